From an optimization exercise on the open Yosys and OpenROAD flow, aimed at small area, a short achievable clock period and few clock cycles; shortcuts taken in it are not production practice.
RTL that was checked went through simulation tests only; none was proved equivalent to the original.
Runs are listed by start time; runs that overlapped did not see each other's results, and the first one shown may already differ from the original design.
The series may have gaps, and a smaller design here may also do less where the tests do not look.
Only the layout flow was run in runs 2 to 7; the RTL was not checked for function there.
No driver is modelled on the clock port, so clocking that relies on it looks cheaper here than on a real chip.
Power and IR drop assume default switching activity.

==> flow/design.v <==
module addr_sel
(
	input clk,
	input [6:0] addr_serial_num,							 
	output reg [9:0] sram_raddr_w0,			 
	output reg [9:0] sram_raddr_w1,			 
	output reg [9:0] sram_raddr_d0,
	output reg [9:0] sram_raddr_d1
);
wire [9:0] sram_raddr_w0_nx;			 
wire [9:0] sram_raddr_w1_nx;			 
wire [9:0] sram_raddr_d0_nx;
wire [9:0] sram_raddr_d1_nx;
always@(posedge clk) begin				 
	sram_raddr_w0 <= sram_raddr_w0_nx;
	sram_raddr_w1 <= sram_raddr_w1_nx;
	sram_raddr_d0 <= sram_raddr_d0_nx;
	sram_raddr_d1 <= sram_raddr_d1_nx;
end
assign sram_raddr_w0_nx = (addr_serial_num<=98)? { {3{1'd0}} , addr_serial_num} : 127;
assign sram_raddr_w1_nx = (addr_serial_num>=4 && addr_serial_num<=102)? { {3{1'd0}} , addr_serial_num-7'd4} : 127;
assign sram_raddr_d0_nx = (addr_serial_num<=98)? { {3{1'd0}} , addr_serial_num} : 127;
assign sram_raddr_d1_nx = (addr_serial_num>=4 && addr_serial_num<=102)? { {3{1'd0}} , addr_serial_num-7'd4} : 127;
endmodule
module quantize#(
	parameter ARRAY_SIZE = 8,
	parameter SRAM_DATA_WIDTH = 32,
	parameter DATA_WIDTH = 8,
	parameter OUTPUT_DATA_WIDTH = 16
)
(
	input signed [ARRAY_SIZE*(DATA_WIDTH+DATA_WIDTH+5)-1:0] ori_data,
	output reg signed [ARRAY_SIZE*OUTPUT_DATA_WIDTH-1:0] quantized_data
);
localparam max_val = 32767,min_val = -32768;
localparam ORI_WIDTH = DATA_WIDTH+DATA_WIDTH+5;
reg signed [ORI_WIDTH-1:0] ori_shifted_data;
integer i;
always@* begin
	for(i=0; i<ARRAY_SIZE; i=i+1) begin	
		ori_shifted_data = ori_data[i*ORI_WIDTH +: ORI_WIDTH];
		if(ori_shifted_data >= max_val) quantized_data[i*OUTPUT_DATA_WIDTH +: OUTPUT_DATA_WIDTH] = max_val;
		else if(ori_shifted_data <= min_val) quantized_data[i*OUTPUT_DATA_WIDTH +: OUTPUT_DATA_WIDTH] = min_val;
		else quantized_data[i*OUTPUT_DATA_WIDTH +: OUTPUT_DATA_WIDTH] = ori_shifted_data[OUTPUT_DATA_WIDTH-1:0];
	end
end
endmodule
module systolic#(
	parameter ARRAY_SIZE = 8,
	parameter SRAM_DATA_WIDTH = 32,
	parameter DATA_WIDTH = 8
)
(
	input clk,
	input srstn,
	input alu_start,												 
	input [8:0] cycle_num,
	input [SRAM_DATA_WIDTH-1:0] sram_rdata_w0,		 
	input [SRAM_DATA_WIDTH-1:0] sram_rdata_w1,
	input [SRAM_DATA_WIDTH-1:0] sram_rdata_d0,		 
	input [SRAM_DATA_WIDTH-1:0] sram_rdata_d1,
	input [5:0] matrix_index,
	output reg signed [(ARRAY_SIZE*(DATA_WIDTH+DATA_WIDTH+5))-1:0] mul_outcome
);
localparam FIRST_OUT = ARRAY_SIZE+1;
localparam PARALLEL_START = ARRAY_SIZE+ARRAY_SIZE+1;
localparam OUTCOME_WIDTH = DATA_WIDTH+DATA_WIDTH+5;
reg signed [OUTCOME_WIDTH-1:0] matrix_mul_2D [0:ARRAY_SIZE-1] [0:ARRAY_SIZE-1]; 		
reg signed [OUTCOME_WIDTH-1:0] matrix_mul_2D_nx [0:ARRAY_SIZE-1] [0:ARRAY_SIZE-1]; 		
reg signed [DATA_WIDTH-1:0] data_queue [0:ARRAY_SIZE-1] [0:ARRAY_SIZE-1];
reg signed [DATA_WIDTH-1:0] weight_queue [0:ARRAY_SIZE-1] [0:ARRAY_SIZE-1];
reg signed [DATA_WIDTH+DATA_WIDTH-1:0] mul_result;
reg [5:0] upper_bound;
reg [5:0] lower_bound;
integer i,j;
always@(posedge clk) begin
	if(~srstn) begin
		for(i=0; i<ARRAY_SIZE; i=i+1) begin
			for(j=0; j<ARRAY_SIZE; j=j+1) begin
				weight_queue[i][j] <= 0;
				data_queue[i][j]   <= 0;
			end
		end
	end
	else begin
		if(alu_start) begin
			for(i=0; i<4; i=i+1) begin
				weight_queue[0][i] <= sram_rdata_w0[31-8*i-:8];
				weight_queue[0][i+4] <= sram_rdata_w1[31-8*i-:8];
			end
			for(i=1; i<ARRAY_SIZE; i=i+1) 
				for(j=0; j<ARRAY_SIZE; j=j+1) 
					weight_queue[i][j] <= weight_queue[i-1][j];
			for(i=0; i<4; i=i+1) begin
				data_queue[i][0] <= sram_rdata_d0[31-8*i-:8];
				data_queue[i+4][0] <= sram_rdata_d1[31-8*i-:8];
			end
			for(i=0; i<ARRAY_SIZE; i=i+1) 
				for(j=1; j<ARRAY_SIZE; j=j+1) 
					data_queue[i][j] <= data_queue[i][j-1];
		end
	end
end
always@(posedge clk) begin
	if(~srstn) begin
		for(i=0; i<ARRAY_SIZE; i=i+1) 
			for(j=0; j<ARRAY_SIZE; j=j+1)  
				matrix_mul_2D[i][j] <= 0;
	end
	else begin
		for(i=0; i<ARRAY_SIZE; i=i+1) 
			for(j=0; j<ARRAY_SIZE; j=j+1) 
				matrix_mul_2D[i][j] <= matrix_mul_2D_nx[i][j];
	end
end
always@(*) begin
	if(alu_start) begin			 
		for(i=0; i<ARRAY_SIZE; i=i+1) begin
			for(j=0; j<ARRAY_SIZE; j=j+1) begin
				if( (cycle_num>=FIRST_OUT && (i+j)==(cycle_num-FIRST_OUT)%16) || (cycle_num >=PARALLEL_START && (i+j)==(cycle_num-PARALLEL_START)%16) ) begin
					mul_result = weight_queue[i][j] * data_queue[i][j];
					matrix_mul_2D_nx[i][j] =  { {5{mul_result[15]}} , mul_result };
				end
				else if( cycle_num>=1 && i+j<=(cycle_num-1) ) begin
					mul_result = weight_queue[i][j] * data_queue[i][j];
					matrix_mul_2D_nx[i][j] = matrix_mul_2D[i][j] + { {5{mul_result[15]}} , mul_result };
				end
				else begin
				 	mul_result = 0;	
					matrix_mul_2D_nx[i][j] = matrix_mul_2D[i][j];
				end
			end
		end
	end
	else begin
		mul_result = 0;
		for(i=0; i<ARRAY_SIZE; i=i+1) 
			for(j=0; j<ARRAY_SIZE; j=j+1) 
				matrix_mul_2D_nx[i][j] = matrix_mul_2D[i][j];
	end		
end
always@(*) begin	
	if(matrix_index < ARRAY_SIZE) begin
		upper_bound = matrix_index;
		lower_bound = matrix_index + ARRAY_SIZE;
	end
	else begin
		upper_bound = matrix_index - ARRAY_SIZE;
		lower_bound = matrix_index;
	end
	for(i=0; i<ARRAY_SIZE*OUTCOME_WIDTH; i=i+1)
		mul_outcome[i] = 0;
	for(i=0; i<ARRAY_SIZE; i=i+1) begin
		for(j=0; j<ARRAY_SIZE-i; j=j+1) begin
			if(i+j == upper_bound)
				mul_outcome[i*OUTCOME_WIDTH+:OUTCOME_WIDTH] = matrix_mul_2D[i][j];
		end
	end
	for(i=1; i<ARRAY_SIZE; i=i+1) begin
		for(j=ARRAY_SIZE-i; j<ARRAY_SIZE; j=j+1) begin
			if(i+j == lower_bound)
				mul_outcome[i*OUTCOME_WIDTH+:OUTCOME_WIDTH] = matrix_mul_2D[i][j];
		end
	end
end
endmodule
module systolic_controll#(
	parameter ARRAY_SIZE = 8
)
(
	input clk,
	input srstn,
	input tpu_start,																 
	output reg sram_write_enable,
	output reg [6:0] addr_serial_num,
	output reg alu_start,																 
	output reg [8:0] cycle_num,													 
	output reg [5:0] matrix_index,													 
	output reg [1:0] data_set,
	output reg tpu_done														 
);
localparam IDLE = 3'd0, LOAD_DATA = 3'd1, WAIT1 = 3'd2, ROLLING = 3'd3;
reg [2:0] state;
reg [2:0] state_nx;
reg [1:0] data_set_nx;
reg tpu_done_nx;
reg [6:0] addr_serial_num_nx;
reg [8:0] cycle_num_nx;
reg [5:0] matrix_index_nx;
always@(posedge clk) begin
	if(~srstn) begin
		state <= IDLE;
		data_set <= 0;
		cycle_num <= 0;
		matrix_index <= 0;
		addr_serial_num <= 0;
		tpu_done <= 0;
	end
	else begin
		state <= state_nx;
		data_set <= data_set_nx;
		cycle_num <= cycle_num_nx;
		matrix_index <= matrix_index_nx;
		addr_serial_num <= addr_serial_num_nx;
		tpu_done <= tpu_done_nx;
	end
end
always@(*) begin
	case(state) 
		IDLE:	 begin
			if(tpu_start)
				state_nx = LOAD_DATA;
			else
				state_nx = IDLE;
			tpu_done_nx = 0;
		end
		LOAD_DATA: begin
			state_nx = WAIT1;
			tpu_done_nx = 0;
		end
		WAIT1: begin
			state_nx = ROLLING;
			tpu_done_nx = 0;
		end
		ROLLING: begin
			if(matrix_index==15 && data_set == 1) begin
				state_nx = IDLE;
				tpu_done_nx = 1;
			end
			else begin
				state_nx = ROLLING;
				tpu_done_nx = 0;
			end
		end
		default: begin
			state_nx = IDLE;
			tpu_done_nx = 0;
		end
	endcase
end
always@(*) begin
	case(state)
		IDLE: begin
			if(tpu_start)
				addr_serial_num_nx = 0;
			else
				addr_serial_num_nx = addr_serial_num;
		end
		LOAD_DATA:
			addr_serial_num_nx = 1;
		WAIT1: 
			addr_serial_num_nx = 2;
		ROLLING: begin
			if(addr_serial_num == 127)
				addr_serial_num_nx = addr_serial_num;
			else
				addr_serial_num_nx = addr_serial_num + 1;
		end
		default:
			addr_serial_num_nx = 0;
	endcase
end
always@(*) begin
	case(state)
		IDLE: begin
			alu_start = 0;
			cycle_num_nx = 0;
			matrix_index_nx = 0;
			data_set_nx = 0;
			sram_write_enable = 0;
		end
		LOAD_DATA: begin
			alu_start = 0;
			cycle_num_nx = 0;
			matrix_index_nx = 0;
			data_set_nx = 0;
			sram_write_enable = 0;
		end
		WAIT1: begin
			alu_start = 0;
			cycle_num_nx = 0;
			matrix_index_nx = 0;
			data_set_nx = 0;
			sram_write_enable = 0;
		end
		ROLLING: begin
			alu_start = 1;
			cycle_num_nx = cycle_num + 1;
			if(cycle_num >= ARRAY_SIZE+1) begin
				if(matrix_index == 15) begin
					matrix_index_nx = 0;
					data_set_nx = data_set + 1;
				end
				else begin
					matrix_index_nx = matrix_index + 1;
					data_set_nx = data_set;
				end
				sram_write_enable = 1;
			end
			else begin
				matrix_index_nx = 0;
				data_set_nx = data_set;
				sram_write_enable = 0;
			end
		end
		default: begin
			alu_start = 0;
			cycle_num_nx = 0;
			matrix_index_nx = 0;
			data_set_nx = 0;
			sram_write_enable = 0;
		end
	endcase
end
endmodule
module write_out#(
	parameter ARRAY_SIZE = 8,
	parameter OUTPUT_DATA_WIDTH = 16
)
(
	input clk,
	input srstn,
	input sram_write_enable,
	input [1:0] data_set,
	input [5:0] matrix_index,
	input signed [ARRAY_SIZE*OUTPUT_DATA_WIDTH-1:0] quantized_data,
	output reg sram_write_enable_a0,
	output reg [ARRAY_SIZE*OUTPUT_DATA_WIDTH-1:0] sram_wdata_a,
 	output reg [5:0] sram_waddr_a,
	output reg sram_write_enable_b0,
	output reg [ARRAY_SIZE*OUTPUT_DATA_WIDTH-1:0] sram_wdata_b,
 	output reg [5:0] sram_waddr_b,
	output reg sram_write_enable_c0,
	output reg [ARRAY_SIZE*OUTPUT_DATA_WIDTH-1:0] sram_wdata_c,
 	output reg [5:0] sram_waddr_c
);
integer i;
localparam MAX_INDEX = ARRAY_SIZE - 1;
reg sram_write_enable_a0_nx;
reg sram_write_enable_b0_nx;
reg sram_write_enable_c0_nx;
reg [ARRAY_SIZE*OUTPUT_DATA_WIDTH-1:0] sram_wdata_a_nx;
reg [ARRAY_SIZE*OUTPUT_DATA_WIDTH-1:0] sram_wdata_b_nx;
reg [ARRAY_SIZE*OUTPUT_DATA_WIDTH-1:0] sram_wdata_c_nx;
reg [5:0] sram_waddr_a_nx;
reg [5:0] sram_waddr_b_nx;
reg [5:0] sram_waddr_c_nx;
always@(posedge clk) begin
	if(~srstn) begin
		sram_write_enable_a0 <= 1;
		sram_write_enable_b0 <= 1;
		sram_write_enable_c0 <= 1;
		sram_wdata_a <= 0;
		sram_wdata_b <= 0;
		sram_wdata_c <= 0;
		sram_waddr_a <= 0;
		sram_waddr_b <= 0;
		sram_waddr_c <= 0;
	end
	else begin
		sram_write_enable_a0 <= sram_write_enable_a0_nx;
		sram_write_enable_b0 <= sram_write_enable_b0_nx;
		sram_write_enable_c0 <= sram_write_enable_c0_nx;
		sram_wdata_a <= sram_wdata_a_nx;
		sram_wdata_b <= sram_wdata_b_nx;
		sram_wdata_c <= sram_wdata_c_nx;
		sram_waddr_a <= sram_waddr_a_nx;
		sram_waddr_b <= sram_waddr_b_nx;
		sram_waddr_c <= sram_waddr_c_nx;
	end
end
always@(*) begin
	if(sram_write_enable) begin
		case(data_set)
			0: begin
				if(matrix_index < ARRAY_SIZE) begin
					sram_write_enable_a0_nx = 0;
					for(i=0; i<ARRAY_SIZE; i=i+1) begin
						if(i<=matrix_index)
							sram_wdata_a_nx[(MAX_INDEX-i)*OUTPUT_DATA_WIDTH +: OUTPUT_DATA_WIDTH] = quantized_data[i*OUTPUT_DATA_WIDTH +: OUTPUT_DATA_WIDTH];
						else
							sram_wdata_a_nx[(MAX_INDEX-i)*OUTPUT_DATA_WIDTH +: OUTPUT_DATA_WIDTH] = 0;
					end
					sram_waddr_a_nx = matrix_index;
				end
				else begin							 
					sram_write_enable_a0_nx = 0;
				 	for(i=0; i<ARRAY_SIZE; i=i+1) begin
						if(i < 15-matrix_index)
							sram_wdata_a_nx[(MAX_INDEX-i)*OUTPUT_DATA_WIDTH +: OUTPUT_DATA_WIDTH] = quantized_data[(i+1+(matrix_index-ARRAY_SIZE))*OUTPUT_DATA_WIDTH +: OUTPUT_DATA_WIDTH];
						else
							sram_wdata_a_nx[(MAX_INDEX-i)*OUTPUT_DATA_WIDTH +: OUTPUT_DATA_WIDTH] = 0;
					end
					sram_waddr_a_nx = matrix_index;
				end
			end
			default: begin
				sram_write_enable_a0_nx = 1;
				for(i=0; i<ARRAY_SIZE*OUTPUT_DATA_WIDTH; i=i+1) 
					sram_wdata_a_nx[i] = 0;
				sram_waddr_a_nx = 0;
			end
		endcase
	end
	else begin
		sram_write_enable_a0_nx = 1;
		for(i=0; i<ARRAY_SIZE*OUTPUT_DATA_WIDTH; i=i+1) 
			sram_wdata_a_nx[i] = 0;
		sram_waddr_a_nx = 0;
	end
end
always@(*) begin
	if(sram_write_enable) begin
		case(data_set)
			0: begin
				if(matrix_index < ARRAY_SIZE) begin			 
					sram_write_enable_b0_nx = 1;
					for(i=0; i<ARRAY_SIZE*OUTPUT_DATA_WIDTH; i=i+1) 
						sram_wdata_b_nx[i] = 0;
					sram_waddr_b_nx = 0;
				end
				else begin														 
					sram_write_enable_b0_nx = 0;
					for(i=0; i<ARRAY_SIZE; i=i+1) begin
						if(i <= matrix_index-ARRAY_SIZE)
							sram_wdata_b_nx[(MAX_INDEX-i)*OUTPUT_DATA_WIDTH +: OUTPUT_DATA_WIDTH] = quantized_data[i*OUTPUT_DATA_WIDTH +: OUTPUT_DATA_WIDTH];
						else
							sram_wdata_b_nx[(MAX_INDEX-i)*OUTPUT_DATA_WIDTH +: OUTPUT_DATA_WIDTH] = 0;
					end	
					sram_waddr_b_nx = matrix_index - ARRAY_SIZE;
				end
			end
			1: begin
				if(matrix_index < ARRAY_SIZE) begin
					sram_write_enable_b0_nx = 0;
					for(i=0; i<ARRAY_SIZE; i=i+1) begin
						if(i < ARRAY_SIZE-matrix_index-1)
							sram_wdata_b_nx[(MAX_INDEX-i)*OUTPUT_DATA_WIDTH +: OUTPUT_DATA_WIDTH] = quantized_data[(i+1+matrix_index)*OUTPUT_DATA_WIDTH +: OUTPUT_DATA_WIDTH];
						else
							sram_wdata_b_nx[(MAX_INDEX-i)*OUTPUT_DATA_WIDTH +: OUTPUT_DATA_WIDTH] = 0;
					end
					sram_waddr_b_nx = matrix_index + ARRAY_SIZE;	
				end
				else begin
					sram_write_enable_b0_nx = 1;
					for(i=0; i<ARRAY_SIZE*OUTPUT_DATA_WIDTH; i=i+1)
						sram_wdata_b_nx[i] = 0;
					sram_waddr_b_nx = 0;
				end
			end
			default: begin
				sram_write_enable_b0_nx = 1;
				for(i=0; i<ARRAY_SIZE*OUTPUT_DATA_WIDTH; i=i+1) 
					sram_wdata_b_nx[i] = 0;
				sram_waddr_b_nx = 0;
			end
		endcase
	end
	else begin
		sram_write_enable_b0_nx = 1;
		for(i=0; i<ARRAY_SIZE*OUTPUT_DATA_WIDTH; i=i+1) 
			sram_wdata_b_nx[i] = 0;
		sram_waddr_b_nx = 0;
	end
end
always@(*) begin
	if(sram_write_enable) begin
		case(data_set)
			1: begin
				if(matrix_index < ARRAY_SIZE) begin			 
					sram_write_enable_c0_nx = 0;
					for(i=0; i<ARRAY_SIZE; i=i+1) begin
						if(i<=matrix_index)
							sram_wdata_c_nx[(MAX_INDEX-i)*OUTPUT_DATA_WIDTH +: OUTPUT_DATA_WIDTH] = quantized_data[i*OUTPUT_DATA_WIDTH +: OUTPUT_DATA_WIDTH];
						else
							sram_wdata_c_nx[(MAX_INDEX-i)*OUTPUT_DATA_WIDTH +: OUTPUT_DATA_WIDTH] = 0;
					end
					sram_waddr_c_nx = matrix_index;
				end
				else begin														 
					sram_write_enable_c0_nx = 0;
					for(i=0; i<ARRAY_SIZE; i=i+1) begin
						if(i < 15-matrix_index)
							sram_wdata_c_nx[(MAX_INDEX-i)*OUTPUT_DATA_WIDTH +: OUTPUT_DATA_WIDTH] = quantized_data[(i+1+(matrix_index-ARRAY_SIZE))*OUTPUT_DATA_WIDTH +: OUTPUT_DATA_WIDTH];
						else
							sram_wdata_c_nx[(MAX_INDEX-i)*OUTPUT_DATA_WIDTH +: OUTPUT_DATA_WIDTH] = 0;
					end	
					sram_waddr_c_nx = matrix_index;
				end
			end
			default: begin
				sram_write_enable_c0_nx = 1;
				for(i=0; i<ARRAY_SIZE*OUTPUT_DATA_WIDTH; i=i+1) 
					sram_wdata_c_nx[i] = 0;
				sram_waddr_c_nx = 0;
			end
		endcase
	end
	else begin
		sram_write_enable_c0_nx = 1;
		for(i=0; i<ARRAY_SIZE*OUTPUT_DATA_WIDTH; i=i+1) 
			sram_wdata_c_nx[i] = 0;
		sram_waddr_c_nx = 0;
	end
end
endmodule
module tpu_top#(
	parameter ARRAY_SIZE = 8,
	parameter SRAM_DATA_WIDTH = 32,
	parameter DATA_WIDTH = 8,
	parameter OUTPUT_DATA_WIDTH = 16
)
(
	input clk,
	input srstn,
	input tpu_start,
	input [SRAM_DATA_WIDTH-1:0] sram_rdata_w0,
	input [SRAM_DATA_WIDTH-1:0] sram_rdata_w1,
	input [SRAM_DATA_WIDTH-1:0] sram_rdata_d0,
	input [SRAM_DATA_WIDTH-1:0] sram_rdata_d1,
	output [9:0] sram_raddr_w0,
	output [9:0] sram_raddr_w1,
	output [9:0] sram_raddr_d0,
	output [9:0] sram_raddr_d1,
	output sram_write_enable_a0,
	output [ARRAY_SIZE*OUTPUT_DATA_WIDTH-1:0] sram_wdata_a,
	output [5:0] sram_waddr_a,
	output sram_write_enable_b0,
	output [ARRAY_SIZE*OUTPUT_DATA_WIDTH-1:0] sram_wdata_b,
	output [5:0] sram_waddr_b,
	output sram_write_enable_c0,
	output [ARRAY_SIZE*OUTPUT_DATA_WIDTH-1:0] sram_wdata_c,
	output [5:0] sram_waddr_c,
	output tpu_done
);
localparam ORI_WIDTH = DATA_WIDTH+DATA_WIDTH+5;
wire [6:0] addr_serial_num;
wire signed [ARRAY_SIZE*ORI_WIDTH-1:0] ori_data;
wire signed [ARRAY_SIZE*OUTPUT_DATA_WIDTH-1:0] quantized_data;
wire alu_start;
wire [8:0] cycle_num;
wire [5:0] matrix_index;
wire sram_write_enable;
wire [1:0] data_set;
addr_sel addr_sel 
(
	.clk(clk),
	.addr_serial_num(addr_serial_num),	
	.sram_raddr_w0(sram_raddr_w0),
	.sram_raddr_w1(sram_raddr_w1),
	.sram_raddr_d0(sram_raddr_d0),
	.sram_raddr_d1(sram_raddr_d1)
);
quantize #(
	.ARRAY_SIZE(ARRAY_SIZE),
	.SRAM_DATA_WIDTH(SRAM_DATA_WIDTH),
	.DATA_WIDTH(DATA_WIDTH),
	.OUTPUT_DATA_WIDTH(OUTPUT_DATA_WIDTH)
) quantize
(
	.ori_data(ori_data),
	.quantized_data(quantized_data)	
);
systolic #(
	.ARRAY_SIZE(ARRAY_SIZE),
	.SRAM_DATA_WIDTH(SRAM_DATA_WIDTH),
	.DATA_WIDTH(DATA_WIDTH)
) systolic
(
	.clk(clk),
	.srstn(srstn),
	.alu_start(alu_start),
	.cycle_num(cycle_num),
	.sram_rdata_w0(sram_rdata_w0),
	.sram_rdata_w1(sram_rdata_w1),
	.sram_rdata_d0(sram_rdata_d0),
	.sram_rdata_d1(sram_rdata_d1),
	.matrix_index(matrix_index),
	.mul_outcome(ori_data)
);
systolic_controll  #(
	.ARRAY_SIZE(ARRAY_SIZE)
) systolic_controll
(
	.clk(clk),
	.srstn(srstn),
	.tpu_start(tpu_start),
	.sram_write_enable(sram_write_enable),
	.addr_serial_num(addr_serial_num),
	.alu_start(alu_start),
	.cycle_num(cycle_num),
	.matrix_index(matrix_index),
	.data_set(data_set),
	.tpu_done(tpu_done)
);
write_out #(
	.ARRAY_SIZE(ARRAY_SIZE),
	.OUTPUT_DATA_WIDTH(OUTPUT_DATA_WIDTH)
) write_out
(
	.clk(clk), 
	.srstn(srstn),
	.sram_write_enable(sram_write_enable),
	.data_set(data_set),
	.matrix_index(matrix_index),
	.quantized_data(quantized_data),
	.sram_write_enable_a0(sram_write_enable_a0),
	.sram_wdata_a(sram_wdata_a),
	.sram_waddr_a(sram_waddr_a),
	.sram_write_enable_b0(sram_write_enable_b0),
	.sram_wdata_b(sram_wdata_b),
	.sram_waddr_b(sram_waddr_b),
	.sram_write_enable_c0(sram_write_enable_c0),
	.sram_wdata_c(sram_wdata_c),
	.sram_waddr_c(sram_waddr_c)
);
endmodule
==> flow/run.sh <==
#!/bin/bash
# synth_recipe.tcl (not shown) runs the flow's synth.tcl, then flattens the netlist and writes it again
# the make line also repeats each setting of config.mk as NAME=value (left out here)
make -C /OpenROAD-flow-scripts/flow DESIGN_CONFIG=/design/flow/config.mk WORK_HOME=/design/flow/orfs CLKGATE_MAP_FILE= SYNTH_SCRIPT=/design/flow/synth_recipe.tcl finish
==> flow/config.mk <==
export PLATFORM = sky130hd
export DESIGN_NAME = tpu_top
export DESIGN_NICKNAME = tpu_top
export VERILOG_FILES = /design/flow/design.v
export SDC_FILE = /design/flow/constraint.sdc
export NUM_CORES = 8
export LEC_CHECK = 0
export CAP_MARGIN = 20
export CORE_MARGIN = 2
export CORE_UTILIZATION = 55
export SLEW_MARGIN = 20
==> flow/constraint.sdc <==
create_clock -name core_clock -period 9.0 [get_ports {clk}]
set_input_delay 1.8000 -clock core_clock [delete_from_list [all_inputs] [get_ports {clk}]]
set_output_delay 1.8000 -clock core_clock [all_outputs]
set_load 0.01 [all_outputs]
==> results.sh, run 1 <==
export IMPL_status="timing/DRC/antenna clean"
export IMPL_maxSlewViolCount=0
export IMPL_number_of_gates_given_a_new_drive_strength_after_cts=0
export IMPL_core_area_um2=618000
export IMPL_cts_tree="built"
export IMPL_clk_pin_slew_worst_paths_ps=60
export IMPL_post_cts_repair_setup_buffers=0
export IMPL_max_vdd_ir_drop_uv=156
export IMPL_finalInstanceArea_um2=367000
export IMPL_hold_buf_count_cts=0
export IMPL_cts_buffers=363
export IMPL_finish_net_count=48800
export IMPL_detail_route_antenna_nets=0
export IMPL_grt_overflow_total=0
export IMPL_die_height_um=791
export IMPL_post_route_min_period_ps=8140
export IMPL_grt_first_pass_wirelength_mm=1980
export IMPL_r2r_end="write_out.sram_wdata_a[32]"
export IMPL_power_density_nw_per_um2=83.3
export IMPL_post_synth_inst_count=42500
export IMPL_holdPathStages=0
export IMPL_maxCapViolCount=0
export IMPL_die_area_um2=626000
export IMPL_ys_ff_latch=2814
export IMPL_numPortBuffers=564
export IMPL_dpl_instance_area_um2=354000
export IMPL_antenna_found_initial=137
export IMPL_start_util=0.551
export IMPL_netlist_cell_type_count=111
export IMPL_synth_sequential_area_ratio=0.165
export IMPL_ctsRootBufferMaster="clkbuf_16"
export IMPL_crit_arrival_ps=9200
export IMPL_initial_detailed_routing_violation_count=30900
export IMPL_first_global_vias=298000
export IMPL_synth_yosys_warnings=12
export IMPL_regToRegSetupSlack_ps=860
export IMPL_synth_edf_count=0
export IMPL_total_wirelength_mm=1350
export IMPL_dieWidth_um=791
export IMPL_syn_cell_area_um2=341000
export IMPL_critPathRequiredTime_ps=10060
export IMPL_clock_sinks=2814
export IMPL_pin_count_of_the_biggest_net_entering_global_routing=193
export IMPL_grt_total_usage=0.422
export IMPL_gpl_final_weighted_congestion=1.10
export IMPL_timing_rr_start="systolic_controll.matrix_index[4]"
export IMPL_rows=289
export IMPL_viasPerCell=6.12
export IMPL_fmax_ghz=0.123
export IMPL_fin_worst_skew_ps=108
export IMPL_postLayoutCoreUtil=0.594
export IMPL_drc_errors=0
export IMPL_cellLeakagePower_nw=169
export IMPL_number_of_optimization_iterations_in_the_first_detailed_route_pass=11
export IMPL_setup_worst_path_end_class="flip-flop"
export IMPL_critical_path_max_fanout=31
export IMPL_num_vias=309000
export IMPL_asyncSetResetFlopFracSynth=0
export IMPL_setup_viol_count_final=0
export IMPL_wire_per_inst_um=26.8
export IMPL_cts_path_max_buffers=4
export IMPL_rsz0062_at_grt="false"
export IMPL_dpl_hpwl_mm=1070
export IMPL_report_final_hold_viol_count=0
export IMPL_hp_class="flip-flop to flip-flop"
export IMPL_cts_htree_levels=5
export IMPL_timing_hold_worst_start="systolic_controll.addr_serial_num[6]"
export IMPL_whs_endpoint="addr_sel.sram_raddr_w0[6]"
export IMPL_tns_ps=0
export IMPL_transition_at_the_pin_with_the_smallest_max_transition_slack_ps=1410
export IMPL_final_layout_size_suffix_gt1_frac=0.0416
export IMPL_area_growth_pct=7.82
export IMPL_cp_start_kind="flip-flop"
export IMPL_top_level_ports=577
export IMPL_crit_type="flip-flop to flip-flop"
export IMPL_synth_area_per_cell_um2=8.01
export IMPL_postSynth_topFlopCell="dfxtp_1"
export IMPL_timing_max_slew_rel_slack=0.0579
export IMPL_clk_latency_ps=1150
export IMPL_timing_reg2reg_worst_path_depth=19
export IMPL_final_period_utilization=0.904
## kinds of logic after synthesis
logic type | count (synthesis) | synth area share
and+or+nand+nor | 14100 | 0.195
AOI/OAI and AO/OA | 8867 | 0.165
buffers and inverters | 7719 | 0.0864
adders and majority gates | 6765 | 0.327
DFF | 2814 | 0.165
xor gates and xnor gates | 2033 | 0.0522
muxes | 260 | 0.00865
other | 1 | 0.0000110
## cell type report
cell class                      count  area, um^2
Multi-Input combinational cell  32000      256000
Clock buffer                      495       10400
Tap cell                         8148       10200
Sequential cell                  2814       56300
Inverter                         5511       20700
Antenna cell                      141         353
Timing Repair Buffer             1171       10700
Fill cell                       56300      251000
Clock inverter                    174        2480
## synth_stat cells (all sizes together), types with 198 or more instances
cell type	instances	area (um^2)
and3	198	1240
nand2b	369	2310
nand2	4910	18400
dfxtp	2814	56300
nor3	917	4590
a311oi	288	2520
inv	5505	20700
fa	3584	71700
o221ai	208	1840
nor2	3085	11600
a31oi	253	1580
o21bai	219	1640
xnor2	1469	12900
nand3	574	2870
a21oi	3296	16500
ha	3181	39800
o21ai	1735	8710
a211oi	601	4530
a21o	404	3030
xor2	564	4940
nor2b	249	1560
o211ai	288	2160
clkbuf	1919	7200
and2	3117	19500
buf	289	1550
## routing by layer
layer  global-route usage  part of all wire  up-vias
met3                0.110              0.10     3907
li1                     -                 -   139000
met4                0.338             0.099       84
met1                0.510              0.37   151000
met5              0.00145           0.00050        -
met2                0.636              0.43    14300
## worst max path at each step
stage | end | depth (start not counted) | startpoint
after floorplan | write_out.sram_wdata_b[100] | 27 | systolic_controll.matrix_index[0]
after global placement | write_out.sram_wdata_c[93] | 15 | systolic_controll.matrix_index[1]
after detailed placement | systolic.matrix_mul_2D[3][20] | 27 | systolic.weight_queue[3][0]
after CTS | systolic.matrix_mul_2D[3][20] | 27 | systolic.weight_queue[3][0]
after global routing | systolic.matrix_mul_2D[3][20] | 27 | systolic.weight_queue[3][0]
final | write_out.sram_wdata_a[32] | 19 | systolic_controll.matrix_index[4]
## critical path: stages, from the launching register on
cell and delay (ps):
dfxtp_2 320, inv_1 80, ha_1 230, ha_2 210, inv_1 80, ha_4 540
or4b_4 820, nor2_4 840, buf_4 360, a221oi_1 200, a2111oi_0 950, a211oi_1 100
buf_4 190, nor4b_1 330, and4_1 830, nor2_1 190, o21ai_0 480, a211oi_1 100
a21oi_1 860, a221o_1 310
## state kept, by name (all words and copies together) (netlist names), 7 cells and up
register,flops
addr_sel.sram_raddr_w0,7
addr_sel.sram_raddr_w1,7
systolic.data_queue,512
systolic.matrix_mul_2D,1344
systolic.weight_queue,512
systolic_controll.addr_serial_num,7
systolic_controll.cycle_num,9
write_out.sram_wdata_a,128
write_out.sram_wdata_b,128
write_out.sram_wdata_c,128
## stage by stage
step / total power, W / cells / hold WS (ps) / worst slack, ps
2_1_floorplan: 0.0137 / 42500 / 419 / 2420
3_3_place_gp: 0.0145 / 49600 / 414 / 1190
3_5_place_dp: 0.0145 / 49600 / 416 / 1320
4_1_cts: 0.0306 / 50300 / 429 / 1290
5_1_grt: 0.0312 / 50400 / 438 / 705
6_report: 0.0306 / 50500 / 428 / 860
## cells in the final DEF, fill, tap and decap left out, types with 192 or more instances in the layout
cell             count
nand2_1           4890
a211oi_1           592
a21o_1             403
and2_1            3100
nand3_1            571
dfxtp_1           2809
xnor2_1           1460
a31oi_1            249
clkbuf_16          365
fa_1              3584
a311oi_1           287
ha_1              3175
and3_1             195
xor2_1             564
o211ai_1           288
buf_4              552
o221ai_1           204
nor2_1            3042
clkdlybuf4s50_1    563
nor2b_1            245
a21oi_1           3279
inv_1             5498
o21bai_1           218
or3_1              192
nor3_1             912
nand2b_1           369
o21ai_0           1666
## where the power goes
group	leakage (nW)	internal (W)	switching (W)	total [W]
Clock	6.32	0.00954	0.00679	0.0163
Combinational	140	0.000415	0.00116	0.00158
Sequential	22.7	0.0125	0.000171	0.0127
Total	169	0.0225	0.00812	0.0306
Testbench counts, summed over its fixed seeds: cycles 4,320.
==> run 2: changes to the inputs <==
==> flow/design.v (replaced) <==
module addr_sel #(
	parameter DONE_CYC = 41
)
(
	input clk,
	input [5:0] cnt_nx,
	output [9:0] sram_raddr_w0,
	output [9:0] sram_raddr_w1,
	output [9:0] sram_raddr_d0,
	output [9:0] sram_raddr_d1
);
reg [4:0] addr0;
reg [4:0] addr1;
always @(posedge clk) begin
	addr0 <= (cnt_nx == DONE_CYC) ? 5'd0 : cnt_nx[4:0];
	addr1 <= cnt_nx[4:0] - 5'd4;
end
assign sram_raddr_w0 = {5'd0, addr0};
assign sram_raddr_d0 = {5'd0, addr0};
assign sram_raddr_w1 = {5'd0, addr1};
assign sram_raddr_d1 = {5'd0, addr1};
endmodule
module quantize
(
	input [17:0] x,
	output [15:0] q
);
wire wrapped = (x == 18'h20000);
wire hi_ovf = ~x[17] & (x[16] | x[15]);
wire lo_ovf = x[17] & ~(x[16] & x[15]);
wire pos = hi_ovf | wrapped;
wire neg = lo_ovf & ~wrapped;
assign q = pos ? 16'h7fff : neg ? 16'h8000 : x[15:0];
endmodule
module systolic
(
	input clk,
	input [31:0] sram_rdata_w0,
	input [31:0] sram_rdata_w1,
	input [31:0] sram_rdata_d0,
	input [31:0] sram_rdata_d1,
	input [14:0] clr,
	output [64*18-1:0] acc_flat
);
reg [7:0] wq [0:7][0:7];
reg [7:0] dq [0:7][0:7];
reg [17:0] acc [0:7][0:7];
integer i, j;
always @(posedge clk) begin
	for (j = 0; j < 4; j = j + 1) begin
		wq[0][j]   <= sram_rdata_w0[31-8*j -: 8];
		wq[0][j+4] <= sram_rdata_w1[31-8*j -: 8];
		dq[j][0]   <= sram_rdata_d0[31-8*j -: 8];
		dq[j+4][0] <= sram_rdata_d1[31-8*j -: 8];
	end
	for (i = 1; i < 8; i = i + 1)
		for (j = 0; j < 8; j = j + 1)
			wq[i][j] <= wq[i-1][j];
	for (i = 0; i < 8; i = i + 1)
		for (j = 1; j < 8; j = j + 1)
			dq[i][j] <= dq[i][j-1];
end
genvar gi, gj;
generate
	for (gi = 0; gi < 8; gi = gi + 1) begin : row
		for (gj = 0; gj < 8; gj = gj + 1) begin : col
			wire signed [15:0] prod = $signed(wq[gi][gj]) * $signed(dq[gi][gj]);
			wire [17:0] base = clr[gi+gj] ? 18'd0 : acc[gi][gj];
			always @(posedge clk)
				acc[gi][gj] <= base + {{2{prod[15]}}, prod};
			assign acc_flat[(gi*8+gj)*18 +: 18] = acc[gi][gj];
		end
	end
endgenerate
endmodule
module systolic_controll #(
	parameter DONE_CYC = 41
)
(
	input clk,
	input srstn,
	input tpu_start,
	output reg [5:0] cnt,
	output [5:0] cnt_nx,
	output reg tpu_done
);
assign cnt_nx = (~srstn) ? 6'd0 :
                tpu_start ? 6'd1 :
                (cnt != 6'd0 && cnt != DONE_CYC) ? cnt + 6'd1 : 6'd0;
always @(posedge clk) begin
	cnt <= cnt_nx;
	tpu_done <= (cnt_nx == DONE_CYC);
end
endmodule
module write_out
(
	input clk,
	input srstn,
	input [5:0] cnt,
	input [5:0] cnt_nx,
	input [64*18-1:0] acc_flat,
	input [14:0] rd,
	output reg sram_write_enable_a0,
	output [127:0] sram_wdata_a,
	output [5:0] sram_waddr_a,
	output reg sram_write_enable_b0,
	output [127:0] sram_wdata_b,
	output [5:0] sram_waddr_b,
	output reg sram_write_enable_c0,
	output [127:0] sram_wdata_c,
	output [5:0] sram_waddr_c
);
reg [127:0] xw;
reg [127:0] yw;
reg [3:0] addr_ac;
reg addr_b3;
reg odd;       
wire [5:0] pm_nx = cnt_nx - 6'd10;
wire [5:0] pm = cnt - 6'd10;
always @(posedge clk) begin
	odd <= pm_nx[3];
end
genvar s, t;
generate
	for (s = 0; s < 8; s = s + 1) begin : slot
		wire [17:0] rterm [0:s];
		wire [17:0] cterm [0:s];
		for (t = 0; t <= s; t = t + 1) begin : rp
			assign rterm[t] = (t == 0 ? 18'd0 : rterm[t-1]) |
				({18{rd[7-s+t]}} & acc_flat[((7-s)*8+t)*18 +: 18]);
		end
		assign cterm[0] = 18'd0;
		for (t = 1; t <= s; t = t + 1) begin : cp
			assign cterm[t] = cterm[t-1] |
				({18{rd[7+t]}} & acc_flat[((7-s+t)*8+s)*18 +: 18]);
		end
		wire [15:0] rq, cq;
		quantize qr (.x(rterm[s]), .q(rq));
		quantize qc (.x(cterm[s]), .q(cq));
		always @(posedge clk) begin
			xw[s*16 +: 16] <= odd ? cq : rq;
			yw[s*16 +: 16] <= odd ? rq : cq;
		end
	end
endgenerate
always @(posedge clk) begin
	addr_ac <= pm[3:0];
	addr_b3 <= ~pm[3];
	sram_write_enable_a0 <= ~(srstn && cnt >= 6'd10 && cnt <= 6'd24);
	sram_write_enable_b0 <= ~(srstn && cnt >= 6'd18 && cnt <= 6'd32);
	sram_write_enable_c0 <= ~(srstn && cnt >= 6'd26 && cnt <= 6'd40);
end
assign sram_wdata_a = xw;
assign sram_wdata_c = xw;
assign sram_wdata_b = yw;
assign sram_waddr_a = {2'd0, addr_ac};
assign sram_waddr_c = {2'd0, addr_ac};
assign sram_waddr_b = {2'd0, addr_b3, addr_ac[2:0]};
endmodule
module tpu_top#(
	parameter ARRAY_SIZE = 8,
	parameter SRAM_DATA_WIDTH = 32,
	parameter DATA_WIDTH = 8,
	parameter OUTPUT_DATA_WIDTH = 16
)
(
	input clk,
	input srstn,
	input tpu_start,
	input [SRAM_DATA_WIDTH-1:0] sram_rdata_w0,
	input [SRAM_DATA_WIDTH-1:0] sram_rdata_w1,
	input [SRAM_DATA_WIDTH-1:0] sram_rdata_d0,
	input [SRAM_DATA_WIDTH-1:0] sram_rdata_d1,
	output [9:0] sram_raddr_w0,
	output [9:0] sram_raddr_w1,
	output [9:0] sram_raddr_d0,
	output [9:0] sram_raddr_d1,
	output sram_write_enable_a0,
	output [ARRAY_SIZE*OUTPUT_DATA_WIDTH-1:0] sram_wdata_a,
	output [5:0] sram_waddr_a,
	output sram_write_enable_b0,
	output [ARRAY_SIZE*OUTPUT_DATA_WIDTH-1:0] sram_wdata_b,
	output [5:0] sram_waddr_b,
	output sram_write_enable_c0,
	output [ARRAY_SIZE*OUTPUT_DATA_WIDTH-1:0] sram_wdata_c,
	output [5:0] sram_waddr_c,
	output tpu_done
);
wire [5:0] cnt;
wire [5:0] cnt_nx;
wire [64*18-1:0] acc_flat;
reg [14:0] clr;
reg [14:0] rd;
integer s;
always @(posedge clk) begin
	for (s = 0; s < 15; s = s + 1) begin
		clr[s] <= (cnt_nx[2:0] == ((s + 2) & 7));
		rd[s]  <= (cnt_nx[2:0] == ((s + 2) & 7));
	end
end
systolic_controll systolic_controll (
	.clk(clk),
	.srstn(srstn),
	.tpu_start(tpu_start),
	.cnt(cnt),
	.cnt_nx(cnt_nx),
	.tpu_done(tpu_done)
);
addr_sel addr_sel (
	.clk(clk),
	.cnt_nx(cnt_nx),
	.sram_raddr_w0(sram_raddr_w0),
	.sram_raddr_w1(sram_raddr_w1),
	.sram_raddr_d0(sram_raddr_d0),
	.sram_raddr_d1(sram_raddr_d1)
);
systolic systolic (
	.clk(clk),
	.sram_rdata_w0(sram_rdata_w0),
	.sram_rdata_w1(sram_rdata_w1),
	.sram_rdata_d0(sram_rdata_d0),
	.sram_rdata_d1(sram_rdata_d1),
	.clr(clr),
	.acc_flat(acc_flat)
);
write_out write_out (
	.clk(clk),
	.srstn(srstn),
	.cnt(cnt),
	.cnt_nx(cnt_nx),
	.acc_flat(acc_flat),
	.rd(rd),
	.sram_write_enable_a0(sram_write_enable_a0),
	.sram_wdata_a(sram_wdata_a),
	.sram_waddr_a(sram_waddr_a),
	.sram_write_enable_b0(sram_write_enable_b0),
	.sram_wdata_b(sram_wdata_b),
	.sram_waddr_b(sram_waddr_b),
	.sram_write_enable_c0(sram_write_enable_c0),
	.sram_wdata_c(sram_wdata_c),
	.sram_waddr_c(sram_waddr_c)
);
endmodule
==> run 2 against run 1 <==
Against the previous run:
- sequential share of layout area increased by 1.4 points
- register-to-register slack improved by 1400 ps
- via count decreased by 36%
- cell count decreased by 27%
- clock skew decreased by 55 ps
- setup slack improved by 1400 ps
- synthesized cell count decreased by 31%
- final area decreased by 20%
- area after synthesis decreased by 20%
- critical path type unchanged
==> results.sh, run 2 <==
export IMPL_dpl_hpwl_mm=597
export IMPL_dp_cells=36100
export IMPL_clk_pin_slew_worst_paths_ps=60
export IMPL_clk_latency_ps=1010
export IMPL_cts_path_max_buffers=4
export IMPL_rsz0062_at_grt="false"
export IMPL_largest_register="systolic.acc"
export IMPL_cts_buffers=320
export IMPL_final_cells=36700
export IMPL_num_vias=198000
export IMPL_setup_worst_path_end_class="flip-flop"
export IMPL_synth_edf_count=0
export IMPL_hp_class="flip-flop to flip-flop"
export IMPL_layout_common_cells="inv_1 (5,551), fa_1 (3,584), ha_1 (2,890)"
export IMPL_cts_tree="built"
export IMPL_cp_start_kind="flip-flop"
export IMPL_synth_top_cells_by_count="inv_1 (5,552), fa_1 (3,584), ha_1 (2,890)"
export IMPL_fmax_ghz=0.148
export IMPL_finish_net_count=36600
export IMPL_detail_route_antenna_nets=0
export IMPL_top_level_ports=577
export IMPL_area_growth_pct=8.38
export IMPL_synth_largest_area_cell="fa_1"
export IMPL_fin_worst_skew_ps=53.5
export IMPL_post_cts_repair_setup_buffers=0
export IMPL_grt_total_usage=0.290
export IMPL_first_global_vias=203000
export IMPL_die_area_um2=500000
export IMPL_drc_errors=0
export IMPL_postSynth_topFlopCell="dfxtp_1"
export IMPL_final_period_utilization=0.750
export IMPL_largest_register_ff_count=1152
export IMPL_crit_type="flip-flop to flip-flop"
export IMPL_rows=258
export IMPL_yosys_cell_count_top_type="inv_1"
export IMPL_core_area_um2=493000
export IMPL_setup_viol_count_final=0
export IMPL_initial_detailed_routing_violation_count=12000
export IMPL_asyncSetResetFlopFracSynth=0
export IMPL_total_wirelength_mm=717
export IMPL_number_of_gates_given_a_new_drive_strength_after_cts=0
export IMPL_timing_max_slew_rel_slack=0.165
export IMPL_gpl_final_weighted_congestion=0.921
export IMPL_numPortBuffers=550
export IMPL_final_layout_size_suffix_gt1_frac=0.0251
export IMPL_viasPerCell=5.39
export IMPL_ctsRootBufferMaster="clkbuf_16"
export IMPL_synth_yosys_warnings=8
export IMPL_synth_sequential_area_ratio=0.182
export IMPL_hold_buf_count_cts=0
export IMPL_netlist_top_cells_area="fa_1 (26%), dfxtp_1 (18%), ha_1 (13%)"
export IMPL_largest_registers="systolic.acc x1152, systolic.dq x512, systolic.wq x512"
export IMPL_maxSlewViolCount=0
export IMPL_status="timing/DRC/antenna clean"
export IMPL_wire_per_inst_um=19.5
export IMPL_ys_ff_latch=2464
export IMPL_critical_path_max_fanout=9
export IMPL_cts_htree_levels=5
export IMPL_antenna_found_initial=38
export IMPL_tns_ps=0
export IMPL_transition_at_the_pin_with_the_smallest_max_transition_slack_ps=1220
export IMPL_pin_count_of_the_biggest_net_entering_global_routing=144
export IMPL_layout_cells_most_common="inv_1"
export IMPL_grt_overflow_total=0
export IMPL_dieWidth_um=707
export IMPL_grt_first_pass_wirelength_mm=1150
export IMPL_maxCapViolCount=0
export IMPL_synth_area_per_cell_um2=9.21
export IMPL_critPathRequiredTime_ps=9860
export IMPL_die_height_um=707
export IMPL_report_final_hold_viol_count=0
export IMPL_syn_cell_area_um2=272000
export IMPL_crit_arrival_ps=7610
export IMPL_clock_sinks=2464
export IMPL_post_synth_inst_count=29500
export IMPL_post_route_min_period_ps=6750
export IMPL_netlist_cell_type_count=99
export IMPL_start_util=0.551
export IMPL_number_of_optimization_iterations_in_the_first_detailed_route_pass=9
export IMPL_netlist_area_leader_share=0.264
[run 2: cell count changes in the layout (fill, tap and decap cells not counted), moves of 266 or more]
cell	before	now
nand2_1	4890	1537
a21oi_1	3279	1218
nor2_1	3042	1337
o21ai_0	1666	578
nor2b_1	245	1249
nor3_1	912	291
buf_4	552	58
and2_1	3100	2642
dfxtp_1	2809	2455
a211oi_1	592	246
ha_1	3175	2890
a311oi_1	287	8
nand3_1	571	303
a22oi_1	119	385
[run 2: stage by stage]
| step | util | instance area, um^2 | hold WS, ps | setup WS [ps] |
|---|---|---|---|---|
| after global placement | 0.575 | 283000 | 435 | 2270 |
| after CTS | 0.597 | 294000 | 444 | 2250 |
| after detailed placement | 0.575 | 283000 | 442 | 2280 |
| after floorplan | - | 272000 | 389 | 3280 |
| after global routing | 0.597 | 294000 | 469 | 1890 |
| final | 0.597 | 295000 | 446 | 2250 |
[run 2: worst paths after layout]
check / endpoint / slack (ps) / from / cells past startpoint
max: systolic.acc[57][17] / 2250 / systolic.dq[57][5] / 23
min: systolic.dq[47][0] / 450 / systolic.dq[46][0] / 0
max reg2reg: systolic.acc[57][17] / 2250 / systolic.dq[57][5] / 23
min reg2reg: systolic.dq[47][0] / 450 / systolic.dq[46][0] / 0
[run 2: kinds of logic after synthesis]
| group | share of synthesized area |
|---|---|
| xor gates and xnor gates | 0.0650 |
| buffers and inverters | 0.0870 |
| and+or+nand+nor | 0.158 |
| adders and majority gates | 0.399 |
| muxes | 0.0100 |
| other | 0.0000138 |
| DFF | 0.182 |
| AOI/OAI and AO/OA | 0.0993 |
[run 2: critical path: stages, from the launching register on]
cell and delay (ps):
dfxtp_1 1040, nand2_1 190, fa_1 530, fa_1 490, inv_1 50, fa_1 470
inv_1 50, fa_1 470, inv_1 40, ha_1 290, a21oi_1 230, o21bai_1 90
a21oi_1 250, o21bai_1 90, a21oi_1 240, xnor2_1 100, ha_1 360, a211o_1 350
or3_1 310, nor3_1 210, nor3b_1 110, o31a_1 280, o31a_1 250, xnor2_1 120
[run 2: layout make-up]
class | count | area, um^2
diodes | 23 | 57.6
well taps | 6500 | 8130
flip-flops and latches | 2464 | 49400
clock inverters | 143 | 2030
fillers | 43900 | 198000
repair buffers | 618 | 6130
inverters | 5552 | 20800
multi-input cells | 21000 | 199000
clock buffers | 428 | 9070
[run 2: layer usage]
layer  vias to the layer above  share of wire  global-route usage
li1                      94800              -                   -
met1                     98200           0.47               0.422
met2                      4130           0.44               0.458
met3                       803          0.060              0.0429
met4                         6          0.025              0.0651
met5                         -       0.000053                   0
Power of run 2 is not shown: the default activity estimate is doubtful for this run.
==> run 3: changes to the inputs <==
--- a/flow/design.v
+++ b/flow/design.v
@@ -21,9 +21,22 @@
 assign sram_raddr_d1 = {5'd0, addr1};
 endmodule
-module quantize
+module quantize #(
+	parameter NK = 2,
+	parameter [NK*5-1:0] KPOS = {5'd12, 5'd6},
+	parameter [17:0] CORR = 18'd0
+)
 (
-	input [17:0] x,
+	input [17:0] pc,
+	input [NK-1:0] kc,
 	output [15:0] q
 );
+reg [17:0] kv;
+integer i;
+always @(*) begin
+	kv = 18'd0;
+	for (i = 0; i < NK; i = i + 1)
+		kv[KPOS[i*5 +: 5]] = ~kc[i];
+end
+wire [17:0] x = ~pc + kv + CORR;
 wire wrapped = (x == 18'h20000);
 wire hi_ovf = ~x[17] & (x[16] | x[15]);
@@ -33,45 +46,696 @@
 assign q = pos ? 16'h7fff : neg ? 16'h8000 : x[15:0];
 endmodule
-module systolic
+module systolic #(
+	parameter NK = 2
+)
 (
 	input clk,
+	input [5:0] cnt,
+	input [5:0] cnt_nx,
 	input [31:0] sram_rdata_w0,
 	input [31:0] sram_rdata_w1,
 	input [31:0] sram_rdata_d0,
 	input [31:0] sram_rdata_d1,
-	input [14:0] clr,
-	output [64*18-1:0] acc_flat
+	output [8*18-1:0] pbot,
+	output [8*NK-1:0] kbot
 );
-reg [7:0] wq [0:7][0:7];
-reg [7:0] dq [0:7][0:7];
-reg [17:0] acc [0:7][0:7];
-integer i, j;
-always @(posedge clk) begin
-	for (j = 0; j < 4; j = j + 1) begin
-		wq[0][j]   <= sram_rdata_w0[31-8*j -: 8];
-		wq[0][j+4] <= sram_rdata_w1[31-8*j -: 8];
-		dq[j][0]   <= sram_rdata_d0[31-8*j -: 8];
-		dq[j+4][0] <= sram_rdata_d1[31-8*j -: 8];
+wire [7:0] lane [0:7];    
+wire [7:0] dlane [0:7];   
+genvar gi, gj;
+generate
+	for (gj = 0; gj < 4; gj = gj + 1) begin : lanes
+		assign lane[gj]     = sram_rdata_w0[31-8*gj -: 8];
+		assign lane[gj+4]   = sram_rdata_w1[31-8*gj -: 8];
+		assign dlane[gj]    = sram_rdata_d0[31-8*gj -: 8];
+		assign dlane[gj+4]  = sram_rdata_d1[31-8*gj -: 8];
 	end
-	for (i = 1; i < 8; i = i + 1)
-		for (j = 0; j < 8; j = j + 1)
-			wq[i][j] <= wq[i-1][j];
-	for (i = 0; i < 8; i = i + 1)
-		for (j = 1; j < 8; j = j + 1)
-			dq[i][j] <= dq[i][j-1];
+endgenerate
+reg [14:0] en;
+integer s;
+always @(posedge clk) begin
+	en[0] <= (cnt_nx[2:0] == 3'd1);
+	for (s = 1; s < 15; s = s + 1)
+		en[s] <= en[s-1];
 end
-genvar gi, gj;
+reg [7:0] wr [0:7][0:7];
+reg [7:0] dr [0:7][0:7];
+reg [17:0] pr [0:7][0:7];
+reg [NK-1:0] kr [0:7][0:7];
 generate
 	for (gi = 0; gi < 8; gi = gi + 1) begin : row
+		wire [2:0] rsel = cnt[2:0] - 3'd1 - gi;
+		always @(posedge clk)
+			dr[gi][0] <= dlane[rsel];
 		for (gj = 0; gj < 8; gj = gj + 1) begin : col
-			wire signed [15:0] prod = $signed(wq[gi][gj]) * $signed(dq[gi][gj]);
-			wire [17:0] base = clr[gi+gj] ? 18'd0 : acc[gi][gj];
-			always @(posedge clk)
-				acc[gi][gj] <= base + {{2{prod[15]}}, prod};
-			assign acc_flat[(gi*8+gj)*18 +: 18] = acc[gi][gj];
+			wire [17:0] po;
+			wire [NK-1:0] ko;
+			always @(posedge clk) begin
+				if (en[gi+gj])
+					wr[gi][gj] <= lane[gj];
+				pr[gi][gj] <= po;
+				kr[gi][gj] <= ko;
+			end
+			if (gj > 0) begin : sh
+				always @(posedge clk)
+					dr[gi][gj] <= dr[gi][gj-1];
+			end
+			if (gi == 0) begin : first
+				mac_first u (.w(wr[gi][gj]), .d(dr[gi][gj]), .po(po), .ko(ko));
+			end else begin : other
+				mac u (.w(wr[gi][gj]), .d(dr[gi][gj]), .pi(pr[gi-1][gj]), .ki(kr[gi-1][gj]), .po(po), .ko(ko));
+			end
 		end
+		assign pbot[gi*18 +: 18] = pr[7][gi];
+		assign kbot[gi*NK +: NK] = kr[7][gi];
 	end
 endgenerate
 endmodule
+module fa (input a, input b, input c, output s, output co);
+assign s = a ^ b ^ c;
+assign co = (a & b) | (c & (a ^ b));
+endmodule
+module mac_first (
+	input [7:0] w,
+	input [7:0] d,
+	output [17:0] po,
+	output [1:0] ko
+);
+wire p1;
+wire p2;
+wire p3;
+wire p4;
+wire p5;
+wire p6;
+wire p7;
+wire p8;
+wire p9;
+wire p10;
+wire p11;
+wire p12;
+wire p13;
+wire p14;
+wire p15;
+wire p16;
+wire p17;
+wire p18;
+wire p19;
+wire p20;
+wire p21;
+wire p22;
+wire p23;
+wire p24;
+wire p25;
+wire p26;
+wire p27;
+wire p28;
+wire p29;
+wire p30;
+wire p31;
+wire p32;
+wire p33;
+wire p34;
+wire p35;
+wire p36;
+wire p37;
+wire p38;
+wire p39;
+wire p40;
+wire p41;
+wire p42;
+wire p43;
+wire p44;
+wire p45;
+wire p46;
+wire p47;
+wire p48;
+wire p49;
+wire p50;
+wire p51;
+wire p52;
+wire p53;
+wire p54;
+wire p55;
+wire p56;
+wire p57;
+wire p58;
+wire p59;
+wire p60;
+wire p61;
+wire p62;
+wire p63;
+wire p64;
+wire s65;
+wire c66;
+wire s67;
+wire c68;
+wire s69;
+wire c70;
+wire s71;
+wire c72;
+wire s73;
+wire c74;
+wire s75;
+wire c76;
+wire s77;
+wire c78;
+wire s79;
+wire c80;
+wire s81;
+wire c82;
+wire s83;
+wire c84;
+wire s85;
+wire c86;
+wire s87;
+wire c88;
+wire s89;
+wire c90;
+wire s91;
+wire c92;
+wire s93;
+wire c94;
+wire s95;
+wire c96;
+wire s97;
+wire c98;
+wire s99;
+wire c100;
+wire s101;
+wire c102;
+wire s103;
+wire c104;
+wire s105;
+wire c106;
+wire s107;
+wire c108;
+wire s109;
+wire c110;
+wire s111;
+wire c112;
+wire s113;
+wire c114;
+wire s115;
+wire c116;
+wire s117;
+wire c118;
+wire s119;
+wire c120;
+wire s121;
+wire c122;
+wire s123;
+wire c124;
+wire s125;
+wire c126;
+wire s127;
+wire c128;
+wire s129;
+wire c130;
+wire s131;
+wire c132;
+wire s133;
+wire c134;
+wire s135;
+wire c136;
+wire s137;
+wire c138;
+wire s139;
+wire c140;
+wire s141;
+wire c142;
+wire s143;
+wire c144;
+wire s145;
+wire c146;
+wire s147;
+wire c148;
+wire s149;
+wire c150;
+wire s151;
+wire c152;
+wire s153;
+wire c154;
+wire s155;
+wire c156;
+wire s157;
+wire c158;
+wire s159;
+wire c160;
+assign p1 = ~(w[0] & d[0]);
+assign p2 = ~(w[0] & d[1]);
+assign p3 = ~(w[0] & d[2]);
+assign p4 = ~(w[0] & d[3]);
+assign p5 = ~(w[0] & d[4]);
+assign p6 = ~(w[0] & d[5]);
+assign p7 = ~(w[0] & d[6]);
+assign p8 = w[0] & d[7];
+assign p9 = ~(w[1] & d[0]);
+assign p10 = ~(w[1] & d[1]);
+assign p11 = ~(w[1] & d[2]);
+assign p12 = ~(w[1] & d[3]);
+assign p13 = ~(w[1] & d[4]);
+assign p14 = ~(w[1] & d[5]);
+assign p15 = ~(w[1] & d[6]);
+assign p16 = w[1] & d[7];
+assign p17 = ~(w[2] & d[0]);
+assign p18 = ~(w[2] & d[1]);
+assign p19 = ~(w[2] & d[2]);
+assign p20 = ~(w[2] & d[3]);
+assign p21 = ~(w[2] & d[4]);
+assign p22 = ~(w[2] & d[5]);
+assign p23 = ~(w[2] & d[6]);
+assign p24 = w[2] & d[7];
+assign p25 = ~(w[3] & d[0]);
+assign p26 = ~(w[3] & d[1]);
+assign p27 = ~(w[3] & d[2]);
+assign p28 = ~(w[3] & d[3]);
+assign p29 = ~(w[3] & d[4]);
+assign p30 = ~(w[3] & d[5]);
+assign p31 = ~(w[3] & d[6]);
+assign p32 = w[3] & d[7];
+assign p33 = ~(w[4] & d[0]);
+assign p34 = ~(w[4] & d[1]);
+assign p35 = ~(w[4] & d[2]);
+assign p36 = ~(w[4] & d[3]);
+assign p37 = ~(w[4] & d[4]);
+assign p38 = ~(w[4] & d[5]);
+assign p39 = ~(w[4] & d[6]);
+assign p40 = w[4] & d[7];
+assign p41 = ~(w[5] & d[0]);
+assign p42 = ~(w[5] & d[1]);
+assign p43 = ~(w[5] & d[2]);
+assign p44 = ~(w[5] & d[3]);
+assign p45 = ~(w[5] & d[4]);
+assign p46 = ~(w[5] & d[5]);
+assign p47 = ~(w[5] & d[6]);
+assign p48 = w[5] & d[7];
+assign p49 = ~(w[6] & d[0]);
+assign p50 = ~(w[6] & d[1]);
+assign p51 = ~(w[6] & d[2]);
+assign p52 = ~(w[6] & d[3]);
+assign p53 = ~(w[6] & d[4]);
+assign p54 = ~(w[6] & d[5]);
+assign p55 = ~(w[6] & d[6]);
+assign p56 = w[6] & d[7];
+assign p57 = w[7] & d[0];
+assign p58 = w[7] & d[1];
+assign p59 = w[7] & d[2];
+assign p60 = w[7] & d[3];
+assign p61 = w[7] & d[4];
+assign p62 = w[7] & d[5];
+assign p63 = w[7] & d[6];
+assign p64 = ~(w[7] & d[7]);
+assign s65 = p7 ^ p14;
+assign c66 = p7 & p14;
+assign s67 = p8 ^ p15;
+assign c68 = p8 & p15;
+fa u70 (.a(p22), .b(p29), .c(p36), .s(s69), .co(c70));
+assign s71 = p16 ^ p23;
+assign c72 = p16 & p23;
+fa u74 (.a(p30), .b(p37), .c(p44), .s(s73), .co(c74));
+fa u76 (.a(p24), .b(p31), .c(p38), .s(s75), .co(c76));
+fa u78 (.a(p5), .b(p12), .c(1'b1), .s(s77), .co(c78));
+fa u80 (.a(p6), .b(p13), .c(p20), .s(s79), .co(c80));
+fa u82 (.a(p27), .b(p34), .c(1'b1), .s(s81), .co(c82));
+fa u84 (.a(p21), .b(p28), .c(p35), .s(s83), .co(c84));
+fa u86 (.a(p42), .b(p49), .c(s65), .s(s85), .co(c86));
+fa u88 (.a(p43), .b(p50), .c(p57), .s(s87), .co(c88));
+fa u90 (.a(c66), .b(s67), .c(s69), .s(s89), .co(c90));
+fa u92 (.a(p51), .b(p58), .c(c68), .s(s91), .co(c92));
+fa u94 (.a(s71), .b(c70), .c(s73), .s(s93), .co(c94));
+fa u96 (.a(p45), .b(p52), .c(p59), .s(s95), .co(c96));
+fa u98 (.a(c72), .b(c74), .c(s75), .s(s97), .co(c98));
+fa u100 (.a(p32), .b(p39), .c(p46), .s(s99), .co(c100));
+fa u102 (.a(p53), .b(p60), .c(c76), .s(s101), .co(c102));
+assign s103 = p40 ^ p47;
+assign c104 = p40 & p47;
+fa u106 (.a(p54), .b(p61), .c(1'b1), .s(s105), .co(c106));
+fa u108 (.a(p48), .b(p55), .c(1'b1), .s(s107), .co(c108));
+fa u110 (.a(1'b0), .b(p3), .c(1'b1), .s(s109), .co(c110));
+fa u112 (.a(p4), .b(p11), .c(p18), .s(s111), .co(c112));
+fa u114 (.a(p19), .b(p26), .c(p33), .s(s113), .co(c114));
+fa u116 (.a(p41), .b(c78), .c(s81), .s(s115), .co(c116));
+fa u118 (.a(c82), .b(c80), .c(s83), .s(s117), .co(c118));
+fa u120 (.a(c84), .b(s87), .c(c86), .s(s119), .co(c120));
+fa u122 (.a(c88), .b(s91), .c(c90), .s(s121), .co(c122));
+fa u124 (.a(s95), .b(c92), .c(c94), .s(s123), .co(c124));
+fa u126 (.a(c96), .b(s99), .c(c98), .s(s125), .co(c126));
+fa u128 (.a(s103), .b(s105), .c(c100), .s(s127), .co(c128));
+fa u130 (.a(p62), .b(c104), .c(c106), .s(s129), .co(c130));
+assign s131 = p56 ^ p63;
+assign c132 = p56 & p63;
+fa u134 (.a(1'b0), .b(p2), .c(1'b1), .s(s133), .co(c134));
+fa u136 (.a(p10), .b(p17), .c(s109), .s(s135), .co(c136));
+fa u138 (.a(p25), .b(c110), .c(s111), .s(s137), .co(c138));
+fa u140 (.a(s77), .b(c112), .c(s113), .s(s139), .co(c140));
+fa u142 (.a(c114), .b(s79), .c(s115), .s(s141), .co(c142));
+fa u144 (.a(c116), .b(s85), .c(s117), .s(s143), .co(c144));
+fa u146 (.a(c118), .b(s89), .c(s119), .s(s145), .co(c146));
+fa u148 (.a(s93), .b(c120), .c(s121), .s(s147), .co(c148));
+fa u150 (.a(s97), .b(c122), .c(s123), .s(s149), .co(c150));
+fa u152 (.a(s101), .b(c124), .c(s125), .s(s151), .co(c152));
+fa u154 (.a(c102), .b(s127), .c(c126), .s(s153), .co(c154));
+fa u156 (.a(s107), .b(s129), .c(c128), .s(s155), .co(c156));
+fa u158 (.a(c108), .b(s131), .c(c130), .s(s157), .co(c158));
+assign s159 = p64 ^ c132;
+assign c160 = p64 & c132;
+wire [17:0] x = {1'b1, 1'b1, c160, c158, c156, c154, c152, c150, c148, c146, c144, c142, c140, c138, c136, c134, s133, p1};
+wire [17:0] y = {1'b1, 1'b1, 1'b0, s159, s157, s155, s153, s151, s149, s147, s145, s143, s141, s139, s137, s135, p9, 1'b1};
+assign {ko[0], po[5:0]} = {1'b0, x[5:0]} + {1'b0, y[5:0]};
+assign {ko[1], po[11:6]} = {1'b0, x[11:6]} + {1'b0, y[11:6]};
+assign po[17:12] = x[17:12] + y[17:12];
+endmodule
+module mac (
+	input [7:0] w,
+	input [7:0] d,
+	input [17:0] pi,
+	input [1:0] ki,
+	output [17:0] po,
+	output [1:0] ko
+);
+wire p1;
+wire p2;
+wire p3;
+wire p4;
+wire p5;
+wire p6;
+wire p7;
+wire p8;
+wire p9;
+wire p10;
+wire p11;
+wire p12;
+wire p13;
+wire p14;
+wire p15;
+wire p16;
+wire p17;
+wire p18;
+wire p19;
+wire p20;
+wire p21;
+wire p22;
+wire p23;
+wire p24;
+wire p25;
+wire p26;
+wire p27;
+wire p28;
+wire p29;
+wire p30;
+wire p31;
+wire p32;
+wire p33;
+wire p34;
+wire p35;
+wire p36;
+wire p37;
+wire p38;
+wire p39;
+wire p40;
+wire p41;
+wire p42;
+wire p43;
+wire p44;
+wire p45;
+wire p46;
+wire p47;
+wire p48;
+wire p49;
+wire p50;
+wire p51;
+wire p52;
+wire p53;
+wire p54;
+wire p55;
+wire p56;
+wire p57;
+wire p58;
+wire p59;
+wire p60;
+wire p61;
+wire p62;
+wire p63;
+wire p64;
+wire s65;
+wire c66;
+wire s67;
+wire c68;
+wire s69;
+wire c70;
+wire s71;
+wire c72;
+wire s73;
+wire c74;
+wire s75;
+wire c76;
+wire s77;
+wire c78;
+wire s79;
+wire c80;
+wire s81;
+wire c82;
+wire s83;
+wire c84;
+wire s85;
+wire c86;
+wire s87;
+wire c88;
+wire s89;
+wire c90;
+wire s91;
+wire c92;
+wire s93;
+wire c94;
+wire s95;
+wire c96;
+wire s97;
+wire c98;
+wire s99;
+wire c100;
+wire s101;
+wire c102;
+wire s103;
+wire c104;
+wire s105;
+wire c106;
+wire s107;
+wire c108;
+wire s109;
+wire c110;
+wire s111;
+wire c112;
+wire s113;
+wire c114;
+wire s115;
+wire c116;
+wire s117;
+wire c118;
+wire s119;
+wire c120;
+wire s121;
+wire c122;
+wire s123;
+wire c124;
+wire s125;
+wire c126;
+wire s127;
+wire c128;
+wire s129;
+wire c130;
+wire s131;
+wire c132;
+wire s133;
+wire c134;
+wire s135;
+wire c136;
+wire s137;
+wire c138;
+wire s139;
+wire c140;
+wire s141;
+wire c142;
+wire s143;
+wire c144;
+wire s145;
+wire c146;
+wire s147;
+wire c148;
+wire s149;
+wire c150;
+wire s151;
+wire c152;
+wire s153;
+wire c154;
+wire s155;
+wire c156;
+wire s157;
+wire c158;
+wire s159;
+wire c160;
+wire s161;
+wire c162;
+wire s163;
+wire c164;
+wire s165;
+wire c166;
+wire s167;
+wire c168;
+wire s169;
+wire c170;
+wire s171;
+wire c172;
+wire s173;
+wire c174;
+wire s175;
+wire c176;
+wire s177;
+wire c178;
+wire s179;
+wire c180;
+wire s181;
+wire c182;
+wire s183;
+wire c184;
+assign p1 = ~(w[0] & d[0]);
+assign p2 = ~(w[0] & d[1]);
+assign p3 = ~(w[0] & d[2]);
+assign p4 = ~(w[0] & d[3]);
+assign p5 = ~(w[0] & d[4]);
+assign p6 = ~(w[0] & d[5]);
+assign p7 = ~(w[0] & d[6]);
+assign p8 = w[0] & d[7];
+assign p9 = ~(w[1] & d[0]);
+assign p10 = ~(w[1] & d[1]);
+assign p11 = ~(w[1] & d[2]);
+assign p12 = ~(w[1] & d[3]);
+assign p13 = ~(w[1] & d[4]);
+assign p14 = ~(w[1] & d[5]);
+assign p15 = ~(w[1] & d[6]);
+assign p16 = w[1] & d[7];
+assign p17 = ~(w[2] & d[0]);
+assign p18 = ~(w[2] & d[1]);
+assign p19 = ~(w[2] & d[2]);
+assign p20 = ~(w[2] & d[3]);
+assign p21 = ~(w[2] & d[4]);
+assign p22 = ~(w[2] & d[5]);
+assign p23 = ~(w[2] & d[6]);
+assign p24 = w[2] & d[7];
+assign p25 = ~(w[3] & d[0]);
+assign p26 = ~(w[3] & d[1]);
+assign p27 = ~(w[3] & d[2]);
+assign p28 = ~(w[3] & d[3]);
+assign p29 = ~(w[3] & d[4]);
+assign p30 = ~(w[3] & d[5]);
+assign p31 = ~(w[3] & d[6]);
+assign p32 = w[3] & d[7];
+assign p33 = ~(w[4] & d[0]);
+assign p34 = ~(w[4] & d[1]);
+assign p35 = ~(w[4] & d[2]);
+assign p36 = ~(w[4] & d[3]);
+assign p37 = ~(w[4] & d[4]);
+assign p38 = ~(w[4] & d[5]);
+assign p39 = ~(w[4] & d[6]);
+assign p40 = w[4] & d[7];
+assign p41 = ~(w[5] & d[0]);
+assign p42 = ~(w[5] & d[1]);
+assign p43 = ~(w[5] & d[2]);
+assign p44 = ~(w[5] & d[3]);
+assign p45 = ~(w[5] & d[4]);
+assign p46 = ~(w[5] & d[5]);
+assign p47 = ~(w[5] & d[6]);
+assign p48 = w[5] & d[7];
+assign p49 = ~(w[6] & d[0]);
+assign p50 = ~(w[6] & d[1]);
+assign p51 = ~(w[6] & d[2]);
+assign p52 = ~(w[6] & d[3]);
+assign p53 = ~(w[6] & d[4]);
+assign p54 = ~(w[6] & d[5]);
+assign p55 = ~(w[6] & d[6]);
+assign p56 = w[6] & d[7];
+assign p57 = w[7] & d[0];
+assign p58 = w[7] & d[1];
+assign p59 = w[7] & d[2];
+assign p60 = w[7] & d[3];
+assign p61 = w[7] & d[4];
+assign p62 = w[7] & d[5];
+assign p63 = w[7] & d[6];
+assign p64 = ~(w[7] & d[7]);
+assign s65 = pi[5] ^ p6;
+assign c66 = pi[5] & p6;
+fa u68 (.a(pi[6]), .b(ki[0]), .c(p7), .s(s67), .co(c68));
+fa u70 (.a(p14), .b(p21), .c(p28), .s(s69), .co(c70));
+fa u72 (.a(pi[7]), .b(p8), .c(p15), .s(s71), .co(c72));
+fa u74 (.a(p22), .b(p29), .c(p36), .s(s73), .co(c74));
+assign s75 = p43 ^ p50;
+assign c76 = p43 & p50;
+fa u78 (.a(pi[8]), .b(p16), .c(p23), .s(s77), .co(c78));
+fa u80 (.a(p30), .b(p37), .c(p44), .s(s79), .co(c80));
+assign s81 = p51 ^ p58;
+assign c82 = p51 & p58;
+fa u84 (.a(pi[9]), .b(p24), .c(p31), .s(s83), .co(c84));
+fa u86 (.a(p38), .b(p45), .c(p52), .s(s85), .co(c86));
+fa u88 (.a(pi[10]), .b(p32), .c(p39), .s(s87), .co(c88));
+assign s89 = pi[3] ^ p4;
+assign c90 = pi[3] & p4;
+fa u92 (.a(pi[4]), .b(p5), .c(p12), .s(s91), .co(c92));
+assign s93 = p19 ^ p26;
+assign c94 = p19 & p26;
+fa u96 (.a(p13), .b(p20), .c(p27), .s(s95), .co(c96));
+fa u98 (.a(p34), .b(p41), .c(s65), .s(s97), .co(c98));
+fa u100 (.a(p35), .b(p42), .c(p49), .s(s99), .co(c100));
+fa u102 (.a(c66), .b(s67), .c(s69), .s(s101), .co(c102));
+fa u104 (.a(p57), .b(s75), .c(c68), .s(s103), .co(c104));
+fa u106 (.a(c70), .b(s71), .c(s73), .s(s105), .co(c106));
+fa u108 (.a(c76), .b(s81), .c(c72), .s(s107), .co(c108));
+fa u110 (.a(c74), .b(s77), .c(s79), .s(s109), .co(c110));
+fa u112 (.a(p59), .b(c82), .c(c78), .s(s111), .co(c112));
+fa u114 (.a(c80), .b(s83), .c(s85), .s(s113), .co(c114));
+fa u116 (.a(p46), .b(p53), .c(p60), .s(s115), .co(c116));
+fa u118 (.a(c84), .b(c86), .c(s87), .s(s117), .co(c118));
+fa u120 (.a(pi[11]), .b(p40), .c(p47), .s(s119), .co(c120));
+fa u122 (.a(p54), .b(p61), .c(c88), .s(s121), .co(c122));
+fa u124 (.a(pi[12]), .b(ki[1]), .c(p48), .s(s123), .co(c124));
+assign s125 = p55 ^ p62;
+assign c126 = p55 & p62;
+assign s127 = pi[13] ^ p56;
+assign c128 = pi[13] & p56;
+assign s129 = pi[2] ^ p3;
+assign c130 = pi[2] & p3;
+fa u132 (.a(p11), .b(p18), .c(p25), .s(s131), .co(c132));
+fa u134 (.a(p33), .b(c90), .c(s93), .s(s133), .co(c134));
+fa u136 (.a(c94), .b(c92), .c(s95), .s(s135), .co(c136));
+fa u138 (.a(c96), .b(s99), .c(c98), .s(s137), .co(c138));
+fa u140 (.a(c100), .b(c102), .c(s103), .s(s139), .co(c140));
+fa u142 (.a(c104), .b(c106), .c(s107), .s(s141), .co(c142));
+fa u144 (.a(c108), .b(c110), .c(s111), .s(s143), .co(c144));
+fa u146 (.a(s115), .b(c112), .c(c114), .s(s145), .co(c146));
+fa u148 (.a(c116), .b(s119), .c(c118), .s(s147), .co(c148));
+fa u150 (.a(s125), .b(c120), .c(s123), .s(s149), .co(c150));
+fa u152 (.a(p63), .b(c126), .c(s127), .s(s151), .co(c152));
+assign s153 = pi[14] ^ p64;
+assign c154 = pi[14] & p64;
+assign s155 = pi[1] ^ p2;
+assign c156 = pi[1] & p2;
+fa u158 (.a(p10), .b(p17), .c(s129), .s(s157), .co(c158));
+fa u160 (.a(c130), .b(s89), .c(s131), .s(s159), .co(c160));
+fa u162 (.a(c132), .b(s91), .c(s133), .s(s161), .co(c162));
+fa u164 (.a(c134), .b(s97), .c(s135), .s(s163), .co(c164));
+fa u166 (.a(c136), .b(s101), .c(s137), .s(s165), .co(c166));
+fa u168 (.a(s105), .b(c138), .c(s139), .s(s167), .co(c168));
+fa u170 (.a(s109), .b(c140), .c(s141), .s(s169), .co(c170));
+fa u172 (.a(s113), .b(c142), .c(s143), .s(s171), .co(c172));
+fa u174 (.a(s117), .b(c144), .c(s145), .s(s173), .co(c174));
+fa u176 (.a(s121), .b(c146), .c(s147), .s(s175), .co(c176));
+fa u178 (.a(c122), .b(s149), .c(c148), .s(s177), .co(c178));
+fa u180 (.a(c124), .b(s151), .c(c150), .s(s179), .co(c180));
+fa u182 (.a(c128), .b(s153), .c(c152), .s(s181), .co(c182));
+assign s183 = pi[15] ^ c154;
+assign c184 = pi[15] & c154;
+wire [17:0] x = {pi[17], c184, c182, c180, c178, c176, c174, c172, c170, c168, c166, c164, c162, c160, c158, c156, s155, pi[0]};
+wire [17:0] y = {1'b1, pi[16], s183, s181, s179, s177, s175, s173, s171, s169, s167, s165, s163, s161, s159, s157, p9, p1};
+assign {ko[0], po[5:0]} = {1'b0, x[5:0]} + {1'b0, y[5:0]};
+assign {ko[1], po[11:6]} = {1'b0, x[11:6]} + {1'b0, y[11:6]};
+assign po[17:12] = x[17:12] + y[17:12];
+endmodule
 module systolic_controll #(
 	parameter DONE_CYC = 41
@@ -93,5 +757,9 @@
 end
 endmodule
-module write_out
+module write_out #(
+	parameter NK = 2,
+	parameter [NK*5-1:0] KPOS = {5'd12, 5'd6},
+	parameter [17:0] CORR = 18'd0
+)
 (
 	input clk,
@@ -99,6 +767,6 @@
 	input [5:0] cnt,
 	input [5:0] cnt_nx,
-	input [64*18-1:0] acc_flat,
-	input [14:0] rd,
+	input [8*18-1:0] pbot,
+	input [8*NK-1:0] kbot,
 	output reg sram_write_enable_a0,
 	output [127:0] sram_wdata_a,
@@ -115,30 +783,33 @@
 reg [3:0] addr_ac;
 reg addr_b3;
-reg odd;       
+reg odd;         
+reg [7:0] lsel;  
+reg [7:0] umask;  
 wire [5:0] pm_nx = cnt_nx - 6'd10;
 wire [5:0] pm = cnt - 6'd10;
+integer p;
 always @(posedge clk) begin
 	odd <= pm_nx[3];
+	for (p = 0; p < 8; p = p + 1) begin
+		lsel[p] <= (pm_nx[2:0] == p);
+		umask[p] <= (pm_nx[2:0] < p);
+	end
 end
+wire [15:0] q [0:7];
 genvar s, t;
 generate
+	for (s = 0; s < 8; s = s + 1) begin : colq
+		quantize #(.NK(NK), .KPOS(KPOS), .CORR(CORR)) u (.pc(pbot[s*18 +: 18]), .kc(kbot[s*NK +: NK]), .q(q[s]));
+	end
 	for (s = 0; s < 8; s = s + 1) begin : slot
-		wire [17:0] rterm [0:s];
-		wire [17:0] cterm [0:s];
-		for (t = 0; t <= s; t = t + 1) begin : rp
-			assign rterm[t] = (t == 0 ? 18'd0 : rterm[t-1]) |
-				({18{rd[7-s+t]}} & acc_flat[((7-s)*8+t)*18 +: 18]);
-		end
-		assign cterm[0] = 18'd0;
-		for (t = 1; t <= s; t = t + 1) begin : cp
-			assign cterm[t] = cterm[t-1] |
-				({18{rd[7+t]}} & acc_flat[((7-s+t)*8+s)*18 +: 18]);
+		wire [15:0] lt [0:s];
+		for (t = 0; t <= s; t = t + 1) begin : lp
+			assign lt[t] = (t == 0 ? 16'd0 : lt[t-1]) | ({16{lsel[7-s+t]}} & q[t]);
 		end
-		wire [15:0] rq, cq;
-		quantize qr (.x(rterm[s]), .q(rq));
-		quantize qc (.x(cterm[s]), .q(cq));
+		wire [15:0] lv = lt[s];
+		wire [15:0] uv = {16{umask[s]}} & q[s];
 		always @(posedge clk) begin
-			xw[s*16 +: 16] <= odd ? cq : rq;
-			yw[s*16 +: 16] <= odd ? rq : cq;
+			xw[s*16 +: 16] <= odd ? uv : lv;
+			yw[s*16 +: 16] <= odd ? lv : uv;
 		end
 	end
@@ -187,16 +858,11 @@
 	output tpu_done
 );
+localparam NK = 2;
+localparam [NK*5-1:0] KPOS = {5'd12, 5'd6};
+localparam [17:0] CORR = 18'd0;
 wire [5:0] cnt;
 wire [5:0] cnt_nx;
-wire [64*18-1:0] acc_flat;
-reg [14:0] clr;
-reg [14:0] rd;
-integer s;
-always @(posedge clk) begin
-	for (s = 0; s < 15; s = s + 1) begin
-		clr[s] <= (cnt_nx[2:0] == ((s + 2) & 7));
-		rd[s]  <= (cnt_nx[2:0] == ((s + 2) & 7));
-	end
-end
+wire [8*18-1:0] pbot;
+wire [8*NK-1:0] kbot;
 systolic_controll systolic_controll (
 	.clk(clk),
@@ -215,20 +881,22 @@
 	.sram_raddr_d1(sram_raddr_d1)
 );
-systolic systolic (
+systolic #(.NK(NK)) systolic (
 	.clk(clk),
+	.cnt(cnt),
+	.cnt_nx(cnt_nx),
 	.sram_rdata_w0(sram_rdata_w0),
 	.sram_rdata_w1(sram_rdata_w1),
 	.sram_rdata_d0(sram_rdata_d0),
 	.sram_rdata_d1(sram_rdata_d1),
-	.clr(clr),
-	.acc_flat(acc_flat)
+	.pbot(pbot),
+	.kbot(kbot)
 );
-write_out write_out (
+write_out #(.NK(NK), .KPOS(KPOS), .CORR(CORR)) write_out (
 	.clk(clk),
 	.srstn(srstn),
 	.cnt(cnt),
 	.cnt_nx(cnt_nx),
-	.acc_flat(acc_flat),
-	.rd(rd),
+	.pbot(pbot),
+	.kbot(kbot),
 	.sram_write_enable_a0(sram_write_enable_a0),
 	.sram_wdata_a(sram_wdata_a),
--- a/flow/config.mk
+++ b/flow/config.mk
@@ -9,3 +9,5 @@
 export CORE_MARGIN = 2
 export CORE_UTILIZATION = 55
+export SETUP_SLACK_MARGIN = 5
 export SLEW_MARGIN = 20
+export SYNTH_HIERARCHICAL = 1
==> run 3 against run 2 <==
Against the previous run:
- setup slack better by 2700 ps
- maximum frequency up 66%
- routed wire length down 31%
- global-route usage down 2.2 points
- non-clock buffer count up 30
==> results.sh, run 3 <==
export IMPL_status="timing/DRC/antenna clean"
export IMPL_dieWidth_um=609
export IMPL_ctsRootBufferMaster="clkbuf_16"
export IMPL_drc_errors=0
export IMPL_critPathRequiredTime_ps=9860
export IMPL_core_area_um2=365000
export IMPL_number_of_optimization_iterations_in_the_first_detailed_route_pass=13
export IMPL_total_wirelength_mm=494
export IMPL_largest_registers="systolic.pr x1152, systolic.dr x512, systolic.wr x512"
export IMPL_tns_ps=0
export IMPL_die_height_um=609
export IMPL_synth_sequential_area_ratio=0.285
export IMPL_critical_path_max_fanout=10
export IMPL_num_vias=131000
export IMPL_setup_worst_path_end_class="flip-flop"
export IMPL_finish_net_count=23100
export IMPL_grt_first_pass_wirelength_mm=788
export IMPL_clk_latency_ps=930
export IMPL_numPortBuffers=550
export IMPL_maxCapViolCount=0
export IMPL_ys_ff_latch=2616
export IMPL_rsz0062_at_grt="true"
export IMPL_clock_sinks=2616
export IMPL_transition_at_the_pin_with_the_smallest_max_transition_slack_ps=1430
export IMPL_synth_largest_area_cell="fa_1"
export IMPL_area_growth_pct=9.75
export IMPL_hp_class="flip-flop to flip-flop"
export IMPL_postSynth_topFlopCell="dfxtp_1"
export IMPL_grt_overflow_total=0
export IMPL_first_global_vias=138000
export IMPL_netlist_cell_type_count=95
export IMPL_timing_critical_path_cells="inv_1 -> ha_1 -> ha_1 -> or3b_2 -> a21oi_1 -> a211oi_1 -> o41ai_4 -> o21ai_2 -> nor2_1 -> a222oi_1 -> and3_1 -> o21ai_0"
export IMPL_setup_viol_count_final=0
export IMPL_wire_per_inst_um=21.4
export IMPL_timing_hold_worst_start="systolic.pr[9][17]"
export IMPL_detail_route_antenna_nets=0
export IMPL_post_synth_inst_count=17700
export IMPL_critPathSlowestCell="nor2_1"
export IMPL_asyncSetResetFlopFracSynth=0
export IMPL_crit_arrival_ps=4920
export IMPL_netlist_area_leader_share=0.325
export IMPL_yosys_cell_count_top_type="nand2_1"
export IMPL_grt_total_usage=0.268
export IMPL_worst_path_most_repeated_cell="ha_1"
export IMPL_largest_register_ff_count=1152
export IMPL_antenna_found_initial=39
export IMPL_holdWs_ps=415
export IMPL_syn_cell_area_um2=202000
export IMPL_pin_count_of_the_biggest_net_entering_global_routing=120
export IMPL_critical_path_startpoint="systolic.pr[58][6]"
export IMPL_synth_top_cells_by_count="nand2_1 (3,311), fa_1 (3,272), dfxtp_1 (2,104)"
export IMPL_fin_worst_skew_ps=43.6
export IMPL_post_route_min_period_ps=4060
export IMPL_fmax_ghz=0.246
export IMPL_synth_yosys_warnings=19
export IMPL_top_level_ports=577
export IMPL_layout_cells_most_common="nand2_1"
export IMPL_synth_edf_count=512
export IMPL_die_area_um2=371000
export IMPL_start_util=0.552
export IMPL_maxSlewViolCount=0
export IMPL_dpl_hpwl_mm=399
export IMPL_viasPerCell=5.69
export IMPL_timing_rr_start="systolic.pr[58][6]"
export IMPL_report_final_hold_viol_count=0
export IMPL_cts_buffers=309
export IMPL_cp_start_kind="flip-flop"
export IMPL_crit_type="flip-flop to flip-flop"
export IMPL_final_period_utilization=0.452
export IMPL_largest_register="systolic.pr"
export IMPL_cts_path_max_buffers=4
export IMPL_gpl_final_weighted_congestion=0.919
export IMPL_layout_common_cells="nand2_1 (3,311), fa_1 (3,272), dfxtp_1 (2,045)"
export IMPL_timing_max_slew_rel_slack=0.0450
export IMPL_netlist_top_cells_area="fa_1 (32%), dfxtp_1 (21%), ha_1 (11%)"
export IMPL_initial_detailed_routing_violation_count=8962
export IMPL_synth_area_per_cell_um2=11.4
export IMPL_cts_tree="built"
export IMPL_clk_pin_slew_worst_paths_ps=60
export IMPL_rows=222
export IMPL_final_layout_size_suffix_gt1_frac=0.0632
export IMPL_cts_htree_levels=5
export IMPL_critPathMaxStageDelay_ps=1110
## run 3: cell count changes after synthesis, sizes merged, moves of 360 or more
cell    change
dfxtp     -360
edfxtp    +512
inv      -5216
nor2b    -1170
nand2    +1782
and2     -1701
ha       -1113
xnor2    -1202
nor2     -1042
a21oi     -472
## run 3: worst max-delay path, delay by kind of cell, from the launching register on
kind            cells  cell delay, ps
simple gates        3            1850
buf+inv             1              60
compound gates      6            1280
fa+ha+maj           2             490
flops               1             300
## run 3: Yosys stat by module, one instance, submodules excluded, excerpt
module,times used,cells inside
mac,56,151
mac_first,8,143
addr_sel,1,53
systolic_controll,1,40
fa,3080,1
## run 3: layer usage
metal | vias to the layer above | global-route usage | part of all wire
met5 | - | 0 | 0.00023
met2 | 3114 | 0.452 | 0.49
met3 | 734 | 0.0411 | 0.058
li1 | 59900 | - | -
met1 | 67200 | 0.364 | 0.43
met4 | 14 | 0.0700 | 0.027
## run 3: cell families after synthesis
| logic type | count (synthesis) | synth area share |
|---|---|---|
| buf+inv | 1160 | 0.0263 |
| simple gates | 5258 | 0.120 |
| other cells | 18 | 0.000335 |
| compound gates | 2882 | 0.0998 |
| xor+xnor | 689 | 0.0300 |
| fa+ha+maj | 5049 | 0.435 |
| flops | 2616 | 0.285 |
| mux | 44 | 0.00262 |
## run 3: worst paths after layout
check | end | slack (ps) | cells past startpoint
setup / recovery | write_out.yw[70] | 4940 | 12
hold / removal | systolic.pr[17][17] | 420 | 1
setup reg to reg | write_out.yw[70] | 4940 | 12
hold reg to reg | systolic.pr[17][17] | 420 | 1
## run 3: what timing repair did
item / CTS / global route
buffers inserted: 0 / 7
resized for setup: 24 / 34
hold endpoints to repair: 0 / 0
endpoints found under the setup margin: 44 / 73
pin swaps: 0 / 0
hold buffers: 0 / 0
## run 3: cell type report
| type | count | area [um^2] |
|---|---|---|
| Fill cell | 30200 | 144000 |
| Multi-Input combinational cell | 14000 | 139000 |
| Sequential cell | 2616 | 57600 |
| Clock buffer | 385 | 8750 |
| Timing Repair Buffer | 648 | 6250 |
| Tap cell | 4816 | 6030 |
| Clock inverter | 181 | 2070 |
| Inverter | 337 | 1270 |
| Antenna cell | 22 | 55.1 |
## run 3: metrics by stage
stage	area [um^2]	setup slack, ps	util	cells
CTS	221000	5000	0.605	23000
floorplan	202000	5490	-	17800
global placement	210000	4680	0.575	22400
detailed placement	210000	4650	0.575	22400
finish	221000	4940	0.606	23000
global route	221000	4840	0.606	23000
Power of run 3 is not shown: default switching activity piles up to over one toggle a cycle in this logic, so the estimate is an artifact.
==> run 4: changes to the inputs <==
--- a/flow/design.v
+++ b/flow/design.v
@@ -119,5 +119,5 @@
 	input [7:0] d,
 	output [17:0] po,
-	output [1:0] ko
+	output [4:0] ko
 );
 wire p1;
@@ -281,4 +281,6 @@
 wire s159;
 wire c160;
+wire s161;
+wire c162;
 assign p1 = ~(w[0] & d[0]);
 assign p2 = ~(w[0] & d[1]);
@@ -350,58 +352,59 @@
 assign c68 = p8 & p15;
 fa u70 (.a(p22), .b(p29), .c(p36), .s(s69), .co(c70));
-assign s71 = p16 ^ p23;
-assign c72 = p16 & p23;
-fa u74 (.a(p30), .b(p37), .c(p44), .s(s73), .co(c74));
+fa u72 (.a(p16), .b(p23), .c(p30), .s(s71), .co(c72));
+fa u74 (.a(p37), .b(p44), .c(1'b1), .s(s73), .co(c74));
 fa u76 (.a(p24), .b(p31), .c(p38), .s(s75), .co(c76));
-fa u78 (.a(p5), .b(p12), .c(1'b1), .s(s77), .co(c78));
-fa u80 (.a(p6), .b(p13), .c(p20), .s(s79), .co(c80));
-fa u82 (.a(p27), .b(p34), .c(1'b1), .s(s81), .co(c82));
-fa u84 (.a(p21), .b(p28), .c(p35), .s(s83), .co(c84));
-fa u86 (.a(p42), .b(p49), .c(s65), .s(s85), .co(c86));
-fa u88 (.a(p43), .b(p50), .c(p57), .s(s87), .co(c88));
-fa u90 (.a(c66), .b(s67), .c(s69), .s(s89), .co(c90));
-fa u92 (.a(p51), .b(p58), .c(c68), .s(s91), .co(c92));
-fa u94 (.a(s71), .b(c70), .c(s73), .s(s93), .co(c94));
-fa u96 (.a(p45), .b(p52), .c(p59), .s(s95), .co(c96));
-fa u98 (.a(c72), .b(c74), .c(s75), .s(s97), .co(c98));
-fa u100 (.a(p32), .b(p39), .c(p46), .s(s99), .co(c100));
-fa u102 (.a(p53), .b(p60), .c(c76), .s(s101), .co(c102));
-assign s103 = p40 ^ p47;
-assign c104 = p40 & p47;
-fa u106 (.a(p54), .b(p61), .c(1'b1), .s(s105), .co(c106));
-fa u108 (.a(p48), .b(p55), .c(1'b1), .s(s107), .co(c108));
-fa u110 (.a(1'b0), .b(p3), .c(1'b1), .s(s109), .co(c110));
-fa u112 (.a(p4), .b(p11), .c(p18), .s(s111), .co(c112));
-fa u114 (.a(p19), .b(p26), .c(p33), .s(s113), .co(c114));
-fa u116 (.a(p41), .b(c78), .c(s81), .s(s115), .co(c116));
-fa u118 (.a(c82), .b(c80), .c(s83), .s(s117), .co(c118));
-fa u120 (.a(c84), .b(s87), .c(c86), .s(s119), .co(c120));
-fa u122 (.a(c88), .b(s91), .c(c90), .s(s121), .co(c122));
-fa u124 (.a(s95), .b(c92), .c(c94), .s(s123), .co(c124));
-fa u126 (.a(c96), .b(s99), .c(c98), .s(s125), .co(c126));
-fa u128 (.a(s103), .b(s105), .c(c100), .s(s127), .co(c128));
-fa u130 (.a(p62), .b(c104), .c(c106), .s(s129), .co(c130));
-assign s131 = p56 ^ p63;
-assign c132 = p56 & p63;
-fa u134 (.a(1'b0), .b(p2), .c(1'b1), .s(s133), .co(c134));
-fa u136 (.a(p10), .b(p17), .c(s109), .s(s135), .co(c136));
-fa u138 (.a(p25), .b(c110), .c(s111), .s(s137), .co(c138));
-fa u140 (.a(s77), .b(c112), .c(s113), .s(s139), .co(c140));
-fa u142 (.a(c114), .b(s79), .c(s115), .s(s141), .co(c142));
-fa u144 (.a(c116), .b(s85), .c(s117), .s(s143), .co(c144));
-fa u146 (.a(c118), .b(s89), .c(s119), .s(s145), .co(c146));
-fa u148 (.a(s93), .b(c120), .c(s121), .s(s147), .co(c148));
-fa u150 (.a(s97), .b(c122), .c(s123), .s(s149), .co(c150));
-fa u152 (.a(s101), .b(c124), .c(s125), .s(s151), .co(c152));
-fa u154 (.a(c102), .b(s127), .c(c126), .s(s153), .co(c154));
-fa u156 (.a(s107), .b(s129), .c(c128), .s(s155), .co(c156));
+fa u78 (.a(1'b0), .b(p32), .c(1'b1), .s(s77), .co(c78));
+fa u80 (.a(p5), .b(p12), .c(1'b1), .s(s79), .co(c80));
+fa u82 (.a(p6), .b(p13), .c(p20), .s(s81), .co(c82));
+fa u84 (.a(p27), .b(p34), .c(1'b1), .s(s83), .co(c84));
+fa u86 (.a(p21), .b(p28), .c(p35), .s(s85), .co(c86));
+fa u88 (.a(p42), .b(p49), .c(s65), .s(s87), .co(c88));
+fa u90 (.a(p43), .b(p50), .c(p57), .s(s89), .co(c90));
+fa u92 (.a(c66), .b(s67), .c(s69), .s(s91), .co(c92));
+fa u94 (.a(p51), .b(p58), .c(c68), .s(s93), .co(c94));
+fa u96 (.a(s73), .b(c70), .c(s71), .s(s95), .co(c96));
+fa u98 (.a(p45), .b(p52), .c(p59), .s(s97), .co(c98));
+fa u100 (.a(c74), .b(c72), .c(s75), .s(s99), .co(c100));
+fa u102 (.a(p39), .b(p46), .c(p53), .s(s101), .co(c102));
+fa u104 (.a(p60), .b(s77), .c(c76), .s(s103), .co(c104));
+fa u106 (.a(p40), .b(p47), .c(p54), .s(s105), .co(c106));
+fa u108 (.a(p61), .b(c78), .c(1'b1), .s(s107), .co(c108));
+fa u110 (.a(p48), .b(p55), .c(1'b1), .s(s109), .co(c110));
+fa u112 (.a(1'b0), .b(p3), .c(1'b1), .s(s111), .co(c112));
+fa u114 (.a(p4), .b(p11), .c(p18), .s(s113), .co(c114));
+fa u116 (.a(p19), .b(p26), .c(p33), .s(s115), .co(c116));
+fa u118 (.a(p41), .b(c80), .c(s83), .s(s117), .co(c118));
+fa u120 (.a(c84), .b(c82), .c(s85), .s(s119), .co(c120));
+fa u122 (.a(c86), .b(s89), .c(c88), .s(s121), .co(c122));
+fa u124 (.a(c90), .b(s93), .c(c92), .s(s123), .co(c124));
+fa u126 (.a(s97), .b(c94), .c(c96), .s(s125), .co(c126));
+fa u128 (.a(c98), .b(s101), .c(c100), .s(s127), .co(c128));
+fa u130 (.a(c102), .b(s105), .c(s107), .s(s129), .co(c130));
+fa u132 (.a(p62), .b(s109), .c(c106), .s(s131), .co(c132));
+assign s133 = p56 ^ p63;
+assign c134 = p56 & p63;
+fa u136 (.a(1'b0), .b(p2), .c(1'b1), .s(s135), .co(c136));
+fa u138 (.a(p10), .b(p17), .c(s111), .s(s137), .co(c138));
+fa u140 (.a(p25), .b(c112), .c(s113), .s(s139), .co(c140));
+fa u142 (.a(s79), .b(c114), .c(s115), .s(s141), .co(c142));
+fa u144 (.a(c116), .b(s81), .c(s117), .s(s143), .co(c144));
+fa u146 (.a(c118), .b(s87), .c(s119), .s(s145), .co(c146));
+fa u148 (.a(c120), .b(s91), .c(s121), .s(s147), .co(c148));
+fa u150 (.a(s95), .b(c122), .c(s123), .s(s149), .co(c150));
+fa u152 (.a(s99), .b(c124), .c(s125), .s(s151), .co(c152));
+fa u154 (.a(s103), .b(c126), .c(s127), .s(s153), .co(c154));
+fa u156 (.a(c104), .b(s129), .c(c128), .s(s155), .co(c156));
 fa u158 (.a(c108), .b(s131), .c(c130), .s(s157), .co(c158));
-assign s159 = p64 ^ c132;
-assign c160 = p64 & c132;
-wire [17:0] x = {1'b1, 1'b1, c160, c158, c156, c154, c152, c150, c148, c146, c144, c142, c140, c138, c136, c134, s133, p1};
-wire [17:0] y = {1'b1, 1'b1, 1'b0, s159, s157, s155, s153, s151, s149, s147, s145, s143, s141, s139, s137, s135, p9, 1'b1};
+fa u160 (.a(c110), .b(s133), .c(c132), .s(s159), .co(c160));
+fa u162 (.a(p64), .b(c134), .c(1'b1), .s(s161), .co(c162));
+wire [17:0] x = {1'b1, 1'b1, c162, c160, c158, c156, c154, c152, c150, c148, c146, c144, c142, c140, c138, c136, s135, p1};
+wire [17:0] y = {1'b1, 1'b1, 1'b0, s161, s159, s157, s155, s153, s151, s149, s147, s145, s143, s141, s139, s137, p9, 1'b1};
 assign {ko[0], po[5:0]} = {1'b0, x[5:0]} + {1'b0, y[5:0]};
-assign {ko[1], po[11:6]} = {1'b0, x[11:6]} + {1'b0, y[11:6]};
-assign po[17:12] = x[17:12] + y[17:12];
+assign {ko[1], po[7:6]} = {1'b0, x[7:6]} + {1'b0, y[7:6]};
+assign {ko[2], po[9:8]} = {1'b0, x[9:8]} + {1'b0, y[9:8]};
+assign {ko[3], po[11:10]} = {1'b0, x[11:10]} + {1'b0, y[11:10]};
+assign {ko[4], po[13:12]} = {1'b0, x[13:12]} + {1'b0, y[13:12]};
+assign po[17:14] = x[17:14] + y[17:14];
 endmodule
 module mac (
@@ -409,7 +412,7 @@
 	input [7:0] d,
 	input [17:0] pi,
-	input [1:0] ki,
+	input [4:0] ki,
 	output [17:0] po,
-	output [1:0] ko
+	output [4:0] ko
 );
 wire p1;
@@ -597,4 +600,8 @@
 wire s183;
 wire c184;
+wire s185;
+wire c186;
+wire s187;
+wire c188;
 assign p1 = ~(w[0] & d[0]);
 assign p2 = ~(w[0] & d[1]);
@@ -669,72 +676,76 @@
 assign s75 = p43 ^ p50;
 assign c76 = p43 & p50;
-fa u78 (.a(pi[8]), .b(p16), .c(p23), .s(s77), .co(c78));
-fa u80 (.a(p30), .b(p37), .c(p44), .s(s79), .co(c80));
-assign s81 = p51 ^ p58;
-assign c82 = p51 & p58;
+fa u78 (.a(pi[8]), .b(ki[1]), .c(p16), .s(s77), .co(c78));
+fa u80 (.a(p23), .b(p30), .c(p37), .s(s79), .co(c80));
+fa u82 (.a(p44), .b(p51), .c(p58), .s(s81), .co(c82));
 fa u84 (.a(pi[9]), .b(p24), .c(p31), .s(s83), .co(c84));
 fa u86 (.a(p38), .b(p45), .c(p52), .s(s85), .co(c86));
-fa u88 (.a(pi[10]), .b(p32), .c(p39), .s(s87), .co(c88));
-assign s89 = pi[3] ^ p4;
-assign c90 = pi[3] & p4;
-fa u92 (.a(pi[4]), .b(p5), .c(p12), .s(s91), .co(c92));
-assign s93 = p19 ^ p26;
-assign c94 = p19 & p26;
-fa u96 (.a(p13), .b(p20), .c(p27), .s(s95), .co(c96));
-fa u98 (.a(p34), .b(p41), .c(s65), .s(s97), .co(c98));
-fa u100 (.a(p35), .b(p42), .c(p49), .s(s99), .co(c100));
-fa u102 (.a(c66), .b(s67), .c(s69), .s(s101), .co(c102));
-fa u104 (.a(p57), .b(s75), .c(c68), .s(s103), .co(c104));
-fa u106 (.a(c70), .b(s71), .c(s73), .s(s105), .co(c106));
-fa u108 (.a(c76), .b(s81), .c(c72), .s(s107), .co(c108));
-fa u110 (.a(c74), .b(s77), .c(s79), .s(s109), .co(c110));
-fa u112 (.a(p59), .b(c82), .c(c78), .s(s111), .co(c112));
-fa u114 (.a(c80), .b(s83), .c(s85), .s(s113), .co(c114));
-fa u116 (.a(p46), .b(p53), .c(p60), .s(s115), .co(c116));
-fa u118 (.a(c84), .b(c86), .c(s87), .s(s117), .co(c118));
-fa u120 (.a(pi[11]), .b(p40), .c(p47), .s(s119), .co(c120));
-fa u122 (.a(p54), .b(p61), .c(c88), .s(s121), .co(c122));
-fa u124 (.a(pi[12]), .b(ki[1]), .c(p48), .s(s123), .co(c124));
-assign s125 = p55 ^ p62;
-assign c126 = p55 & p62;
-assign s127 = pi[13] ^ p56;
-assign c128 = pi[13] & p56;
-assign s129 = pi[2] ^ p3;
-assign c130 = pi[2] & p3;
-fa u132 (.a(p11), .b(p18), .c(p25), .s(s131), .co(c132));
-fa u134 (.a(p33), .b(c90), .c(s93), .s(s133), .co(c134));
-fa u136 (.a(c94), .b(c92), .c(s95), .s(s135), .co(c136));
-fa u138 (.a(c96), .b(s99), .c(c98), .s(s137), .co(c138));
-fa u140 (.a(c100), .b(c102), .c(s103), .s(s139), .co(c140));
-fa u142 (.a(c104), .b(c106), .c(s107), .s(s141), .co(c142));
-fa u144 (.a(c108), .b(c110), .c(s111), .s(s143), .co(c144));
-fa u146 (.a(s115), .b(c112), .c(c114), .s(s145), .co(c146));
-fa u148 (.a(c116), .b(s119), .c(c118), .s(s147), .co(c148));
-fa u150 (.a(s125), .b(c120), .c(s123), .s(s149), .co(c150));
-fa u152 (.a(p63), .b(c126), .c(s127), .s(s151), .co(c152));
-assign s153 = pi[14] ^ p64;
-assign c154 = pi[14] & p64;
-assign s155 = pi[1] ^ p2;
-assign c156 = pi[1] & p2;
-fa u158 (.a(p10), .b(p17), .c(s129), .s(s157), .co(c158));
-fa u160 (.a(c130), .b(s89), .c(s131), .s(s159), .co(c160));
-fa u162 (.a(c132), .b(s91), .c(s133), .s(s161), .co(c162));
-fa u164 (.a(c134), .b(s97), .c(s135), .s(s163), .co(c164));
-fa u166 (.a(c136), .b(s101), .c(s137), .s(s165), .co(c166));
-fa u168 (.a(s105), .b(c138), .c(s139), .s(s167), .co(c168));
-fa u170 (.a(s109), .b(c140), .c(s141), .s(s169), .co(c170));
-fa u172 (.a(s113), .b(c142), .c(s143), .s(s171), .co(c172));
-fa u174 (.a(s117), .b(c144), .c(s145), .s(s173), .co(c174));
-fa u176 (.a(s121), .b(c146), .c(s147), .s(s175), .co(c176));
-fa u178 (.a(c122), .b(s149), .c(c148), .s(s177), .co(c178));
-fa u180 (.a(c124), .b(s151), .c(c150), .s(s179), .co(c180));
-fa u182 (.a(c128), .b(s153), .c(c152), .s(s181), .co(c182));
-assign s183 = pi[15] ^ c154;
-assign c184 = pi[15] & c154;
-wire [17:0] x = {pi[17], c184, c182, c180, c178, c176, c174, c172, c170, c168, c166, c164, c162, c160, c158, c156, s155, pi[0]};
-wire [17:0] y = {1'b1, pi[16], s183, s181, s179, s177, s175, s173, s171, s169, s167, s165, s163, s161, s159, s157, p9, p1};
+fa u88 (.a(pi[10]), .b(ki[2]), .c(p32), .s(s87), .co(c88));
+assign s89 = p39 ^ p46;
+assign c90 = p39 & p46;
+assign s91 = pi[11] ^ p40;
+assign c92 = pi[11] & p40;
+assign s93 = pi[3] ^ p4;
+assign c94 = pi[3] & p4;
+fa u96 (.a(pi[4]), .b(p5), .c(p12), .s(s95), .co(c96));
+assign s97 = p19 ^ p26;
+assign c98 = p19 & p26;
+fa u100 (.a(p13), .b(p20), .c(p27), .s(s99), .co(c100));
+fa u102 (.a(p34), .b(p41), .c(s65), .s(s101), .co(c102));
+fa u104 (.a(p35), .b(p42), .c(p49), .s(s103), .co(c104));
+fa u106 (.a(c66), .b(s67), .c(s69), .s(s105), .co(c106));
+fa u108 (.a(p57), .b(s75), .c(c68), .s(s107), .co(c108));
+fa u110 (.a(c70), .b(s71), .c(s73), .s(s109), .co(c110));
+fa u112 (.a(c76), .b(c72), .c(c74), .s(s111), .co(c112));
+fa u114 (.a(s77), .b(s79), .c(s81), .s(s113), .co(c114));
+fa u116 (.a(p59), .b(c78), .c(c80), .s(s115), .co(c116));
+fa u118 (.a(c82), .b(s83), .c(s85), .s(s117), .co(c118));
+fa u120 (.a(p53), .b(p60), .c(s89), .s(s119), .co(c120));
+fa u122 (.a(c84), .b(c86), .c(s87), .s(s121), .co(c122));
+fa u124 (.a(p47), .b(p54), .c(p61), .s(s123), .co(c124));
+fa u126 (.a(c90), .b(s91), .c(c88), .s(s125), .co(c126));
+fa u128 (.a(pi[12]), .b(ki[3]), .c(p48), .s(s127), .co(c128));
+fa u130 (.a(p55), .b(p62), .c(c92), .s(s129), .co(c130));
+assign s131 = pi[13] ^ p56;
+assign c132 = pi[13] & p56;
+assign s133 = pi[2] ^ p3;
+assign c134 = pi[2] & p3;
+fa u136 (.a(p11), .b(p18), .c(p25), .s(s135), .co(c136));
+fa u138 (.a(p33), .b(c94), .c(s97), .s(s137), .co(c138));
+fa u140 (.a(c98), .b(c96), .c(s99), .s(s139), .co(c140));
+fa u142 (.a(c100), .b(s103), .c(c102), .s(s141), .co(c142));
+fa u144 (.a(c104), .b(c106), .c(s107), .s(s143), .co(c144));
+fa u146 (.a(c108), .b(c110), .c(s111), .s(s145), .co(c146));
+fa u148 (.a(c112), .b(c114), .c(s115), .s(s147), .co(c148));
+fa u150 (.a(s119), .b(c116), .c(c118), .s(s149), .co(c150));
+fa u152 (.a(s123), .b(c120), .c(c122), .s(s151), .co(c152));
+fa u154 (.a(c124), .b(s127), .c(s129), .s(s153), .co(c154));
+fa u156 (.a(p63), .b(s131), .c(c128), .s(s155), .co(c156));
+fa u158 (.a(pi[14]), .b(ki[4]), .c(p64), .s(s157), .co(c158));
+assign s159 = pi[1] ^ p2;
+assign c160 = pi[1] & p2;
+fa u162 (.a(p10), .b(p17), .c(s133), .s(s161), .co(c162));
+fa u164 (.a(c134), .b(s93), .c(s135), .s(s163), .co(c164));
+fa u166 (.a(c136), .b(s95), .c(s137), .s(s165), .co(c166));
+fa u168 (.a(c138), .b(s101), .c(s139), .s(s167), .co(c168));
+fa u170 (.a(c140), .b(s105), .c(s141), .s(s169), .co(c170));
+fa u172 (.a(s109), .b(c142), .c(s143), .s(s171), .co(c172));
+fa u174 (.a(s113), .b(c144), .c(s145), .s(s173), .co(c174));
+fa u176 (.a(s117), .b(c146), .c(s147), .s(s175), .co(c176));
+fa u178 (.a(s121), .b(c148), .c(s149), .s(s177), .co(c178));
+fa u180 (.a(s125), .b(c150), .c(s151), .s(s179), .co(c180));
+fa u182 (.a(c126), .b(s153), .c(c152), .s(s181), .co(c182));
+fa u184 (.a(c130), .b(s155), .c(c154), .s(s183), .co(c184));
+fa u186 (.a(c132), .b(s157), .c(c156), .s(s185), .co(c186));
+assign s187 = pi[15] ^ c158;
+assign c188 = pi[15] & c158;
+wire [17:0] x = {pi[17], c188, c186, c184, c182, c180, c178, c176, c174, c172, c170, c168, c166, c164, c162, c160, s159, pi[0]};
+wire [17:0] y = {1'b1, pi[16], s187, s185, s183, s181, s179, s177, s175, s173, s171, s169, s167, s165, s163, s161, p9, p1};
 assign {ko[0], po[5:0]} = {1'b0, x[5:0]} + {1'b0, y[5:0]};
-assign {ko[1], po[11:6]} = {1'b0, x[11:6]} + {1'b0, y[11:6]};
-assign po[17:12] = x[17:12] + y[17:12];
+assign {ko[1], po[7:6]} = {1'b0, x[7:6]} + {1'b0, y[7:6]};
+assign {ko[2], po[9:8]} = {1'b0, x[9:8]} + {1'b0, y[9:8]};
+assign {ko[3], po[11:10]} = {1'b0, x[11:10]} + {1'b0, y[11:10]};
+assign {ko[4], po[13:12]} = {1'b0, x[13:12]} + {1'b0, y[13:12]};
+assign po[17:14] = x[17:14] + y[17:14];
 endmodule
 module systolic_controll #(
@@ -858,6 +869,6 @@
 	output tpu_done
 );
-localparam NK = 2;
-localparam [NK*5-1:0] KPOS = {5'd12, 5'd6};
+localparam NK = 5;
+localparam [NK*5-1:0] KPOS = {5'd14, 5'd12, 5'd10, 5'd8, 5'd6};
 localparam [17:0] CORR = 18'd0;
 wire [5:0] cnt;
==> run 4 against run 3 <==
Against the previous run:
- largest cell class unchanged
- global-route usage is 0.22 points higher
- highest routed layer unchanged
- setup slack better by 110 ps
- clock skew down 8.6 ps
- core utilization up 0.25 points
- clock-buffer cell count grew 50
- via count fell by 5.2%
- routed wire length is 0.95% lower
==> results.sh, run 4 <==
export IMPL_netlist_area_leader_share=0.367
export IMPL_postSynth_topFlopCell="dfxtp_1"
export IMPL_timing_critical_path_cells="clkdlybuf4s50_1"
export IMPL_rows=221
export IMPL_synth_sequential_area_ratio=0.308
export IMPL_cts_buffers=324
export IMPL_seq_area_um2=61400
export IMPL_final_period_utilization=0.439
export IMPL_final_layout_size_suffix_gt1_frac=0.0514
export IMPL_critPathSlowestCell="clkdlybuf4s50_1"
export IMPL_detail_route_antenna_nets=0
export IMPL_hold_buf_count_cts=0
export IMPL_maxSlewViolCount=0
export IMPL_post_synth_inst_count=16500
export IMPL_maxCapViolCount=0
export IMPL_dpl_hpwl_mm=391
export IMPL_synth_largest_area_cell="fa_1"
export IMPL_tns_ps=0
export IMPL_transition_at_the_pin_with_the_smallest_max_transition_slack_ps=1260
export IMPL_drc_errors=0
export IMPL_antenna_found_initial=17
export IMPL_largest_register="systolic.pr"
export IMPL_synth_edf_count=512
export IMPL_initial_detailed_routing_violation_count=8946
export IMPL_critPathMaxStageDelay_ps=670
export IMPL_largest_registers="systolic.pr x1152, systolic.dr x512, systolic.wr x512"
export IMPL_ys_ff_latch=2808
export IMPL_finish_net_count=22200
export IMPL_setup_worst_path_end_class="output port"
export IMPL_viasPerCell=5.64
export IMPL_regToRegSetupSlack_ps=5080
export IMPL_start_util=0.551
export IMPL_crit_type="flip-flop to output port"
export IMPL_timing_max_slew_rel_slack=0.154
export IMPL_cts_tree="built"
export IMPL_timing_rr_start="systolic_controll.cnt[0]"
export IMPL_critPathTopFamily="buffers and inverters"
export IMPL_netlist_cell_type_count=90
export IMPL_grt_first_pass_wirelength_mm=774
export IMPL_pin_count_of_the_biggest_net_entering_global_routing=124
export IMPL_netlist_top_cells_area="fa_1 (37%), dfxtp_1 (23%), ha_1 (9.2%)"
export IMPL_hp_class="flip-flop to flip-flop"
export IMPL_num_vias=124000
export IMPL_cp_start_kind="flip-flop"
export IMPL_fmax_ghz=0.253
export IMPL_clk_pin_slew_worst_paths_ps=60
export IMPL_number_of_optimization_iterations_in_the_first_detailed_route_pass=10
export IMPL_setup_viol_count_final=0
export IMPL_die_area_um2=367000
export IMPL_clock_sinks=2808
export IMPL_r2r_end="systolic.dr[56][4]"
export IMPL_holdPathStages=1
export IMPL_grt_overflow_total=0
export IMPL_critical_path_max_fanout=2
export IMPL_post_route_min_period_ps=3950
export IMPL_synth_top_cells_by_count="fa_1 (3,656), nand2_1 (3,351), dfxtp_1 (2,296)"
export IMPL_fillers=29100
export IMPL_clk_latency_ps=930
export IMPL_first_global_vias=132000
export IMPL_worstSetupPathDepth=1
export IMPL_numPortBuffers=550
export IMPL_dieWidth_um=606
export IMPL_fin_worst_skew_ps=35.0
export IMPL_core_area_um2=361000
export IMPL_setup_worst_path_end="sram_wdata_c[98]"
export IMPL_cts_htree_levels=5
export IMPL_total_wirelength_mm=489
export IMPL_timing_reg2reg_worst_path_depth=10
export IMPL_wire_per_inst_um=22.2
export IMPL_yosys_cell_count_top_type="fa_1"
export IMPL_asyncSetResetFlopFracSynth=0
export IMPL_worstPathBufferInverterCount=1
export IMPL_area_growth_pct=10.3
export IMPL_synth_yosys_warnings=19
export IMPL_grt_total_usage=0.271
export IMPL_critical_path_startpoint="write_out.xw[98]"
export IMPL_layout_common_cells="fa_1 (3,656), nand2_1 (3,351), dfxtp_1 (2,270)"
export IMPL_die_height_um=606
export IMPL_largest_register_ff_count=1152
export IMPL_top_level_ports=577
export IMPL_crit_arrival_ps=2150
export IMPL_gpl_final_weighted_congestion=0.914
export IMPL_synth_area_per_cell_um2=12.1
export IMPL_rsz0062_at_grt="true"
export IMPL_cts_path_max_buffers=4
export IMPL_critPathRequiredTime_ps=7200
export IMPL_layout_cells_most_common="fa_1"
export IMPL_syn_cell_area_um2=199000
export IMPL_multi_input_comb_area_um2=133000
export IMPL_status="timing/DRC/antenna clean"
export IMPL_ctsRootBufferMaster="clkbuf_16"
export IMPL_report_final_hold_viol_count=0
-- run 4: final cells by class --
type,instances,area share
diodes,12,0.000137
clock buffers,435,0.0424
clock inverters,164,0.00817
inverters,513,0.00878
multi-input cells,12600,0.606
flip-flops and latches,2808,0.279
well taps,4794,0.0273
repair buffers,620,0.0276
-- run 4: how the worst min path moves through the flow --
stage / from / to / slack, ps
floorplan: systolic.dr[0][1] / systolic.dr[1][1] / 330
global placement: systolic.en[12] / systolic.en[13] / 410
detailed placement: systolic.pr[5][17] / systolic.pr[13][17] / 410
CTS: systolic.pr[5][17] / systolic.pr[13][17] / 420
global route: systolic.pr[0][17] / systolic.pr[8][17] / 440
finish: systolic.pr[5][17] / systolic.pr[13][17] / 420
-- run 4: through the flow --
stage | util | hold slack (ps) | area [um^2] | setup WS [ps] | std cells
2_1_floorplan | - | 329 | 200000 | 5550 | 16600
3_3_place_gp | 0.577 | 412 | 208000 | 4730 | 21400
3_5_place_dp | 0.577 | 413 | 209000 | 4720 | 21400
4_1_cts | 0.608 | 419 | 220000 | 5000 | 22000
5_1_grt | 0.608 | 435 | 220000 | 4870 | 22000
6_report | 0.608 | 422 | 220000 | 5050 | 22000
-- run 4: modules after synthesis (local to each module, per instance), a selection --
module | cells inside | cell area (um^2) | copies in the design | flops+latches
addr_sel | 53 | 523 | 1 | 10
fa | 1 | 20.0 | 3280 | 0
mac | 124 | 881 | 56 | 0
mac_first | 117 | 752 | 8 | 0
systolic_controll | 40 | 384 | 1 | 7
-- run 4: repair_timing --
item | CTS | global route
pin swaps | 0 | 1
setup endpoints to repair | 24 | 72
resized for setup | 13 | 5
buffers inserted | 0 | 2
-- run 4: per-layer routing --
metal | track usage | vias up | wire [um]
met5 | 0 | - | 40
met4 | 0.0799 | 6 | 15100
met3 | 0.0375 | 760 | 26700
met2 | 0.438 | 3252 | 232000
met1 | 0.382 | 64700 | 215000
li1 | - | 55400 | -
-- run 4: logic make-up after synthesis --
kind of cell,count (synthesis),synth area share
xor gates and xnor gates,409,0.0190
AOI/OAI and AO/OA,1970,0.0688
and+or+nand+nor,4962,0.116
other,18,0.000339
muxes,44,0.00265
DFF,2808,0.308
buffers and inverters,1120,0.0258
adders and majority gates,5129,0.460
Power of run 4 is left out for the same reason.
==> run 5: changes to the inputs <==
==> flow/flow/run.sh (new file) <==
#!/bin/bash
set -euo pipefail
MARGIN=$(cat flow/margin.txt)
bash standard.sh SETUP_SLACK_MARGIN=$MARGIN finish > standard_flow.log 2>&1
==> flow/flow/margin.txt (new file) <==
6.0
==> flow/standard.sh (new file) <==
#!/bin/bash
# synth_recipe.tcl (not shown) runs the flow's synth.tcl, then flattens the netlist and writes it again
# the make line also repeats each setting of config.mk as NAME=value (left out here)
make -C /OpenROAD-flow-scripts/flow DESIGN_CONFIG=/design/flow/config.mk WORK_HOME=/design/flow/orfs CLKGATE_MAP_FILE= SYNTH_SCRIPT=/design/flow/synth_recipe.tcl "${@:-finish}"
removed: flow/run.sh
==> run 5 against run 4 <==
Against the previous run:
- still clean
- clock skew is 29 ps higher
- register-to-register slack better by 620 ps
- core utilization is 8.6 points higher
- critical endpoint is now sram_wdata_c[74]
- largest cell class unchanged
==> results.sh, run 5 <==
export IMPL_status="timing/DRC/antenna clean"
export IMPL_postSynth_topFlopCell="dfxtp_1"
export IMPL_netlist_cell_type_count=90
export IMPL_synth_area_per_cell_um2=12.1
export IMPL_synth_edf_count=512
export IMPL_clk_latency_ps=980
export IMPL_yosys_cell_count_top_type="fa_1"
export IMPL_core_area_um2=361000
export IMPL_cts_htree_levels=5
export IMPL_pin_count_of_the_biggest_net_entering_global_routing=137
export IMPL_maxCapViolCount=0
export IMPL_crit_type="flip-flop to output port"
export IMPL_post_synth_inst_count=16500
export IMPL_fillers=25900
export IMPL_drc_errors=0
export IMPL_gpl_final_weighted_congestion=0.925
export IMPL_dpl_instance_area_um2=210000
export IMPL_fmax_ghz=0.293
export IMPL_viasPerCell=5.62
export IMPL_die_area_um2=367000
export IMPL_critical_path_max_fanout=2
export IMPL_grt_first_pass_wirelength_mm=816
export IMPL_wire_per_inst_um=22.6
export IMPL_dieWidth_um=606
export IMPL_synth_top_cells_by_count="fa_1 (3,656), nand2_1 (3,351), dfxtp_1 (2,296)"
export IMPL_critPathRequiredTime_ps=7200
export IMPL_detail_route_antenna_nets=0
export IMPL_grt_overflow_total=0
export IMPL_numPortBuffers=550
export IMPL_rsz0062_at_grt="true"
export IMPL_fin_worst_skew_ps=63.6
export IMPL_total_wirelength_mm=535
export IMPL_timing_max_slew_rel_slack=0.0575
export IMPL_final_period_utilization=0.379
export IMPL_layout_cells_most_common="nand2_1"
export IMPL_timing_reg2reg_worst_path_depth=7
export IMPL_asyncSetResetFlopFracSynth=0
export IMPL_first_global_vias=140000
export IMPL_setup_worst_path_end_class="output port"
export IMPL_holdWs_ps=409
export IMPL_netlist_top_cells_area="fa_1 (37%), dfxtp_1 (23%), ha_1 (9.2%)"
export IMPL_setup_viol_count_final=0
export IMPL_timing_critical_path_cells="buf_8 -> buf_6"
export IMPL_critPathSlowestCell="dfxtp_4"
export IMPL_synth_largest_area_cell="fa_1"
export IMPL_cp_start_kind="flip-flop"
export IMPL_largest_register="systolic.pr"
export IMPL_die_height_um=606
export IMPL_grt_total_usage=0.286
export IMPL_rows=221
export IMPL_holdPathStages=0
export IMPL_synth_sequential_area_ratio=0.308
export IMPL_initial_detailed_routing_violation_count=9202
export IMPL_timing_hold_worst_start="systolic.dr[51][1]"
export IMPL_report_final_hold_viol_count=0
export IMPL_finish_net_count=23800
export IMPL_regToRegSetupSlack_ps=5700
export IMPL_dpl_hpwl_mm=396
export IMPL_tns_ps=0
export IMPL_top_level_ports=577
export IMPL_area_growth_pct=25.9
export IMPL_finalInstanceArea_um2=251000
export IMPL_ctsRootBufferMaster="clkbuf_16"
export IMPL_number_of_optimization_iterations_in_the_first_detailed_route_pass=13
export IMPL_critical_path_startpoint="write_out.xw[74]"
export IMPL_largest_registers="systolic.pr x1152, systolic.dr x512, systolic.wr x512"
export IMPL_post_route_min_period_ps=3410
export IMPL_whs_endpoint="systolic.dr[52][1]"
export IMPL_critPathMaxStageDelay_ps=360
export IMPL_clock_sinks=2808
export IMPL_timing_rr_start="systolic.wr[50][2]"
export IMPL_hold_buf_count_cts=0
export IMPL_syn_cell_area_um2=199000
export IMPL_layout_common_cells="nand2_1 (2,849), fa_1 (2,173), dfxtp_1 (1,544)"
export IMPL_netlist_area_leader_share=0.367
export IMPL_final_layout_size_suffix_gt1_frac=0.375
export IMPL_cts_path_max_buffers=4
export IMPL_worstPathBufferInverterCount=2
export IMPL_largest_register_ff_count=1152
export IMPL_r2r_end="systolic.pr[50][11]"
export IMPL_maxSlewViolCount=0
export IMPL_cts_tree="built"
export IMPL_crit_arrival_ps=1610
export IMPL_critPathTopFamily="flip-flops"
export IMPL_transition_at_the_pin_with_the_smallest_max_transition_slack_ps=1410
export IMPL_antenna_found_initial=24
export IMPL_start_util=0.551
export IMPL_cts_buffers=327
export IMPL_ys_ff_latch=2808
export IMPL_hp_class="flip-flop to flip-flop"
export IMPL_num_vias=133000
export IMPL_synth_yosys_warnings=19
export IMPL_clk_pin_slew_worst_paths_ps=70
-- run 5: how the worst max path moves through the flow --
stage,endpoint,slack [ps],cells past startpoint
3_5_place_dp,write_out.xw[123],5270,11
6_report,sram_wdata_c[74],5590,2
3_3_place_gp,write_out.yw[116],5290,11
4_1_cts,sram_wdata_c[74],5520,2
5_1_grt,sram_wdata_c[74],5570,2
2_1_floorplan,systolic.pr[10][9],5930,7
-- run 5: metal layers --
layer / vias to the layer above / GRT usage / share of wire
met4: 6 / 0.101 / 0.040
met3: 1027 / 0.0381 / 0.054
met1: 69200 / 0.395 / 0.43
met5: - / 0 / 0.000077
met2: 3874 / 0.467 / 0.48
li1: 58800 / - / -
-- run 5: kinds of logic (layout without fill, tap and decap cells) --
family                     Yosys count  in the layout  synth area share
AOI/OAI and AO/OA                 1970           1973            0.0688
xor gates and xnor gates           409            410            0.0190
adders and majority gates         5129           5129             0.460
buffers and inverters             1120           3389            0.0258
DFF                               2808           2808             0.308
muxes                               44             44           0.00265
other                               18            137          0.000339
and+or+nand+nor                   4962           4968             0.116
-- run 5: per-module statistics from Yosys, one instance, submodules excluded, excerpt --
| module | times used | cells | area [um^2] | flip-flops and latches |
|---|---|---|---|---|
| addr_sel | 1 | 53 | 523 | 10 |
| fa | 3280 | 1 | 20.0 | 0 |
| mac | 56 | 124 | 881 | 0 |
| mac_first | 8 | 117 | 752 | 0 |
| systolic_controll | 1 | 40 | 384 | 7 |
-- run 5: per-stage QoR --
step / instances / worst slack [ps] / util
2_1_floorplan: 16600 / 5930 / -
3_3_place_gp: 21400 / 5290 / 0.582
3_5_place_dp: 21400 / 5270 / 0.582
4_1_cts: 23200 / 5520 / 0.662
5_1_grt: 23600 / 5570 / 0.694
6_report: 23700 / 5590 / 0.694
-- run 5: area by class of cell --
class | instances | area (um^2) | area share
diodes | 7 | 17.5 | 0.0000698
clock inverters | 159 | 1790 | 0.00714
clock buffers | 449 | 9600 | 0.0383
well taps | 4794 | 6000 | 0.0239
repair buffers | 2268 | 21200 | 0.0846
inverters | 513 | 1960 | 0.00781
multi-input cells | 12700 | 147000 | 0.586
flip-flops and latches | 2808 | 63200 | 0.252
-- run 5: what timing repair did --
| item | CTS | global route |
|---|---|---|
| cloned | 11 | 3 |
| pin swaps | 1258 | 1418 |
| resized for setup | 4707 | 2154 |
| endpoints found under the setup margin | 1442 | 1429 |
| buffers inserted | 1170 | 486 |
Power of run 5 is left out for the same reason.
==> run 6: changes to the inputs <==
--- a/flow/design.v
+++ b/flow/design.v
@@ -82,9 +82,14 @@
 reg [17:0] pr [0:7][0:7];
 reg [NK-1:0] kr [0:7][0:7];
+reg [2:0] rs [0:7];
+always @(posedge clk) begin
+	rs[0] <= cnt_nx[2:0] - 3'd1;
+	for (s = 1; s < 8; s = s + 1)
+		rs[s] <= rs[s-1];
+end
 generate
 	for (gi = 0; gi < 8; gi = gi + 1) begin : row
-		wire [2:0] rsel = cnt[2:0] - 3'd1 - gi;
 		always @(posedge clk)
-			dr[gi][0] <= dlane[rsel];
+			dr[gi][0] <= dlane[rs[gi]];
 		for (gj = 0; gj < 8; gj = gj + 1) begin : col
 			wire [17:0] po;
--- a/flow/config.mk
+++ b/flow/config.mk
@@ -9,4 +9,6 @@
 export CORE_MARGIN = 2
 export CORE_UTILIZATION = 55
+export CTS_CLUSTER_DIAMETER = 120
+export CTS_CLUSTER_SIZE = 30
 export SETUP_SLACK_MARGIN = 5
 export SLEW_MARGIN = 20
==> run 6 against run 5 <==
Against the previous run:
- critical endpoint is now sram_wdata_a[48]
- critical path type unchanged
- via count shrank 0.15%
- synthesized cell count grew 1.6%
- setup slack lost 56 ps
- largest cell class unchanged
- clock-buffer cell count shrank 277
- highest routed layer is now met4
- global-route usage shrank 0.66 points
- register-to-register slack lost 80 ps
- core utilization shrank 2.5 points
- area after synthesis grew 1.0%
==> results.sh, run 6 <==
export IMPL_status="timing/DRC/antenna clean"
export IMPL_fillers=27100
export IMPL_wire_per_inst_um=22.7
export IMPL_post_synth_mux_area_share=0.00648
export IMPL_worstPathBufferInverterCount=2
export IMPL_grt_total_usage=0.280
export IMPL_dieWidth_um=609
export IMPL_timing_critical_path_cells="buf_6 -> buf_6"
export IMPL_netlist_top_cells_area="fa_1 (36%), dfxtp_1 (23%), ha_1 (9.1%)"
export IMPL_post_route_min_period_ps=3470
export IMPL_timing_reg2reg_worst_path_depth=16
export IMPL_route_layer_met1_wl_mm=229
export IMPL_synth_edf_count=512
export IMPL_finish_net_count=23800
export IMPL_synth_sequential_area_ratio=0.307
export IMPL_worst_path_most_repeated_cell="buf_6"
export IMPL_critPathMaxStageDelay_ps=440
export IMPL_cts_path_max_buffers=4
export IMPL_area_growth_pct=21.5
export IMPL_clk_latency_ps=990
export IMPL_hp_class="flip-flop to flip-flop"
export IMPL_final_period_utilization=0.385
export IMPL_first_global_vias=140000
export IMPL_start_util=0.552
export IMPL_top_level_ports=577
export IMPL_route_top_layer_used="met4"
export IMPL_die_height_um=609
export IMPL_fmax_ghz=0.288
export IMPL_cts_tree="built"
export IMPL_netlist_cell_type_count=93
export IMPL_synth_compound_gate_area_share=0.0682
export IMPL_fin_worst_skew_ps=70.8
export IMPL_holdPathStages=0
export IMPL_maxSlewViolCount=0
export IMPL_cp_start_kind="flip-flop"
export IMPL_netlist_area_leader_share=0.364
export IMPL_clock_sinks=2832
export IMPL_number_of_optimization_iterations_in_the_first_detailed_route_pass=12
export IMPL_setup_viol_count_final=0
export IMPL_synth_yosys_warnings=21
export IMPL_worstSetupPathDepth=2
export IMPL_setup_worst_path_end_class="output port"
export IMPL_transition_at_the_pin_with_the_smallest_max_transition_slack_ps=1310
export IMPL_largest_register="systolic.pr"
export IMPL_crit_type="flip-flop to output port"
export IMPL_report_final_hold_viol_count=0
export IMPL_largest_register_ff_count=1152
export IMPL_synth_area_per_cell_um2=12.0
export IMPL_largest_registers="systolic.pr x1152, systolic.dr x512, systolic.wr x512"
export IMPL_crit_arrival_ps=1670
export IMPL_maxCapViolCount=0
export IMPL_yosys_cell_count_top_type="fa_1"
export IMPL_core_area_um2=365000
export IMPL_critical_path_max_fanout=2
export IMPL_gpl_final_weighted_congestion=0.920
export IMPL_initial_detailed_routing_violation_count=9186
export IMPL_pin_count_of_the_biggest_net_entering_global_routing=108
export IMPL_postLayoutCoreUtil=0.670
export IMPL_route_met3_wl_mm=27.6
export IMPL_tns_ps=0
export IMPL_dpl_hpwl_mm=396
export IMPL_grt_overflow_total=0
export IMPL_syn_cell_area_um2=201000
export IMPL_dpl_instance_area_um2=212000
export IMPL_antenna_found_initial=6
export IMPL_die_area_um2=371000
export IMPL_grt_first_pass_wirelength_mm=810
export IMPL_asyncSetResetFlopFracSynth=0
export IMPL_synth_top_cells_by_count="fa_1 (3,656), nand2_1 (3,339), dfxtp_1 (2,320)"
export IMPL_cts_htree_levels=3
export IMPL_finalInstanceArea_um2=244000
export IMPL_layout_common_cells="nand2_1 (2,853), fa_1 (2,188), dfxtp_1 (1,562)"
export IMPL_rsz0062_at_grt="true"
export IMPL_main_combinational_cell_family_by_area_after_synthesis="adder cells"
export IMPL_critPathTopFamily="flip-flops"
export IMPL_postSynth_topFlopCell="dfxtp_1"
export IMPL_clk_pin_slew_worst_paths_ps=120
export IMPL_total_wirelength_mm=532
export IMPL_seq_area_um2=63600
export IMPL_detail_route_antenna_nets=0
export IMPL_timing_max_slew_rel_slack=0.125
export IMPL_synth_largest_area_cell="fa_1"
export IMPL_rows=222
export IMPL_synthSimpleGateAreaFrac=0.118
export IMPL_multi_input_comb_area_um2=148000
export IMPL_post_synth_inst_count=16700
export IMPL_synth_adder_area_share=0.455
export IMPL_viasPerCell=5.65
export IMPL_cts_buffers=121
export IMPL_ys_ff_latch=2832
export IMPL_critPathSlowestCell="dfxtp_4"
export IMPL_hold_buf_count_cts=0
export IMPL_critPathRequiredTime_ps=7200
export IMPL_route_met2_wl_mm=259
export IMPL_drc_errors=0
export IMPL_num_vias=133000
export IMPL_numPortBuffers=550
export IMPL_final_layout_size_suffix_gt1_frac=0.356
export IMPL_layout_cells_most_common="nand2_1"
export IMPL_ctsRootBufferMaster="clkbuf_16"
export IMPL_synth_xor_xnor_area_share=0.0186
run 6: area by class of cell:
type / instances / share of cell area
multi-input cells: 12900 / 0.606
flip-flops and latches: 2832 / 0.260
repair buffers: 2222 / 0.0842
well taps: 4816 / 0.0246
clock buffers: 172 / 0.0137
inverters: 526 / 0.00819
clock inverters: 46 / 0.00260
diodes: 7 / 0.0000716
run 6: what timing repair did:
action / 4_1_cts / 5_1_grt
setup buffers: 1199 / 415
cloned: 11 / 5
pin swaps: 1182 / 1349
endpoints found under the setup margin: 1395 / 1398
gates resized for setup: 4724 / 2060
run 6: cells by family (layout without fill, tap and decap cells):
logic type,count (synthesis),in the layout
flops,2832,2832
other cells,18,137
xor+xnor,408,410
mux,118,118
buf+inv,1163,2966
fa+ha+maj,5119,5119
simple gates,5072,5077
compound gates,1990,1997
run 6: worst paths after layout:
path	from	slack (ps)	endpoint
worst max-delay path	write_out.xw[48]	5530	sram_wdata_a[48]
worst min-delay path	systolic.dr[61][2]	400	systolic.dr[62][2]
worst max register to register	systolic.pr[56][10]	5620	write_out.xw[52]
worst min register to register	systolic.dr[61][2]	400	systolic.dr[62][2]
run 6: stage by stage:
step,std cells,hold WS (ps),setup WS [ps]
6_report,23500,399,5530
5_1_grt,23500,419,5510
4_1_cts,23000,409,5510
3_5_place_dp,21600,415,5320
3_3_place_gp,21600,412,5220
2_1_floorplan,16800,326,5930
run 6: modules after synthesis (local to each module, per instance), excerpt:
module,cells inside,copies in the design
fa,1,3280
mac,124,56
mac_first,117,8
addr_sel,53,1
systolic_controll,40,1
run 6: routing by layer:
| layer | vias up | global-route usage |
|---|---|---|
| li1 | 58900 | - |
| met1 | 69500 | 0.389 |
| met2 | 3492 | 0.466 |
| met3 | 846 | 0.0340 |
| met4 | 0 | 0.0753 |
| met5 | - | 0 |
Power of run 6 is left out for the same reason.
==> run 7: changes to the inputs <==
--- a/flow/config.mk
+++ b/flow/config.mk
@@ -9,6 +9,4 @@
 export CORE_MARGIN = 2
 export CORE_UTILIZATION = 55
-export CTS_CLUSTER_DIAMETER = 120
-export CTS_CLUSTER_SIZE = 30
 export SETUP_SLACK_MARGIN = 5
 export SLEW_MARGIN = 20
==> run 7 against run 6 <==
Against the previous run:
- still clean
- setup slack gained 95 ps
- via count grew 1.3%
- core utilization grew 2.0 points
- clock skew shrank 3.4 ps
- critical path depth is the same
- critical endpoint is now sram_wdata_a[84]
- highest routed layer is now met5
==> results.sh, run 7 <==
export IMPL_status="timing/DRC/antenna clean"
export IMPL_numPortBuffers=550
export IMPL_final_period_utilization=0.375
export IMPL_dieWidth_um=609
export IMPL_synth_sequential_area_ratio=0.307
export IMPL_netlist_area_leader_share=0.364
export IMPL_grt_first_pass_wirelength_mm=819
export IMPL_cts_buffers=333
export IMPL_drc_errors=0
export IMPL_timing_reg2reg_worst_path_depth=7
export IMPL_largest_register_ff_count=1152
export IMPL_transition_at_the_pin_with_the_smallest_max_transition_slack_ps=1310
export IMPL_die_height_um=609
export IMPL_grt_total_usage=0.283
export IMPL_start_util=0.552
export IMPL_synth_top_cells_by_count="fa_1 (3,656), nand2_1 (3,339), dfxtp_1 (2,320)"
export IMPL_clk_pin_slew_worst_paths_ps=60
export IMPL_asyncSetResetFlopFracSynth=0
export IMPL_synth_area_per_cell_um2=12.0
export IMPL_num_vias=135000
export IMPL_layout_cells_most_common="nand2_1"
export IMPL_postSynth_topFlopCell="dfxtp_1"
export IMPL_detail_route_antenna_nets=0
export IMPL_initial_detailed_routing_violation_count=9337
export IMPL_critPathRequiredTime_ps=7200
export IMPL_cts_tree="built"
export IMPL_cp_start_kind="flip-flop"
export IMPL_netlist_top_cells_area="fa_1 (36%), dfxtp_1 (23%), ha_1 (9.1%)"
export IMPL_timing_max_slew_rel_slack=0.126
export IMPL_netlist_cell_type_count=93
export IMPL_synth_edf_count=512
export IMPL_largest_registers="systolic.pr x1152, systolic.dr x512, systolic.wr x512"
export IMPL_maxSlewViolCount=0
export IMPL_setup_worst_path_end_class="output port"
export IMPL_r2r_end="systolic.pr[4][11]"
export IMPL_crit_type="flip-flop to output port"
export IMPL_post_synth_inst_count=16700
export IMPL_synth_largest_area_cell="fa_1"
export IMPL_core_area_um2=365000
export IMPL_final_layout_size_suffix_gt1_frac=0.365
export IMPL_viasPerCell=5.63
export IMPL_rows=222
export IMPL_clock_sinks=2832
export IMPL_fillers=26400
export IMPL_hp_class="flip-flop to flip-flop"
export IMPL_pin_count_of_the_biggest_net_entering_global_routing=108
export IMPL_synth_yosys_warnings=21
export IMPL_tns_ps=0
export IMPL_die_area_um2=371000
export IMPL_ctsRootBufferMaster="clkbuf_16"
export IMPL_timing_hold_worst_start="systolic.dr[62][7]"
export IMPL_largest_register="systolic.pr"
export IMPL_timing_rr_start="systolic.wr[4][2]"
export IMPL_cts_path_max_buffers=4
export IMPL_gpl_final_weighted_congestion=0.920
export IMPL_first_global_vias=142000
export IMPL_setup_worst_path_end="sram_wdata_a[84]"
export IMPL_maxCapViolCount=0
export IMPL_antenna_found_initial=10
export IMPL_syn_cell_area_um2=201000
export IMPL_finish_net_count=24000
export IMPL_rsz0062_at_grt="true"
export IMPL_crit_arrival_ps=1570
export IMPL_fmax_ghz=0.296
export IMPL_cts_htree_levels=5
export IMPL_report_final_hold_viol_count=0
export IMPL_critical_path_startpoint="write_out.xw[84]"
export IMPL_top_level_ports=577
export IMPL_post_route_min_period_ps=3370
export IMPL_wire_per_inst_um=22.6
export IMPL_ys_ff_latch=2832
export IMPL_dpl_hpwl_mm=396
export IMPL_layout_common_cells="nand2_1 (2,875), fa_1 (2,192), dfxtp_1 (1,577)"
export IMPL_regToRegSetupSlack_ps=5690
export IMPL_fin_worst_skew_ps=67.4
export IMPL_clk_latency_ps=980
export IMPL_area_growth_pct=25.2
export IMPL_number_of_optimization_iterations_in_the_first_detailed_route_pass=9
export IMPL_yosys_cell_count_top_type="fa_1"
export IMPL_grt_overflow_total=0
export IMPL_total_wirelength_mm=539
export IMPL_critical_path_max_fanout=2
export IMPL_setup_viol_count_final=0
[run 7: Yosys stat by module, one instance, submodules excluded, excerpt]
module / flops+latches / copies in the design
systolic_controll: 7 / 1
mac: 0 / 56
addr_sel: 10 / 1
fa: 0 / 3280
mac_first: 0 / 8
[run 7: worst max-delay path, cell delays in order, from the launching register on]
cell,delay [ps]
dfxtp_4,350
buf_12,140
buf_6,120
[run 7: cell type report]
cell class | instances | area (um^2) | area share
multi-input combinational | 12900 | 148000 | 0.588
sequential | 2832 | 63600 | 0.252
timing repair buffer | 2243 | 20600 | 0.0819
clock buffer | 471 | 9880 | 0.0392
tap | 4816 | 6030 | 0.0239
inverter | 526 | 2000 | 0.00793
clock inverter | 146 | 1700 | 0.00673
antenna | 6 | 15.0 | 0.0000596
[run 7: worst min-delay path by stage]
stage	end	slack [ps]	depth (start not counted)
2_1_floorplan	systolic.rs[2][2]	330	0
3_3_place_gp	systolic.pr[8][17]	410	1
3_5_place_dp	systolic.pr[18][17]	420	1
4_1_cts	systolic.dr[63][7]	410	0
5_1_grt	systolic.dr[63][7]	410	0
6_report	systolic.dr[63][7]	390	0
[run 7: cells by family after synthesis]
family          after synthesis  share of synthesized area
compound gates             1990                     0.0682
xor+xnor                    408                     0.0186
fa+ha+maj                  5119                      0.455
buf+inv                    1163                     0.0269
flops                      2832                      0.307
mux                         118                    0.00648
other cells                  18                   0.000336
simple gates               5072                      0.118
[run 7: repair_timing]
item | 4_1_cts | 5_1_grt
setup buffers | 1168 | 467
resized for setup | 4602 | 2062
endpoints found under the setup margin | 1361 | 1383
hold buffers | 0 | 0
gates cloned | 12 | 9
pin swaps | 1115 | 1462
[run 7: per-layer routing]
layer | global-route usage | up-vias | share of wire
met4 | 0.0897 | 2 | 0.036
li1 | - | 59600 | -
met3 | 0.0367 | 1015 | 0.056
met2 | 0.466 | 3802 | 0.48
met5 | 0 | - | 0.000043
met1 | 0.391 | 70100 | 0.43
[run 7: per-stage QoR]
step	utilization	cell area [um^2]	instances	hold WS, ps	setup slack (ps)
after global placement	0.581	212000	21600	412	5220
after detailed placement	0.582	212000	21600	415	5320
after global routing	0.690	252000	23900	410	5580
final	0.690	252000	23900	394	5630
after floorplan	-	204000	16800	326	5930
after CTS	0.659	241000	23400	407	5560
Power of run 7 is left out for the same reason.
==> run 8: changes to the inputs <==
==> flow/design.v (replaced) <==
module addr_sel #(
	parameter DONE_CYC = 41
)
(
	input clk,
	input [5:0] cnt_nx,
	output [9:0] sram_raddr_w0,
	output [9:0] sram_raddr_w1,
	output [9:0] sram_raddr_d0,
	output [9:0] sram_raddr_d1
);
reg [4:0] addr0;
reg [4:0] addr1;
always @(posedge clk) begin
	addr0 <= (cnt_nx == DONE_CYC) ? 5'd0 : cnt_nx[4:0];
	addr1 <= cnt_nx[4:0] - 5'd4;
end
assign sram_raddr_w0 = {5'd0, addr0};
assign sram_raddr_d0 = {5'd0, addr0};
assign sram_raddr_w1 = {5'd0, addr1};
assign sram_raddr_d1 = {5'd0, addr1};
endmodule
module quantize #(
	parameter NK = 2,
	parameter [NK*5-1:0] KPOS = {5'd12, 5'd6},
	parameter [17:0] CORR = 18'd0
)
(
	input [17:0] pc,
	input [NK-1:0] kc,
	output [15:0] q
);
reg [17:0] kv;
integer i;
always @(*) begin
	kv = 18'd0;
	for (i = 0; i < NK; i = i + 1)
		kv[KPOS[i*5 +: 5]] = ~kc[i];
end
wire [17:0] x = ~pc + kv + CORR;
wire wrapped = (x == 18'h20000);
wire hi_ovf = ~x[17] & (x[16] | x[15]);
wire lo_ovf = x[17] & ~(x[16] & x[15]);
wire pos = hi_ovf | wrapped;
wire neg = lo_ovf & ~wrapped;
assign q = pos ? 16'h7fff : neg ? 16'h8000 : x[15:0];
endmodule
module systolic #(
	parameter NK = 2
)
(
	input clk,
	input [5:0] cnt,
	input [5:0] cnt_nx,
	input [31:0] sram_rdata_w0,
	input [31:0] sram_rdata_w1,
	input [31:0] sram_rdata_d0,
	input [31:0] sram_rdata_d1,
	output [8*18-1:0] pbot,
	output [8*NK-1:0] kbot
);
wire [7:0] lane [0:7];    
wire [7:0] dlane [0:7];   
genvar gi, gj;
generate
	for (gj = 0; gj < 4; gj = gj + 1) begin : lanes
		assign lane[gj]     = sram_rdata_w0[31-8*gj -: 8];
		assign lane[gj+4]   = sram_rdata_w1[31-8*gj -: 8];
		assign dlane[gj]    = sram_rdata_d0[31-8*gj -: 8];
		assign dlane[gj+4]  = sram_rdata_d1[31-8*gj -: 8];
	end
endgenerate
reg [14:0] en;
integer s;
always @(posedge clk) begin
	en[0] <= (cnt_nx[2:0] == 3'd1);
	for (s = 1; s < 15; s = s + 1)
		en[s] <= en[s-1];
end
reg [7:0] wr [0:7][0:7];
reg [11:0] dr [0:7][0:7];    
reg [17:0] pr [0:7][0:7];
reg [NK-1:0] kr [0:7][0:7];
reg [2:0] rs [0:7];
always @(posedge clk) begin
	rs[0] <= cnt_nx[2:0] - 3'd1;
	for (s = 1; s < 8; s = s + 1)
		rs[s] <= rs[s-1];
end
generate
	for (gi = 0; gi < 8; gi = gi + 1) begin : row
		wire [7:0] db = dlane[rs[gi]];
		wire [8:0] dx = {db, 1'b0};
		wire [11:0] denc;
		for (gj = 0; gj < 4; gj = gj + 1) begin : enc
			assign denc[3*gj]   = dx[2*gj+1] ^ dx[2*gj];
			assign denc[3*gj+1] = (dx[2*gj+2] & ~dx[2*gj+1] & ~dx[2*gj]) | (~dx[2*gj+2] & dx[2*gj+1] & dx[2*gj]);
			assign denc[3*gj+2] = dx[2*gj+2];
		end
		always @(posedge clk)
			dr[gi][0] <= denc;
		for (gj = 0; gj < 8; gj = gj + 1) begin : col
			wire [17:0] po;
			wire [NK-1:0] ko;
			always @(posedge clk) begin
				if (en[gi+gj])
					wr[gi][gj] <= lane[gj];
				pr[gi][gj] <= po;
				kr[gi][gj] <= ko;
			end
			if (gj > 0) begin : sh
				always @(posedge clk)
					dr[gi][gj] <= dr[gi][gj-1];
			end
			if (gi == 0) begin : first
				mac_first u (.w(wr[gi][gj]), .d(dr[gi][gj]), .po(po), .ko(ko));
			end else begin : other
				mac u (.w(wr[gi][gj]), .d(dr[gi][gj]), .pi(pr[gi-1][gj]), .ki(kr[gi-1][gj]), .po(po), .ko(ko));
			end
		end
		assign pbot[gi*18 +: 18] = pr[7][gi];
		assign kbot[gi*NK +: NK] = kr[7][gi];
	end
endgenerate
endmodule
module fa (input a, input b, input c, output s, output co);
assign s = a ^ b ^ c;
assign co = (a & b) | (c & (a ^ b));
endmodule
module mac_first (
	input [7:0] w,
	input [11:0] d,
	output [17:0] po,
	output [4:0] ko
);
wire p1;
wire p2;
wire p3;
wire p4;
wire p5;
wire p6;
wire p7;
wire p8;
wire p9;
wire p10;
wire p11;
wire p12;
wire p13;
wire p14;
wire p15;
wire p16;
wire p17;
wire p18;
wire p19;
wire p20;
wire p21;
wire p22;
wire p23;
wire p24;
wire p25;
wire p26;
wire p27;
wire p28;
wire p29;
wire p30;
wire p31;
wire p32;
wire p33;
wire p34;
wire p35;
wire p36;
wire p37;
wire p38;
wire p39;
wire p40;
wire s41;
wire c42;
wire s43;
wire c44;
wire s45;
wire c46;
wire s47;
wire c48;
wire s49;
wire c50;
wire s51;
wire c52;
wire s53;
wire c54;
wire s55;
wire c56;
wire s57;
wire c58;
wire s59;
wire c60;
wire s61;
wire c62;
wire s63;
wire c64;
wire s65;
wire c66;
wire s67;
wire c68;
wire s69;
wire c70;
wire s71;
wire c72;
wire s73;
wire c74;
wire s75;
wire c76;
wire s77;
wire c78;
wire s79;
wire c80;
wire s81;
wire c82;
wire s83;
wire c84;
wire s85;
wire c86;
wire s87;
wire c88;
wire s89;
wire c90;
wire s91;
wire c92;
wire s93;
wire c94;
wire s95;
wire c96;
wire s97;
wire c98;
assign p1 = ~(((d[0] & w[0])) ^ d[2]);
assign p2 = ~(((d[0] & w[1]) | (d[1] & w[0])) ^ d[2]);
assign p3 = ~(((d[0] & w[2]) | (d[1] & w[1])) ^ d[2]);
assign p4 = ~(((d[0] & w[3]) | (d[1] & w[2])) ^ d[2]);
assign p5 = ~(((d[0] & w[4]) | (d[1] & w[3])) ^ d[2]);
assign p6 = ~(((d[0] & w[5]) | (d[1] & w[4])) ^ d[2]);
assign p7 = ~(((d[0] & w[6]) | (d[1] & w[5])) ^ d[2]);
assign p8 = ~(((d[0] & w[7]) | (d[1] & w[6])) ^ d[2]);
assign p9 = (((d[0] | d[1]) & w[7]) ^ d[2]);
assign p10 = ~d[2];
assign p11 = ~(((d[3] & w[0])) ^ d[5]);
assign p12 = ~(((d[3] & w[1]) | (d[4] & w[0])) ^ d[5]);
assign p13 = ~(((d[3] & w[2]) | (d[4] & w[1])) ^ d[5]);
assign p14 = ~(((d[3] & w[3]) | (d[4] & w[2])) ^ d[5]);
assign p15 = ~(((d[3] & w[4]) | (d[4] & w[3])) ^ d[5]);
assign p16 = ~(((d[3] & w[5]) | (d[4] & w[4])) ^ d[5]);
assign p17 = ~(((d[3] & w[6]) | (d[4] & w[5])) ^ d[5]);
assign p18 = ~(((d[3] & w[7]) | (d[4] & w[6])) ^ d[5]);
assign p19 = (((d[3] | d[4]) & w[7]) ^ d[5]);
assign p20 = ~d[5];
assign p21 = ~(((d[6] & w[0])) ^ d[8]);
assign p22 = ~(((d[6] & w[1]) | (d[7] & w[0])) ^ d[8]);
assign p23 = ~(((d[6] & w[2]) | (d[7] & w[1])) ^ d[8]);
assign p24 = ~(((d[6] & w[3]) | (d[7] & w[2])) ^ d[8]);
assign p25 = ~(((d[6] & w[4]) | (d[7] & w[3])) ^ d[8]);
assign p26 = ~(((d[6] & w[5]) | (d[7] & w[4])) ^ d[8]);
assign p27 = ~(((d[6] & w[6]) | (d[7] & w[5])) ^ d[8]);
assign p28 = ~(((d[6] & w[7]) | (d[7] & w[6])) ^ d[8]);
assign p29 = (((d[6] | d[7]) & w[7]) ^ d[8]);
assign p30 = ~d[8];
assign p31 = ~(((d[9] & w[0])) ^ d[11]);
assign p32 = ~(((d[9] & w[1]) | (d[10] & w[0])) ^ d[11]);
assign p33 = ~(((d[9] & w[2]) | (d[10] & w[1])) ^ d[11]);
assign p34 = ~(((d[9] & w[3]) | (d[10] & w[2])) ^ d[11]);
assign p35 = ~(((d[9] & w[4]) | (d[10] & w[3])) ^ d[11]);
assign p36 = ~(((d[9] & w[5]) | (d[10] & w[4])) ^ d[11]);
assign p37 = ~(((d[9] & w[6]) | (d[10] & w[5])) ^ d[11]);
assign p38 = ~(((d[9] & w[7]) | (d[10] & w[6])) ^ d[11]);
assign p39 = (((d[9] | d[10]) & w[7]) ^ d[11]);
assign p40 = ~d[11];
fa u42 (.a(1'b0), .b(p30), .c(1'b1), .s(s41), .co(c42));
fa u44 (.a(1'b0), .b(p6), .c(1'b1), .s(s43), .co(c44));
fa u46 (.a(p40), .b(p7), .c(p15), .s(s45), .co(c46));
assign s47 = p8 ^ p16;
assign c48 = p8 & p16;
fa u50 (.a(p9), .b(p17), .c(1'b1), .s(s49), .co(c50));
fa u52 (.a(1'b0), .b(p20), .c(1'b1), .s(s51), .co(c52));
fa u54 (.a(1'b0), .b(p4), .c(1'b1), .s(s53), .co(c54));
fa u56 (.a(p5), .b(p13), .c(p21), .s(s55), .co(c56));
fa u58 (.a(c42), .b(p14), .c(p22), .s(s57), .co(c58));
fa u60 (.a(p23), .b(p31), .c(c44), .s(s59), .co(c60));
fa u62 (.a(p24), .b(p32), .c(s47), .s(s61), .co(c62));
fa u64 (.a(p25), .b(p33), .c(c48), .s(s63), .co(c64));
fa u66 (.a(p18), .b(p26), .c(p34), .s(s65), .co(c66));
fa u68 (.a(p19), .b(p27), .c(1'b1), .s(s67), .co(c68));
fa u70 (.a(1'b0), .b(p28), .c(1'b1), .s(s69), .co(c70));
fa u72 (.a(1'b0), .b(p10), .c(1'b1), .s(s71), .co(c72));
fa u74 (.a(1'b0), .b(p2), .c(1'b1), .s(s73), .co(c74));
fa u76 (.a(p3), .b(p11), .c(s51), .s(s75), .co(c76));
fa u78 (.a(c52), .b(p12), .c(s53), .s(s77), .co(c78));
fa u80 (.a(s41), .b(c54), .c(s55), .s(s79), .co(c80));
fa u82 (.a(s43), .b(c56), .c(s57), .s(s81), .co(c82));
fa u84 (.a(c58), .b(s45), .c(s59), .s(s83), .co(c84));
fa u86 (.a(c46), .b(c60), .c(s61), .s(s85), .co(c86));
fa u88 (.a(s49), .b(s63), .c(c62), .s(s87), .co(c88));
fa u90 (.a(c50), .b(s65), .c(c64), .s(s89), .co(c90));
fa u92 (.a(p35), .b(s67), .c(c66), .s(s91), .co(c92));
fa u94 (.a(p36), .b(c68), .c(s69), .s(s93), .co(c94));
fa u96 (.a(p29), .b(p37), .c(c70), .s(s95), .co(c96));
fa u98 (.a(1'b0), .b(p38), .c(1'b1), .s(s97), .co(c98));
wire [17:0] x = {1'b0, 1'b1, 1'b0, c98, c96, c94, c92, c90, c88, c86, c84, c82, c80, c78, c76, c74, c72, s71};
wire [17:0] y = {1'b1, 1'b1, 1'b1, p39, s97, s95, s93, s91, s89, s87, s85, s83, s81, s79, s77, s75, s73, p1};
assign {ko[0], po[5:0]} = {1'b0, x[5:0]} + {1'b0, y[5:0]};
assign {ko[1], po[7:6]} = {1'b0, x[7:6]} + {1'b0, y[7:6]};
assign {ko[2], po[9:8]} = {1'b0, x[9:8]} + {1'b0, y[9:8]};
assign {ko[3], po[11:10]} = {1'b0, x[11:10]} + {1'b0, y[11:10]};
assign {ko[4], po[13:12]} = {1'b0, x[13:12]} + {1'b0, y[13:12]};
assign po[17:14] = x[17:14] + y[17:14];
endmodule
module mac (
	input [7:0] w,
	input [11:0] d,
	input [17:0] pi,
	input [4:0] ki,
	output [17:0] po,
	output [4:0] ko
);
wire p1;
wire p2;
wire p3;
wire p4;
wire p5;
wire p6;
wire p7;
wire p8;
wire p9;
wire p10;
wire p11;
wire p12;
wire p13;
wire p14;
wire p15;
wire p16;
wire p17;
wire p18;
wire p19;
wire p20;
wire p21;
wire p22;
wire p23;
wire p24;
wire p25;
wire p26;
wire p27;
wire p28;
wire p29;
wire p30;
wire p31;
wire p32;
wire p33;
wire p34;
wire p35;
wire p36;
wire p37;
wire p38;
wire p39;
wire p40;
wire s41;
wire c42;
wire s43;
wire c44;
wire s45;
wire c46;
wire s47;
wire c48;
wire s49;
wire c50;
wire s51;
wire c52;
wire s53;
wire c54;
wire s55;
wire c56;
wire s57;
wire c58;
wire s59;
wire c60;
wire s61;
wire c62;
wire s63;
wire c64;
wire s65;
wire c66;
wire s67;
wire c68;
wire s69;
wire c70;
wire s71;
wire c72;
wire s73;
wire c74;
wire s75;
wire c76;
wire s77;
wire c78;
wire s79;
wire c80;
wire s81;
wire c82;
wire s83;
wire c84;
wire s85;
wire c86;
wire s87;
wire c88;
wire s89;
wire c90;
wire s91;
wire c92;
wire s93;
wire c94;
wire s95;
wire c96;
wire s97;
wire c98;
wire s99;
wire c100;
wire s101;
wire c102;
wire s103;
wire c104;
wire s105;
wire c106;
wire s107;
wire c108;
wire s109;
wire c110;
wire s111;
wire c112;
wire s113;
wire c114;
assign p1 = ~(((d[0] & w[0])) ^ d[2]);
assign p2 = ~(((d[0] & w[1]) | (d[1] & w[0])) ^ d[2]);
assign p3 = ~(((d[0] & w[2]) | (d[1] & w[1])) ^ d[2]);
assign p4 = ~(((d[0] & w[3]) | (d[1] & w[2])) ^ d[2]);
assign p5 = ~(((d[0] & w[4]) | (d[1] & w[3])) ^ d[2]);
assign p6 = ~(((d[0] & w[5]) | (d[1] & w[4])) ^ d[2]);
assign p7 = ~(((d[0] & w[6]) | (d[1] & w[5])) ^ d[2]);
assign p8 = ~(((d[0] & w[7]) | (d[1] & w[6])) ^ d[2]);
assign p9 = (((d[0] | d[1]) & w[7]) ^ d[2]);
assign p10 = ~d[2];
assign p11 = ~(((d[3] & w[0])) ^ d[5]);
assign p12 = ~(((d[3] & w[1]) | (d[4] & w[0])) ^ d[5]);
assign p13 = ~(((d[3] & w[2]) | (d[4] & w[1])) ^ d[5]);
assign p14 = ~(((d[3] & w[3]) | (d[4] & w[2])) ^ d[5]);
assign p15 = ~(((d[3] & w[4]) | (d[4] & w[3])) ^ d[5]);
assign p16 = ~(((d[3] & w[5]) | (d[4] & w[4])) ^ d[5]);
assign p17 = ~(((d[3] & w[6]) | (d[4] & w[5])) ^ d[5]);
assign p18 = ~(((d[3] & w[7]) | (d[4] & w[6])) ^ d[5]);
assign p19 = (((d[3] | d[4]) & w[7]) ^ d[5]);
assign p20 = ~d[5];
assign p21 = ~(((d[6] & w[0])) ^ d[8]);
assign p22 = ~(((d[6] & w[1]) | (d[7] & w[0])) ^ d[8]);
assign p23 = ~(((d[6] & w[2]) | (d[7] & w[1])) ^ d[8]);
assign p24 = ~(((d[6] & w[3]) | (d[7] & w[2])) ^ d[8]);
assign p25 = ~(((d[6] & w[4]) | (d[7] & w[3])) ^ d[8]);
assign p26 = ~(((d[6] & w[5]) | (d[7] & w[4])) ^ d[8]);
assign p27 = ~(((d[6] & w[6]) | (d[7] & w[5])) ^ d[8]);
assign p28 = ~(((d[6] & w[7]) | (d[7] & w[6])) ^ d[8]);
assign p29 = (((d[6] | d[7]) & w[7]) ^ d[8]);
assign p30 = ~d[8];
assign p31 = ~(((d[9] & w[0])) ^ d[11]);
assign p32 = ~(((d[9] & w[1]) | (d[10] & w[0])) ^ d[11]);
assign p33 = ~(((d[9] & w[2]) | (d[10] & w[1])) ^ d[11]);
assign p34 = ~(((d[9] & w[3]) | (d[10] & w[2])) ^ d[11]);
assign p35 = ~(((d[9] & w[4]) | (d[10] & w[3])) ^ d[11]);
assign p36 = ~(((d[9] & w[5]) | (d[10] & w[4])) ^ d[11]);
assign p37 = ~(((d[9] & w[6]) | (d[10] & w[5])) ^ d[11]);
assign p38 = ~(((d[9] & w[7]) | (d[10] & w[6])) ^ d[11]);
assign p39 = (((d[9] | d[10]) & w[7]) ^ d[11]);
assign p40 = ~d[11];
assign s41 = pi[6] ^ ki[0];
assign c42 = pi[6] & ki[0];
assign s43 = pi[4] ^ p30;
assign c44 = pi[4] & p30;
assign s45 = pi[5] ^ p6;
assign c46 = pi[5] & p6;
fa u48 (.a(p40), .b(s41), .c(p7), .s(s47), .co(c48));
assign s49 = p15 ^ p23;
assign c50 = p15 & p23;
fa u52 (.a(pi[7]), .b(c42), .c(p8), .s(s51), .co(c52));
fa u54 (.a(p16), .b(p24), .c(p32), .s(s53), .co(c54));
fa u56 (.a(pi[8]), .b(ki[1]), .c(p9), .s(s55), .co(c56));
fa u58 (.a(p17), .b(p25), .c(p33), .s(s57), .co(c58));
fa u60 (.a(pi[9]), .b(p18), .c(p26), .s(s59), .co(c60));
fa u62 (.a(pi[10]), .b(ki[2]), .c(p19), .s(s61), .co(c62));
assign s63 = pi[2] ^ p20;
assign c64 = pi[2] & p20;
assign s65 = pi[3] ^ p4;
assign c66 = pi[3] & p4;
fa u68 (.a(p5), .b(p13), .c(p21), .s(s67), .co(c68));
fa u70 (.a(c44), .b(p14), .c(p22), .s(s69), .co(c70));
fa u72 (.a(p31), .b(c46), .c(s49), .s(s71), .co(c72));
fa u74 (.a(c50), .b(c48), .c(s51), .s(s73), .co(c74));
fa u76 (.a(c52), .b(c54), .c(s55), .s(s75), .co(c76));
fa u78 (.a(p34), .b(c56), .c(c58), .s(s77), .co(c78));
fa u80 (.a(p27), .b(p35), .c(c60), .s(s79), .co(c80));
fa u82 (.a(pi[11]), .b(p28), .c(p36), .s(s81), .co(c82));
fa u84 (.a(pi[12]), .b(ki[3]), .c(p29), .s(s83), .co(c84));
assign s85 = pi[0] ^ p10;
assign c86 = pi[0] & p10;
assign s87 = pi[1] ^ p2;
assign c88 = pi[1] & p2;
fa u90 (.a(p3), .b(p11), .c(s63), .s(s89), .co(c90));
fa u92 (.a(c64), .b(p12), .c(s65), .s(s91), .co(c92));
fa u94 (.a(s43), .b(c66), .c(s67), .s(s93), .co(c94));
fa u96 (.a(s45), .b(c68), .c(s69), .s(s95), .co(c96));
fa u98 (.a(c70), .b(s47), .c(s71), .s(s97), .co(c98));
fa u100 (.a(s53), .b(c72), .c(s73), .s(s99), .co(c100));
fa u102 (.a(s57), .b(c74), .c(s75), .s(s101), .co(c102));
fa u104 (.a(s59), .b(c76), .c(s77), .s(s103), .co(c104));
fa u106 (.a(s61), .b(c78), .c(s79), .s(s105), .co(c106));
fa u108 (.a(c62), .b(s81), .c(c80), .s(s107), .co(c108));
fa u110 (.a(p37), .b(c82), .c(s83), .s(s109), .co(c110));
fa u112 (.a(pi[13]), .b(p38), .c(c84), .s(s111), .co(c112));
fa u114 (.a(pi[14]), .b(ki[4]), .c(p39), .s(s113), .co(c114));
wire [17:0] x = {pi[17], pi[16], c114, c112, c110, c108, c106, c104, c102, c100, c98, c96, c94, c92, c90, c88, c86, s85};
wire [17:0] y = {1'b1, 1'b1, pi[15], s113, s111, s109, s107, s105, s103, s101, s99, s97, s95, s93, s91, s89, s87, p1};
assign {ko[0], po[5:0]} = {1'b0, x[5:0]} + {1'b0, y[5:0]};
assign {ko[1], po[7:6]} = {1'b0, x[7:6]} + {1'b0, y[7:6]};
assign {ko[2], po[9:8]} = {1'b0, x[9:8]} + {1'b0, y[9:8]};
assign {ko[3], po[11:10]} = {1'b0, x[11:10]} + {1'b0, y[11:10]};
assign {ko[4], po[13:12]} = {1'b0, x[13:12]} + {1'b0, y[13:12]};
assign po[17:14] = x[17:14] + y[17:14];
endmodule
module systolic_controll #(
	parameter DONE_CYC = 41
)
(
	input clk,
	input srstn,
	input tpu_start,
	output reg [5:0] cnt,
	output [5:0] cnt_nx,
	output reg tpu_done
);
assign cnt_nx = (~srstn) ? 6'd0 :
                tpu_start ? 6'd1 :
                (cnt != 6'd0 && cnt != DONE_CYC) ? cnt + 6'd1 : 6'd0;
always @(posedge clk) begin
	cnt <= cnt_nx;
	tpu_done <= (cnt_nx == DONE_CYC);
end
endmodule
module write_out #(
	parameter NK = 2,
	parameter [NK*5-1:0] KPOS = {5'd12, 5'd6},
	parameter [17:0] CORR = 18'd0
)
(
	input clk,
	input srstn,
	input [5:0] cnt,
	input [5:0] cnt_nx,
	input [8*18-1:0] pbot,
	input [8*NK-1:0] kbot,
	output reg sram_write_enable_a0,
	output [127:0] sram_wdata_a,
	output [5:0] sram_waddr_a,
	output reg sram_write_enable_b0,
	output [127:0] sram_wdata_b,
	output [5:0] sram_waddr_b,
	output reg sram_write_enable_c0,
	output [127:0] sram_wdata_c,
	output [5:0] sram_waddr_c
);
reg [127:0] xw;
reg [127:0] yw;
reg [3:0] addr_ac;
reg addr_b3;
reg odd;         
reg [7:0] lsel;  
reg [7:0] umask;  
wire [5:0] pm_nx = cnt_nx - 6'd10;
wire [5:0] pm = cnt - 6'd10;
integer p;
always @(posedge clk) begin
	odd <= pm_nx[3];
	for (p = 0; p < 8; p = p + 1) begin
		lsel[p] <= (pm_nx[2:0] == p);
		umask[p] <= (pm_nx[2:0] < p);
	end
end
wire [15:0] q [0:7];
genvar s, t;
generate
	for (s = 0; s < 8; s = s + 1) begin : colq
		quantize #(.NK(NK), .KPOS(KPOS), .CORR(CORR)) u (.pc(pbot[s*18 +: 18]), .kc(kbot[s*NK +: NK]), .q(q[s]));
	end
	for (s = 0; s < 8; s = s + 1) begin : slot
		wire [15:0] lt [0:s];
		for (t = 0; t <= s; t = t + 1) begin : lp
			assign lt[t] = (t == 0 ? 16'd0 : lt[t-1]) | ({16{lsel[7-s+t]}} & q[t]);
		end
		wire [15:0] lv = lt[s];
		wire [15:0] uv = {16{umask[s]}} & q[s];
		always @(posedge clk) begin
			xw[s*16 +: 16] <= odd ? uv : lv;
			yw[s*16 +: 16] <= odd ? lv : uv;
		end
	end
endgenerate
always @(posedge clk) begin
	addr_ac <= pm[3:0];
	addr_b3 <= ~pm[3];
	sram_write_enable_a0 <= ~(srstn && cnt >= 6'd10 && cnt <= 6'd24);
	sram_write_enable_b0 <= ~(srstn && cnt >= 6'd18 && cnt <= 6'd32);
	sram_write_enable_c0 <= ~(srstn && cnt >= 6'd26 && cnt <= 6'd40);
end
assign sram_wdata_a = xw;
assign sram_wdata_c = xw;
assign sram_wdata_b = yw;
assign sram_waddr_a = {2'd0, addr_ac};
assign sram_waddr_c = {2'd0, addr_ac};
assign sram_waddr_b = {2'd0, addr_b3, addr_ac[2:0]};
endmodule
module tpu_top#(
	parameter ARRAY_SIZE = 8,
	parameter SRAM_DATA_WIDTH = 32,
	parameter DATA_WIDTH = 8,
	parameter OUTPUT_DATA_WIDTH = 16
)
(
	input clk,
	input srstn,
	input tpu_start,
	input [SRAM_DATA_WIDTH-1:0] sram_rdata_w0,
	input [SRAM_DATA_WIDTH-1:0] sram_rdata_w1,
	input [SRAM_DATA_WIDTH-1:0] sram_rdata_d0,
	input [SRAM_DATA_WIDTH-1:0] sram_rdata_d1,
	output [9:0] sram_raddr_w0,
	output [9:0] sram_raddr_w1,
	output [9:0] sram_raddr_d0,
	output [9:0] sram_raddr_d1,
	output sram_write_enable_a0,
	output [ARRAY_SIZE*OUTPUT_DATA_WIDTH-1:0] sram_wdata_a,
	output [5:0] sram_waddr_a,
	output sram_write_enable_b0,
	output [ARRAY_SIZE*OUTPUT_DATA_WIDTH-1:0] sram_wdata_b,
	output [5:0] sram_waddr_b,
	output sram_write_enable_c0,
	output [ARRAY_SIZE*OUTPUT_DATA_WIDTH-1:0] sram_wdata_c,
	output [5:0] sram_waddr_c,
	output tpu_done
);
localparam NK = 5;
localparam [NK*5-1:0] KPOS = {5'd14, 5'd12, 5'd10, 5'd8, 5'd6};
localparam [17:0] CORR = 18'd0;
wire [5:0] cnt;
wire [5:0] cnt_nx;
wire [8*18-1:0] pbot;
wire [8*NK-1:0] kbot;
systolic_controll systolic_controll (
	.clk(clk),
	.srstn(srstn),
	.tpu_start(tpu_start),
	.cnt(cnt),
	.cnt_nx(cnt_nx),
	.tpu_done(tpu_done)
);
addr_sel addr_sel (
	.clk(clk),
	.cnt_nx(cnt_nx),
	.sram_raddr_w0(sram_raddr_w0),
	.sram_raddr_w1(sram_raddr_w1),
	.sram_raddr_d0(sram_raddr_d0),
	.sram_raddr_d1(sram_raddr_d1)
);
systolic #(.NK(NK)) systolic (
	.clk(clk),
	.cnt(cnt),
	.cnt_nx(cnt_nx),
	.sram_rdata_w0(sram_rdata_w0),
	.sram_rdata_w1(sram_rdata_w1),
	.sram_rdata_d0(sram_rdata_d0),
	.sram_rdata_d1(sram_rdata_d1),
	.pbot(pbot),
	.kbot(kbot)
);
write_out #(.NK(NK), .KPOS(KPOS), .CORR(CORR)) write_out (
	.clk(clk),
	.srstn(srstn),
	.cnt(cnt),
	.cnt_nx(cnt_nx),
	.pbot(pbot),
	.kbot(kbot),
	.sram_write_enable_a0(sram_write_enable_a0),
	.sram_wdata_a(sram_wdata_a),
	.sram_waddr_a(sram_waddr_a),
	.sram_write_enable_b0(sram_write_enable_b0),
	.sram_wdata_b(sram_wdata_b),
	.sram_waddr_b(sram_waddr_b),
	.sram_write_enable_c0(sram_write_enable_c0),
	.sram_wdata_c(sram_wdata_c),
	.sram_waddr_c(sram_waddr_c)
);
endmodule
==> run 8 against run 7 <==
Against the previous run:
- flip-flop and latch count is 256 higher
- highest routed layer unchanged
- non-clock buffer count is 209 lower
- critical endpoint is now sram_wdata_a[44]
- sequential share of layout area is 3.5 points higher
- routed wire length is 5.1% higher
- critical path depth is 1 lower
==> results.sh, run 8 <==
export IMPL_critPathTopFamily="flip-flops"
export IMPL_regToRegSetupSlack_ps=5700
export IMPL_num_vias=136000
export IMPL_place_worst_setup_slack_ps=4880
export IMPL_post_synth_inst_count=17000
export IMPL_clock_sinks=3088
export IMPL_synth_adder_area_share=0.305
export IMPL_ys_ff_latch=3088
export IMPL_largest_register="systolic.pr"
export IMPL_synth_yosys_warnings=21
export IMPL_synthSimpleGateAreaFrac=0.0372
export IMPL_grt_total_usage=0.296
export IMPL_die_area_um2=366000
export IMPL_number_of_optimization_iterations_in_the_first_detailed_route_pass=10
export IMPL_initial_detailed_routing_violation_count=12800
export IMPL_timing_max_slew_rel_slack=0.217
export IMPL_yosys_cell_count_top_type="dfxtp_1"
export IMPL_rows=220
export IMPL_final_period_utilization=0.372
export IMPL_layout_common_cells="xnor2_1 (2,409), fa_1 (1,841), dfxtp_1 (1,671)"
export IMPL_critical_path_max_fanout=2
export IMPL_synth_sequential_area_ratio=0.337
export IMPL_synth_top_cells_by_count="dfxtp_1 (2,576), xnor2_1 (2,575), fa_1 (2,224)"
export IMPL_drc_errors=0
export IMPL_start_util=0.553
export IMPL_cts_htree_levels=5
export IMPL_timing_critical_path_cells="buf_6"
export IMPL_synth_largest_area_cell="dfxtp_1"
export IMPL_hp_class="flip-flop to flip-flop"
export IMPL_synth_area_per_cell_um2=11.7
export IMPL_rsz0062_at_grt="true"
export IMPL_timing_final_ws_setup_ps=5650
export IMPL_critPathRequiredTime_ps=7200
export IMPL_area_growth_pct=20.3
export IMPL_setup_worst_path_end_class="output port"
export IMPL_numPortBuffers=550
export IMPL_transition_at_the_pin_with_the_smallest_max_transition_slack_ps=1170
export IMPL_antenna_found_initial=9
export IMPL_tns_ps=0
export IMPL_report_final_hold_viol_count=0
export IMPL_total_wirelength_mm=567
export IMPL_layout_cells_most_common="xnor2_1"
export IMPL_largest_register_ff_count=1152
export IMPL_die_height_um=605
export IMPL_netlist_top_cells_area="dfxtp_1 (26%), fa_1 (22%), xnor2_1 (11%)"
export IMPL_netlist_cell_type_count=97
export IMPL_gpl_final_weighted_congestion=0.936
export IMPL_synth_edf_count=512
export IMPL_crit_type="flip-flop to output port"
export IMPL_dp_cells=21100
export IMPL_status="timing/DRC/antenna clean"
export IMPL_fin_worst_skew_ps=31.4
export IMPL_synth_compound_gate_area_share=0.140
export IMPL_final_cells=23200
export IMPL_maxCapViolCount=0
export IMPL_fmax_ghz=0.299
export IMPL_viasPerCell=5.86
export IMPL_asyncSetResetFlopFracSynth=0
export IMPL_maxSlewViolCount=0
export IMPL_main_combinational_cell_family_by_area_after_synthesis="adder cells"
export IMPL_first_global_vias=135000
export IMPL_grt_first_pass_wirelength_mm=835
export IMPL_detail_route_antenna_nets=0
export IMPL_setup_viol_count_final=0
export IMPL_final_layout_size_suffix_gt1_frac=0.305
export IMPL_fillers=27100
export IMPL_syn_cell_area_um2=199000
export IMPL_wire_per_inst_um=24.4
export IMPL_critPathSlowestCell="dfxtp_4"
export IMPL_critPathMaxStageDelay_ps=470
export IMPL_holdWs_ps=353
export IMPL_top_level_ports=577
export IMPL_cp_start_kind="flip-flop"
export IMPL_synth_xor_xnor_area_share=0.122
export IMPL_cts_buffers=342
export IMPL_dieWidth_um=605
export IMPL_netlist_area_leader_share=0.260
export IMPL_worstPathBufferInverterCount=1
export IMPL_post_synth_mux_area_share=0.00619
export IMPL_crit_arrival_ps=1550
export IMPL_postSynth_topFlopCell="dfxtp_1"
export IMPL_cts_tree="built"
export IMPL_pin_count_of_the_biggest_net_entering_global_routing=117
export IMPL_dpl_hpwl_mm=416
export IMPL_finish_net_count=21800
export IMPL_post_route_min_period_ps=3350
export IMPL_grt_overflow_total=0
export IMPL_clk_pin_slew_worst_paths_ps=70
export IMPL_clk_latency_ps=940
export IMPL_core_area_um2=359000
export IMPL_largest_registers="systolic.pr x1152, systolic.dr x768, systolic.wr x512"
export IMPL_cts_path_max_buffers=4
export IMPL_ctsRootBufferMaster="clkbuf_16"
[run 8: what timing repair did]
| item | CTS | global route |
|---|---|---|
| pin swaps | 297 | 788 |
| gates cloned | 8 | 7 |
| gates resized for setup | 3751 | 1794 |
| setup buffers | 909 | 508 |
| endpoints found under the setup margin | 922 | 1048 |
| hold buffers | 0 | 0 |
[run 8: logic make-up after synthesis]
logic type | Yosys count
AO/OA/AOI/OAI | 3893
XOR/XNOR | 2744
adder cells (fa/ha/maj) | 3503
buffers and inverters | 2356
flip-flops | 3088
multiplexers | 115
other | 18
AND/OR/NAND/NOR | 1307
[run 8: metrics by stage]
step | area (um^2) | util
2_1_floorplan | 199000 | -
3_3_place_gp | 204000 | 0.569
3_5_place_dp | 204000 | 0.569
4_1_cts | 228000 | 0.635
5_1_grt | 239000 | 0.665
6_report | 239000 | 0.665
[run 8: per-layer routing]
layer | part of all wire | vias to the layer above | GRT usage
met1 | 0.42 | 68800 | 0.404
met3 | 0.069 | 1274 | 0.0432
met2 | 0.47 | 5501 | 0.483
met5 | 0.000042 | - | 0
li1 | - | 60500 | -
met4 | 0.039 | 4 | 0.101
[run 8: layout make-up]
| class | count | area, um^2 | share of cell area |
|---|---|---|---|
| multi-input combinational | 11800 | 131000 | 0.547 |
| sequential | 3088 | 68700 | 0.288 |
| clock buffer | 455 | 9830 | 0.0411 |
| tap | 4773 | 5970 | 0.0250 |
| timing repair buffer | 2034 | 18200 | 0.0764 |
| antenna | 10 | 25.0 | 0.000105 |
| inverter | 921 | 3480 | 0.0146 |
| clock inverter | 174 | 1950 | 0.00815 |
[run 8: Yosys stat by module (local to each module, per instance), a selection]
module             area (um^2)  cells
mac                       1190    145
mac_first                 1060    133
addr_sel                   523     53
systolic_controll          384     40
fa                        20.0      1
[run 8: worst paths after layout]
path,startpoint,endpoint,depth (start not counted)
min reg2reg,systolic.rs[1][0],systolic.rs[2][0],0
max,write_out.xw[44],sram_wdata_a[44],1
max reg2reg,systolic.pr[58][8],write_out.yw[66],15
min,systolic.rs[1][0],systolic.rs[2][0],0
Testbench counts for the RTL of run 8, summed over its fixed seeds: cycles 4,032.
Power of run 8 is left out for the same reason.
==> run 9: changes to the inputs <==
==> flow/flow/margin.txt (replaced) <==
5.5
==> run 9 against run 8 <==
Against the previous run:
- flip-flop and latch count is the same
- via count shrank 6.1%
- setup slack worse by 120 ps
- global-route usage down 1.2 points
- routed wire length decreased by 7.5%
- highest routed layer unchanged
- first-iteration DRC count fell by 7.1%
- synthesized cell count stayed put
- clock-buffer cell count down 6
- area after synthesis is the same
- core utilization down 6.2 points
- largest cell class unchanged
==> results.sh, run 9 <==
export IMPL_status="timing/DRC/antenna clean"
export IMPL_timing_max_slew_rel_slack=0.179
export IMPL_critPathRequiredTime_ps=7200
export IMPL_critPathSlowestCell="dfxtp_4"
export IMPL_total_wirelength_mm=524
export IMPL_dpl_hpwl_mm=412
export IMPL_synth_sequential_area_ratio=0.337
export IMPL_report_final_hold_viol_count=0
export IMPL_clk_latency_ps=940
export IMPL_finish_net_count=20400
export IMPL_synth_top_cells_by_count="dfxtp_1 (2,576), xnor2_1 (2,575), fa_1 (2,224)"
export IMPL_yosys_cell_count_top_type="dfxtp_1"
export IMPL_syn_cell_area_um2=199000
export IMPL_multi_input_comb_area_um2=122000
export IMPL_dpl_instance_area_um2=204000
export IMPL_netlist_area_leader_share=0.260
export IMPL_dieWidth_um=605
export IMPL_post_route_min_period_ps=3470
export IMPL_grt_total_usage=0.284
export IMPL_num_vias=128000
export IMPL_grt_first_pass_wirelength_mm=799
export IMPL_final_period_utilization=0.385
export IMPL_numPortBuffers=550
export IMPL_core_area_um2=359000
export IMPL_synth_xor_xnor_area_share=0.122
export IMPL_worstPathBufferInverterCount=1
export IMPL_cp_start_kind="flip-flop"
export IMPL_layout_cells_most_common="xnor2_1"
export IMPL_synth_edf_count=512
export IMPL_netlist_cell_type_count=97
export IMPL_ys_ff_latch=3088
export IMPL_start_util=0.553
export IMPL_synth_compound_gate_area_share=0.140
export IMPL_antenna_found_initial=38
export IMPL_clk_pin_slew_worst_paths_ps=60
export IMPL_grt_overflow_total=0
export IMPL_maxSlewViolCount=0
export IMPL_pin_count_of_the_biggest_net_entering_global_routing=100
export IMPL_synth_yosys_warnings=21
export IMPL_postSynth_topFlopCell="dfxtp_1"
export IMPL_die_height_um=605
export IMPL_hold_buf_count_cts=0
export IMPL_setup_viol_count_final=0
export IMPL_wire_per_inst_um=24.0
export IMPL_timing_critical_path_cells="dlygate4sd2_1"
export IMPL_maxCapViolCount=0
export IMPL_rows=220
export IMPL_synthSimpleGateAreaFrac=0.0372
export IMPL_ctsRootBufferMaster="clkbuf_16"
export IMPL_asyncSetResetFlopFracSynth=0
export IMPL_synth_adder_area_share=0.305
export IMPL_largest_register="systolic.pr"
export IMPL_rsz0062_at_grt="true"
export IMPL_fmax_ghz=0.288
export IMPL_largest_register_ff_count=1152
export IMPL_area_growth_pct=9.11
export IMPL_tns_ps=0
export IMPL_finalInstanceArea_um2=217000
export IMPL_layout_common_cells="xnor2_1 (2,566), dfxtp_1 (2,473), fa_1 (2,224)"
export IMPL_synth_largest_area_cell="dfxtp_1"
export IMPL_cts_tree="built"
export IMPL_setup_worst_path_end_class="output port"
export IMPL_holdWs_ps=405
export IMPL_hp_class="flip-flop to flip-flop"
export IMPL_largest_registers="systolic.pr x1152, systolic.dr x768, systolic.wr x512"
export IMPL_timing_final_ws_setup_ps=5530
export IMPL_viasPerCell=5.85
export IMPL_top_level_ports=577
export IMPL_crit_type="flip-flop to output port"
export IMPL_final_layout_size_suffix_gt1_frac=0.0866
export IMPL_netlist_top_cells_area="dfxtp_1 (26%), fa_1 (22%), xnor2_1 (11%)"
export IMPL_seq_area_um2=67200
export IMPL_number_of_optimization_iterations_in_the_first_detailed_route_pass=10
export IMPL_transition_at_the_pin_with_the_smallest_max_transition_slack_ps=1230
export IMPL_cts_htree_levels=5
export IMPL_synth_area_per_cell_um2=11.7
export IMPL_clock_sinks=3088
export IMPL_die_area_um2=366000
export IMPL_drc_errors=0
export IMPL_place_worst_setup_slack_ps=4710
export IMPL_post_synth_mux_area_share=0.00619
export IMPL_detail_route_antenna_nets=0
export IMPL_cts_buffers=337
export IMPL_fin_worst_skew_ps=41.3
export IMPL_critPathMaxStageDelay_ps=420
export IMPL_fillers=29700
export IMPL_initial_detailed_routing_violation_count=11900
export IMPL_first_global_vias=128000
export IMPL_post_synth_inst_count=17000
export IMPL_main_combinational_cell_family_by_area_after_synthesis="adder cells"
export IMPL_critPathTopFamily="flip-flops"
export IMPL_gpl_final_weighted_congestion=0.939
export IMPL_crit_arrival_ps=1670
export IMPL_critical_path_max_fanout=2
export IMPL_cts_path_max_buffers=4
[run 9: cell counts after synthesis]
No cell type changed its count.
[run 9: what timing repair did]
item / in CTS / in global routing
setup endpoints to repair: 533 / 188
gates resized for setup: 625 / 64
pin swaps: 7 / 19
gates cloned: 0 / 1
buffers inserted: 21 / 40
[run 9: metal layers]
metal,vias up,GRT usage,wire length (um)
met5,-,0,85
met4,12,0.0901,17700
met3,976,0.0431,36000
met2,4749,0.460,247000
met1,64400,0.391,224000
li1,57700,-,-
[run 9: layout make-up]
type / count / share of cell area
Antenna cell: 11 / 0.000127
Clock buffer: 449 / 0.0446
Clock inverter: 172 / 0.00886
Inverter: 921 / 0.0160
Multi-Input combinational cell: 11700 / 0.565
Sequential cell: 3088 / 0.310
Tap cell: 4773 / 0.0276
Timing Repair Buffer: 690 / 0.0283
[run 9: cell families (layout without fill, tap and decap cells)]
kind of cell    after synthesis  count (layout)
xor+xnor                   2744            2744
buf+inv                    2356            2232
fa+ha+maj                  3503            3503
other cells                  18             189
flops                      3088            3088
simple gates               1307            1307
mux                         115             115
compound gates             3893            3894
[run 9: worst paths after layout]
path                       startpoint                  end  slack, ps  cells past startpoint
hold reg to reg   systolic.dr[58][11]  systolic.dr[59][11]        400                      0
setup / recovery     write_out.xw[46]     sram_wdata_a[46]       5530                      1
setup reg to reg   systolic.pr[57][8]    write_out.xw[126]       5610                     14
hold / removal    systolic.dr[58][11]  systolic.dr[59][11]        400                      0
[run 9: Yosys stat by module (local to each module, per instance), excerpt]
module             flops+latches  times used
addr_sel                      10           1
fa                             0        1848
mac                            0          56
mac_first                      0           8
systolic_controll              7           1
[run 9: metrics by stage]
stage / utilization / instances
after floorplan: - / 17200
after global placement: 0.569 / 21200
after detailed placement: 0.569 / 21200
after CTS: 0.601 / 21800
after global routing: 0.603 / 21800
final: 0.603 / 21800
Power of run 9 is left out for the same reason.
==> run 10: changes to the inputs <==
--- a/flow/config.mk
+++ b/flow/config.mk
@@ -9,4 +9,5 @@
 export CORE_MARGIN = 2
 export CORE_UTILIZATION = 55
+export CTS_BUF_LIST = sky130_fd_sc_hd__clkbuf_8
 export SETUP_SLACK_MARGIN = 5
 export SLEW_MARGIN = 20
==> run 10 against run 9 <==
Against the previous run:
- final area increased by 0.54%
- global-route usage increased by 0.11 points
- non-clock buffer count decreased by 3
- routed wire length increased by 0.60%
- via count increased by 1.3%
- core utilization increased by 0.32 points
- sequential share of layout area about the same
- flip-flop and latch count unchanged
- setup slack got worse by 87 ps
==> results.sh, run 10 <==
export IMPL_rsz0062_at_grt="true"
export IMPL_largest_register="systolic.pr"
export IMPL_rows=220
export IMPL_transition_at_the_pin_with_the_smallest_max_transition_slack_ps=1220
export IMPL_critPathTopFamily="flip-flops"
export IMPL_yosys_cell_count_top_type="dfxtp_1"
export IMPL_crit_type="flip-flop to output port"
export IMPL_asyncSetResetFlopFracSynth=0
export IMPL_largest_register_ff_count=1152
export IMPL_number_of_optimization_iterations_in_the_first_detailed_route_pass=9
export IMPL_detail_route_antenna_nets=0
export IMPL_clk_pin_slew_worst_paths_ps=60
export IMPL_seq_area_um2=67600
export IMPL_final_layout_size_suffix_gt1_frac=0.132
export IMPL_worstPathBufferInverterCount=1
export IMPL_area_growth_pct=9.69
export IMPL_pin_count_of_the_biggest_net_entering_global_routing=100
export IMPL_final_period_utilization=0.395
export IMPL_cts_buffers=544
export IMPL_postSynth_topFlopCell="dfxtp_1"
export IMPL_layout_cells_most_common="xnor2_1"
export IMPL_viasPerCell=5.83
export IMPL_layout_common_cells="xnor2_1 (2,565), dfxtp_1 (2,318), fa_1 (2,224)"
export IMPL_hold_buf_count_cts=0
export IMPL_fin_worst_skew_ps=67.5
export IMPL_maxSlewViolCount=0
export IMPL_critPathMaxStageDelay_ps=450
export IMPL_critPathRequiredTime_ps=7200
export IMPL_synth_compound_gate_area_share=0.140
export IMPL_num_vias=129000
export IMPL_multi_input_comb_area_um2=122000
export IMPL_timing_critical_path_cells="buf_6"
export IMPL_top_level_ports=577
export IMPL_grt_total_usage=0.285
export IMPL_first_global_vias=131000
export IMPL_die_area_um2=366000
export IMPL_total_wirelength_mm=528
export IMPL_post_synth_mux_area_share=0.00619
export IMPL_report_final_hold_viol_count=0
export IMPL_main_combinational_cell_family_by_area_after_synthesis="adder cells"
export IMPL_critical_path_max_fanout=2
export IMPL_maxCapViolCount=0
export IMPL_largest_registers="systolic.pr x1152, systolic.dr x768, systolic.wr x512"
export IMPL_dpl_hpwl_mm=412
export IMPL_ctsRootBufferMaster="clkbuf_8"
export IMPL_dieWidth_um=605
export IMPL_crit_arrival_ps=1750
export IMPL_synth_edf_count=512
export IMPL_syn_cell_area_um2=199000
export IMPL_antenna_found_initial=15
export IMPL_wire_per_inst_um=23.7
export IMPL_critPathSlowestCell="dfxtp_4"
export IMPL_clock_sinks=3088
export IMPL_synth_yosys_warnings=21
export IMPL_core_area_um2=359000
export IMPL_grt_first_pass_wirelength_mm=805
export IMPL_hp_class="flip-flop to flip-flop"
export IMPL_grt_overflow_total=0
export IMPL_synth_xor_xnor_area_share=0.122
export IMPL_finish_net_count=20600
export IMPL_synth_sequential_area_ratio=0.337
export IMPL_dpl_instance_area_um2=204000
export IMPL_drc_errors=0
export IMPL_start_util=0.553
export IMPL_cts_path_max_buffers=4
export IMPL_synthSimpleGateAreaFrac=0.0372
export IMPL_synth_area_per_cell_um2=11.7
export IMPL_synth_top_cells_by_count="dfxtp_1 (2,576), xnor2_1 (2,575), fa_1 (2,224)"
export IMPL_fillers=29700
export IMPL_post_route_min_period_ps=3550
export IMPL_synth_largest_area_cell="dfxtp_1"
export IMPL_setup_viol_count_final=0
export IMPL_timing_max_slew_rel_slack=0.182
export IMPL_tns_ps=0
export IMPL_ys_ff_latch=3088
export IMPL_synth_adder_area_share=0.305
export IMPL_clk_latency_ps=1180
export IMPL_status="timing/DRC/antenna clean"
export IMPL_netlist_cell_type_count=97
export IMPL_finalInstanceArea_um2=218000
export IMPL_cts_htree_levels=6
export IMPL_numPortBuffers=550
export IMPL_cts_tree="built"
export IMPL_setup_worst_path_end_class="output port"
export IMPL_netlist_top_cells_area="dfxtp_1 (26%), fa_1 (22%), xnor2_1 (11%)"
export IMPL_initial_detailed_routing_violation_count=12200
export IMPL_cp_start_kind="flip-flop"
export IMPL_gpl_final_weighted_congestion=0.939
export IMPL_netlist_area_leader_share=0.260
export IMPL_die_height_um=605
export IMPL_fmax_ghz=0.281
export IMPL_post_synth_inst_count=17000
## run 10: final timing paths
| path | cells after the start | start | end | slack, ps |
|---|---|---|---|---|
| worst max-delay path | 1 | write_out.xw[48] | sram_wdata_a[48] | 5450 |
| worst min-delay path | 0 | systolic.dr[27][2] | systolic.dr[28][2] | 390 |
| worst max register to register | 11 | systolic.pr[56][8] | write_out.xw[118] | 5530 |
| worst min register to register | 0 | systolic.dr[27][2] | systolic.dr[28][2] | 390 |
## run 10: layout make-up
class / count / area share
Antenna cell: 10 / 0.000115
Clock buffer: 659 / 0.0416
Clock inverter: 332 / 0.0113
Inverter: 921 / 0.0159
Multi-Input combinational cell: 11700 / 0.562
Sequential cell: 3088 / 0.310
Tap cell: 4773 / 0.0274
Timing Repair Buffer: 687 / 0.0315
## run 10: logic make-up after synthesis
| kind of cell | count (synthesis) |
|---|---|
| AND/OR/NAND/NOR | 1307 |
| flip-flops | 3088 |
| adder cells (fa/ha/maj) | 3503 |
| buffers and inverters | 2356 |
| AO/OA/AOI/OAI | 3893 |
| other | 18 |
| XOR/XNOR | 2744 |
| multiplexers | 115 |
## run 10: routing by layer
metal / up-vias / share of wire / GRT usage
li1: 58200 / - / -
met1: 65200 / 0.43 / 0.392
met2: 5130 / 0.47 / 0.462
met3: 946 / 0.070 / 0.0454
met4: 12 / 0.032 / 0.0901
met5: - / 0.00018 / 0
## run 10: repair_timing
item / 4_1_cts / 5_1_grt
resized for setup: 2495 / 88
cloned: 0 / 3
pin swaps: 10 / 15
buffers inserted: 27 / 32
endpoints found under the setup margin: 539 / 415
## run 10: stage by stage
stage	util	worst slack, ps	instances	hold slack (ps)
final	0.606	5450	22200	389
after CTS	0.604	5340	22200	386
after detailed placement	0.569	4710	21200	397
after global routing	0.606	5400	22200	396
after floorplan	-	5550	17200	326
after global placement	0.569	4760	21200	399
## run 10: modules after synthesis, one instance, submodules excluded, excerpt
module,flip-flops and latches,cells,area (um^2)
mac,0,145,1190
mac_first,0,133,1060
addr_sel,10,53,523
systolic_controll,7,40,384
fa,0,1,20.0
Power of run 10 is left out for the same reason.
==> run 11: changes to the inputs <==
--- a/flow/config.mk
+++ b/flow/config.mk
@@ -8,6 +8,5 @@
 export CAP_MARGIN = 20
 export CORE_MARGIN = 2
-export CORE_UTILIZATION = 55
-export CTS_BUF_LIST = sky130_fd_sc_hd__clkbuf_8
+export CORE_UTILIZATION = 65
 export SETUP_SLACK_MARGIN = 5
 export SLEW_MARGIN = 20
==> run 11 against run 10 <==
Against the previous run:
- die area is 15% lower
- critical path type unchanged
- highest routed layer unchanged
- setup slack gained 79 ps
- still clean
- register-to-register slack is essentially flat
- critical endpoint is now sram_wdata_a[62]
==> results.sh, run 11 <==
export IMPL_status="timing/DRC/antenna clean"
export IMPL_clock_sinks=3088
export IMPL_die_height_um=557
export IMPL_cts_tree="built"
export IMPL_ys_ff_latch=3088
export IMPL_ctsRootBufferMaster="clkbuf_16"
export IMPL_postSynth_topFlopCell="dfxtp_1"
export IMPL_hp_class="flip-flop to flip-flop"
export IMPL_largest_register_ff_count=1152
export IMPL_area_growth_pct=8.45
export IMPL_timing_max_slew_rel_slack=0.191
export IMPL_post_synth_mux_area_share=0.00619
export IMPL_asyncSetResetFlopFracSynth=0
export IMPL_top_level_ports=577
export IMPL_postLayoutCoreUtil=0.710
export IMPL_total_wirelength_mm=514
export IMPL_rsz0062_at_grt="true"
export IMPL_worstPathBufferInverterCount=1
export IMPL_hold_buf_count_cts=0
export IMPL_rows=202
export IMPL_number_of_optimization_iterations_in_the_first_detailed_route_pass=12
export IMPL_main_combinational_cell_family_by_area_after_synthesis="adder cells"
export IMPL_critical_path_max_fanout=2
export IMPL_pin_count_of_the_biggest_net_entering_global_routing=110
export IMPL_finish_net_count=20400
export IMPL_synth_edf_count=512
export IMPL_netlist_cell_type_count=97
export IMPL_finalInstanceArea_um2=215000
export IMPL_transition_at_the_pin_with_the_smallest_max_transition_slack_ps=1210
export IMPL_viasPerCell=6.17
export IMPL_report_final_hold_viol_count=0
export IMPL_clk_pin_slew_worst_paths_ps=60
export IMPL_synth_area_per_cell_um2=11.7
export IMPL_cp_start_kind="flip-flop"
export IMPL_antenna_found_initial=35
export IMPL_critPathRequiredTime_ps=7200
export IMPL_critPathTopFamily="flip-flops"
export IMPL_core_area_um2=303000
export IMPL_largest_register="systolic.pr"
export IMPL_timing_critical_path_cells="dlygate4sd2_1"
export IMPL_detail_route_antenna_nets=0
export IMPL_cts_path_max_buffers=4
export IMPL_clk_latency_ps=930
export IMPL_synthSimpleGateAreaFrac=0.0372
export IMPL_numPortBuffers=550
export IMPL_crit_type="flip-flop to output port"
export IMPL_dieWidth_um=557
export IMPL_tns_ps=0
export IMPL_critPathMaxStageDelay_ps=430
export IMPL_gpl_final_weighted_congestion=0.971
export IMPL_fillers=22300
export IMPL_num_vias=130000
export IMPL_final_layout_size_suffix_gt1_frac=0.0861
export IMPL_maxSlewViolCount=0
export IMPL_yosys_cell_count_top_type="dfxtp_1"
export IMPL_setup_worst_path_end_class="output port"
export IMPL_netlist_top_cells_area="dfxtp_1 (26%), fa_1 (22%), xnor2_1 (11%)"
export IMPL_synth_xor_xnor_area_share=0.122
export IMPL_largest_registers="systolic.pr x1152, systolic.dr x768, systolic.wr x512"
export IMPL_final_period_utilization=0.386
export IMPL_grt_first_pass_wirelength_mm=784
export IMPL_cts_buffers=331
export IMPL_layout_cells_most_common="xnor2_1"
export IMPL_dpl_instance_area_um2=203000
export IMPL_synth_largest_area_cell="dfxtp_1"
export IMPL_die_area_um2=310000
export IMPL_fmax_ghz=0.288
export IMPL_grt_overflow_total=0
export IMPL_synth_top_cells_by_count="dfxtp_1 (2,576), xnor2_1 (2,575), fa_1 (2,224)"
export IMPL_layout_common_cells="xnor2_1 (2,564), dfxtp_1 (2,473), fa_1 (2,224)"
export IMPL_critPathSlowestCell="dfxtp_2"
export IMPL_syn_cell_area_um2=199000
export IMPL_drc_errors=0
export IMPL_setup_viol_count_final=0
export IMPL_cts_htree_levels=5
export IMPL_synth_compound_gate_area_share=0.140
export IMPL_post_route_min_period_ps=3470
export IMPL_initial_detailed_routing_violation_count=14800
export IMPL_synth_yosys_warnings=21
export IMPL_holdWs_ps=389
export IMPL_first_global_vias=130000
export IMPL_fin_worst_skew_ps=36.7
export IMPL_dpl_hpwl_mm=399
export IMPL_post_synth_inst_count=17000
export IMPL_maxCapViolCount=0
export IMPL_start_util=0.655
export IMPL_wire_per_inst_um=24.4
export IMPL_grt_total_usage=0.328
export IMPL_netlist_area_leader_share=0.260
export IMPL_crit_arrival_ps=1670
export IMPL_synth_sequential_area_ratio=0.337
export IMPL_synth_adder_area_share=0.305
run 11: changes by cell type in the layout (fill, tap and decap cells not counted), sizes merged, moves of 13 or more:
cell / delta
clkinv: -13
buf: -408
dlygate4sd2: +381
clkdlybuf4s15: +25
inv: -128
bufinv: -13
clkbuf: -203
run 11: through the flow:
step / cells / setup slack, ps
final: 21100 / 5530
after global routing: 21100 / 5390
after CTS: 21000 / 5230
after detailed placement: 20400 / 4960
after global placement: 20400 / 4960
after floorplan: 17200 / 5550
run 11: logic make-up (layout without fill, tap and decap cells):
kind of cell	count (synthesis)	after routing
and+or+nand+nor	1307	1307
AOI/OAI and AO/OA	3893	3894
buffers and inverters	2356	2235
adders and majority gates	3503	3503
other	18	199
xor gates and xnor gates	2744	2744
DFF	3088	3088
muxes	115	115
run 11: final cells by class:
cell class	count	area, um^2	area share
multi-input combinational	11700	122000	0.568
sequential	3088	67200	0.312
clock buffer	450	9500	0.0441
timing repair buffer	695	6100	0.0283
tap	3978	4980	0.0231
inverter	921	3460	0.0161
clock inverter	169	1780	0.00827
antenna	21	52.6	0.000244
run 11: timing repair:
action / in CTS / in global routing
cloned: 0 / 1
pin swaps: 7 / 25
endpoints found under the setup margin: 552 / 198
gates resized for setup: 587 / 90
setup buffers: 19 / 46
run 11: worst paths after layout:
path,from,endpoint,slack [ps],cells after the start
max,write_out.xw[62],sram_wdata_a[62],5530,1
min,systolic.dr[35][11],systolic.dr[36][11],390,0
max reg2reg,systolic.pr[57][8],write_out.xw[125],5530,12
min reg2reg,systolic.dr[35][11],systolic.dr[36][11],390,0
run 11: worst reg2reg max path, delay by kind of cell, from the launching register on:
| kind | cells | cell delay, ps |
|---|---|---|
| fa+ha+maj | 1 | 340 |
| buf+inv | 1 | 40 |
| simple gates | 6 | 1860 |
| flops | 1 | 310 |
| compound gates | 3 | 620 |
| xor+xnor | 1 | 240 |
run 11: modules after synthesis, one instance, submodules excluded, a selection:
module,flip-flops and latches,times used
mac,0,56
mac_first,0,8
addr_sel,10,1
systolic_controll,7,1
fa,0,1848
run 11: per-layer routing:
layer	wire length, um	vias up	GRT usage
li1	-	57700	-
met1	210000	65000	0.446
met2	239000	5957	0.520
met3	41300	1195	0.0585
met4	23300	18	0.133
met5	128	-	0
Power of run 11 is left out for the same reason.
==> run 12: changes to the inputs <==
--- a/flow/design.v
+++ b/flow/design.v
@@ -572,15 +572,15 @@
 reg [3:0] addr_ac;
 reg addr_b3;
-reg odd;         
-reg [7:0] lsel;  
-reg [7:0] umask;  
+reg [7:0] xl, yl;   
+reg [7:0] xu, yu;   
 wire [5:0] pm_nx = cnt_nx - 6'd10;
 wire [5:0] pm = cnt - 6'd10;
 integer p;
 always @(posedge clk) begin
-	odd <= pm_nx[3];
 	for (p = 0; p < 8; p = p + 1) begin
-		lsel[p] <= (pm_nx[2:0] == p);
-		umask[p] <= (pm_nx[2:0] < p);
+		xl[p] <= (pm_nx[2:0] == p) & ~pm_nx[3];
+		yl[p] <= (pm_nx[2:0] == p) & pm_nx[3];
+		xu[p] <= (pm_nx[2:0] < p) & pm_nx[3];
+		yu[p] <= (pm_nx[2:0] < p) & ~pm_nx[3];
 	end
 end
@@ -592,13 +592,13 @@
 	end
 	for (s = 0; s < 8; s = s + 1) begin : slot
-		wire [15:0] lt [0:s];
+		wire [15:0] xt [0:s];
+		wire [15:0] yt [0:s];
 		for (t = 0; t <= s; t = t + 1) begin : lp
-			assign lt[t] = (t == 0 ? 16'd0 : lt[t-1]) | ({16{lsel[7-s+t]}} & q[t]);
+			assign xt[t] = (t == 0 ? 16'd0 : xt[t-1]) | ({16{xl[7-s+t]}} & q[t]);
+			assign yt[t] = (t == 0 ? 16'd0 : yt[t-1]) | ({16{yl[7-s+t]}} & q[t]);
 		end
-		wire [15:0] lv = lt[s];
-		wire [15:0] uv = {16{umask[s]}} & q[s];
 		always @(posedge clk) begin
-			xw[s*16 +: 16] <= odd ? uv : lv;
-			yw[s*16 +: 16] <= odd ? lv : uv;
+			xw[s*16 +: 16] <= xt[s] | ({16{xu[s]}} & q[s]);
+			yw[s*16 +: 16] <= yt[s] | ({16{yu[s]}} & q[s]);
 		end
 	end
==> run 12 against run 11 <==
Against the previous run:
- still clean
- critical path depth increased by 11
- area after synthesis increased by 0.18%
- first-iteration DRC count increased by 9.5%
- clock-buffer cell count unchanged
- maximum frequency decreased by 1.4%
- clock skew increased by 9.0 ps
- core utilization decreased by 0.30 points
- synthesized cell count about the same
- cell count increased by 0.34%
- critical endpoint is now write_out.xw[106]
==> results.sh, run 12 <==
export IMPL_synth_edf_count=512
export IMPL_largest_register_ff_count=1152
export IMPL_maxCapViolCount=0
export IMPL_core_area_um2=305000
export IMPL_status="timing/DRC/antenna clean"
export IMPL_asyncSetResetFlopFracSynth=0
export IMPL_syn_cell_area_um2=199000
export IMPL_post_synth_inst_count=17000
export IMPL_drc_errors=0
export IMPL_number_of_optimization_iterations_in_the_first_detailed_route_pass=15
export IMPL_grt_first_pass_wirelength_mm=792
export IMPL_antenna_found_initial=40
export IMPL_route_met2_wl_mm=238
export IMPL_first_global_vias=131000
export IMPL_top_level_ports=577
export IMPL_route_met3_wl_mm=43.4
export IMPL_fillers=22400
export IMPL_fmax_ghz=0.284
export IMPL_synth_area_per_cell_um2=11.7
export IMPL_synth_largest_area_cell="dfxtp_1"
export IMPL_layout_cells_most_common="xnor2_1"
export IMPL_post_route_min_period_ps=3520
export IMPL_maxSlewViolCount=0
export IMPL_timing_max_slew_rel_slack=0.174
export IMPL_hp_class="flip-flop to flip-flop"
export IMPL_critical_path_startpoint="systolic.pr[56][6]"
export IMPL_critical_path_max_fanout=16
export IMPL_die_area_um2=311000
export IMPL_grt_overflow_total=0
export IMPL_layout_common_cells="xnor2_1 (2,513), dfxtp_1 (2,499), fa_1 (2,224)"
export IMPL_netlist_top_cells_area="dfxtp_1 (26%), fa_1 (22%), xnor2_1 (11%)"
export IMPL_cts_path_max_buffers=4
export IMPL_tns_ps=0
export IMPL_largest_register="systolic.pr"
export IMPL_num_vias=131000
export IMPL_viasPerCell=6.22
export IMPL_dieWidth_um=557
export IMPL_netlist_cell_type_count=98
export IMPL_netlist_area_leader_share=0.261
export IMPL_dpl_hpwl_mm=399
export IMPL_crit_arrival_ps=4380
export IMPL_numPortBuffers=550
export IMPL_yosys_cell_count_top_type="dfxtp_1"
export IMPL_total_wirelength_mm=519
export IMPL_setup_viol_count_final=0
export IMPL_pin_count_of_the_biggest_net_entering_global_routing=97
export IMPL_wire_per_inst_um=24.5
export IMPL_finish_net_count=20400
export IMPL_gpl_final_weighted_congestion=0.958
export IMPL_cp_start_kind="flip-flop"
export IMPL_report_final_hold_viol_count=0
export IMPL_route_top_layer_used="met5"
export IMPL_postSynth_topFlopCell="dfxtp_1"
export IMPL_hold_buf_count_cts=0
export IMPL_ctsRootBufferMaster="clkbuf_16"
export IMPL_cts_tree="built"
export IMPL_synth_yosys_warnings=21
export IMPL_clock_sinks=3102
export IMPL_timing_rr_start="systolic.pr[56][6]"
export IMPL_transition_at_the_pin_with_the_smallest_max_transition_slack_ps=1240
export IMPL_setup_worst_path_end_class="flip-flop"
export IMPL_clk_pin_slew_worst_paths_ps=60
export IMPL_area_growth_pct=8.51
export IMPL_crit_type="flip-flop to flip-flop"
export IMPL_cts_buffers=335
export IMPL_initial_detailed_routing_violation_count=16200
export IMPL_critPathRequiredTime_ps=9860
export IMPL_holdWs_ps=391
export IMPL_rsz0062_at_grt="true"
export IMPL_synth_top_cells_by_count="dfxtp_1 (2,590), xnor2_1 (2,519), fa_1 (2,224)"
export IMPL_largest_registers="systolic.pr x1152, systolic.dr x768, systolic.wr x512"
export IMPL_cts_htree_levels=5
export IMPL_start_util=0.652
export IMPL_rows=203
export IMPL_die_height_um=557
export IMPL_clk_latency_ps=940
export IMPL_fin_worst_skew_ps=45.7
export IMPL_timing_hold_worst_start="systolic.dr[20][11]"
export IMPL_synth_sequential_area_ratio=0.338
export IMPL_final_period_utilization=0.391
export IMPL_final_layout_size_suffix_gt1_frac=0.0770
export IMPL_detail_route_antenna_nets=0
export IMPL_route_layer_met1_wl_mm=217
export IMPL_ys_ff_latch=3102
export IMPL_grt_total_usage=0.330
## run 12: cell types whose count changed after synthesis, moves of 67 or more
cell,delta
nand2_1,+127
clkbuf_1,+158
buf_2,-251
o21ai_0,-257
nand2b_1,-67
clkbuf_2,+134
a211oi_1,+117
a222oi_1,+144
and3_1,-68
inv_1,-129
## run 12: kinds of logic (layout without fill, tap and decap cells)
family,Yosys count,count (layout),synth area share
compound gates,3925,3925,0.144
xor+xnor,2743,2743,0.122
fa+ha+maj,3504,3504,0.304
buf+inv,2253,2064,0.0490
flops,3102,3102,0.338
mux,123,123,0.00662
other cells,18,203,0.000340
simple gates,1371,1371,0.0361
## run 12: final timing paths
path | slack (ps) | to | cells after the start
max | 5480 | write_out.xw[106] | 12
min | 390 | systolic.dr[21][11] | 0
max reg2reg | 5480 | write_out.xw[106] | 12
min reg2reg | 390 | systolic.dr[21][11] | 0
## run 12: final cells by class
type,count,area (um^2),area share
multi-input combinational,11800,123000,0.569
sequential,3102,67400,0.312
clock buffer,450,9730,0.0451
timing repair buffer,654,5790,0.0268
tap,4100,5130,0.0238
inverter,790,2970,0.0137
clock inverter,170,1920,0.00889
antenna,25,62.6,0.000290
## run 12: stage by stage
stage | area, um^2 | util | instances | setup slack [ps]
floorplan | 200000 | - | 17200 | 5510
global placement | 204000 | 0.668 | 20500 | 4670
detailed placement | 204000 | 0.668 | 20500 | 4610
CTS | 215000 | 0.706 | 21100 | 5450
global route | 216000 | 0.707 | 21100 | 5340
finish | 216000 | 0.707 | 21100 | 5480
## run 12: critical path, stage by stage, from the launching register on
cell and delay (ps):
dfxtp_1 320, inv_1 40, ha_1 200, ha_1 220, a21o_1 200, nand2b_1 80
xor2_1 280, nand3_1 180, nor4_4 410, nand4_4 320, nand2_1 820, a22oi_1 210
nand3_1 150
## run 12: timing repair
item	in CTS	in global routing
resized for setup	605	54
buffers inserted	0	20
endpoints found under the setup margin	483	163
pin swaps	0	8
## run 12: layer usage
metal,track usage,vias to the layer above
met5,0,-
met4,0.115,24
met3,0.0641,1260
met2,0.520,6225
met1,0.457,65500
li1,-,58400
## run 12: per-module statistics from Yosys, one instance, submodules excluded, a selection
| module | flops+latches | area, um^2 | times used |
|---|---|---|---|
| addr_sel | 10 | 523 | 1 |
| mac_first | 0 | 1060 | 8 |
| fa | 0 | 20.0 | 1848 |
| systolic_controll | 7 | 384 | 1 |
| mac | 0 | 1190 | 56 |
Testbench counts for the RTL of run 12, summed over its fixed seeds: cycles 4,032.
Power of run 12 is left out for the same reason.
==> run 13: changes to the inputs <==
==> flow/flow/run.sh (replaced) <==
#!/bin/bash
set -euo pipefail
MARGIN=$(cat flow/margin.txt)
export IO_MARGIN=$(cat flow/io_margin.txt)
export POST_CTS_TCL=$(pwd)/flow/post_cts.tcl
bash standard.sh SETUP_SLACK_MARGIN=$MARGIN finish > standard_flow.log 2>&1
==> flow/flow/io_margin.txt (new file) <==
6.2
==> flow/flow/post_cts.tcl (new file) <==
# Runs at the end of ORFS's CTS step (POST_CTS_TCL). The cells that feed the
# partial-sum registers of the MAC array are held fixed, and timing repair
# runs once more, with a larger setup margin, on everything else: the
# read-out of the bottom row, the output registers and port buffers, and
# the logic behind the input ports.
set mac_cells [all_fanin -to [get_pins -hierarchical {systolic.pr*/D systolic.kr*/D}] -only_cells -flat]
puts "post_cts: holding [llength $mac_cells] cells of the MAC array"
set_dont_touch $mac_cells
repair_timing -setup -setup_margin $::env(IO_MARGIN) -repair_tns 100 -match_cell_footprint -verbose
unset_dont_touch $mac_cells
detailed_placement
check_placement -verbose
report_worst_slack -max
--- a/flow/config.mk
+++ b/flow/config.mk
@@ -8,5 +8,5 @@
 export CAP_MARGIN = 20
 export CORE_MARGIN = 2
-export CORE_UTILIZATION = 65
+export CORE_UTILIZATION = 55
 export SETUP_SLACK_MARGIN = 5
 export SLEW_MARGIN = 20
==> run 13 against run 12 <==
Against the previous run:
- the flow now stops in clock tree synthesis
- synthesized cell count stayed put
- area after synthesis did not move
==> results.sh, run 13 <==
export IMPL_status="stopped before the end"
export IMPL_rows=220
export IMPL_ys_ff_latch=3102
export IMPL_synth_sequential_area_ratio=0.338
export IMPL_run_stop_error="Error: cts.tcl, 90 invalid command name \"all_fanin\""
export IMPL_top_level_ports=577
export IMPL_die_height_um=605
export IMPL_postSynth_topFlopCell="dfxtp_1"
export IMPL_netlist_cell_type_count=98
export IMPL_start_util=0.553
export IMPL_syn_cell_area_um2=199000
export IMPL_synth_area_per_cell_um2=11.7
export IMPL_post_synth_inst_count=17000
export IMPL_netlist_area_leader_share=0.261
export IMPL_dpl_hpwl_mm=411
export IMPL_netlist_top_cells_area="dfxtp_1 (26%), fa_1 (22%), xnor2_1 (11%)"
export IMPL_synth_yosys_warnings=21
export IMPL_numPortBuffers=550
export IMPL_dieWidth_um=605
export IMPL_synth_edf_count=512
export IMPL_synth_top_cells_by_count="dfxtp_1 (2,590), xnor2_1 (2,519), fa_1 (2,224)"
export IMPL_yosys_cell_count_top_type="dfxtp_1"
export IMPL_failed_stage="clock tree synthesis"
export IMPL_synth_largest_area_cell="dfxtp_1"
export IMPL_asyncSetResetFlopFracSynth=0
export IMPL_clock_sinks=3102
export IMPL_gpl_final_weighted_congestion=0.927
run 13: per-module statistics from Yosys (local to each module, per instance), a selection:
module | copies in the design | cell area, um^2 | cells inside | flops+latches
fa | 1848 | 20.0 | 1 | 0
systolic_controll | 1 | 384 | 40 | 7
mac_first | 8 | 1060 | 133 | 0
mac | 56 | 1190 | 145 | 0
addr_sel | 1 | 523 | 53 | 10
run 13: worst min path at each step:
stage | end | slack [ps] | start | cells after the start
3_5_place_dp | systolic.rs[3][0] | 350 | systolic.rs[2][0] | 0
3_3_place_gp | systolic.rs[3][0] | 340 | systolic.rs[2][0] | 0
2_1_floorplan | systolic.dr[1][0] | 330 | systolic.dr[0][0] | 0
run 13: cells by family after synthesis:
kind of cell    after synthesis  share of synthesized area
fa+ha+maj                  3504                      0.304
buf+inv                    2253                     0.0490
mux                         123                    0.00662
flops                      3102                      0.338
compound gates             3925                      0.144
simple gates               1371                     0.0361
xor+xnor                   2743                      0.122
other cells                  18                   0.000340
run 13: per-stage QoR:
stage          instances  setup WS (ps)  hold WS, ps  instance area [um^2]   util
3_5_place_dp       21100           4550          348                205000  0.570
3_3_place_gp       21100           4640          343                205000  0.570
2_1_floorplan      17200           5510          326                200000      -
==> run 14: changes to the inputs <==
--- a/flow/flow/post_cts.tcl
+++ b/flow/flow/post_cts.tcl
@@ -4,5 +4,5 @@
 # read-out of the bottom row, the output registers and port buffers, and
 # the logic behind the input ports.
-set mac_cells [all_fanin -to [get_pins -hierarchical {systolic.pr*/D systolic.kr*/D}] -only_cells -flat]
+set mac_cells [get_fanin -to [get_pins -hierarchical {systolic.pr*/D systolic.kr*/D}] -only_cells -flat]
 puts "post_cts: holding [llength $mac_cells] cells of the MAC array"
 set_dont_touch $mac_cells
==> run 14 against run 13 <==
Against the previous run:
- the flow again stops in clock tree synthesis
- synthesized cell count is the same
- area after synthesis is the same
==> results.sh, run 14 <==
export IMPL_asyncSetResetFlopFracSynth=0
export IMPL_dpl_instance_area_um2=205000
export IMPL_postSynth_topFlopCell="dfxtp_1"
export IMPL_dieWidth_um=605
export IMPL_netlist_cell_type_count=98
export IMPL_synth_area_per_cell_um2=11.7
export IMPL_gpl_final_weighted_congestion=0.927
export IMPL_yosys_cell_count_top_type="dfxtp_1"
export IMPL_netlist_area_leader_share=0.261
export IMPL_clock_sinks=3102
export IMPL_dpl_hpwl_mm=411
export IMPL_run_stop_error="[ERROR RSZ-3006] Failed to insert buffer before loads for net systolic.dr\\[9\\]\\[1\\]"
export IMPL_syn_cell_area_um2=199000
export IMPL_synth_sequential_area_ratio=0.338
export IMPL_top_level_ports=577
export IMPL_post_synth_inst_count=17000
export IMPL_synth_top_cells_by_count="dfxtp_1 (2,590), xnor2_1 (2,519), fa_1 (2,224)"
export IMPL_place_worst_setup_slack_ps=4550
export IMPL_start_util=0.553
export IMPL_synth_yosys_warnings=21
export IMPL_status="stopped before the end"
export IMPL_failed_stage="clock tree synthesis"
export IMPL_synth_largest_area_cell="dfxtp_1"
export IMPL_ys_ff_latch=3102
export IMPL_rows=220
export IMPL_numPortBuffers=550
export IMPL_netlist_top_cells_area="dfxtp_1 (26%), fa_1 (22%), xnor2_1 (11%)"
export IMPL_synth_edf_count=512
export IMPL_die_height_um=605
==> run 14: worst max-delay path by stage <==
stage | start | to | slack, ps | depth (start not counted)
3_5_place_dp | srstn | write_out.yl[2] | 4550 | 9
3_3_place_gp | tpu_start | write_out.yl[2] | 4640 | 9
2_1_floorplan | tpu_start | write_out.xu[5] | 5510 | 8
==> run 14: stage by stage <==
step	instances	hold slack, ps
floorplan	17200	326
global placement	21100	343
detailed placement	21100	348
==> run 14: Yosys stat by module, one instance, submodules excluded, excerpt <==
module,flip-flops and latches,copies in the design,cell area [um^2]
addr_sel,10,1,523
fa,0,1848,20.0
mac,0,56,1190
mac_first,0,8,1060
systolic_controll,7,1,384
==> run 14: kinds of logic after synthesis <==
family | Yosys count | share of synthesized area
adder cells (fa/ha/maj) | 3504 | 0.304
multiplexers | 123 | 0.00662
flip-flops | 3102 | 0.338
buffers and inverters | 2253 | 0.0490
XOR/XNOR | 2743 | 0.122
AO/OA/AOI/OAI | 3925 | 0.144
other | 18 | 0.000340
AND/OR/NAND/NOR | 1371 | 0.0361
==> run 15: changes to the inputs <==
==> flow/flow/post_cts.tcl (replaced) <==
# Runs at the end of ORFS's CTS step (POST_CTS_TCL). The cells that feed the
# partial-sum registers of the MAC array, and their nets, are held fixed,
# and timing repair runs once more, with a larger setup margin, on
# everything else: the read-out of the bottom row, the output registers and
# port buffers, and the logic behind the input ports.
set mac_cells [get_fanin -to [get_pins -hierarchical {systolic.pr*/D systolic.kr*/D}] -only_cells -flat]
set mac_nets [get_nets -of_objects [get_pins -of_objects $mac_cells]]
puts "post_cts: holding [llength $mac_cells] cells and [llength $mac_nets] nets of the MAC array"
set_dont_touch $mac_cells
set_dont_touch $mac_nets
repair_timing -setup -setup_margin $::env(IO_MARGIN) -repair_tns 100 -match_cell_footprint -verbose
unset_dont_touch $mac_nets
unset_dont_touch $mac_cells
detailed_placement
check_placement -verbose
report_worst_slack -max
==> run 15 against run 14 <==
Against the previous run:
- the flow again stops in clock tree synthesis
- area after synthesis unchanged
- synthesized cell count unchanged
==> results.sh, run 15 <==
export IMPL_synth_area_per_cell_um2=11.7
export IMPL_yosys_cell_count_top_type="dfxtp_1"
export IMPL_dpl_instance_area_um2=205000
export IMPL_clock_sinks=3102
export IMPL_post_synth_inst_count=17000
export IMPL_dpl_hpwl_mm=411
export IMPL_synth_sequential_area_ratio=0.338
export IMPL_synthSimpleGateAreaFrac=0.0361
export IMPL_top_level_ports=577
export IMPL_main_combinational_cell_family_by_area_after_synthesis="adder cells"
export IMPL_syn_cell_area_um2=199000
export IMPL_synth_yosys_warnings=21
export IMPL_gpl_final_weighted_congestion=0.927
export IMPL_numPortBuffers=550
export IMPL_failed_stage="clock tree synthesis"
export IMPL_rows=220
export IMPL_netlist_top_cells_area="dfxtp_1 (26%), fa_1 (22%), xnor2_1 (11%)"
export IMPL_start_util=0.553
export IMPL_ys_ff_latch=3102
export IMPL_synth_edf_count=512
export IMPL_status="stopped before the end"
export IMPL_asyncSetResetFlopFracSynth=0
export IMPL_synth_xor_xnor_area_share=0.122
export IMPL_synth_largest_area_cell="dfxtp_1"
export IMPL_synth_adder_area_share=0.304
export IMPL_die_height_um=605
export IMPL_postSynth_topFlopCell="dfxtp_1"
export IMPL_synth_compound_gate_area_share=0.144
export IMPL_synth_top_cells_by_count="dfxtp_1 (2,590), xnor2_1 (2,519), fa_1 (2,224)"
export IMPL_dieWidth_um=605
export IMPL_run_stop_error="[ERROR ODB-0373] Attempt to connect iterm to dont_touch net pbot\\[71\\]"
export IMPL_netlist_cell_type_count=98
export IMPL_netlist_area_leader_share=0.261
export IMPL_post_synth_mux_area_share=0.00662
run 15: cell counts after synthesis:
Identical to the previous run, type by type.
run 15: logic make-up after synthesis:
| family | count (synthesis) |
|---|---|
| adders and majority gates | 3504 |
| other | 18 |
| and+or+nand+nor | 1371 |
| muxes | 123 |
| DFF | 3102 |
| xor gates and xnor gates | 2743 |
| AOI/OAI and AO/OA | 3925 |
| buffers and inverters | 2253 |
run 15: metrics by stage:
stage / utilization / setup WS (ps) / cells
2_1_floorplan: - / 5510 / 17200
3_3_place_gp: 0.570 / 4640 / 21100
3_5_place_dp: 0.570 / 4550 / 21100
run 15: how the worst max path moves through the flow:
stage / slack (ps) / endpoint / from
after global placement: 4640 / write_out.yl[2] / tpu_start
after floorplan: 5510 / write_out.xu[5] / tpu_start
after detailed placement: 4550 / write_out.yl[2] / srstn
run 15: per-module statistics from Yosys (local to each module, per instance), a selection:
module             cells  times used
fa                     1        1848
mac_first            133           8
mac                  145          56
systolic_controll     40           1
addr_sel              53           1
==> run 16: changes to the inputs <==
==> flow/flow/run.sh (replaced) <==
#!/bin/bash
set -euo pipefail
MARGIN=$(cat flow/margin.txt)
bash standard.sh SETUP_SLACK_MARGIN=$MARGIN finish > standard_flow.log 2>&1
removed: flow/flow/io_margin.txt
removed: flow/flow/post_cts.tcl
==> run 16 against run 15 <==
Against the previous run:
- the run now finishes clean
- synthesized cell count unchanged
- area after synthesis unchanged
==> results.sh, run 16 <==
export IMPL_die_height_um=605
export IMPL_cts_buffers=345
export IMPL_worstSetupPathDepth=1
export IMPL_seq_area_um2=67400
export IMPL_gpl_final_weighted_congestion=0.927
export IMPL_fmax_ghz=0.290
export IMPL_postSynth_topFlopCell="dfxtp_1"
export IMPL_largest_register_ff_count=1152
export IMPL_yosys_cell_count_top_type="dfxtp_1"
export IMPL_post_route_min_period_ps=3450
export IMPL_largest_register="systolic.pr"
export IMPL_rows=220
export IMPL_wire_per_inst_um=24.1
export IMPL_tns_ps=0
export IMPL_report_final_hold_viol_count=0
export IMPL_core_area_um2=359000
export IMPL_rsz0062_at_grt="true"
export IMPL_asyncSetResetFlopFracSynth=0
export IMPL_crit_arrival_ps=1650
export IMPL_critical_path_max_fanout=2
export IMPL_timing_rr_start="systolic.pr[59][6]"
export IMPL_layout_common_cells="xnor2_1 (2,512), dfxtp_1 (2,493), fa_1 (2,224)"
export IMPL_pin_count_of_the_biggest_net_entering_global_routing=87
export IMPL_layout_cells_most_common="xnor2_1"
export IMPL_netlist_top_cells_area="dfxtp_1 (26%), fa_1 (22%), xnor2_1 (11%)"
export IMPL_netlist_area_leader_share=0.261
export IMPL_critical_path_startpoint="write_out.xw[37]"
export IMPL_crit_type="flip-flop to output port"
export IMPL_cts_path_max_buffers=4
export IMPL_critPathMaxStageDelay_ps=400
export IMPL_finish_net_count=20400
export IMPL_grt_overflow_total=0
export IMPL_maxCapViolCount=0
export IMPL_largest_registers="systolic.pr x1152, systolic.dr x768, systolic.wr x512"
export IMPL_start_util=0.553
export IMPL_ys_ff_latch=3102
export IMPL_critPathSlowestCell="dfxtp_1"
export IMPL_numPortBuffers=550
export IMPL_dieWidth_um=605
export IMPL_maxSlewViolCount=0
export IMPL_clock_sinks=3102
export IMPL_syn_cell_area_um2=199000
export IMPL_r2r_end="write_out.xw[126]"
export IMPL_netlist_cell_type_count=98
export IMPL_synth_area_per_cell_um2=11.7
export IMPL_top_level_ports=577
export IMPL_timing_max_slew_rel_slack=0.211
export IMPL_number_of_optimization_iterations_in_the_first_detailed_route_pass=14
export IMPL_critPathRequiredTime_ps=7200
export IMPL_clk_pin_slew_worst_paths_ps=60
export IMPL_regToRegSetupSlack_ps=5600
export IMPL_dpl_hpwl_mm=411
export IMPL_drc_errors=0
export IMPL_timing_hold_worst_start="systolic.rs[2][0]"
export IMPL_first_global_vias=130000
export IMPL_synth_largest_area_cell="dfxtp_1"
export IMPL_whs_endpoint="systolic.rs[3][0]"
export IMPL_fin_worst_skew_ps=60.6
export IMPL_clk_latency_ps=960
export IMPL_cts_htree_levels=5
export IMPL_total_wirelength_mm=527
export IMPL_timing_reg2reg_worst_path_depth=12
export IMPL_num_vias=130000
export IMPL_timing_critical_path_cells="dlygate4sd2_1"
export IMPL_ctsRootBufferMaster="clkbuf_16"
export IMPL_synth_yosys_warnings=21
export IMPL_synth_sequential_area_ratio=0.338
export IMPL_cp_start_kind="flip-flop"
export IMPL_grt_first_pass_wirelength_mm=806
export IMPL_area_growth_pct=9.06
export IMPL_cts_tree="built"
export IMPL_setup_viol_count_final=0
export IMPL_synth_edf_count=512
export IMPL_transition_at_the_pin_with_the_smallest_max_transition_slack_ps=1180
export IMPL_holdPathStages=0
export IMPL_initial_detailed_routing_violation_count=13600
export IMPL_viasPerCell=5.94
export IMPL_fillers=29800
export IMPL_die_area_um2=367000
export IMPL_grt_total_usage=0.284
export IMPL_synth_top_cells_by_count="dfxtp_1 (2,590), xnor2_1 (2,519), fa_1 (2,224)"
export IMPL_multi_input_comb_area_um2=123000
export IMPL_worstPathBufferInverterCount=1
export IMPL_detail_route_antenna_nets=0
export IMPL_post_synth_inst_count=17000
export IMPL_final_period_utilization=0.383
export IMPL_final_layout_size_suffix_gt1_frac=0.0786
export IMPL_critPathTopFamily="flip-flops"
export IMPL_setup_worst_path_end_class="output port"
export IMPL_antenna_found_initial=17
export IMPL_status="timing/DRC/antenna clean"
export IMPL_hp_class="flip-flop to flip-flop"
-- run 16: cell counts after synthesis --
No cell type changed its count.
-- run 16: cell type report --
type,instances,area share
Multi-Input combinational cell,11800,0.567
Tap cell,4773,0.0275
Inverter,790,0.0137
Clock inverter,169,0.00819
Antenna cell,10,0.000115
Sequential cell,3102,0.311
Clock buffer,473,0.0463
Timing Repair Buffer,652,0.0269
-- run 16: worst max path at each step --
stage,end,slack [ps]
4_1_cts,sram_wdata_a[81],5380
3_3_place_gp,write_out.yl[2],4640
3_5_place_dp,write_out.yl[2],4550
5_1_grt,write_out.yw[123],5390
6_report,sram_wdata_a[37],5550
2_1_floorplan,write_out.xu[5],5510
-- run 16: modules after synthesis (local to each module, per instance), excerpt --
| module | flops+latches | area (um^2) | cells inside |
|---|---|---|---|
| addr_sel | 10 | 523 | 53 |
| fa | 0 | 20.0 | 1 |
| mac | 0 | 1190 | 145 |
| mac_first | 0 | 1060 | 133 |
| systolic_controll | 7 | 384 | 40 |
-- run 16: repair_timing --
item / 4_1_cts / 5_1_grt
pin swaps: 0 / 7
buffers inserted: 6 / 17
cloned: 0 / 0
hold buffers: 0 / 0
setup endpoints to repair: 485 / 148
resized for setup: 678 / 51
-- run 16: logic make-up after synthesis --
group | after synthesis | share of synthesized area
xor+xnor | 2743 | 0.122
simple gates | 1371 | 0.0361
other cells | 18 | 0.000340
buf+inv | 2253 | 0.0490
compound gates | 3925 | 0.144
flops | 3102 | 0.338
mux | 123 | 0.00662
fa+ha+maj | 3504 | 0.304
-- run 16: per-stage QoR --
stage,setup WS [ps],instance area [um^2],cells,hold WS [ps],utilization
2_1_floorplan,5510,200000,17200,326,-
3_3_place_gp,4640,205000,21100,343,0.570
3_5_place_dp,4550,205000,21100,348,0.570
4_1_cts,5380,217000,21800,356,0.602
5_1_grt,5390,217000,21800,353,0.604
6_report,5550,217000,21800,354,0.604
-- run 16: layer usage --
layer,vias to the layer above,global-route usage,wire length (um)
met5,-,0,78
li1,58400,-,-
met4,12,0.0875,17000
met1,65200,0.398,230000
met2,4963,0.455,244000
met3,981,0.0406,35100
-- run 16: worst register-to-register path, cell delays in order, from the launching register on --
cell and delay, ps:
dfxtp_1 300, inv_1 40, ha_1 200, ha_1 220, a211o_1 320, o211ai_1 110, a21oi_2 100, xnor2_2 420
nor2_1 160, nand4_4 230, nand2_1 560, a222oi_1 530, nand3_1 110
Power of run 16 is left out for the same reason.
==> run 17: changes to the inputs <==
==> flow/flow/run.sh (replaced) <==
#!/bin/bash
# The standard layout (standard.sh, unchanged synthesis), with
#  - the clock port placed at the middle of the bottom edge (pre_io.tcl,
#    run by ORFS just before its pin placement), so that the clock tree
#    starts near the middle of the design instead of at a corner.
set -euo pipefail
MARGIN=$(cat flow/margin.txt)
export PRE_IO_PLACEMENT_TCL=$(pwd)/flow/pre_io.tcl
bash standard.sh SETUP_SLACK_MARGIN=$MARGIN finish > standard_flow.log 2>&1
==> flow/flow/pre_io.tcl (new file) <==
# Keep the clock port within 10 um of the middle of the bottom edge.
set block [ord::get_db_block]
set dbu [$block getDbUnitsPerMicron]
set die [$block getDieArea]
set mid [expr {([$die xMin] + [$die xMax]) / 2.0 / $dbu}]
set lo [expr {$mid - 10}]
set hi [expr {$mid + 10}]
puts "pre_io: clock port on bottom:$lo-$hi"
set_io_pin_constraint -pin_names {clk} -region bottom:$lo-$hi
==> run 17 against run 16 <==
Against the previous run:
- sequential share of layout area is essentially flat
- still clean
- highest routed layer unchanged
- via count shrank 0.17%
- non-clock buffer count shrank 5
- critical path type unchanged
==> results.sh, run 17 <==
export IMPL_status="timing/DRC/antenna clean"
export IMPL_wire_per_inst_um=24.1
export IMPL_total_wirelength_mm=525
export IMPL_layout_common_cells="xnor2_1 (2,512), dfxtp_1 (2,493), fa_1 (2,224)"
export IMPL_drc_errors=0
export IMPL_cp_start_kind="flip-flop"
export IMPL_fillers=29900
export IMPL_ctsRootBufferMaster="clkbuf_16"
export IMPL_hold_buf_count_cts=0
export IMPL_hp_class="flip-flop to flip-flop"
export IMPL_num_vias=129000
export IMPL_ys_ff_latch=3102
export IMPL_dieWidth_um=605
export IMPL_post_route_min_period_ps=3470
export IMPL_asyncSetResetFlopFracSynth=0
export IMPL_largest_registers="systolic.pr x1152, systolic.dr x768, systolic.wr x512"
export IMPL_detail_route_antenna_nets=0
export IMPL_area_growth_pct=9.04
export IMPL_multi_input_comb_area_um2=123000
export IMPL_timing_hold_worst_start="systolic.dr[12][11]"
export IMPL_postSynth_topFlopCell="dfxtp_1"
export IMPL_cts_tree="built"
export IMPL_antenna_found_initial=21
export IMPL_synth_yosys_warnings=21
export IMPL_postLayoutCoreUtil=0.603
export IMPL_setup_worst_path_end_class="output port"
export IMPL_core_area_um2=359000
export IMPL_timing_final_ws_setup_ps=5530
export IMPL_number_of_optimization_iterations_in_the_first_detailed_route_pass=15
export IMPL_final_layout_size_suffix_gt1_frac=0.0780
export IMPL_synth_largest_area_cell="dfxtp_1"
export IMPL_start_util=0.553
export IMPL_die_area_um2=367000
export IMPL_final_period_utilization=0.386
export IMPL_crit_type="flip-flop to output port"
export IMPL_timing_max_slew_rel_slack=0.185
export IMPL_synth_sequential_area_ratio=0.338
export IMPL_netlist_top_cells_area="dfxtp_1 (26%), fa_1 (22%), xnor2_1 (11%)"
export IMPL_dpl_hpwl_mm=410
export IMPL_numPortBuffers=550
export IMPL_clock_sinks=3102
export IMPL_rsz0062_at_grt="true"
export IMPL_setup_viol_count_final=0
export IMPL_transition_at_the_pin_with_the_smallest_max_transition_slack_ps=1220
export IMPL_synth_top_cells_by_count="dfxtp_1 (2,590), xnor2_1 (2,519), fa_1 (2,224)"
export IMPL_syn_cell_area_um2=199000
export IMPL_crit_arrival_ps=1670
export IMPL_pin_count_of_the_biggest_net_entering_global_routing=86
export IMPL_yosys_cell_count_top_type="dfxtp_1"
export IMPL_top_level_ports=577
export IMPL_fin_worst_skew_ps=54.3
export IMPL_grt_first_pass_wirelength_mm=803
export IMPL_maxCapViolCount=0
export IMPL_clk_pin_slew_worst_paths_ps=60
export IMPL_netlist_cell_type_count=98
export IMPL_synth_edf_count=512
export IMPL_rows=220
export IMPL_seq_area_um2=67400
export IMPL_cts_buffers=345
export IMPL_netlist_area_leader_share=0.261
export IMPL_die_height_um=605
export IMPL_clk_latency_ps=950
export IMPL_finish_net_count=20400
export IMPL_critPathRequiredTime_ps=7200
export IMPL_critical_path_max_fanout=2
export IMPL_report_final_hold_viol_count=0
export IMPL_fmax_ghz=0.288
export IMPL_critical_path_startpoint="write_out.xw[83]"
export IMPL_cts_path_max_buffers=4
export IMPL_place_worst_setup_slack_ps=4610
export IMPL_viasPerCell=5.93
export IMPL_largest_register_ff_count=1152
export IMPL_largest_register="systolic.pr"
export IMPL_timing_rr_start="systolic.pr[57][6]"
export IMPL_grt_total_usage=0.283
export IMPL_synth_area_per_cell_um2=11.7
export IMPL_layout_cells_most_common="xnor2_1"
export IMPL_cts_htree_levels=5
export IMPL_maxSlewViolCount=0
export IMPL_initial_detailed_routing_violation_count=13300
export IMPL_post_synth_inst_count=17000
export IMPL_tns_ps=0
export IMPL_gpl_final_weighted_congestion=0.925
export IMPL_first_global_vias=130000
export IMPL_grt_overflow_total=0
[run 17: cell types whose count changed in the layout (fill, tap and decap cells not counted), sizes merged, moves of 6 or more]
cell,before,now
dlygate4sd2,329,343
buf,118,111
clkdlybuf4s15,75,65
clkbuf,478,468
clkinvlp,12,18
[run 17: layer usage]
| metal | track usage | vias to the layer above | part of all wire |
|---|---|---|---|
| li1 | - | 58400 | - |
| met1 | 0.397 | 64900 | 0.44 |
| met2 | 0.452 | 5004 | 0.46 |
| met3 | 0.0412 | 997 | 0.069 |
| met4 | 0.0892 | 14 | 0.033 |
| met5 | 0 | - | 0.00019 |
[run 17: metrics by stage]
step | instance area [um^2] | hold WS (ps) | cells
6_report | 217000 | 397 | 21800
5_1_grt | 217000 | 403 | 21800
4_1_cts | 216000 | 388 | 21800
3_5_place_dp | 205000 | 389 | 21100
3_3_place_gp | 205000 | 382 | 21100
2_1_floorplan | 200000 | 326 | 17200
[run 17: layout make-up]
class,count,area share
tap,4773,0.0275
multi-input combinational,11800,0.567
inverter,790,0.0137
sequential,3102,0.311
clock buffer,463,0.0454
timing repair buffer,647,0.0269
clock inverter,181,0.00899
antenna,13,0.000150
[run 17: kinds of logic after synthesis]
| group | after synthesis | synth area share |
|---|---|---|
| DFF | 3102 | 0.338 |
| xor gates and xnor gates | 2743 | 0.122 |
| buffers and inverters | 2253 | 0.0490 |
| and+or+nand+nor | 1371 | 0.0361 |
| muxes | 123 | 0.00662 |
| adders and majority gates | 3504 | 0.304 |
| other | 18 | 0.000340 |
| AOI/OAI and AO/OA | 3925 | 0.144 |
[run 17: critical path: stages, from the launching register on]
cell and delay [ps]:
dfxtp_4 360, buf_12 130, clkdlybuf4s15_1 230
[run 17: timing repair]
action	4_1_cts	5_1_grt
gates resized for setup	647	49
setup endpoints to repair	470	137
pin swaps	0	4
setup buffers	5	13
[run 17: path summary, 6_finish.rpt]
check                                      endpoint  slack, ps  depth (start not counted)
worst min register to register  systolic.dr[13][11]        400                          0
worst max register to register    write_out.xw[120]       5580                         13
worst min-delay path            systolic.dr[13][11]        400                          0
worst max-delay path               sram_wdata_c[83]       5530                          2
[run 17: Yosys stat by module (local to each module, per instance), a selection]
module | cell area [um^2] | times used | cells inside | flip-flops and latches
mac | 1190 | 56 | 145 | 0
mac_first | 1060 | 8 | 133 | 0
fa | 20.0 | 1848 | 1 | 0
addr_sel | 523 | 1 | 53 | 10
systolic_controll | 384 | 1 | 40 | 7
Power of run 17 is left out for the same reason.
==> run 18: changes to the inputs <==
==> flow/flow/run.sh (replaced) <==
#!/bin/bash
set -euo pipefail
MARGIN=$(cat flow/margin.txt)
bash standard.sh SETUP_SLACK_MARGIN=$MARGIN finish > standard_flow.log 2>&1
==> flow/flow/margin.txt (replaced) <==
5.75
removed: flow/flow/pre_io.tcl
==> run 18 against run 17 <==
Against the previous run:
- clock skew down 16 ps
- sequential share of layout area shrank 0.15 points
- register-to-register slack gained 190 ps
- non-clock buffer count grew 120
- critical path depth unchanged
- core utilization increased by 0.83 points
- maximum frequency increased by 3.1%
- synthesized cell count stayed put
- clock-buffer cell count shrank 14
- global-route usage increased by 0.11 points
- critical path type unchanged
- critical endpoint is now sram_wdata_a[98]
==> results.sh, run 18 <==
export IMPL_synthSimpleGateAreaFrac=0.0361
export IMPL_cts_htree_levels=5
export IMPL_yosys_cell_count_top_type="dfxtp_1"
export IMPL_largest_register_ff_count=1152
export IMPL_critPathMaxStageDelay_ps=360
export IMPL_timing_critical_path_cells="buf_6 -> buf_6"
export IMPL_die_area_um2=367000
export IMPL_status="timing/DRC/antenna clean"
export IMPL_dieWidth_um=605
export IMPL_grt_total_usage=0.284
export IMPL_crit_type="flip-flop to output port"
export IMPL_maxSlewViolCount=0
export IMPL_synth_compound_gate_area_share=0.144
export IMPL_worst_path_most_repeated_cell="buf_6"
export IMPL_ys_ff_latch=3102
export IMPL_synth_sequential_area_ratio=0.338
export IMPL_critPathSlowestCell="dfxtp_4"
export IMPL_initial_detailed_routing_violation_count=13600
export IMPL_cts_tree="built"
export IMPL_layout_common_cells="xnor2_1 (2,501), dfxtp_1 (2,230), fa_1 (2,221)"
export IMPL_antenna_found_initial=14
export IMPL_drc_errors=0
export IMPL_top_level_ports=577
export IMPL_number_of_optimization_iterations_in_the_first_detailed_route_pass=13
export IMPL_fmax_ghz=0.297
export IMPL_hold_buf_count_cts=0
export IMPL_num_vias=130000
export IMPL_fillers=29300
export IMPL_post_synth_inst_count=17000
export IMPL_netlist_cell_type_count=98
export IMPL_largest_register="systolic.pr"
export IMPL_synth_edf_count=512
export IMPL_synth_largest_area_cell="dfxtp_1"
export IMPL_rows=220
export IMPL_grt_first_pass_wirelength_mm=805
export IMPL_critPathTopFamily="flip-flops"
export IMPL_regToRegSetupSlack_ps=5770
export IMPL_timing_max_slew_rel_slack=0.234
export IMPL_wire_per_inst_um=24.2
export IMPL_clock_sinks=3102
export IMPL_post_synth_mux_area_share=0.00662
export IMPL_pin_count_of_the_biggest_net_entering_global_routing=81
export IMPL_numPortBuffers=550
export IMPL_synth_xor_xnor_area_share=0.122
export IMPL_fin_worst_skew_ps=37.9
export IMPL_setup_viol_count_final=0
export IMPL_die_height_um=605
export IMPL_critPathRequiredTime_ps=7200
export IMPL_report_final_hold_viol_count=0
export IMPL_largest_registers="systolic.pr x1152, systolic.dr x768, systolic.wr x512"
export IMPL_detail_route_antenna_nets=0
export IMPL_maxCapViolCount=0
export IMPL_cts_buffers=342
export IMPL_netlist_area_leader_share=0.261
export IMPL_gpl_final_weighted_congestion=0.921
export IMPL_total_wirelength_mm=530
export IMPL_worstPathBufferInverterCount=2
export IMPL_dpl_hpwl_mm=411
export IMPL_core_area_um2=359000
export IMPL_synth_area_per_cell_um2=11.7
export IMPL_netlist_top_cells_area="dfxtp_1 (26%), fa_1 (22%), xnor2_1 (11%)"
export IMPL_final_period_utilization=0.374
export IMPL_hp_class="flip-flop to flip-flop"
export IMPL_first_global_vias=129000
export IMPL_main_combinational_cell_family_by_area_after_synthesis="adder cells"
export IMPL_cts_path_max_buffers=4
export IMPL_postSynth_topFlopCell="dfxtp_1"
export IMPL_area_growth_pct=10.5
export IMPL_synth_adder_area_share=0.304
export IMPL_setup_worst_path_end_class="output port"
export IMPL_syn_cell_area_um2=199000
export IMPL_clk_pin_slew_worst_paths_ps=60
export IMPL_clk_latency_ps=940
export IMPL_tns_ps=0
export IMPL_asyncSetResetFlopFracSynth=0
export IMPL_rsz0062_at_grt="true"
export IMPL_post_route_min_period_ps=3370
export IMPL_synth_yosys_warnings=21
export IMPL_finish_net_count=20500
export IMPL_grt_overflow_total=0
export IMPL_cp_start_kind="flip-flop"
export IMPL_ctsRootBufferMaster="clkbuf_16"
export IMPL_synth_top_cells_by_count="dfxtp_1 (2,590), xnor2_1 (2,519), fa_1 (2,224)"
export IMPL_start_util=0.553
export IMPL_critical_path_max_fanout=2
export IMPL_transition_at_the_pin_with_the_smallest_max_transition_slack_ps=1150
export IMPL_layout_cells_most_common="xnor2_1"
export IMPL_viasPerCell=5.93
export IMPL_final_layout_size_suffix_gt1_frac=0.126
export IMPL_crit_arrival_ps=1570
run 18: cell types whose count changed in the layout (fill, tap and decap cells not counted), moves of 12 or more:
cell,delta
dfxtp_4,+108
buf_6,+394
clkdlybuf4s15_1,-45
nand2_4,+12
dlygate4sd2_1,-343
dfxtp_2,+155
dfxtp_1,-263
clkdlybuf4s15_2,-20
clkinv_1,+13
buf_4,+99
buf_2,+35
run 18: kinds of logic (layout without fill, tap and decap cells):
group	count (synthesis)	in the layout
other cells	18	186
simple gates	1371	1375
buf+inv	2253	2195
mux	123	123
fa+ha+maj	3504	3504
xor+xnor	2743	2743
flops	3102	3102
compound gates	3925	3926
run 18: metal layers:
layer / global-route usage / vias up / wire, um
li1: - / 58700 / -
met1: 0.400 / 65400 / 230000
met2: 0.456 / 5015 / 247000
met3: 0.0419 / 951 / 37200
met4: 0.0811 / 2 / 15900
met5: 0 / - / 110
run 18: stage by stage:
step                      instances  setup slack [ps]  hold slack [ps]  utilization  instance area [um^2]
after detailed placement      21100              4910              380        0.570                205000
final                         21900              5630              375        0.612                220000
after floorplan               17200              5780              326            -                200000
after CTS                     21800              5570              377        0.606                218000
after global placement        21100              4960              381        0.570                205000
after global routing          21900              5600              385        0.612                220000
run 18: cell type report:
class / count / area (um^2) / share of cell area
Multi-Input combinational cell: 11800 / 124000 / 0.563
Sequential cell: 3102 / 68000 / 0.309
Antenna cell: 8 / 20.0 / 0.0000910
Timing Repair Buffer: 767 / 7570 / 0.0344
Inverter: 790 / 2970 / 0.0135
Clock buffer: 449 / 9610 / 0.0437
Clock inverter: 189 / 1960 / 0.00889
Tap cell: 4773 / 5970 / 0.0272
run 18: path summary, 6_finish.rpt:
| check | from | end | depth (start not counted) |
|---|---|---|---|
| hold / removal | systolic.dr[12][11] | systolic.dr[13][11] | 0 |
| setup reg to reg | systolic.pr[60][6] | write_out.xw[126] | 13 |
| hold reg to reg | systolic.dr[12][11] | systolic.dr[13][11] | 0 |
| setup / recovery | write_out.xw[98] | sram_wdata_a[98] | 2 |
run 18: per-module statistics from Yosys, one instance, submodules excluded, excerpt:
module / flops+latches / times used / cell area [um^2]
mac: 0 / 56 / 1190
mac_first: 0 / 8 / 1060
addr_sel: 10 / 1 / 523
systolic_controll: 7 / 1 / 384
fa: 0 / 1848 / 20.0
run 18: repair_timing:
| action | 4_1_cts | 5_1_grt |
|---|---|---|
| pin swaps | 9 | 58 |
| gates cloned | 0 | 5 |
| setup endpoints to repair | 590 | 539 |
| buffers inserted | 37 | 111 |
| gates resized for setup | 2463 | 298 |
Power of run 18 is left out for the same reason.
==> run 19: changes to the inputs <==
--- a/flow/config.mk
+++ b/flow/config.mk
@@ -9,4 +9,5 @@
 export CORE_MARGIN = 2
 export CORE_UTILIZATION = 55
+export PLACE_DENSITY = 0.72
 export SETUP_SLACK_MARGIN = 5
 export SLEW_MARGIN = 20
==> run 19 against run 18 <==
Against the previous run:
- still clean
- final area up 0.59%
- clock skew increased by 31 ps
- area after synthesis did not move
- maximum frequency decreased by 3.3%
- clock-buffer cell count increased by 14
- routed wire length grew 2.1%
- sequential share of layout area is 0.15 points lower
- flip-flop and latch count unchanged
- first-iteration DRC count rose by 20%
- core utilization up 0.36 points
- cell count rose by 0.25%
- synthesized cell count did not move
- largest cell class unchanged
==> results.sh, run 19 <==
export IMPL_status="timing/DRC/antenna clean"
export IMPL_asyncSetResetFlopFracSynth=0
export IMPL_crit_arrival_ps=1680
export IMPL_postSynth_topFlopCell="dfxtp_1"
export IMPL_whs_endpoint="systolic.dr[51][2]"
export IMPL_largest_register_ff_count=1152
export IMPL_synthSimpleGateAreaFrac=0.0361
export IMPL_area_growth_pct=11.2
export IMPL_post_synth_inst_count=17000
export IMPL_critPathRequiredTime_ps=7200
export IMPL_timing_hold_worst_start="systolic.dr[50][2]"
export IMPL_report_final_hold_viol_count=0
export IMPL_synth_adder_area_share=0.304
export IMPL_rows=220
export IMPL_main_combinational_cell_family_by_area_after_synthesis="adder cells"
export IMPL_clock_sinks=3102
export IMPL_crit_type="flip-flop to output port"
export IMPL_hold_buf_count_cts=0
export IMPL_timing_rr_start="systolic.pr[57][12]"
export IMPL_synth_area_per_cell_um2=11.7
export IMPL_cp_start_kind="flip-flop"
export IMPL_clk_pin_slew_worst_paths_ps=70
export IMPL_grt_overflow_total=0
export IMPL_setup_worst_path_end_class="output port"
export IMPL_top_level_ports=577
export IMPL_total_wirelength_mm=541
export IMPL_start_util=0.553
export IMPL_clk_latency_ps=980
export IMPL_timing_max_slew_rel_slack=0.151
export IMPL_netlist_cell_type_count=98
export IMPL_core_area_um2=359000
export IMPL_holdPathStages=0
export IMPL_cts_htree_levels=5
export IMPL_ctsRootBufferMaster="clkbuf_16"
export IMPL_critPathSlowestCell="dfxtp_4"
export IMPL_syn_cell_area_um2=199000
export IMPL_synth_edf_count=512
export IMPL_yosys_cell_count_top_type="dfxtp_1"
export IMPL_antenna_found_initial=17
export IMPL_timing_critical_path_cells="buf_12 -> buf_6"
export IMPL_dpl_hpwl_mm=411
export IMPL_critPathTopFamily="flip-flops"
export IMPL_wire_per_inst_um=24.6
export IMPL_hp_class="flip-flop to flip-flop"
export IMPL_synth_largest_area_cell="dfxtp_1"
export IMPL_fin_worst_skew_ps=69.0
export IMPL_die_area_um2=367000
export IMPL_maxCapViolCount=0
export IMPL_rsz0062_at_grt="true"
export IMPL_setup_viol_count_final=0
export IMPL_final_layout_size_suffix_gt1_frac=0.128
export IMPL_layout_common_cells="xnor2_1 (2,506), dfxtp_1 (2,228), fa_1 (2,224)"
export IMPL_largest_registers="systolic.pr x1152, systolic.dr x768, systolic.wr x512"
export IMPL_grt_total_usage=0.288
export IMPL_synth_top_cells_by_count="dfxtp_1 (2,590), xnor2_1 (2,519), fa_1 (2,224)"
export IMPL_cts_tree="built"
export IMPL_tns_ps=0
export IMPL_netlist_area_leader_share=0.261
export IMPL_drc_errors=0
export IMPL_die_height_um=605
export IMPL_cts_buffers=336
export IMPL_synth_yosys_warnings=21
export IMPL_seq_area_um2=68100
export IMPL_r2r_end="write_out.xw[112]"
export IMPL_fillers=28100
export IMPL_layout_cells_most_common="xnor2_1"
export IMPL_num_vias=134000
export IMPL_critPathMaxStageDelay_ps=460
export IMPL_netlist_top_cells_area="dfxtp_1 (26%), fa_1 (22%), xnor2_1 (11%)"
export IMPL_pin_count_of_the_biggest_net_entering_global_routing=97
export IMPL_grt_first_pass_wirelength_mm=820
export IMPL_number_of_optimization_iterations_in_the_first_detailed_route_pass=17
export IMPL_worstPathBufferInverterCount=2
export IMPL_ys_ff_latch=3102
export IMPL_detail_route_antenna_nets=0
export IMPL_final_period_utilization=0.387
export IMPL_largest_register="systolic.pr"
export IMPL_regToRegSetupSlack_ps=5720
export IMPL_synth_compound_gate_area_share=0.144
export IMPL_first_global_vias=134000
export IMPL_dieWidth_um=605
export IMPL_timing_reg2reg_worst_path_depth=14
export IMPL_post_route_min_period_ps=3480
export IMPL_critical_path_startpoint="write_out.xw[59]"
export IMPL_post_synth_mux_area_share=0.00662
export IMPL_cts_path_max_buffers=4
export IMPL_synth_xor_xnor_area_share=0.122
export IMPL_numPortBuffers=550
export IMPL_critical_path_max_fanout=2
export IMPL_transition_at_the_pin_with_the_smallest_max_transition_slack_ps=1270
export IMPL_initial_detailed_routing_violation_count=16300
export IMPL_fmax_ghz=0.287
export IMPL_gpl_final_weighted_congestion=0.960
export IMPL_viasPerCell=6.09
export IMPL_maxSlewViolCount=0
export IMPL_multi_input_comb_area_um2=124000
export IMPL_synth_sequential_area_ratio=0.338
export IMPL_finish_net_count=20600
run 19: what timing repair did:
action / CTS / global route
gates cloned: 0 / 4
gates resized for setup: 2573 / 309
setup endpoints to repair: 569 / 673
setup buffers: 78 / 133
pin swaps: 13 / 52
run 19: cells by family after synthesis:
kind of cell             count (synthesis)
AND/OR/NAND/NOR                       1371
AO/OA/AOI/OAI                         3925
buffers and inverters                 2253
XOR/XNOR                              2743
flip-flops                            3102
adder cells (fa/ha/maj)               3504
multiplexers                           123
other                                   18
run 19: worst max path at each step:
stage               slack (ps)            endpoint  cells after the start
floorplan                 5780  systolic.dr[16][7]                      6
global placement          4920  systolic.dr[24][7]                      7
detailed placement        4890     write_out.yl[2]                      9
finish                    5520    sram_wdata_a[59]                      2
CTS                       5490    sram_wdata_c[81]                      2
global route              5510    sram_wdata_a[59]                      2
run 19: modules after synthesis, one instance, submodules excluded, excerpt:
module / copies in the design / cells
mac: 56 / 145
mac_first: 8 / 133
addr_sel: 1 / 53
systolic_controll: 1 / 40
fa: 1848 / 1
run 19: area by class of cell:
cell class	instances	share of cell area
multi-input combinational	11800	0.559
clock inverter	157	0.00934
timing repair buffer	842	0.0396
antenna	7	0.0000792
tap	4773	0.0270
inverter	790	0.0134
clock buffer	463	0.0434
sequential	3102	0.308
run 19: stage by stage:
step	cell area (um^2)	hold WS, ps	util	instances	worst slack, ps
finish	221000	402	0.615	22000	5520
floorplan	200000	326	-	17200	5780
CTS	219000	401	0.608	21800	5490
global placement	205000	413	0.570	21100	4920
detailed placement	205000	414	0.570	21100	4890
global route	221000	411	0.615	22000	5510
run 19: routing by layer:
metal | track usage | up-vias | routed length (um) | part of all wire
met5 | 0 | - | 25 | 0.000046
met4 | 0.108 | 4 | 23800 | 0.044
met3 | 0.0549 | 1373 | 46800 | 0.086
met2 | 0.458 | 6621 | 248000 | 0.46
met1 | 0.392 | 67200 | 222000 | 0.41
li1 | - | 58800 | - | -
run 19: worst reg2reg max path: stages, from the launching register on:
cell      delay [ps]
dfxtp_1          310
inv_1             40
ha_1             310
and4bb_1         250
o221ai_2         160
a211oi_4         390
buf_4            210
xor2_4           120
a21oi_4          220
buf_4            170
o211ai_1          90
buf_4            230
a22o_1           220
a221oi_1         290
nand3_1          160
Power of run 19 is left out for the same reason.

separate check: timing with driven ports:
Ports are ideal in the flow. The routed layouts listed here were re-timed in OpenROAD. Step 1 (the two cells are an assumption about what drives the block):
set clk [get_ports {clk}]
set_driving_cell -lib_cell sky130_fd_sc_hd__clkbuf_16 $clk
set_driving_cell -lib_cell sky130_fd_sc_hd__buf_2 [delete_from_list [all_inputs] $clk]
Step 2 also shifts input and output timing later by t, the mid clock arrival at the registers, as if the neighbouring blocks saw the same clock. Three values: no drivers, after step 1, after step 2; two values: the first two.
run | t, ns | setup slack, ns | hold WS [ns] | worst setup path at the end | worst data-port slew with drivers (ns)
run 1 | 1.248 | 0.860 / 0.860 / 0.860 | 0.428 / 0.428 / 0.428 | register to register | 0.20
run 2 | 1.097 | 2.246 / 2.246 / 2.246 | 0.446 / 0.446 / 0.446 | register to register | 0.35
run 3 | 1.018 | 4.936 / 4.921 / 4.648 | 0.415 / 0.415 / 0.415 | input to register | 0.15
run 4 | 1.019 | 5.049 / 4.944 / 4.687 | 0.422 / 0.422 / 0.422 | input to register | 0.06
run 5 | 1.042 | 5.588 / 5.485 / 5.300 | 0.409 / 0.409 / 0.409 | input to register | 0.05
run 6 | 1.060 | 5.532 / 5.429 / 5.364 | 0.399 / 0.399 / 0.399 | input to register | 0.04
run 7 | 1.044 | 5.627 / 5.523 / 5.344 | 0.394 / 0.394 / 0.394 | input to register | 0.04
run 8 | 1.025 | 5.650 / 5.548 / 5.027 | 0.353 / 0.353 / 0.353 | input to register | 0.18
run 9 | 1.014 | 5.534 / 5.434 / 4.590 | 0.405 / 0.405 / 0.405 | input to register | 0.15
run 10 | 1.256 | 5.447 / 5.348 / 4.595 | 0.389 / 0.389 / 0.389 | input to register | 0.14
run 11 | 1.031 | 5.525 / 5.411 / 4.645 | 0.389 / 0.389 / 0.389 | input to register | 0.16
run 12 | 1.028 | 5.477 / 5.404 / 4.675 | 0.391 / 0.391 / 0.391 | input to register | 0.12
run 16 | 1.030 | 5.549 / 5.448 / 4.715 | 0.354 / 0.354 / 0.354 | input to register | 0.15
run 17 | 0.998 | 5.528 / 5.449 / 4.698 | 0.397 / 0.397 / 0.397 | input to register | 0.15
run 18 | 1.034 | 5.632 / 5.528 / 4.918 | 0.375 / 0.375 / 0.375 | input to register | 0.14
run 19 | 1.043 | 5.517 / 5.409 / 4.863 | 0.402 / 0.402 / 0.402 | input to register | 0.12
After both steps setup and hold are still met in every run listed. The setup slack of run 9, which loses most, moves by -0.100 ns with the drivers and by -0.944 ns with both steps.
